What follows belongs to an exercise in optimizing a design on an open flow for small area and a short achievable clock period; a production flow would make more cautious choices. RTL that was checked went through simulation tests only; none was proved equivalent to the original. The runs stand in the order in which they began. Some may have run side by side, so a run need not build on the results above it, and the first need not be the original design. Not every run is shown, and edits may drop behaviour that the tests do not exercise. The RTL of runs 6 and 7 was laid out without a check of its function. Power figures rest on the tool's default switching activity, not on a simulated workload.

===== flow/design.v =====
`default_nettype none
module conv_1_control #(
    parameter
        AXI_HP_BIT   = 64,
        ADDR_WIDTH   = 14,
        DATA_WIDTH   = 16,
        ROW_WIDTH    = 10,
        COLUMN_WIDTH = 9,
        MAC_WIDTH    = DATA_WIDTH + DATA_WIDTH,
        OUT_WIDTH    = MAC_WIDTH + 4
)(
    input  wire                                            clk,
    input  wire                                            reset,
    input  wire                                            sudo_reset,
    input  wire                                            conv1_en,
    output reg                                             conv1_done,
    input wire  [9:0]                                      in_row,      
    input wire  [9:0]                                      in_column,   
    input wire  [11:0]                                     input_channel,   
    input wire  [11:0]                                     output_channel,   
    output reg                                             in_rd_en,
    output reg  [ADDR_WIDTH:0]                             in_rd_addr,
    input  wire [AXI_HP_BIT-1:0]                           in_rd_data,
    output reg                                             we_rd_en,
    output reg  [ADDR_WIDTH-1:0]                           we_rd_addr,
    input  wire [AXI_HP_BIT-1:0]                           we_rd_data,
    output reg                                             out_wr_en,
    output reg [ADDR_WIDTH-1:0]                            out_wr_addr,
    output reg [AXI_HP_BIT-1:0]                            out_wr_data
);
    localparam IDLE          = 0,
               LOAD_WEIGHT   = 1,
               LOAD_DATA     = 2,
               LAST_ADD      = 8,
               CONVOLUTION   = 3,
               STORE         = 4,
               DELETE        = 7,
               NEXT          = 5,
               DONE          = 6;
    reg [3:0] state, n_state;
    reg [63:0] buffer [0:3];
    reg [12:0] channel_cnt, weight_cnt, output_cnt;
    reg [10:0] input_cnt;
    reg [3:0] add_cnt;
    reg [5:0] next_channel;
    reg [14:0] next_weight;
    reg [10:0] out_channel_cnt;
    reg [3:0] wait_cnt;
    always@(posedge clk or negedge reset)begin
        if(!reset)begin
            state <= IDLE;
        end
        else if(sudo_reset)begin
            state <= IDLE;
        end
        else
            state <= n_state;
    end
    always@(*)begin
        n_state = state;
        conv1_done = 0;
        case(state)
            IDLE: begin
                if(conv1_en)begin
                    n_state = LOAD_WEIGHT;
                end
            end
            LOAD_WEIGHT: begin
                n_state = LOAD_DATA;
            end
            LOAD_DATA: begin
                n_state = CONVOLUTION;
            end
            CONVOLUTION: begin
                if(channel_cnt == input_channel - 1)begin
                    n_state = STORE;
                end else if(add_cnt == 3)begin
                    n_state = LAST_ADD;
                end else begin
                    n_state = LOAD_DATA;
                end
            end
            LAST_ADD:begin
                n_state = LOAD_WEIGHT;
            end
            STORE: begin
                if(next_channel==(in_row*in_column/4-1))begin
                    n_state = NEXT;
                end else begin
                    n_state = DELETE;
                end  
            end
            DELETE:begin
                n_state = LOAD_WEIGHT;
            end
            NEXT:begin
                if(next_weight == (output_channel-1)*input_channel/4)begin
                    n_state = DONE;
                end else begin
                    n_state = LOAD_WEIGHT;
                end
            end
            DONE:begin
                conv1_done = 1;
                n_state = IDLE;
            end
            default: n_state = IDLE;
        endcase
    end
    always@(posedge clk or negedge reset)begin
        if(!reset)begin
            in_rd_en      <= 0;
            in_rd_addr    <= 0;  
            input_cnt     <= 0;
            we_rd_en      <= 0;
            we_rd_addr    <= 0;
            weight_cnt    <= 0;
            buffer[0]     <= 0;
            buffer[1]     <= 0;
            buffer[2]     <= 0;
            buffer[3]     <= 0;              
            channel_cnt   <= 0;
            out_wr_en     <= 0;
            out_wr_addr   <= 0;
            out_wr_data   <= 0;
            output_cnt    <= 0;
            next_channel  <= 0;
            next_weight   <= 0;
        end
        else if(sudo_reset)begin
            in_rd_en      <= 0;
            in_rd_addr    <= 0;  
            input_cnt     <= 0;
            we_rd_en      <= 0;
            we_rd_addr    <= 0;
            weight_cnt    <= 0;
            buffer[0]     <= 0;
            buffer[1]     <= 0;
            buffer[2]     <= 0;
            buffer[3]     <= 0;              
            channel_cnt   <= 0;
            out_wr_en     <= 0;
            out_wr_addr   <= 0;
            out_wr_data   <= 0;
            output_cnt    <= 0;
            next_channel  <= 0;
            next_weight   <= 0;
        end
        else if(state == IDLE)begin
            in_rd_en      <= 0;
            in_rd_addr    <= 0;  
            input_cnt     <= 0;
            we_rd_en      <= 0;
            we_rd_addr    <= 0;
            weight_cnt    <= 0;  
            buffer[0]     <= 0;
            buffer[1]     <= 0;
            buffer[2]     <= 0;
            buffer[3]     <= 0;              
            channel_cnt   <= 0;
            add_cnt       <= 0;
            out_wr_en     <= 0;
            out_wr_addr   <= 0;
            out_wr_data   <= 0;
            output_cnt    <= 0;
            next_channel  <= 0;
            next_weight   <= 0;
        end
        else if(state == LOAD_WEIGHT)begin
            in_rd_en      <= 0;
            in_rd_addr    <= 0;  
            input_cnt     <= input_cnt;
            we_rd_en      <= 1;
            we_rd_addr    <= next_weight + weight_cnt;  
            weight_cnt    <= weight_cnt;    
            buffer[0]     <= buffer[0];
            buffer[1]     <= buffer[1];
            buffer[2]     <= buffer[2];
            buffer[3]     <= buffer[3];    
            channel_cnt   <= channel_cnt;
            add_cnt       <= 0;
            out_wr_en     <= 0;
            out_wr_addr   <= 0;
            out_wr_data   <= 0;
            output_cnt    <= output_cnt;
        end
        else if(state == LOAD_DATA)begin
            in_rd_en      <= 1;
            in_rd_addr    <= input_cnt;  
            input_cnt     <= input_cnt;
            we_rd_en      <= 1;
            we_rd_addr    <= next_weight + weight_cnt;  
            weight_cnt    <= weight_cnt;    
            buffer[0]     <= buffer[0];
            buffer[1]     <= buffer[1];
            buffer[2]     <= buffer[2];
            buffer[3]     <= buffer[3];    
            channel_cnt   <= channel_cnt;
            add_cnt       <= add_cnt;
            out_wr_en     <= 0;
            out_wr_addr   <= 0;
            out_wr_data   <= 0;
            output_cnt    <= output_cnt;
        end
        else if(state == CONVOLUTION)begin
            in_rd_en      <= 0;
            in_rd_addr    <= 0;  
            input_cnt     <= input_cnt + in_row*in_column/4;
            we_rd_en      <= 0;
            we_rd_addr    <= next_weight + weight_cnt;  
            if(add_cnt == 0)begin
                buffer[0] <= $signed(buffer[0]) + $signed(in_rd_data[15:0])  * $signed(we_rd_data[15:0]);      
                buffer[1] <= $signed(buffer[1]) + $signed(in_rd_data[31:16]) * $signed(we_rd_data[15:0]);     
                buffer[2] <= $signed(buffer[2]) + $signed(in_rd_data[47:32]) * $signed(we_rd_data[15:0]);     
                buffer[3] <= $signed(buffer[3]) + $signed(in_rd_data[63:48]) * $signed(we_rd_data[15:0]);     
            end
            else if(add_cnt == 1)begin
                buffer[0] <= $signed(buffer[0]) + $signed(in_rd_data[15:0])  * $signed(we_rd_data[31:16]);      
                buffer[1] <= $signed(buffer[1]) + $signed(in_rd_data[31:16]) * $signed(we_rd_data[31:16]);     
                buffer[2] <= $signed(buffer[2]) + $signed(in_rd_data[47:32]) * $signed(we_rd_data[31:16]);     
                buffer[3] <= $signed(buffer[3]) + $signed(in_rd_data[63:48]) * $signed(we_rd_data[31:16]);     
            end
            else if(add_cnt == 2)begin
                buffer[0] <= $signed(buffer[0]) + $signed(in_rd_data[15:0])  * $signed(we_rd_data[47:32]);      
                buffer[1] <= $signed(buffer[1]) + $signed(in_rd_data[31:16]) * $signed(we_rd_data[47:32]);     
                buffer[2] <= $signed(buffer[2]) + $signed(in_rd_data[47:32]) * $signed(we_rd_data[47:32]);     
                buffer[3] <= $signed(buffer[3]) + $signed(in_rd_data[63:48]) * $signed(we_rd_data[47:32]);     
            end
            else if(add_cnt == 3)begin
                buffer[0] <= $signed(buffer[0]) + $signed(in_rd_data[15:0])  * $signed(we_rd_data[63:48]);      
                buffer[1] <= $signed(buffer[1]) + $signed(in_rd_data[31:16]) * $signed(we_rd_data[63:48]);     
                buffer[2] <= $signed(buffer[2]) + $signed(in_rd_data[47:32]) * $signed(we_rd_data[63:48]);     
                buffer[3] <= $signed(buffer[3]) + $signed(in_rd_data[63:48]) * $signed(we_rd_data[63:48]);     
            end
            if(add_cnt == 3)begin
                weight_cnt    <= weight_cnt + 1;  
            end
            add_cnt       <= add_cnt +1;
            channel_cnt   <= channel_cnt + 1;
            out_wr_en     <= 0;
            out_wr_addr   <= 0;
            out_wr_data   <= 0;
            output_cnt    <= output_cnt;
        end    
        else if(state == LAST_ADD)begin
                buffer[0] <= $signed(buffer[0]) + $signed(in_rd_data[15:0])  * $signed(we_rd_data[63:63]);      
                buffer[1] <= $signed(buffer[1]) + $signed(in_rd_data[31:16]) * $signed(we_rd_data[63:63]);     
                buffer[2] <= $signed(buffer[2]) + $signed(in_rd_data[47:32]) * $signed(we_rd_data[63:63]);     
                buffer[3] <= $signed(buffer[3]) + $signed(in_rd_data[63:48]) * $signed(we_rd_data[63:63]);     
        end
        else if(state == STORE)begin
            in_rd_en      <= 0;
            in_rd_addr    <= 0;  
            input_cnt     <= input_cnt%(in_row*in_column/4) + 1;
            we_rd_en      <= 0;
            we_rd_addr    <= next_weight;  
            weight_cnt    <= 0;  
            channel_cnt   <= 0;
            out_wr_en     <= 1;
            out_wr_addr   <= output_cnt;
            out_wr_data   <= {buffer[3][15:0],buffer[2][15:0],buffer[1][15:0],buffer[0][15:0]};
            output_cnt    <= output_cnt + 1;
            next_channel  <= next_channel + 1;
        end  
        else if(state == DELETE)begin
            buffer[0]     <= 0;
            buffer[1]     <= 0;
            buffer[2]     <= 0;
            buffer[3]     <= 0;        
        end    
        else if(state == NEXT)begin
            buffer[0]     <= 0;
            buffer[1]     <= 0;
            buffer[2]     <= 0;
            buffer[3]     <= 0;        
            next_channel  <= 0;
            next_weight <= next_weight + input_channel/4;
        end    
        else if(state == DONE)begin
            in_rd_en      <= 0;
            in_rd_addr    <= 0;  
            input_cnt     <= 0;
            we_rd_en      <= 0;
            we_rd_addr    <= 0;
            weight_cnt    <= 0;
            buffer[0]     <= 0;
            buffer[1]     <= 0;
            buffer[2]     <= 0;
            buffer[3]     <= 0;              
            channel_cnt   <= 0;
            out_wr_en     <= 0;
            out_wr_addr   <= 0;
            out_wr_data   <= 0;
            output_cnt    <= 0;
            next_channel  <= 0;
            next_weight   <= 0;
        end
    end
endmodule

===== flow/run.sh =====
#!/bin/bash
# synth_recipe.tcl (not shown) runs the flow's synth.tcl, then flattens the netlist and writes it again
# the make line also repeats each setting of config.mk as NAME=value (left out here)
make -C /OpenROAD-flow-scripts/flow DESIGN_CONFIG=/design/flow/config.mk WORK_HOME=/design/flow/orfs CLKGATE_MAP_FILE= SYNTH_SCRIPT=/design/flow/synth_recipe.tcl finish

===== flow/config.mk =====
export PLATFORM = sky130hd
export DESIGN_NAME = conv_1_control
export DESIGN_NICKNAME = conv_1_control
export VERILOG_FILES = /design/flow/design.v
export SDC_FILE = /design/flow/constraint.sdc
export NUM_CORES = 8
export LEC_CHECK = 0
export CAP_MARGIN = 30
export CORE_MARGIN = 2
export CORE_UTILIZATION = 40
export SLEW_MARGIN = 30

===== flow/constraint.sdc =====
create_clock -name core_clock -period 140.0 [get_ports {clk}]
set_input_delay 28.0000 -clock core_clock [delete_from_list [all_inputs] [get_ports {clk}]]
set_output_delay 28.0000 -clock core_clock [all_outputs]
set_load 0.01 [all_outputs]

==> results.sh, run 1 <==
export IMPL_synth_area_per_cell_um2=8.29
export IMPL_synthArstFlopShare_pct=98.4
export IMPL_cp_required_ps=140580
export IMPL_cpMostUsedCell="o21a_1"
export IMPL_ys_ff_latch=248
export IMPL_yosys_warnings=2
export IMPL_core_mm2=0.302
export IMPL_vias=100000
export IMPL_cp_arrival_ps=131900
export IMPL_final_max_slew_violation_count=0
export IMPL_dieArea_mm2=0.308
export IMPL_skew_ps=70.2
export IMPL_drc=0
export IMPL_cts_tree="built"
export IMPL_crit_path_end_kind="flop"
export IMPL_clk_pin_slew_worst_paths_ps=60
export IMPL_boundaryPins=287
export IMPL_setup_tns_ps=0
export IMPL_wl_per_cell_um=20.9
export IMPL_antenna_found_initial=38
export IMPL_areaGrowthSynthToFinish_pct=6.69
export IMPL_start_util_pct=40.1
export IMPL_critPathTopFamily="compound AO/OA/AOI/OAI gates"
export IMPL_rows=202
export IMPL_ant_nets=0
export IMPL_timing_max_cap_violations=0
export IMPL_hold_path_class="reg2reg"
export IMPL_drtIter0Drc=6945
export IMPL_worst_pin_slew_ps=1040
export IMPL_grt_pass1_wl_mm=606
export IMPL_portBuffers=281
export IMPL_synth_yosys_seq_area_share_pct=5.13
export IMPL_clockRootBuffer="clkbuf_16"
export IMPL_globalplace_congestion=0.921
export IMPL_cp_start_kind="input pin"
export IMPL_clkLatencyLatePin_ps=710
export IMPL_finalCritPeriodShare_pct=93.8
export IMPL_wl_mm=386
export IMPL_synthesis_area_mm2=0.121
export IMPL_max_slew_margin_pct=30.4
export IMPL_crit_buf_inv=18
export IMPL_synth_cell_types=126
export IMPL_design_final_nets=18100
export IMPL_vias_per_cell=5.41
export IMPL_die_w_um=555
export IMPL_fmax_mhz=7.62
export IMPL_htreeDepth=2
export IMPL_crit_fanout=41
export IMPL_hpwl_mm=288
export IMPL_clock_sinks=248
export IMPL_post_route_min_period_ps=131320
export IMPL_status="complete, no violations"
export IMPL_synth_edff_count=4
export IMPL_first_pass_iters=5
export IMPL_die_h_um=555
export IMPL_grt_setup_unrepaired="no"
export IMPL_gr_total_overflow=0
export IMPL_hold_viol_final=0
export IMPL_slowest_delay_ps=720
export IMPL_layout_drive_gt1_share_pct=4.53
export IMPL_grt_pass1_vias=103000
export IMPL_setup_violations=0
export IMPL_numCtsBuffers=39
export IMPL_cts_buffer_depth=3
export IMPL_track_usage_pct=25.2
export IMPL_grt_max_degree=80
export IMPL_holdBufCountCts=0
export IMPL_critical_path_class="in2reg"
export IMPL_syn_inst=14600
export IMPL_yosys_most_used_dff="dfrtp_1"
export IMPL_slowest_stage="clkdlybuf4s50_1"
[repair_timing]
| item | 4_1_cts | 5_1_grt |
|---|---|---|
| gates resized for setup | 0 | 24 |
| buffers inserted | 0 | 3 |
| setup endpoints to repair | 0 | 11 |
[routing by layer]
layer / GRT usage [%] / vias to the layer above / part of all wire [%]
met4: 6.93 / 32 / 3.2
met5: 0 / - / 0.047
li1: - / 46400 / -
met3: 4.07 / 674 / 7.5
met1: 33.4 / 49900 / 43
met2: 42.4 / 3181 / 47
[metrics by stage]
step	cell area, µm²	cells	hold WS, ps	worst slack, ps	utilization, %
4_1_cts	129000	18500	484	5730	42.8
2_1_floorplan	121000	14700	486	15240	-
5_1_grt	129000	18500	499	126	42.8
6_report	129000	18500	474	8680	42.8
3_3_place_gp	128000	18400	462	6740	42.3
3_5_place_dp	128000	18400	470	5440	42.3
[kinds of logic after synthesis]
family / Yosys count / synth area share, %
muxes: 154 / 1.39
and+or+nand+nor: 4216 / 16.9
DFF: 248 / 5.13
xor gates and xnor gates: 1105 / 7.99
buffers and inverters: 3313 / 10.3
AOI/OAI and AO/OA: 2207 / 12.6
adders and majority gates: 3403 / 45.7
other: 1 / 0.00309
[layout make-up]
class | count | area [µm²]
diodes | 8 | 20.0
clock buffers | 52 | 1090
clock inverters | 16 | 188
fillers | 30700 | 173000
inverters | 2597 | 9750
multi-input cells | 11100 | 103000
flip-flops and latches | 248 | 6230
well taps | 3978 | 4980
repair buffers | 510 | 4250
[cell usage in the layout (no fill, tap or decap), drive strengths merged, types with 156 or more instances in the layout]
| cell | Yosys | final |
|---|---|---|
| a22o | 156 | 156 |
| nand2 | 1760 | 1760 |
| a21oi | 526 | 526 |
| nor2b | 185 | 185 |
| ha | 1687 | 1687 |
| o21bai | 162 | 162 |
| fa | 1716 | 1716 |
| clkdlybuf4s50 | 0 | 205 |
| buf | 91 | 304 |
| o21a | 204 | 204 |
| nor2 | 533 | 534 |
| inv | 2596 | 2598 |
| dfrtp | 244 | 244 |
| nor3 | 265 | 265 |
| and2 | 1022 | 1022 |
| xor2 | 246 | 246 |
| o21ai | 233 | 233 |
| a21o | 233 | 233 |
| xnor2 | 858 | 858 |
[synth_stat cells (11+ instances only)]
cell type / instances / share of area, %
a2111oi_0: 11 / 0.079
nor2_1: 532 / 1.6
a21o_1: 233 / 1.4
o21ai_1: 11 / 0.045
o21a_1: 203 / 1.3
and3_1: 50 / 0.26
and4_1: 14 / 0.10
o2111ai_1: 12 / 0.087
or2_2: 44 / 0.23
a21oi_1: 523 / 2.2
nor4_1: 32 / 0.16
fa_1: 1716 / 28
xor2_1: 246 / 1.8
a21boi_0: 15 / 0.093
buf_2: 26 / 0.11
nand2b_1: 71 / 0.37
and2_1: 1022 / 5.3
nor3_1: 258 / 1.1
o211ai_1: 41 / 0.25
ha_1: 1687 / 17
mux2_2: 91 / 0.84
mux2i_1: 56 / 0.46
a22o_1: 156 / 1.1
nand2_1: 1756 / 5.4
inv_1: 2588 / 8.0
o21bai_1: 162 / 1.0
o31a_1: 18 / 0.13
or3_1: 33 / 0.17
nor2b_1: 185 / 0.95
a211oi_1: 134 / 0.83
a31oi_1: 40 / 0.21
o22ai_1: 74 / 0.38
clkbuf_1: 624 / 1.9
a22oi_1: 30 / 0.19
a31o_2: 11 / 0.079
nor3b_1: 15 / 0.093
o31ai_1: 142 / 0.88
nand3_1: 105 / 0.43
o21ai_0: 219 / 0.90
nand4_1: 35 / 0.18
xnor2_1: 858 / 6.2
buf_1: 56 / 0.17
dfrtp_1: 244 / 5.0
[tightest hold or removal path, stage by stage (launching register included)]
cell and delay (ps):
dfrtp_1 340, nand2_1 50, o21ai_0 60
[registers in the layout, indices dropped and copies added, names as in the netlist]
signal        flops
state             4
in_rd_addr       11
out_wr_data      64
next_channel      6
out_wr_addr      13
we_rd_addr       14
weight_cnt       13
we_rd_en          1
in_rd_en          1
output_cnt       13
input_cnt        11
next_weight      15
out_wr_en         1
buffer           64
add_cnt           4
channel_cnt      13
[path summary, 6_finish.rpt]
path                                                 from                           to  slack (ps)  depth (start not counted)
worst max-delay path                            in_row[3]    input_cnt[10]$_DFFE_PN0P_        8680                        447
worst min-delay path            we_rd_addr[0]$_DFFE_PN0P_    we_rd_addr[0]$_DFFE_PN0P_         470                          2
worst max register to register   input_cnt[6]$_DFFE_PN0P_    input_cnt[10]$_DFFE_PN0P_       40270                        433
worst min register to register  we_rd_addr[0]$_DFFE_PN0P_    we_rd_addr[0]$_DFFE_PN0P_         470                          2
max in group asynchronous                           reset     buffer[1][3]$_DFFE_PN0P_      111120                          3
min in group asynchronous                           reset  channel_cnt[12]$_DFFE_PN0P_       27280                          1
Power of run 1 is not shown: default switching activity piles up to over one toggle a cycle in this logic, so the estimate is an artifact.
==> inputs of run 2 (changes only) <==
==> flow/design.v (replaced) <==
`default_nettype none
module conv_1_control #(
    parameter
        AXI_HP_BIT   = 64,
        ADDR_WIDTH   = 14,
        DATA_WIDTH   = 16,
        ROW_WIDTH    = 10,
        COLUMN_WIDTH = 9,
        MAC_WIDTH    = DATA_WIDTH + DATA_WIDTH,
        OUT_WIDTH    = MAC_WIDTH + 4
)(
    input  wire                    clk,
    input  wire                    reset,
    input  wire                    sudo_reset,
    input  wire                    conv1_en,
    output wire                    conv1_done,
    input  wire [9:0]              in_row,
    input  wire [9:0]              in_column,
    input  wire [11:0]             input_channel,
    input  wire [11:0]             output_channel,
    output wire                    in_rd_en,
    output wire [ADDR_WIDTH:0]     in_rd_addr,
    input  wire [AXI_HP_BIT-1:0]   in_rd_data,
    output reg                     we_rd_en,
    output wire [ADDR_WIDTH-1:0]   we_rd_addr,
    input  wire [AXI_HP_BIT-1:0]   we_rd_data,
    output reg                     out_wr_en,
    output wire [ADDR_WIDTH-1:0]   out_wr_addr,
    output wire [AXI_HP_BIT-1:0]   out_wr_data
);
    reg s_idle, s_lw, s_ld, s_conv, s_la, s_store, s_del, s_next, s_done;
    assign conv1_done = s_done;
    assign in_rd_en   = s_conv;
    reg [11:0] ic_q, oc_q;
    reg [11:0] cc;           
    reg [5:0]  nc;           
    reg [10:0] x;            
    reg [10:0] rn;           
    reg [13:0] wa;           
    reg [12:0] oa;           
    reg [17:0] u;            
    reg        u_ovf;
    reg [10:0] nn;           
    reg        n_big;        
    reg        f1;           
    reg        fin;          
    reg        g0;           
    reg [15:0] in_q0, in_q1, in_q2, in_q3;
    reg [15:0] wl_q;
    reg [15:0] acc0, acc1, acc2, acc3;
    assign in_rd_addr  = {4'b0000, x};
    assign we_rd_addr  = wa;
    assign out_wr_addr = {1'b0, oa};
    assign out_wr_data = {acc3, acc2, acc1, acc0};
    wire [12:0] cc_inc;      
    conv1_inc #(.W(12)) u_cc_inc (.a(cc), .ci(s_conv), .y(cc_inc));
    wire last  = (cc_inc == {1'b0, ic_q});
    wire a3    = (cc[1:0] == 2'd3);
    wire cc0   = (cc == 12'd0);
    wire [6:0] nc_inc;
    conv1_inc #(.W(6)) u_nc_inc (.a(nc), .ci(s_store), .y(nc_inc));
    wire ncmatch = (nc_inc == nn[6:0]) && (nn[10:7] == 4'd0) && !n_big;
    wire g0conv = s_conv & g0;
    wire store1 = s_store & g0;
    wire usub   = store1 | s_next;
    wire [17:0] ub;
    assign ub[1:0]   = ({2{g0conv}} & oc_q[1:0]) | ({2{store1}} & ~ic_q[1:0]) | {2{s_next}};
    assign ub[11:2]  = ({10{g0conv}} & oc_q[11:2]) | ({10{usub}} & ~ic_q[11:2]);
    assign ub[17:12] = {6{usub}};
    wire [18:0] usum;
    conv1_add #(.W(18)) u_uadd (.a(u), .b(ub), .ci(usub), .y(usum));
    wire umatch = !u_ovf && (u[16:2] == 15'd0);
    wire ic_zero = (ic_q == 12'd0);
    wire wa_inc  = s_conv & a3;
    wire [13:0] wb = {{4{s_del}}, {10{s_del}} & ~ic_q[11:2]};
    wire [13:0] wsum;
    wire        wc13;
    conv1_add #(.W(13)) u_wadd (.a(wa[12:0]), .b(wb[12:0]), .ci(s_del | wa_inc), .y({wc13, wsum[12:0]}));
    assign wsum[13] = wa[13] ^ wb[13] ^ (wc13 & ~ic_zero);
    wire [13:0] oa_inc;
    conv1_inc #(.W(13)) u_oa_inc (.a(oa), .ci(s_lw & out_wr_en), .y(oa_inc));
    wire [11:0] xsum;
    conv1_add #(.W(11)) u_xadd (.a(x), .b(nn), .ci(1'b0), .y(xsum));
    wire n_is1  = !n_big && (nn == 11'd1);
    wire bit10  = xsum[10] & ~n_is1;
    wire [10:0] ra_n = s_conv ? {10'h3ff, ~bit10} : rn;
    wire ba = s_conv ? xsum[9] : s_store ? x[7] : (s_del | s_next) ? x[5] : s_lw ? x[3] : x[1];
    wire bb = s_conv ? xsum[8] : s_store ? x[6] : (s_del | s_next) ? x[4] : s_lw ? x[2] : x[0];
    wire [10:0] rb_n, rc_n;
    conv1_divstep u_dsa (.rn(ra_n), .b(ba), .n(nn), .big(n_big), .rn_o(rb_n));
    conv1_divstep u_dsb (.rn(rb_n), .b(bb), .n(nn), .big(n_big), .rn_o(rc_n));
    wire [11:0] xnew;
    conv1_inc #(.W(11)) u_xinc (.a(~rc_n), .ci(1'b1), .y(xnew));
    wire [7:0] b_one, b_two, b_neg;
    genvar gi;
    generate
        for (gi = 0; gi < 8; gi = gi + 1) begin : g_booth
            wire bm1 = (gi == 0) ? 1'b0 : wl_q[2*gi-1];
            wire b0  = wl_q[2*gi];
            wire b1  = wl_q[2*gi+1];
            assign b_one[gi] = b0 ^ bm1;
            assign b_two[gi] = (b1 & ~b0 & ~bm1) | (~b1 & b0 & bm1);
            assign b_neg[gi] = b1;
        end
    endgenerate
    wire clr = f1 | (s_conv & cc0);
    wire [15:0] y0, y1, y2, y3;
    conv1_lane u_l0 (.a(in_q0), .one(b_one), .two(b_two), .neg(b_neg), .c(acc0 & {16{~clr}}), .y(y0));
    conv1_lane u_l1 (.a(in_q1), .one(b_one), .two(b_two), .neg(b_neg), .c(acc1 & {16{~clr}}), .y(y1));
    conv1_lane u_l2 (.a(in_q2), .one(b_one), .two(b_two), .neg(b_neg), .c(acc2 & {16{~clr}}), .y(y2));
    conv1_lane u_l3 (.a(in_q3), .one(b_one), .two(b_two), .neg(b_neg), .c(acc3 & {16{~clr}}), .y(y3));
    wire rc_big = (in_q0[6] & wl_q[9]) | (in_q0[7] & (wl_q[8] | wl_q[9])) |
                  (in_q0[8] & (wl_q[7] | wl_q[8] | wl_q[9])) |
                  (in_q0[9] & (wl_q[6] | wl_q[7] | wl_q[8] | wl_q[9])) |
                  (y0[15:13] != 3'd0);
    wire sl0 = s_conv & (cc[1:0] == 2'd0);
    wire sl1 = s_conv & (cc[1:0] == 2'd1);
    wire sl2 = s_conv & (cc[1:0] == 2'd2);
    wire sl3 = s_conv & a3;
    wire [15:0] wsel = ({16{sl0}} & we_rd_data[15:0])  | ({16{sl1}} & we_rd_data[31:16]) |
                       ({16{sl2}} & we_rd_data[47:32]) | ({16{sl3}} & we_rd_data[63:48]) |
                       ({16{s_la}} & {16{we_rd_data[63]}}) |
                       ({16{s_idle}} & {6'd0, in_column});
    always @(posedge clk or negedge reset) begin
        if (!reset) begin
            s_idle <= 1'b1; s_lw <= 1'b0; s_ld <= 1'b0; s_conv <= 1'b0; s_la <= 1'b0;
            s_store <= 1'b0; s_del <= 1'b0; s_next <= 1'b0; s_done <= 1'b0;
            we_rd_en <= 1'b0; out_wr_en <= 1'b0;
        end else if (sudo_reset) begin
            s_idle <= 1'b1; s_lw <= 1'b0; s_ld <= 1'b0; s_conv <= 1'b0; s_la <= 1'b0;
            s_store <= 1'b0; s_del <= 1'b0; s_next <= 1'b0; s_done <= 1'b0;
            we_rd_en <= 1'b0; out_wr_en <= 1'b0;
        end else begin
            s_idle  <= (s_idle & ~conv1_en) | s_done;
            s_lw    <= (s_idle & conv1_en) | s_la | s_del | (s_next & ~umatch);
            s_ld    <= s_lw | (s_conv & ~last & ~a3);
            s_conv  <= s_ld;
            s_la    <= s_conv & ~last & a3;
            s_store <= s_conv & last;
            s_del   <= s_store & ~ncmatch;
            s_next  <= s_store & ncmatch;
            s_done  <= s_next & umatch;
            we_rd_en  <= s_lw | s_ld;
            out_wr_en <= s_store | s_del | s_next;
        end
    end
    always @(posedge clk) begin
        ic_q  <= input_channel;
        oc_q  <= output_channel;
        f1    <= s_idle;
        fin   <= s_lw & out_wr_en;
        g0    <= s_idle | (g0 & ~s_store);
        cc    <= (s_idle | s_store) ? 12'd0 : cc_inc[11:0];
        nc    <= (s_idle | s_next)  ? 6'd0  : nc_inc[5:0];
        oa    <= s_idle ? 13'd0 : oa_inc[12:0];
        wa    <= s_idle ? 14'd0 : wsum;
        u     <= s_idle ? 18'd0 : usum[17:0];
        u_ovf <= s_idle ? 1'b0  : (u_ovf | (g0conv & usum[18]) | (store1 & usum[17]));
        if (s_idle)             x <= 11'd0;
        else if (s_conv)        x <= xsum[10:0];
        else if (s_ld & fin)    x <= xnew[10:0];
        rn <= rc_n;
        if (f1) begin
            nn    <= y0[12:2];
            n_big <= rc_big;
        end
        in_q0 <= s_idle ? {6'd0, in_row} : in_rd_data[15:0];
        in_q1 <= in_rd_data[31:16];
        in_q2 <= in_rd_data[47:32];
        in_q3 <= in_rd_data[63:48];
        wl_q  <= wsel;
        acc0  <= y0;
        acc1  <= y1;
        acc2  <= y2;
        acc3  <= y3;
    end
endmodule
module conv1_divstep (
    input  wire [10:0] rn,
    input  wire        b,
    input  wire [10:0] n,
    input  wire        big,
    output wire [10:0] rn_o
);
    wire [11:0] tn = {rn, ~b};
    wire [12:0] s;
    conv1_add #(.W(12)) u_add (.a(tn), .b({1'b0, n}), .ci(1'b0), .y(s));
    wire keep = s[12] | big;
    assign rn_o = keep ? tn[10:0] : s[10:0];
endmodule
module conv1_add #(parameter W = 8) (
    input  wire [W-1:0] a,
    input  wire [W-1:0] b,
    input  wire         ci,
    output wire [W:0]   y
);
    wire [W:0] c;
    assign c[0] = ci;
    genvar i;
    generate
        for (i = 0; i < W; i = i + 1) begin : g
            conv1_fa u (.a(a[i]), .b(b[i]), .c(c[i]), .s(y[i]), .co(c[i+1]));
        end
    endgenerate
    assign y[W] = c[W];
endmodule
module conv1_inc #(parameter W = 8) (
    input  wire [W-1:0] a,
    input  wire         ci,
    output wire [W:0]   y
);
    wire [W:0] c;
    assign c[0] = ci;
    genvar i;
    generate
        for (i = 0; i < W; i = i + 1) begin : g
            conv1_ha u (.a(a[i]), .b(c[i]), .s(y[i]), .co(c[i+1]));
        end
    endgenerate
    assign y[W] = c[W];
endmodule
module conv1_fa (
    input  wire a,
    input  wire b,
    input  wire c,
    output wire s,
    output wire co
);
    assign s  = a ^ b ^ c;
    assign co = (a & b) | (a & c) | (b & c);
endmodule
module conv1_ha (
    input  wire a,
    input  wire b,
    output wire s,
    output wire co
);
    assign s  = a ^ b;
    assign co = a & b;
endmodule
module conv1_lane (
    input  wire [15:0] a,
    input  wire [7:0]  one,
    input  wire [7:0]  two,
    input  wire [7:0]  neg,
    input  wire [15:0] c,
    output wire [15:0] y
);
    wire w1, w2, w3, w4, w5, w6, w7, w8, w9, w10, w11, w12, w13, w14, w15, w16;
    wire w17, w18, w19, w20, w21, w22, w23, w24, w25, w26, w27, w28, w29, w30, w31, w32;
    wire w33, w34, w35, w36, w37, w38, w39, w40, w41, w42, w43, w44, w45, w46, w47, w48;
    wire w49, w50, w51, w52, w53, w54, w55, w56, w57, w58, w59, w60, w61, w62, w63, w64;
    wire w65, w66, w67, w68, w69, w70, w71, w72, w73, w74, w75, w76, w77, w78, w79, w80;
    wire w81, w82, w83, w84, w85, w86, w87, w88, w89, w90, w91, w92, w93, w94, w95, w96;
    wire w97, w98, w99, w100, w101, w102, w103, w104, w105, w106, w107, w108, w109, w110, w111, w112;
    wire w113, w114, w115, w116, w117, w118, w119, w120, w121, w122, w123, w124, w125, w126, w127, w128;
    wire w129, w130, w131, w132, w133, w134, w135, w136, w137, w138, w139, w140, w141, w142, w143, w144;
    wire w145, w146, w147, w148, w149, w150, w151, w152, w153, w154, w155, w156, w157, w158, w159, w160;
    wire w161, w162, w163, w164, w165, w166, w167, w168, w169, w170, w171, w172, w173, w174, w175, w176;
    wire w177, w178, w179, w180, w181, w182, w183, w184, w185, w186, w187, w188, w189, w190, w191, w192;
    wire w193, w194, w195, w196, w197, w198, w199, w200, w201, w202, w203, w204, w205, w206, w207, w208;
    wire w209;
    assign w1 = (one[0] & a[0]) ^ neg[0];
    assign w2 = ((one[0] & a[1]) | (two[0] & a[0])) ^ neg[0];
    assign w3 = ((one[0] & a[2]) | (two[0] & a[1])) ^ neg[0];
    assign w4 = ((one[0] & a[3]) | (two[0] & a[2])) ^ neg[0];
    assign w5 = ((one[0] & a[4]) | (two[0] & a[3])) ^ neg[0];
    assign w6 = ((one[0] & a[5]) | (two[0] & a[4])) ^ neg[0];
    assign w7 = ((one[0] & a[6]) | (two[0] & a[5])) ^ neg[0];
    assign w8 = ((one[0] & a[7]) | (two[0] & a[6])) ^ neg[0];
    assign w9 = ((one[0] & a[8]) | (two[0] & a[7])) ^ neg[0];
    assign w10 = ((one[0] & a[9]) | (two[0] & a[8])) ^ neg[0];
    assign w11 = ((one[0] & a[10]) | (two[0] & a[9])) ^ neg[0];
    assign w12 = ((one[0] & a[11]) | (two[0] & a[10])) ^ neg[0];
    assign w13 = ((one[0] & a[12]) | (two[0] & a[11])) ^ neg[0];
    assign w14 = ((one[0] & a[13]) | (two[0] & a[12])) ^ neg[0];
    assign w15 = ((one[0] & a[14]) | (two[0] & a[13])) ^ neg[0];
    assign w16 = ((one[0] & a[15]) | (two[0] & a[14])) ^ neg[0];
    assign w17 = (one[1] & a[0]) ^ neg[1];
    assign w18 = ((one[1] & a[1]) | (two[1] & a[0])) ^ neg[1];
    assign w19 = ((one[1] & a[2]) | (two[1] & a[1])) ^ neg[1];
    assign w20 = ((one[1] & a[3]) | (two[1] & a[2])) ^ neg[1];
    assign w21 = ((one[1] & a[4]) | (two[1] & a[3])) ^ neg[1];
    assign w22 = ((one[1] & a[5]) | (two[1] & a[4])) ^ neg[1];
    assign w23 = ((one[1] & a[6]) | (two[1] & a[5])) ^ neg[1];
    assign w24 = ((one[1] & a[7]) | (two[1] & a[6])) ^ neg[1];
    assign w25 = ((one[1] & a[8]) | (two[1] & a[7])) ^ neg[1];
    assign w26 = ((one[1] & a[9]) | (two[1] & a[8])) ^ neg[1];
    assign w27 = ((one[1] & a[10]) | (two[1] & a[9])) ^ neg[1];
    assign w28 = ((one[1] & a[11]) | (two[1] & a[10])) ^ neg[1];
    assign w29 = ((one[1] & a[12]) | (two[1] & a[11])) ^ neg[1];
    assign w30 = ((one[1] & a[13]) | (two[1] & a[12])) ^ neg[1];
    assign w31 = (one[2] & a[0]) ^ neg[2];
    assign w32 = ((one[2] & a[1]) | (two[2] & a[0])) ^ neg[2];
    assign w33 = ((one[2] & a[2]) | (two[2] & a[1])) ^ neg[2];
    assign w34 = ((one[2] & a[3]) | (two[2] & a[2])) ^ neg[2];
    assign w35 = ((one[2] & a[4]) | (two[2] & a[3])) ^ neg[2];
    assign w36 = ((one[2] & a[5]) | (two[2] & a[4])) ^ neg[2];
    assign w37 = ((one[2] & a[6]) | (two[2] & a[5])) ^ neg[2];
    assign w38 = ((one[2] & a[7]) | (two[2] & a[6])) ^ neg[2];
    assign w39 = ((one[2] & a[8]) | (two[2] & a[7])) ^ neg[2];
    assign w40 = ((one[2] & a[9]) | (two[2] & a[8])) ^ neg[2];
    assign w41 = ((one[2] & a[10]) | (two[2] & a[9])) ^ neg[2];
    assign w42 = ((one[2] & a[11]) | (two[2] & a[10])) ^ neg[2];
    assign w43 = (one[3] & a[0]) ^ neg[3];
    assign w44 = ((one[3] & a[1]) | (two[3] & a[0])) ^ neg[3];
    assign w45 = ((one[3] & a[2]) | (two[3] & a[1])) ^ neg[3];
    assign w46 = ((one[3] & a[3]) | (two[3] & a[2])) ^ neg[3];
    assign w47 = ((one[3] & a[4]) | (two[3] & a[3])) ^ neg[3];
    assign w48 = ((one[3] & a[5]) | (two[3] & a[4])) ^ neg[3];
    assign w49 = ((one[3] & a[6]) | (two[3] & a[5])) ^ neg[3];
    assign w50 = ((one[3] & a[7]) | (two[3] & a[6])) ^ neg[3];
    assign w51 = ((one[3] & a[8]) | (two[3] & a[7])) ^ neg[3];
    assign w52 = ((one[3] & a[9]) | (two[3] & a[8])) ^ neg[3];
    assign w53 = (one[4] & a[0]) ^ neg[4];
    assign w54 = ((one[4] & a[1]) | (two[4] & a[0])) ^ neg[4];
    assign w55 = ((one[4] & a[2]) | (two[4] & a[1])) ^ neg[4];
    assign w56 = ((one[4] & a[3]) | (two[4] & a[2])) ^ neg[4];
    assign w57 = ((one[4] & a[4]) | (two[4] & a[3])) ^ neg[4];
    assign w58 = ((one[4] & a[5]) | (two[4] & a[4])) ^ neg[4];
    assign w59 = ((one[4] & a[6]) | (two[4] & a[5])) ^ neg[4];
    assign w60 = ((one[4] & a[7]) | (two[4] & a[6])) ^ neg[4];
    assign w61 = (one[5] & a[0]) ^ neg[5];
    assign w62 = ((one[5] & a[1]) | (two[5] & a[0])) ^ neg[5];
    assign w63 = ((one[5] & a[2]) | (two[5] & a[1])) ^ neg[5];
    assign w64 = ((one[5] & a[3]) | (two[5] & a[2])) ^ neg[5];
    assign w65 = ((one[5] & a[4]) | (two[5] & a[3])) ^ neg[5];
    assign w66 = ((one[5] & a[5]) | (two[5] & a[4])) ^ neg[5];
    assign w67 = (one[6] & a[0]) ^ neg[6];
    assign w68 = ((one[6] & a[1]) | (two[6] & a[0])) ^ neg[6];
    assign w69 = ((one[6] & a[2]) | (two[6] & a[1])) ^ neg[6];
    assign w70 = ((one[6] & a[3]) | (two[6] & a[2])) ^ neg[6];
    assign w71 = (one[7] & a[0]) ^ neg[7];
    assign w72 = ((one[7] & a[1]) | (two[7] & a[0])) ^ neg[7];
    conv1_fa u74 (.a(w1), .b(neg[0]), .c(c[0]), .s(w73), .co(w74));
    conv1_fa u76 (.a(w3), .b(w17), .c(neg[1]), .s(w75), .co(w76));
    conv1_fa u78 (.a(w4), .b(w18), .c(c[3]), .s(w77), .co(w78));
    conv1_fa u80 (.a(w5), .b(w19), .c(w31), .s(w79), .co(w80));
    conv1_fa u82 (.a(w6), .b(w20), .c(w32), .s(w81), .co(w82));
    conv1_fa u84 (.a(w7), .b(w21), .c(w33), .s(w83), .co(w84));
    conv1_fa u86 (.a(w43), .b(neg[3]), .c(c[6]), .s(w85), .co(w86));
    conv1_fa u88 (.a(w8), .b(w22), .c(w34), .s(w87), .co(w88));
    conv1_fa u90 (.a(w9), .b(w23), .c(w35), .s(w89), .co(w90));
    conv1_fa u92 (.a(w45), .b(w53), .c(neg[4]), .s(w91), .co(w92));
    conv1_fa u94 (.a(w10), .b(w24), .c(w36), .s(w93), .co(w94));
    conv1_fa u96 (.a(w46), .b(w54), .c(c[9]), .s(w95), .co(w96));
    conv1_fa u98 (.a(w11), .b(w25), .c(w37), .s(w97), .co(w98));
    conv1_fa u100 (.a(w47), .b(w55), .c(w61), .s(w99), .co(w100));
    conv1_fa u102 (.a(w12), .b(w26), .c(w38), .s(w101), .co(w102));
    conv1_fa u104 (.a(w48), .b(w56), .c(w62), .s(w103), .co(w104));
    conv1_fa u106 (.a(w13), .b(w27), .c(w39), .s(w105), .co(w106));
    conv1_fa u108 (.a(w49), .b(w57), .c(w63), .s(w107), .co(w108));
    conv1_fa u110 (.a(w67), .b(neg[6]), .c(c[12]), .s(w109), .co(w110));
    conv1_fa u112 (.a(w14), .b(w28), .c(w40), .s(w111), .co(w112));
    conv1_fa u114 (.a(w50), .b(w58), .c(w64), .s(w113), .co(w114));
    conv1_fa u116 (.a(w15), .b(w29), .c(w41), .s(w115), .co(w116));
    conv1_fa u118 (.a(w51), .b(w59), .c(w65), .s(w117), .co(w118));
    conv1_fa u120 (.a(w69), .b(w71), .c(neg[7]), .s(w119), .co(w120));
    assign w121 = w16 ^ w30 ^ w42;
    assign w122 = w52 ^ w60 ^ w66;
    assign w123 = w70 ^ w72 ^ c[15];
    conv1_fa u125 (.a(w74), .b(w2), .c(c[1]), .s(w124), .co(w125));
    conv1_fa u127 (.a(w78), .b(w79), .c(neg[2]), .s(w126), .co(w127));
    conv1_fa u129 (.a(w80), .b(w81), .c(c[5]), .s(w128), .co(w129));
    conv1_fa u131 (.a(w82), .b(w83), .c(w85), .s(w130), .co(w131));
    conv1_fa u133 (.a(w84), .b(w86), .c(w87), .s(w132), .co(w133));
    conv1_fa u135 (.a(w88), .b(w89), .c(w91), .s(w134), .co(w135));
    conv1_fa u137 (.a(w90), .b(w92), .c(w93), .s(w136), .co(w137));
    conv1_fa u139 (.a(w94), .b(w96), .c(w97), .s(w138), .co(w139));
    conv1_fa u141 (.a(w99), .b(neg[5]), .c(c[10]), .s(w140), .co(w141));
    conv1_fa u143 (.a(w98), .b(w100), .c(w101), .s(w142), .co(w143));
    conv1_fa u145 (.a(w102), .b(w104), .c(w105), .s(w144), .co(w145));
    conv1_fa u147 (.a(w106), .b(w108), .c(w110), .s(w146), .co(w147));
    conv1_fa u149 (.a(w111), .b(w113), .c(w68), .s(w148), .co(w149));
    conv1_fa u151 (.a(w112), .b(w114), .c(w115), .s(w150), .co(w151));
    conv1_fa u153 (.a(w117), .b(w119), .c(c[14]), .s(w152), .co(w153));
    assign w154 = w116 ^ w118 ^ w120;
    assign w155 = w121 ^ w122 ^ w123;
    conv1_fa u157 (.a(w125), .b(w75), .c(c[2]), .s(w156), .co(w157));
    conv1_fa u159 (.a(w131), .b(w132), .c(w44), .s(w158), .co(w159));
    conv1_fa u161 (.a(w133), .b(w134), .c(c[8]), .s(w160), .co(w161));
    conv1_fa u163 (.a(w135), .b(w136), .c(w95), .s(w162), .co(w163));
    conv1_fa u165 (.a(w137), .b(w138), .c(w140), .s(w164), .co(w165));
    conv1_fa u167 (.a(w139), .b(w141), .c(w142), .s(w166), .co(w167));
    conv1_fa u169 (.a(w143), .b(w144), .c(w107), .s(w168), .co(w169));
    conv1_fa u171 (.a(w145), .b(w146), .c(w148), .s(w170), .co(w171));
    conv1_fa u173 (.a(w147), .b(w149), .c(w150), .s(w172), .co(w173));
    assign w174 = w151 ^ w153 ^ w154;
    conv1_fa u176 (.a(w157), .b(w76), .c(w77), .s(w175), .co(w176));
    conv1_fa u178 (.a(w165), .b(w166), .c(w103), .s(w177), .co(w178));
    conv1_fa u180 (.a(w167), .b(w168), .c(w109), .s(w179), .co(w180));
    conv1_fa u182 (.a(w169), .b(w170), .c(c[13]), .s(w181), .co(w182));
    conv1_fa u184 (.a(w171), .b(w172), .c(w152), .s(w183), .co(w184));
    assign w185 = w173 ^ w174 ^ w155;
    conv1_fa u187 (.a(w176), .b(w126), .c(c[4]), .s(w186), .co(w187));
    conv1_fa u189 (.a(w187), .b(w127), .c(w128), .s(w188), .co(w189));
    conv1_fa u191 (.a(w189), .b(w129), .c(w130), .s(w190), .co(w191));
    conv1_fa u193 (.a(w191), .b(w158), .c(c[7]), .s(w192), .co(w193));
    conv1_fa u195 (.a(w193), .b(w159), .c(w160), .s(w194), .co(w195));
    conv1_fa u197 (.a(w195), .b(w161), .c(w162), .s(w196), .co(w197));
    conv1_fa u199 (.a(w197), .b(w163), .c(w164), .s(w198), .co(w199));
    conv1_fa u201 (.a(w199), .b(w177), .c(c[11]), .s(w200), .co(w201));
    conv1_fa u203 (.a(w201), .b(w178), .c(w179), .s(w202), .co(w203));
    conv1_fa u205 (.a(w203), .b(w180), .c(w181), .s(w204), .co(w205));
    conv1_fa u207 (.a(w205), .b(w182), .c(w183), .s(w206), .co(w207));
    assign w208 = w207 ^ w184 ^ w185;
    assign w209 = w208;
    assign y = {w209, w206, w204, w202, w200, w198, w196, w194, w192, w190, w188, w186, w175, w156, w124, w73};
endmodule
--- a/flow/config.mk
+++ b/flow/config.mk
@@ -9,3 +9,4 @@
 export CORE_MARGIN = 2
 export CORE_UTILIZATION = 40
 export SLEW_MARGIN = 30
+export SYNTH_HIERARCHICAL = 1
==> results.sh, run 2 <==
export IMPL_status="complete, no violations"
export IMPL_dieArea_mm2=0.0585
export IMPL_gr_total_overflow=0
export IMPL_grt_pass1_wl_mm=98.8
export IMPL_antenna_found_initial=0
export IMPL_timing_max_cap_violations=0
export IMPL_cts_buffer_depth=3
export IMPL_clock_sinks=280
export IMPL_multiInputGateArea_mm2=0.0156
export IMPL_rows=87
export IMPL_holdBufCountCts=0
export IMPL_clkLatencyLatePin_ps=580
export IMPL_drc=0
export IMPL_cts_setup_buffers=0
export IMPL_vias_per_cell=5.28
export IMPL_drtIter0Drc=942
export IMPL_worst_pin_slew_ps=902
export IMPL_cp_required_ps=112000
export IMPL_setup_tns_ps=0
export IMPL_globalplace_congestion=0.824
export IMPL_ant_nets=0
export IMPL_portBuffers=281
export IMPL_critical_path_class="reg2out"
export IMPL_wl_per_cell_um=21.4
export IMPL_grt_pass1_vias=16900
export IMPL_grt_setup_unrepaired="no"
export IMPL_post_route_min_period_ps=29600
export IMPL_seq_area_mm2=0.00580
export IMPL_wl_mm=62.0
export IMPL_reg2reg_to="x[10]$_SDFFE_PP0P_"
export IMPL_fmax_mhz=33.8
export IMPL_skew_ps=27.9
export IMPL_critPathLaunch="x[6]$_SDFFE_PP0P_"
export IMPL_largest_reg_flops=18
export IMPL_slowest_stage="clkdlybuf4s50_1"
export IMPL_final_fill_count=5110
export IMPL_largest_register="u"
export IMPL_grt_max_degree=78
export IMPL_start_util_pct=40.3
export IMPL_finalCritPeriodShare_pct=21.1
export IMPL_layout_common_cells="xnor2_1 (344), fa_1 (322), clkdlybuf4s50_1 (281), a22oi_1 (262), dfxtp_1 (249)"
export IMPL_die_h_um=242
export IMPL_numCtsBuffers=36
export IMPL_critPathTopFamily="buffers and inverters"
export IMPL_slowest_delay_ps=600
export IMPL_crit_buf_inv=1
export IMPL_cts_tree="built"
export IMPL_die_w_um=242
export IMPL_areaGrowthSynthToFinish_pct=18.6
export IMPL_track_usage_pct=21.4
export IMPL_r2r_cells=54
export IMPL_num_antenna_cells=0
export IMPL_boundaryPins=287
export IMPL_first_pass_iters=6
export IMPL_powerDensity_mw_per_mm2=22.0
export IMPL_hold_viol_final=0
export IMPL_p_leak_nw=10.3
export IMPL_mostFrequentLayoutCell="xnor2_1"
export IMPL_htreeDepth=2
export IMPL_hp_start="u_ovf$_SDFF_PP0_"
export IMPL_yosys_warnings=7
export IMPL_whs_endpoint="u_ovf$_SDFF_PP0_"
export IMPL_final_max_slew_violation_count=0
export IMPL_max_slew_margin_pct=39.9
export IMPL_ctsResizeCount=0
export IMPL_reg2reg_slack_ps=121160
export IMPL_setup_violations=0
export IMPL_synth_area_per_cell_um2=11.4
export IMPL_vdd_ir_drop_worst_uv=16.5
export IMPL_cp_arrival_ps=1600
export IMPL_cp_start_kind="flop"
export IMPL_synthesis_area_mm2=0.0226
export IMPL_whs_ps=476
export IMPL_clockRootBuffer="clkbuf_16"
export IMPL_finalPower_w=0.000591
export IMPL_rr_startpoint="nn[0]$_DFFE_PP_"
export IMPL_hpwl_mm=43.7
export IMPL_layout_drive_gt1_share_pct=10.9
export IMPL_syn_inst=1982
export IMPL_hold_path_depth=2
export IMPL_cp_cell_sequence="clkdlybuf4s50_1"
export IMPL_hold_path_class="reg2reg"
export IMPL_vias=15300
export IMPL_crit_path_end_kind="primary output"
export IMPL_clk_pin_slew_worst_paths_ps=60
export IMPL_core_mm2=0.0562
export IMPL_design_final_nets=2652
export IMPL_post_route_util_pct=47.8
export IMPL_crit_fanout=4
## run 2: changes by cell type in the layout (fill, tap and decap cells not counted), moves of 513 or more
cell	before	now
and2_1	1018	25
inv_1	2588	17
xnor2_1	857	344
ha_1	1687	43
nand2_1	1753	62
fa_1	1715	322
## run 2: how the worst max path moves through the flow
stage,to,slack (ps),depth (start not counted)
2_1_floorplan,wl_q[2]$_DFF_P_,111160,2
3_3_place_gp,wl_q[2]$_DFF_P_,110690,3
3_5_place_dp,wl_q[8]$_DFF_P_,110690,4
4_1_cts,in_rd_addr[1],110360,1
5_1_grt,in_rd_addr[1],110340,1
6_report,in_rd_addr[6],110400,1
## run 2: final cells by class
cell class	instances	share of cell area, %
Multi-Input combinational cell	1460	58.1
Clock inverter	21	1.32
Inverter	19	0.266
Tap cell	756	3.53
Clock buffer	45	3.71
Timing Repair Buffer	314	11.5
Sequential cell	280	21.6
## run 2: metal layers
metal | wire, µm | track usage, %
met5 | 0 | 0
met1 | 26500 | 28.3
met2 | 30200 | 36.0
met4 | 1280 | 5.23
met3 | 4010 | 4.33
## run 2: per-stage QoR
| step | worst slack (ps) | cell area [µm²] | cells |
|---|---|---|---|
| finish | 110400 | 26800 | 2895 |
| floorplan | 111160 | 22700 | 1989 |
| global route | 110340 | 26800 | 2895 |
| CTS | 110360 | 26800 | 2894 |
| global placement | 110690 | 25500 | 2828 |
| detailed placement | 110690 | 25500 | 2828 |
## run 2: power by group
part | internal, W | switching, W | total (W)
sequential | 0.000108 | 0.0000170 | 0.000125
clock | 0.0000629 | 0.0000406 | 0.000103
combinational | 0.000185 | 0.000177 | 0.000362
==> inputs of run 3 (changes only) <==
==> flow/flow/run.sh (new file) <==
#!/bin/bash
set -euo pipefail
cat >> config.mk <<'EOC'
export BUFFER_PORTS_ARGS = -buffer_cell sky130_fd_sc_hd__buf_1
export CTS_ARGS = -sink_clustering_enable -repair_clock_nets -dont_use_dummy_load -buf_list {sky130_fd_sc_hd__clkbuf_4 sky130_fd_sc_hd__clkbuf_8}
EOC
bash standard.sh > standard.log 2>&1
==> flow/standard.sh (new file) <==
#!/bin/bash
# synth_recipe.tcl (not shown) runs the flow's synth.tcl, then flattens the netlist and writes it again
# the make line also repeats each setting of config.mk as NAME=value (left out here)
make -C /OpenROAD-flow-scripts/flow DESIGN_CONFIG=/design/flow/config.mk WORK_HOME=/design/flow/orfs CLKGATE_MAP_FILE= SYNTH_SCRIPT=/design/flow/synth_recipe.tcl "${@:-finish}"
--- a/flow/config.mk
+++ b/flow/config.mk
@@ -10,3 +10,5 @@
 export CORE_UTILIZATION = 40
 export SLEW_MARGIN = 30
 export SYNTH_HIERARCHICAL = 1
+export BUFFER_PORTS_ARGS = -buffer_cell sky130_fd_sc_hd__buf_1
+export CTS_ARGS = -sink_clustering_enable -repair_clock_nets -dont_use_dummy_load -buf_list {sky130_fd_sc_hd__clkbuf_4 sky130_fd_sc_hd__clkbuf_8}
removed: flow/run.sh
==> results.sh, run 3 <==
export IMPL_status="complete, no violations"
export IMPL_worst_pin_slew_ps=861
export IMPL_cp_start_kind="flop"
export IMPL_hp_start="u_ovf$_SDFF_PP0_"
export IMPL_rows=87
export IMPL_crit_fanout=4
export IMPL_powerDensity_mw_per_mm2=21.8
export IMPL_design_final_nets=2664
export IMPL_drc=0
export IMPL_setup_tns_ps=0
export IMPL_reg2reg_to="x[10]$_SDFFE_PP0P_"
export IMPL_critical_path_class="reg2out"
export IMPL_final_fill_count=5307
export IMPL_post_route_min_period_ps=29230
export IMPL_p_leak_nw=9.22
export IMPL_met2_usage_pct=35.0
export IMPL_vias_per_cell=5.32
export IMPL_setup_violations=0
export IMPL_track_usage_pct=20.9
export IMPL_grt_pass1_vias=16700
export IMPL_clock_sinks=280
export IMPL_crit_buf_inv=1
export IMPL_dieArea_mm2=0.0585
export IMPL_vias=15300
export IMPL_r2r_cells=55
export IMPL_clk_pin_slew_worst_paths_ps=50
export IMPL_core_mm2=0.0562
export IMPL_vdd_ir_drop_worst_uv=13.0
export IMPL_reg2reg_slack_ps=121530
export IMPL_boundaryPins=287
export IMPL_layout_drive_gt1_share_pct=10.4
export IMPL_grt_setup_unrepaired="no"
export IMPL_drtIter0Drc=901
export IMPL_mostFrequentLayoutCell="xnor2_1"
export IMPL_rr_startpoint="nn[0]$_DFFE_PP_"
export IMPL_antenna_found_initial=1
export IMPL_cts_setup_buffers=0
export IMPL_first_pass_iters=6
export IMPL_largest_reg_flops=18
export IMPL_clockRootBuffer="clkbuf_8"
export IMPL_grt_met1_usage_pct=27.3
export IMPL_slowest_stage="dfxtp_1"
export IMPL_multiInputGateArea_mm2=0.0156
export IMPL_crit_path_end_kind="primary output"
export IMPL_max_slew_margin_pct=42.5
export IMPL_whs_endpoint="u_ovf$_SDFF_PP0_"
export IMPL_wl_mm=61.0
export IMPL_finalPower_w=0.000531
export IMPL_htreeDepth=2
export IMPL_clkLatencyLatePin_ps=640
export IMPL_place_ws_ps=111030
export IMPL_grt_max_degree=59
export IMPL_grt_pass1_wl_mm=95.9
export IMPL_yosys_warnings=7
export IMPL_ant_nets=0
export IMPL_hpwl_mm=43.2
export IMPL_top_usage_layer="met2"
export IMPL_skew_ps=76.3
export IMPL_cp_cell_sequence="buf_1"
export IMPL_cts_tree="built"
export IMPL_syn_inst=1982
export IMPL_holdBufCountCts=0
export IMPL_fin_ws_ps=110770
export IMPL_hold_path_class="reg2reg"
export IMPL_global_route_usage_met3_pct=4.05
export IMPL_areaGrowthSynthToFinish_pct=7.87
export IMPL_seq_area_mm2=0.00580
export IMPL_largest_register="u"
export IMPL_finalCritPeriodShare_pct=20.9
export IMPL_final_max_slew_violation_count=0
export IMPL_die_h_um=242
export IMPL_cp_arrival_ps=1230
export IMPL_cts_buffer_depth=3
export IMPL_gr_total_overflow=0
export IMPL_hold_viol_final=0
export IMPL_die_w_um=242
export IMPL_synthesis_area_mm2=0.0226
export IMPL_numCtsBuffers=53
export IMPL_portBuffers=281
export IMPL_wl_per_cell_um=21.2
export IMPL_synth_area_per_cell_um2=11.4
export IMPL_fmax_mhz=34.2
export IMPL_globalplace_congestion=0.877
export IMPL_timing_max_cap_violations=0
export IMPL_hold_path_depth=2
export IMPL_slowest_delay_ps=410
export IMPL_ctsResizeCount=0
export IMPL_critPathTopFamily="flip-flops"
export IMPL_cp_required_ps=112000
export IMPL_layout_common_cells="xnor2_1 (344), fa_1 (322), buf_1 (281), a22oi_1 (262), dfxtp_1 (248)"
export IMPL_start_util_pct=40.3
==> run 3: cell count changes in the layout (fill, tap and decap cells not counted), sizes merged <==
cell,previous run,this run
bufinv,6,0
buf,33,309
inv,22,18
clkinv,9,1
diode,0,3
clkdlybuf4s50,281,0
clkinvlp,3,0
clkbuf,45,53
==> run 3: report_power, final <==
part           leakage [nW]  internal, W  switching [W]
combinational          6.43     0.000168       0.000172
sequential             2.40     0.000108      0.0000177
clock                 0.381    0.0000330      0.0000318
total                  9.22     0.000309       0.000222
==> run 3: cell type report <==
cell class | instances | area share, %
sequential | 280 | 23.8
multi-input combinational | 1460 | 63.9
timing repair buffer | 309 | 5.18
antenna | 3 | 0.0308
clock buffer | 53 | 2.99
tap | 756 | 3.88
inverter | 19 | 0.292
==> run 3: per-layer routing <==
layer  vias up  routed length, µm
met5         -                  0
met4         0               1620
met3       106               4190
met2       633              29700
met1      7757              25500
li1       6825                  -
==> run 3: metrics by stage <==
| stage | hold WS, ps | cell area (µm²) | instances | utilization [%] |
|---|---|---|---|---|
| after floorplan | 394 | 22700 | 1989 | - |
| after global placement | 473 | 23700 | 2824 | 42.1 |
| after detailed placement | 479 | 23700 | 2824 | 42.1 |
| after CTS | 491 | 24400 | 2877 | 43.4 |
| after global routing | 526 | 24400 | 2878 | 43.4 |
| final | 481 | 24400 | 2880 | 43.5 |
==> run 3: worst max-delay path by stage <==
stage                           end  cells past startpoint         startpoint
CTS                  out_wr_data[5]                      1    acc0[5]$_DFF_P_
finish                in_rd_addr[7]                      1  x[7]$_SDFFE_PP0P_
global route          we_rd_addr[0]                      1   wa[0]$_SDFF_PP0_
detailed placement  wl_q[2]$_DFF_P_                      3     we_rd_data[50]
global placement    wl_q[2]$_DFF_P_                      3     we_rd_data[50]
floorplan           wl_q[2]$_DFF_P_                      2     we_rd_data[50]
==> inputs of run 4 (changes only) <==
==> flow/flow/run.sh (replaced) <==
#!/bin/bash
set -euo pipefail
cat >> config.mk <<'EOC'
export BUFFER_PORTS_ARGS = -buffer_cell sky130_fd_sc_hd__buf_1
export CTS_ARGS = -sink_clustering_enable -repair_clock_nets -dont_use_dummy_load -buf_list {sky130_fd_sc_hd__clkbuf_4 sky130_fd_sc_hd__clkbuf_8} -sink_clustering_size 18 -sink_clustering_max_diameter 60
EOC
bash standard.sh > standard.log 2>&1
--- a/flow/config.mk
+++ b/flow/config.mk
@@ -11,4 +11,4 @@
 export SLEW_MARGIN = 30
 export SYNTH_HIERARCHICAL = 1
 export BUFFER_PORTS_ARGS = -buffer_cell sky130_fd_sc_hd__buf_1
-export CTS_ARGS = -sink_clustering_enable -repair_clock_nets -dont_use_dummy_load -buf_list {sky130_fd_sc_hd__clkbuf_4 sky130_fd_sc_hd__clkbuf_8}
+export CTS_ARGS = -sink_clustering_enable -repair_clock_nets -dont_use_dummy_load -buf_list {sky130_fd_sc_hd__clkbuf_4 sky130_fd_sc_hd__clkbuf_8} -sink_clustering_size 18 -sink_clustering_max_diameter 60
==> results.sh, run 4 <==
export IMPL_status="complete, no violations"
export IMPL_cts_tree="built"
export IMPL_rows=87
export IMPL_wl_met3_mm=3.46
export IMPL_clockRootBuffer="clkbuf_8"
export IMPL_grt_setup_unrepaired="no"
export IMPL_cts_buffer_depth=3
export IMPL_r2r_cells=55
export IMPL_post_route_min_period_ps=29320
export IMPL_vias=15200
export IMPL_cp_arrival_ps=1320
export IMPL_setup_violations=0
export IMPL_holdBufCountCts=0
export IMPL_crit_path_end_kind="primary output"
export IMPL_rr_startpoint="nn[0]$_DFFE_PP_"
export IMPL_highest_layer="met4"
export IMPL_mostFrequentLayoutCell="xnor2_1"
export IMPL_slowest_delay_ps=420
export IMPL_drc=0
export IMPL_numCtsBuffers=30
export IMPL_design_final_nets=2641
export IMPL_grt_pass1_vias=16500
export IMPL_track_usage_pct=20.6
export IMPL_powerDensity_mw_per_mm2=21.3
export IMPL_timing_max_cap_violations=0
export IMPL_vias_per_cell=5.32
export IMPL_die_h_um=242
export IMPL_layout_drive_gt1_share_pct=9.39
export IMPL_wl_per_cell_um=21.2
export IMPL_critical_path_class="reg2out"
export IMPL_gr_total_overflow=0
export IMPL_cts_setup_buffers=0
export IMPL_synth_area_per_cell_um2=11.4
export IMPL_cp_cell_sequence="buf_1"
export IMPL_whs_endpoint="u_ovf$_SDFF_PP0_"
export IMPL_hold_path_depth=2
export IMPL_clk_pin_slew_worst_paths_ps=70
export IMPL_hold_viol_final=0
export IMPL_areaGrowthSynthToFinish_pct=6.46
export IMPL_crit_buf_inv=1
export IMPL_setup_tns_ps=0
export IMPL_hpwl_mm=43.2
export IMPL_ctsResizeCount=0
export IMPL_layout_common_cells="xnor2_1 (344), fa_1 (322), buf_1 (281), a22oi_1 (262), dfxtp_1 (248)"
export IMPL_first_pass_iters=6
export IMPL_core_mm2=0.0562
export IMPL_dieArea_mm2=0.0585
export IMPL_wl_mm=60.5
export IMPL_met2_length_mm=29.7
export IMPL_hp_start="u_ovf$_SDFF_PP0_"
export IMPL_die_w_um=242
export IMPL_grt_pass1_wl_mm=95.2
export IMPL_vdd_ir_drop_worst_uv=13.0
export IMPL_hold_path_class="reg2reg"
export IMPL_finalCritPeriodShare_pct=20.9
export IMPL_boundaryPins=287
export IMPL_portBuffers=281
export IMPL_fmax_mhz=34.1
export IMPL_htreeDepth=1
export IMPL_cp_start_kind="flop"
export IMPL_finalPower_w=0.000512
export IMPL_drtIter0Drc=983
export IMPL_final_fill_count=5339
export IMPL_skew_ps=141
export IMPL_slowest_stage="dfxtp_1"
export IMPL_antenna_found_initial=1
export IMPL_grt_max_degree=59
export IMPL_reg2reg_slack_ps=121600
export IMPL_clock_sinks=280
export IMPL_max_slew_margin_pct=41.5
export IMPL_start_util_pct=40.3
export IMPL_met1_length_mm=25.6
export IMPL_largest_reg_flops=18
export IMPL_largest_register="u"
export IMPL_crit_fanout=4
export IMPL_synthesis_area_mm2=0.0226
export IMPL_worst_pin_slew_ps=877
export IMPL_cp_required_ps=112000
export IMPL_globalplace_congestion=0.877
export IMPL_final_max_slew_violation_count=0
export IMPL_ant_nets=0
export IMPL_syn_inst=1982
export IMPL_clkLatencyLatePin_ps=720
export IMPL_p_leak_nw=9.05
export IMPL_yosys_warnings=7
export IMPL_reg2reg_to="x[10]$_SDFFE_PP0P_"
export IMPL_critPathTopFamily="flip-flops"
==> run 4: area by class of cell <==
cell class	instances	area [µm²]	area share, %
diodes	2	5.00	0.0208
clock buffers	30	413	1.71
inverters	19	71.3	0.296
multi-input cells	1460	15600	64.7
flip-flops and latches	280	5800	24.1
well taps	756	946	3.93
repair buffers	309	1260	5.25
==> run 4: tightest hold or removal path: stages, from the launching register on <==
cell and delay, ps:
dfxtp_1 340, a21oi_1 50, nor2_1 70
==> run 4: layer usage <==
layer  vias up  GRT usage (%)
li1       6770              -
met1      7761           27.2
met2       563           35.1
met3       101           3.19
met4         0           6.03
met5         -              0
==> run 4: where the power goes <==
part           switching [W]  internal [W]  leakage [nW]
clock              0.0000281     0.0000188         0.216
combinational       0.000172      0.000168          6.43
sequential         0.0000177      0.000108          2.40
==> run 4: stage by stage <==
step                      worst slack (ps)  hold WS, ps  instance area [µm²]  utilization [%]  std cells
after global placement              111040          473                23700             42.1       2824
after global routing                110620          538                24100             42.9       2855
after detailed placement            111030          479                23700             42.1       2824
final                               110680          490                24100             42.9       2856
after CTS                           110620          496                24100             42.9       2854
after floorplan                     111160          394                22700                -       1989
==> run 4: worst max path at each step <==
stage | cells past startpoint | slack [ps] | end | start
finish | 1 | 110680 | in_rd_addr[7] | x[7]$_SDFFE_PP0P_
global route | 1 | 110620 | we_rd_addr[0] | wa[0]$_SDFF_PP0_
CTS | 1 | 110620 | out_wr_data[9] | acc0[9]$_DFF_P_
detailed placement | 3 | 111030 | wl_q[2]$_DFF_P_ | we_rd_data[50]
global placement | 3 | 111040 | wl_q[2]$_DFF_P_ | we_rd_data[50]
floorplan | 2 | 111160 | wl_q[2]$_DFF_P_ | we_rd_data[50]
==> inputs of run 5 (changes only) <==
==> flow/flow/run.sh (replaced) <==
#!/bin/bash
set -euo pipefail
cat >> config.mk <<'EOC'
export BUFFER_PORTS_ARGS = -buffer_cell sky130_fd_sc_hd__buf_1
export CTS_ARGS = -sink_clustering_enable -repair_clock_nets -dont_use_dummy_load -buf_list {sky130_fd_sc_hd__clkbuf_8 sky130_fd_sc_hd__clkbuf_16} -sink_clustering_size 24 -sink_clustering_max_diameter 80
EOC
bash standard.sh > standard.log 2>&1
--- a/flow/config.mk
+++ b/flow/config.mk
@@ -11,4 +11,4 @@
 export SLEW_MARGIN = 30
 export SYNTH_HIERARCHICAL = 1
 export BUFFER_PORTS_ARGS = -buffer_cell sky130_fd_sc_hd__buf_1
-export CTS_ARGS = -sink_clustering_enable -repair_clock_nets -dont_use_dummy_load -buf_list {sky130_fd_sc_hd__clkbuf_4 sky130_fd_sc_hd__clkbuf_8} -sink_clustering_size 18 -sink_clustering_max_diameter 60
+export CTS_ARGS = -sink_clustering_enable -repair_clock_nets -dont_use_dummy_load -buf_list {sky130_fd_sc_hd__clkbuf_8 sky130_fd_sc_hd__clkbuf_16} -sink_clustering_size 24 -sink_clustering_max_diameter 80
==> results.sh, run 5 <==
export IMPL_clock_sinks=280
export IMPL_holdBufCountCts=0
export IMPL_slowest_delay_ps=420
export IMPL_drc=0
export IMPL_start_util_pct=40.3
export IMPL_final_fill_count=5309
export IMPL_grt_max_degree=59
export IMPL_crit_fanout=4
export IMPL_vias=15100
export IMPL_hpwl_mm=43.2
export IMPL_globalplace_congestion=0.877
export IMPL_antenna_found_initial=0
export IMPL_layout_common_cells="xnor2_1 (344), fa_1 (322), buf_1 (281), a22oi_1 (262), dfxtp_1 (248)"
export IMPL_critPathLaunch="x[6]$_SDFFE_PP0P_"
export IMPL_cts_tree="built"
export IMPL_ctsResizeCount=0
export IMPL_cts_setup_buffers=0
export IMPL_cp_cell_sequence="buf_1"
export IMPL_core_mm2=0.0562
export IMPL_swShare_pct=41.6
export IMPL_setup_violations=0
export IMPL_clockRootBuffer="clkbuf_16"
export IMPL_layout_drive_gt1_share_pct=9.13
export IMPL_htreeDepth=1
export IMPL_design_final_nets=2635
export IMPL_cp_arrival_ps=1190
export IMPL_cts_buffer_depth=3
export IMPL_wl_per_cell_um=21.1
export IMPL_wl_mm=60.2
export IMPL_dieArea_mm2=0.0585
export IMPL_portBuffers=281
export IMPL_mostFrequentLayoutCell="xnor2_1"
export IMPL_first_pass_iters=5
export IMPL_clk_pin_slew_worst_paths_ps=90
export IMPL_crit_cells=1
export IMPL_critPathTopFamily="flip-flops"
export IMPL_largest_reg_flops=18
export IMPL_die_h_um=242
export IMPL_synthesis_area_mm2=0.0226
export IMPL_vias_per_cell=5.31
export IMPL_sequentialPowerShare_pct=24.0
export IMPL_r2r_cells=55
export IMPL_reg2reg_slack_ps=121560
export IMPL_reg2reg_to="x[10]$_SDFFE_PP0P_"
export IMPL_post_route_min_period_ps=29190
export IMPL_powerDensity_mw_per_mm2=21.6
export IMPL_status="complete, no violations"
export IMPL_cp_start_kind="flop"
export IMPL_fmax_mhz=34.3
export IMPL_track_usage_pct=20.5
export IMPL_clock_power_share_pct=11.2
export IMPL_syn_inst=1982
export IMPL_slowest_stage="dfxtp_1"
export IMPL_p_sw_w=0.000218
export IMPL_vdd_ir_drop_worst_uv=14.2
export IMPL_setup_tns_ps=0
export IMPL_hold_path_class="reg2reg"
export IMPL_boundaryPins=287
export IMPL_dpl_cell_count=2824
export IMPL_max_slew_margin_pct=41.4
export IMPL_hold_viol_final=0
export IMPL_grt_pass1_wl_mm=94.8
export IMPL_final_max_slew_violation_count=0
export IMPL_skew_ps=78.8
export IMPL_yosys_warnings=7
export IMPL_p_int_w=0.000306
export IMPL_timing_max_cap_violations=0
export IMPL_worst_pin_slew_ps=878
export IMPL_p_leak_nw=9.13
export IMPL_cp_required_ps=112000
export IMPL_die_w_um=242
export IMPL_combPwrFrac_pct=64.8
export IMPL_crit_buf_inv=1
export IMPL_ant_nets=0
export IMPL_largest_register="u"
export IMPL_numCtsBuffers=24
export IMPL_fin_cells=2850
export IMPL_rr_startpoint="nn[0]$_DFFE_PP_"
export IMPL_drtIter0Drc=928
export IMPL_critPathCapture="in_rd_addr[6]"
export IMPL_critical_path_class="reg2out"
export IMPL_grt_setup_unrepaired="no"
export IMPL_gr_total_overflow=0
export IMPL_crit_path_end_kind="primary output"
export IMPL_areaGrowthSynthToFinish_pct=7.29
export IMPL_grt_pass1_vias=16500
export IMPL_finalCritPeriodShare_pct=20.9
export IMPL_rows=87
export IMPL_synth_area_per_cell_um2=11.4
export IMPL_clkLatencyLatePin_ps=570
==> run 5: cell type report <==
type	count	area [µm²]	area share [%]
multi-input cells	1460	15600	64.2
flip-flops and latches	280	5800	23.9
repair buffers	309	1260	5.21
well taps	756	946	3.90
clock buffers	24	601	2.47
inverters	19	71.3	0.294
diodes	2	5.00	0.0206
==> run 5: power groups by stage <==
| stage | Combinational, W | Sequential (W) | Clock, W |
|---|---|---|---|
| 6_report | 0.000339 | 0.000126 | 0.0000584 |
| 2_1_floorplan | 0.000383 | 0.000124 | 0 |
| 5_1_grt | 0.000393 | 0.000128 | 0.0000639 |
| 3_5_place_dp | 0.000343 | 0.000128 | 0 |
| 4_1_cts | 0.000347 | 0.000126 | 0.0000613 |
| 3_3_place_gp | 0.000336 | 0.000127 | 0 |
==> run 5: worst register-to-register path: cells and delay by family, from the launching register on <==
| family | cells | cell delay [ps] |
|---|---|---|
| multiplexers | 3 | 710 |
| AND/OR/NAND/NOR | 3 | 770 |
| flip-flops | 1 | 550 |
| buffers and inverters | 3 | 400 |
| AO/OA/AOI/OAI | 2 | 340 |
| adder cells (fa/ha/maj) | 44 | 15600 |
==> run 5: how the worst min path moves through the flow <==
stage / startpoint / cells past startpoint / endpoint / slack (ps)
after floorplan: s_idle$_DFF_PN1_ / 0 / f1$_DFF_P_ / 390
after global placement: u_ovf$_SDFF_PP0_ / 2 / u_ovf$_SDFF_PP0_ / 470
after detailed placement: u_ovf$_SDFF_PP0_ / 2 / u_ovf$_SDFF_PP0_ / 480
after CTS: u_ovf$_SDFF_PP0_ / 2 / u_ovf$_SDFF_PP0_ / 500
after global routing: u_ovf$_SDFF_PP0_ / 2 / u_ovf$_SDFF_PP0_ / 540
final: u_ovf$_SDFF_PP0_ / 2 / u_ovf$_SDFF_PP0_ / 490
==> run 5: stage by stage <==
stage / util, % / hold WS, ps / cell area (µm²) / setup slack (ps) / power (W)
global placement: 42.1 / 473 / 23700 / 111040 / 0.000463
global route: 43.2 / 537 / 24300 / 110730 / 0.000585
detailed placement: 42.1 / 479 / 23700 / 111030 / 0.000471
floorplan: - / 394 / 22700 / 111160 / 0.000507
CTS: 43.2 / 496 / 24300 / 110760 / 0.000535
finish: 43.2 / 486 / 24300 / 110810 / 0.000523
==> run 5: metal layers <==
layer  global-route usage (%)  part of all wire [%]
met5                        0                     0
met4                     5.63                   2.4
met3                     3.10                   6.0
met2                     34.9                    49
met1                     27.3                    43
==> inputs of run 6 (changes only) <==
--- a/flow/design.v
+++ b/flow/design.v
@@ -80,7 +80,9 @@
     wire [13:0] oa_inc;
     conv1_inc #(.W(13)) u_oa_inc (.a(oa), .ci(s_lw & out_wr_en), .y(oa_inc));
     wire [11:0] xsum;
-    conv1_add #(.W(11)) u_xadd (.a(x), .b(nn), .ci(1'b0), .y(xsum));
+    wire        xc1;
+    conv1_ha u_xh0 (.a(x[0]), .b(nn[0]), .s(xsum[0]), .co(xc1));
+    conv1_add #(.W(10)) u_xadd (.a(x[10:1]), .b(nn[10:1]), .ci(xc1), .y(xsum[11:1]));
     wire n_is1  = !n_big && (nn == 11'd1);
     wire bit10  = xsum[10] & ~n_is1;
     wire [10:0] ra_n = s_conv ? {10'h3ff, ~bit10} : rn;
@@ -89,8 +91,7 @@
     wire [10:0] rb_n, rc_n;
     conv1_divstep u_dsa (.rn(ra_n), .b(ba), .n(nn), .big(n_big), .rn_o(rb_n));
     conv1_divstep u_dsb (.rn(rb_n), .b(bb), .n(nn), .big(n_big), .rn_o(rc_n));
-    wire [11:0] xnew;
-    conv1_inc #(.W(11)) u_xinc (.a(~rc_n), .ci(1'b1), .y(xnew));
+    wire [10:0] xnew = 11'd0 - rc_n;
     wire [7:0] b_one, b_two, b_neg;
     genvar gi;
     generate
@@ -183,9 +184,11 @@
     output wire [10:0] rn_o
 );
     wire [11:0] tn = {rn, ~b};
-    wire [12:0] s;
-    conv1_add #(.W(12)) u_add (.a(tn), .b({1'b0, n}), .ci(1'b0), .y(s));
-    wire keep = s[12] | big;
+    wire [11:0] s;
+    wire        c1;
+    conv1_ha u_h0 (.a(tn[0]), .b(n[0]), .s(s[0]), .co(c1));
+    conv1_add #(.W(10)) u_add (.a(tn[10:1]), .b(n[10:1]), .ci(c1), .y(s[11:1]));
+    wire keep = (tn[11] & s[11]) | big;
     assign rn_o = keep ? tn[10:0] : s[10:0];
 endmodule
 module conv1_add #(parameter W = 8) (
==> results.sh, run 6 <==
export IMPL_start_util_pct=40.4
export IMPL_die_h_um=240
export IMPL_powerDensity_mw_per_mm2=22.1
export IMPL_cts_buffer_depth=3
export IMPL_fin_cells=2840
export IMPL_finalCritPeriodShare_pct=21.2
export IMPL_layout_drive_gt1_share_pct=7.08
export IMPL_yosys_warnings=7
export IMPL_fin_area_mm2=0.0240
export IMPL_core_mm2=0.0551
export IMPL_cts_setup_buffers=0
export IMPL_multiInputGateArea_mm2=0.0153
export IMPL_portBuffers=281
export IMPL_reg2reg_to="x[6]$_SDFFE_PP0P_"
export IMPL_worst_pin_slew_ps=768
export IMPL_first_pass_iters=6
export IMPL_cts_tree="built"
export IMPL_largest_register="u"
export IMPL_cp_start_kind="flop"
export IMPL_clockRootBuffer="clkbuf_16"
export IMPL_slowest_stage="dfrtp_2"
export IMPL_setup_tns_ps=0
export IMPL_drtIter0Drc=1217
export IMPL_synth_area_per_cell_um2=11.3
export IMPL_crit_fanout=37
export IMPL_hold_viol_final=0
export IMPL_grt_pass1_vias=16500
export IMPL_track_usage_pct=21.6
export IMPL_whs_endpoint="u_ovf$_SDFF_PP0_"
export IMPL_reg2reg_slack_ps=123370
export IMPL_hold_path_depth=2
export IMPL_setup_violations=0
export IMPL_clock_sinks=280
export IMPL_wl_mm=61.6
export IMPL_areaGrowthSynthToFinish_pct=7.96
export IMPL_gr_total_overflow=0
export IMPL_wl_per_cell_um=21.7
export IMPL_finalPower_w=0.000531
export IMPL_cp_required_ps=112000
export IMPL_cp_cell_sequence="buf_1"
export IMPL_antenna_found_initial=3
export IMPL_syn_inst=1978
export IMPL_post_route_min_period_ps=29630
export IMPL_dpl_cell_area_mm2=0.0234
export IMPL_boundaryPins=287
export IMPL_grt_max_degree=57
export IMPL_die_w_um=240
export IMPL_hold_path_class="reg2reg"
export IMPL_drc=0
export IMPL_holdBufCountCts=0
export IMPL_dieArea_mm2=0.0575
export IMPL_r2r_cells=42
export IMPL_status="complete, no violations"
export IMPL_dpl_cell_count=2814
export IMPL_rows=86
export IMPL_p_leak_nw=8.84
export IMPL_ant_nets=0
export IMPL_layout_common_cells="xnor2_1 (344), fa_1 (317), buf_1 (281), a22oi_1 (258), dfxtp_1 (248)"
export IMPL_seq_area_mm2=0.00581
export IMPL_clkLatencyLatePin_ps=610
export IMPL_synthesis_area_mm2=0.0223
export IMPL_hpwl_mm=45.2
export IMPL_grt_pass1_wl_mm=95.4
export IMPL_clk_pin_slew_worst_paths_ps=90
export IMPL_crit_buf_inv=1
export IMPL_rr_startpoint="nn[0]$_DFFE_PP_"
export IMPL_hp_start="u_ovf$_SDFF_PP0_"
export IMPL_final_max_slew_violation_count=0
export IMPL_ctsResizeCount=0
export IMPL_skew_ps=119
export IMPL_htreeDepth=1
export IMPL_timing_max_cap_violations=0
export IMPL_mostFrequentLayoutCell="xnor2_1"
export IMPL_final_fill_count=5245
export IMPL_vdd_ir_drop_worst_uv=14.2
export IMPL_critPathTopFamily="flip-flops"
export IMPL_numCtsBuffers=25
export IMPL_vias=15400
export IMPL_slowest_delay_ps=810
export IMPL_fmax_mhz=33.8
export IMPL_critical_path_class="reg2out"
export IMPL_grt_setup_unrepaired="no"
export IMPL_cp_arrival_ps=1620
export IMPL_largest_reg_flops=18
export IMPL_design_final_nets=2622
export IMPL_max_slew_margin_pct=48.8
export IMPL_globalplace_congestion=0.876
export IMPL_vias_per_cell=5.42
export IMPL_crit_path_end_kind="primary output"
## run 6: cell count changes in the layout (fill, tap and decap cells not counted), moves of 12 or more
cell     previous run  this run
a22o_1              1        15
and2_1             25        86
and2_4             60         0
mux2_2             18        48
mux2_4             20         0
mux2i_1            19         4
o21ai_0            31        19
## run 6: cell type report
type | instances | area share (%)
Multi-Input combinational cell | 1458 | 63.7
Sequential cell | 280 | 24.2
Timing Repair Buffer | 314 | 5.42
Tap cell | 748 | 3.90
Clock buffer | 25 | 2.60
Inverter | 14 | 0.219
Antenna cell | 1 | 0.0104
## run 6: where the power goes
part           switching [W]  internal (W)  leakage, nW
logic               0.000177      0.000167         6.13
clock network      0.0000300     0.0000312        0.308
registers          0.0000169      0.000108         2.40
total               0.000224      0.000307         8.84
## run 6: worst max-delay path by stage
stage | from | end | slack, ps | depth (start not counted)
after CTS | s_conv$_DFF_PN0_ | in_rd_en | 110350 | 1
final | s_conv$_DFF_PN0_ | in_rd_en | 110380 | 1
after global placement | we_rd_data[45] | wl_q[13]$_DFF_P_ | 110990 | 4
after global routing | s_conv$_DFF_PN0_ | in_rd_en | 110290 | 1
after detailed placement | we_rd_data[45] | wl_q[13]$_DFF_P_ | 110970 | 4
after floorplan | we_rd_data[62] | wl_q[14]$_DFF_P_ | 111100 | 3
## run 6: routing by layer
layer  global-route usage [%]  routed length (µm)  vias up
li1                         -                   -     6816
met1                     28.1               25700     7796
met2                     36.3               29700      646
met3                     4.01                4070      120
met4                     6.96                2110        4
met5                        0                  23        -
## run 6: per-stage QoR
stage	hold WS [ps]	setup WS (ps)	util [%]
floorplan	394	111100	-
global placement	459	110990	42.5
detailed placement	463	110970	42.5
CTS	483	110350	43.6
global route	533	110290	43.6
finish	484	110380	43.6
==> inputs of run 7 (changes only) <==
==> flow/flow/run.sh (replaced) <==
#!/bin/bash
set -euo pipefail
cat >> config.mk <<'EOC'
export BUFFER_PORTS_ARGS = -buffer_cell sky130_fd_sc_hd__buf_1
export CTS_ARGS = -sink_clustering_enable -repair_clock_nets -dont_use_dummy_load -buf_list {sky130_fd_sc_hd__clkbuf_8 sky130_fd_sc_hd__clkbuf_16} -sink_clustering_size 24 -sink_clustering_max_diameter 80
export RECOVER_POWER = 100
EOC
bash standard.sh > standard.log 2>&1
--- a/flow/config.mk
+++ b/flow/config.mk
@@ -12,3 +12,4 @@
 export SYNTH_HIERARCHICAL = 1
 export BUFFER_PORTS_ARGS = -buffer_cell sky130_fd_sc_hd__buf_1
 export CTS_ARGS = -sink_clustering_enable -repair_clock_nets -dont_use_dummy_load -buf_list {sky130_fd_sc_hd__clkbuf_8 sky130_fd_sc_hd__clkbuf_16} -sink_clustering_size 24 -sink_clustering_max_diameter 80
+export RECOVER_POWER = 100
==> results.sh, run 7 <==
export IMPL_status="finished with violations"
export IMPL_so_violations="max-capacitance violations, max-slew violations"
export IMPL_timing_max_cap_violations=3
export IMPL_clkLatencyLatePin_ps=610
export IMPL_grt_max_degree=57
export IMPL_htreeDepth=1
export IMPL_fmax_mhz=33.3
export IMPL_max_slew_margin_pct=-70.5
export IMPL_top_usage_layer="met2"
export IMPL_hold_viol_final=0
export IMPL_critPathTopFamily="flip-flops"
export IMPL_vias_per_cell=5.41
export IMPL_finalPower_w=0.000530
export IMPL_portBuffers=281
export IMPL_holdBufCountCts=0
export IMPL_first_pass_iters=5
export IMPL_clockRootBuffer="clkbuf_16"
export IMPL_setup_tns_ps=0
export IMPL_worst_pin_slew_ps=2560
export IMPL_design_final_nets=2622
export IMPL_syn_inst=1978
export IMPL_fin_area_mm2=0.0240
export IMPL_gr_total_overflow=0
export IMPL_yosys_warnings=7
export IMPL_wl_mm=61.6
export IMPL_p_int_w=0.000306
export IMPL_global_route_usage_met3_pct=4.01
export IMPL_critical_path_class="reg2out"
export IMPL_vdd_ir_drop_worst_uv=14.2
export IMPL_layout_common_cells="xnor2_1 (344), fa_1 (317), buf_1 (277), a22oi_1 (258), dfxtp_1 (248)"
export IMPL_largest_register="u"
export IMPL_track_usage_pct=21.6
export IMPL_powerDensity_mw_per_mm2=22.1
export IMPL_combPwrFrac_pct=64.8
export IMPL_grt_setup_unrepaired="no"
export IMPL_layout_drive_gt1_share_pct=5.69
export IMPL_clock_power_share_pct=11.6
export IMPL_sequentialPowerShare_pct=23.7
export IMPL_swShare_pct=42.2
export IMPL_crit_buf_inv=1
export IMPL_crit_fanout=37
export IMPL_slowest_delay_ps=1160
export IMPL_skew_ps=119
export IMPL_p_leak_nw=8.81
export IMPL_final_max_slew_violation_count=144
export IMPL_grt_pass1_vias=16500
export IMPL_largest_reg_flops=18
export IMPL_die_h_um=240
export IMPL_setup_violations=0
export IMPL_antenna_found_initial=3
export IMPL_crit_path_end_kind="primary output"
export IMPL_finalCritPeriodShare_pct=21.4
export IMPL_cp_cell_sequence="buf_1"
export IMPL_cp_required_ps=112000
export IMPL_dpl_cell_area_mm2=0.0234
export IMPL_cp_arrival_ps=1990
export IMPL_ctsResizeCount=0
export IMPL_wl_per_cell_um=21.7
export IMPL_areaGrowthSynthToFinish_pct=7.80
export IMPL_clk_pin_slew_worst_paths_ps=90
export IMPL_vias=15400
export IMPL_drtIter0Drc=1243
export IMPL_hpwl_mm=45.2
export IMPL_num_antenna_cells=0
export IMPL_cts_buffer_depth=3
export IMPL_grt_pass1_wl_mm=95.4
export IMPL_dieArea_mm2=0.0575
export IMPL_met2_usage_pct=36.3
export IMPL_die_w_um=240
export IMPL_hold_path_class="reg2reg"
export IMPL_post_route_min_period_ps=29990
export IMPL_grt_met1_usage_pct=28.1
export IMPL_start_util_pct=40.4
export IMPL_rows=86
export IMPL_drc=0
export IMPL_cts_tree="built"
export IMPL_p_sw_w=0.000223
export IMPL_synth_area_per_cell_um2=11.3
export IMPL_slowest_stage="dfrtp_1"
export IMPL_boundaryPins=287
export IMPL_cp_start_kind="flop"
export IMPL_mostFrequentLayoutCell="xnor2_1"
export IMPL_ant_nets=0
export IMPL_cts_setup_buffers=0
export IMPL_numCtsBuffers=25
export IMPL_clock_sinks=280
export IMPL_synthesis_area_mm2=0.0223
export IMPL_core_mm2=0.0551
export IMPL_globalplace_congestion=0.876
run 7: cell count changes in the layout (fill, tap and decap cells not counted), moves of 8 or more:
cell | previous run | this run
mux2_1 | 0 | 20
mux2_2 | 48 | 28
and2_0 | 0 | 17
and2_1 | 86 | 69
clkbuf_1 | 0 | 8
run 7: final cells by class:
class	instances	area, µm²
repair buffers	314	1290
multi-input cells	1458	15300
well taps	748	936
fillers	5248	31100
inverters	14	52.6
flip-flops and latches	280	5800
clock buffers	25	626
run 7: final timing paths:
| path | end | startpoint | depth (start not counted) | slack, ps |
|---|---|---|---|---|
| worst min register to register | u_ovf$_SDFF_PP0_ | u_ovf$_SDFF_PP0_ | 2 | 480 |
| min in group asynchronous | s_ld$_DFF_PN0_ | reset | 1 | 27360 |
| worst max-delay path | in_rd_en | s_conv$_DFF_PN0_ | 1 | 110010 |
| max in group asynchronous | out_wr_en$_DFF_PN0_ | reset | 1 | 112260 |
| worst min-delay path | u_ovf$_SDFF_PP0_ | u_ovf$_SDFF_PP0_ | 2 | 480 |
| worst max register to register | x[6]$_SDFFE_PP0P_ | nn[0]$_DFFE_PP_ | 42 | 122690 |
run 7: power groups by stage:
stage / logic [W] / registers [W] / clock network, W
6_report: 0.000343 / 0.000125 / 0.0000613
3_3_place_gp: 0.000334 / 0.000127 / 0
4_1_cts: 0.000352 / 0.000126 / 0.0000634
3_5_place_dp: 0.000346 / 0.000127 / 0
2_1_floorplan: 0.000380 / 0.000124 / 0
5_1_grt: 0.000396 / 0.000128 / 0.0000658
run 7: metal layers:
metal,routed length [µm],up-vias
met5,23,-
met4,2040,4
met3,4560,112
met2,29700,647
met1,25300,7783
li1,-,6815
run 7: through the flow:
stage | utilization, % | std cells | hold WS (ps) | setup WS (ps)
after floorplan | - | 1982 | 394 | 111100
after global placement | 42.5 | 2814 | 459 | 110990
after detailed placement | 42.5 | 2814 | 463 | 110970
after CTS | 43.6 | 2839 | 483 | 110350
after global routing | 43.5 | 2839 | 533 | 109890
final | 43.5 | 2839 | 483 | 110010
==> inputs of run 8 (changes only) <==
--- a/flow/design.v
+++ b/flow/design.v
@@ -18,7 +18,7 @@
     input  wire [9:0]              in_column,
     input  wire [11:0]             input_channel,
     input  wire [11:0]             output_channel,
-    output wire                    in_rd_en,
+    output reg                     in_rd_en,
     output wire [ADDR_WIDTH:0]     in_rd_addr,
     input  wire [AXI_HP_BIT-1:0]   in_rd_data,
     output reg                     we_rd_en,
@@ -28,9 +28,10 @@
     output wire [ADDR_WIDTH-1:0]   out_wr_addr,
     output wire [AXI_HP_BIT-1:0]   out_wr_data
 );
-    reg s_idle, s_lw, s_ld, s_conv, s_la, s_store, s_del, s_next, s_done;
+    reg s_idle, s_lw, s_ld, s_la, s_store, s_del, s_next, s_done;
     assign conv1_done = s_done;
-    assign in_rd_en   = s_conv;
+    wire s_conv;
+    assign s_conv = we_rd_en & ~s_ld;
     reg [11:0] ic_q, oc_q;
     reg [11:0] cc;           
     reg [5:0]  nc;           
@@ -124,18 +125,18 @@
                        ({16{s_idle}} & {6'd0, in_column});
     always @(posedge clk or negedge reset) begin
         if (!reset) begin
-            s_idle <= 1'b1; s_lw <= 1'b0; s_ld <= 1'b0; s_conv <= 1'b0; s_la <= 1'b0;
+            s_idle <= 1'b1; s_lw <= 1'b0; s_ld <= 1'b0; in_rd_en <= 1'b0; s_la <= 1'b0;
             s_store <= 1'b0; s_del <= 1'b0; s_next <= 1'b0; s_done <= 1'b0;
             we_rd_en <= 1'b0; out_wr_en <= 1'b0;
         end else if (sudo_reset) begin
-            s_idle <= 1'b1; s_lw <= 1'b0; s_ld <= 1'b0; s_conv <= 1'b0; s_la <= 1'b0;
+            s_idle <= 1'b1; s_lw <= 1'b0; s_ld <= 1'b0; in_rd_en <= 1'b0; s_la <= 1'b0;
             s_store <= 1'b0; s_del <= 1'b0; s_next <= 1'b0; s_done <= 1'b0;
             we_rd_en <= 1'b0; out_wr_en <= 1'b0;
         end else begin
             s_idle  <= (s_idle & ~conv1_en) | s_done;
             s_lw    <= (s_idle & conv1_en) | s_la | s_del | (s_next & ~umatch);
             s_ld    <= s_lw | (s_conv & ~last & ~a3);
-            s_conv  <= s_ld;
+            in_rd_en <= s_ld;
             s_la    <= s_conv & ~last & a3;
             s_store <= s_conv & last;
             s_del   <= s_store & ~ncmatch;
==> flow/flow/run.sh (replaced) <==
#!/bin/bash
set -euo pipefail
cat >> config.mk <<'EOC'
export BUFFER_PORTS_ARGS = -buffer_cell sky130_fd_sc_hd__buf_1
export CTS_ARGS = -sink_clustering_enable -repair_clock_nets -dont_use_dummy_load -buf_list {sky130_fd_sc_hd__clkbuf_8 sky130_fd_sc_hd__clkbuf_16} -sink_clustering_size 24 -sink_clustering_max_diameter 80
EOC
bash standard.sh > standard.log 2>&1
--- a/flow/config.mk
+++ b/flow/config.mk
@@ -7,9 +7,8 @@
 export LEC_CHECK = 0
 export CAP_MARGIN = 30
 export CORE_MARGIN = 2
-export CORE_UTILIZATION = 40
+export CORE_UTILIZATION = 65
 export SLEW_MARGIN = 30
 export SYNTH_HIERARCHICAL = 1
 export BUFFER_PORTS_ARGS = -buffer_cell sky130_fd_sc_hd__buf_1
 export CTS_ARGS = -sink_clustering_enable -repair_clock_nets -dont_use_dummy_load -buf_list {sky130_fd_sc_hd__clkbuf_8 sky130_fd_sc_hd__clkbuf_16} -sink_clustering_size 24 -sink_clustering_max_diameter 80
-export RECOVER_POWER = 100
==> results.sh, run 8 <==
export IMPL_grt_pass1_vias=16600
export IMPL_slowest_stage="dfxtp_1"
export IMPL_portBuffers=281
export IMPL_hold_path_class="reg2reg"
export IMPL_rows=67
export IMPL_clkLatencyLatePin_ps=540
export IMPL_worst_pin_slew_ps=926
export IMPL_first_pass_iters=6
export IMPL_start_util_pct=66.2
export IMPL_fmax_mhz=34.3
export IMPL_sequentialPowerShare_pct=21.7
export IMPL_fin_area_mm2=0.0234
export IMPL_hpwl_mm=40.7
export IMPL_layout_common_cells="xnor2_1 (346), fa_1 (317), buf_1 (281), a22oi_1 (274), dfxtp_1 (250)"
export IMPL_dpl_cell_area_mm2=0.0230
export IMPL_numCtsBuffers=18
export IMPL_critical_path_class="reg2out"
export IMPL_grt_setup_unrepaired="no"
export IMPL_track_usage_pct=32.5
export IMPL_crit_fanout=4
export IMPL_timing_max_cap_violations=0
export IMPL_clockRootBuffer="clkbuf_16"
export IMPL_cts_tree="built"
export IMPL_largest_register="u"
export IMPL_cts_buffer_depth=3
export IMPL_ctsResizeCount=0
export IMPL_combPwrFrac_pct=69.8
export IMPL_cp_required_ps=112000
export IMPL_crit_buf_inv=1
export IMPL_design_final_nets=2615
export IMPL_drc=0
export IMPL_die_h_um=189
export IMPL_areaGrowthSynthToFinish_pct=5.13
export IMPL_finalCritPeriodShare_pct=20.8
export IMPL_post_route_util_pct=69.6
export IMPL_vias=15600
export IMPL_critPathTopFamily="flip-flops"
export IMPL_layout_drive_gt1_share_pct=8.49
export IMPL_post_route_min_period_ps=29150
export IMPL_vdd_ir_drop_worst_uv=25.0
export IMPL_num_antenna_cells=0
export IMPL_final_max_slew_violation_count=0
export IMPL_setup_violations=0
export IMPL_globalplace_congestion=0.891
export IMPL_cp_cell_sequence="buf_1"
export IMPL_boundaryPins=287
export IMPL_skew_ps=50.6
export IMPL_core_mm2=0.0337
export IMPL_gr_total_overflow=0
export IMPL_clock_power_share_pct=8.5
export IMPL_setup_tns_ps=0
export IMPL_cp_arrival_ps=1150
export IMPL_drtIter0Drc=1330
export IMPL_holdBufCountCts=0
export IMPL_vias_per_cell=6.15
export IMPL_antenna_found_initial=0
export IMPL_max_slew_margin_pct=38.2
export IMPL_dieArea_mm2=0.0358
export IMPL_grt_pass1_wl_mm=91.0
export IMPL_status="complete, no violations"
export IMPL_clk_pin_slew_worst_paths_ps=90
export IMPL_slowest_delay_ps=450
export IMPL_clock_sinks=280
export IMPL_p_sw_w=0.000253
export IMPL_mostFrequentLayoutCell="xnor2_1"
export IMPL_ant_nets=0
export IMPL_synth_area_per_cell_um2=11.3
export IMPL_fin_cells=2532
export IMPL_yosys_warnings=7
export IMPL_cp_start_kind="flop"
export IMPL_swShare_pct=42.9
export IMPL_die_w_um=189
export IMPL_p_int_w=0.000337
export IMPL_wl_mm=56.6
export IMPL_htreeDepth=1
export IMPL_hold_viol_final=0
export IMPL_syn_inst=1973
export IMPL_wl_per_cell_um=22.4
export IMPL_crit_path_end_kind="primary output"
export IMPL_synthesis_area_mm2=0.0223
export IMPL_dpl_cell_count=2514
export IMPL_cts_setup_buffers=0
export IMPL_largest_reg_flops=18
export IMPL_grt_max_degree=69
export IMPL_powerDensity_mw_per_mm2=25.1
export IMPL_p_leak_nw=8.76
-- run 8: changes by cell type in the layout (fill, tap and decap cells not counted), moves of 8 or more --
cell / change
clkbuf_1: -8
or2_2: -9
and2_0: -17
a22oi_1: +16
nand3_1: +12
and2_1: -47
mux2_1: -20
and2_4: +60
a22o_1: -14
nand2b_1: +11
-- run 8: final timing paths --
check,startpoint,endpoint,slack [ps],cells past startpoint
setup / recovery,x[1]$_SDFFE_PP0P_,in_rd_addr[1],110850,1
min in group asynchronous,reset,s_done$_DFF_PN0_,27430,1
setup reg to reg,nn[0]$_DFFE_PP_,x[9]$_SDFFE_PP0P_,123710,41
hold / removal,u_ovf$_SDFF_PP0_,u_ovf$_SDFF_PP0_,490,2
hold reg to reg,u_ovf$_SDFF_PP0_,u_ovf$_SDFF_PP0_,490,2
max in group asynchronous,reset,s_next$_DFF_PN0_,112170,1
-- run 8: metrics by stage --
stage / worst slack (ps) / hold WS, ps / total power [W]
after global routing: 110810 / 511 / 0.000655
final: 110850 / 490 / 0.000589
after global placement: 111010 / 458 / 0.000532
after detailed placement: 110920 / 465 / 0.000542
after floorplan: 111130 / 415 / 0.000582
after CTS: 110840 / 489 / 0.000598
-- run 8: cell type report --
cell class                 instances  area, µm²
multi-input combinational       1462      15300
fill                            2675      10300
sequential                       280       5800
timing repair buffer             314       1300
tap                              448        561
clock buffer                      18        450
inverter                          10       37.5
-- run 8: worst reg2reg max path: cells and delay by family (launching register included) --
kind / cells / cell delay, ps
compound gates: 4 / 1270
xor+xnor: 1 / 110
fa+ha+maj: 31 / 12330
buf+inv: 1 / 220
flops: 1 / 520
mux: 2 / 860
simple gates: 2 / 870
-- run 8: routing by layer --
metal | track usage [%] | routed length (µm)
met5 | 0 | 0
met4 | 11.0 | 1930
met3 | 4.65 | 4320
met2 | 53.6 | 27200
met1 | 44.6 | 23200
-- run 8: power by group through the flow --
stage	clock network (W)	logic (W)	registers (W)
after global placement	0	0.000403	0.000129
final	0.0000500	0.000411	0.000128
after floorplan	0	0.000454	0.000128
after global routing	0.0000537	0.000472	0.000130
after detailed placement	0	0.000413	0.000129
after CTS	0.0000514	0.000418	0.000128
==> inputs of run 9 (changes only) <==
==> flow/config.mk (replaced) <==
export PLATFORM = sky130hd
export DESIGN_NAME = conv_1_control
export DESIGN_NICKNAME = conv_1_control
export VERILOG_FILES = /design/flow/design.v
export SDC_FILE = /design/flow/constraint.sdc
export NUM_CORES = 8
export LEC_CHECK = 0
export CAP_MARGIN = 10
export CORE_MARGIN = 2
export CORE_UTILIZATION = 40
export SLEW_MARGIN = 10
export SYNTH_HIERARCHICAL = 1
export BUFFER_PORTS_ARGS = -buffer_cell sky130_fd_sc_hd__buf_1
export CTS_ARGS = -sink_clustering_enable -repair_clock_nets -dont_use_dummy_load -buf_list {sky130_fd_sc_hd__clkbuf_8 sky130_fd_sc_hd__clkbuf_16} -sink_clustering_size 24 -sink_clustering_max_diameter 80
==> results.sh, run 9 <==
export IMPL_status="complete, no violations"
export IMPL_rows=86
export IMPL_design_final_nets=2623
export IMPL_first_pass_iters=7
export IMPL_post_route_util_pct=43.6
export IMPL_wl_per_cell_um=21.3
export IMPL_cp_start_kind="flop"
export IMPL_boundaryPins=287
export IMPL_slowest_delay_ps=410
export IMPL_setup_violations=0
export IMPL_htreeDepth=1
export IMPL_hold_path_class="reg2reg"
export IMPL_yosys_warnings=7
export IMPL_globalplace_congestion=0.853
export IMPL_largest_register="u"
export IMPL_setup_tns_ps=0
export IMPL_vias_per_cell=5.38
export IMPL_start_util_pct=40.5
export IMPL_layout_common_cells="xnor2_1 (346), fa_1 (317), buf_1 (281), a22oi_1 (274), dfxtp_1 (250)"
export IMPL_p_leak_nw=8.85
export IMPL_cp_required_ps=112000
export IMPL_finalCritPeriodShare_pct=20.9
export IMPL_holdBufCountCts=0
export IMPL_clock_sinks=280
export IMPL_die_w_um=240
export IMPL_clkLatencyLatePin_ps=590
export IMPL_powerDensity_mw_per_mm2=24.7
export IMPL_crit_fanout=3
export IMPL_post_route_min_period_ps=29190
export IMPL_ctsResizeCount=0
export IMPL_antenna_found_initial=1
export IMPL_critPathTopFamily="flip-flops"
export IMPL_largest_reg_flops=18
export IMPL_layout_drive_gt1_share_pct=8.89
export IMPL_clockRootBuffer="clkbuf_16"
export IMPL_fmax_mhz=34.3
export IMPL_wl_mm=60.6
export IMPL_grt_max_degree=64
export IMPL_portBuffers=281
export IMPL_grt_setup_unrepaired="no"
export IMPL_mostFrequentLayoutCell="xnor2_1"
export IMPL_final_fill_count=5303
export IMPL_skew_ps=84.3
export IMPL_slowest_stage="dfxtp_1"
export IMPL_dieArea_mm2=0.0577
export IMPL_vdd_ir_drop_worst_uv=23.7
export IMPL_final_max_slew_violation_count=0
export IMPL_gr_total_overflow=0
export IMPL_clk_pin_slew_worst_paths_ps=100
export IMPL_top_usage_layer="met2"
export IMPL_core_mm2=0.0551
export IMPL_grt_met1_usage_pct=28.6
export IMPL_crit_buf_inv=1
export IMPL_timing_max_cap_violations=0
export IMPL_cts_tree="built"
export IMPL_ant_nets=0
export IMPL_cp_arrival_ps=1190
export IMPL_cp_cell_sequence="buf_1"
export IMPL_drtIter0Drc=922
export IMPL_grt_pass1_vias=16600
export IMPL_max_slew_margin_pct=19.5
export IMPL_synthesis_area_mm2=0.0223
export IMPL_die_h_um=240
export IMPL_grt_pass1_wl_mm=95.4
export IMPL_vias=15300
export IMPL_cts_setup_buffers=0
export IMPL_whs_ps=486
export IMPL_hpwl_mm=43.9
export IMPL_worst_pin_slew_ps=1200
export IMPL_numCtsBuffers=24
export IMPL_synth_area_per_cell_um2=11.3
export IMPL_drc=0
export IMPL_fin_ws_ps=110810
export IMPL_place_ws_ps=110980
export IMPL_track_usage_pct=21.4
export IMPL_areaGrowthSynthToFinish_pct=7.66
export IMPL_met2_usage_pct=35.5
export IMPL_syn_inst=1973
export IMPL_critical_path_class="reg2out"
export IMPL_num_antenna_cells=0
export IMPL_global_route_usage_met3_pct=3.67
export IMPL_hold_viol_final=0
export IMPL_crit_path_end_kind="primary output"
export IMPL_cts_buffer_depth=3
## run 9: final cells by class
| cell class | instances | area (µm²) | area share (%) |
|---|---|---|---|
| Multi-Input combinational cell | 1462 | 15300 | 63.8 |
| Timing Repair Buffer | 316 | 1320 | 5.49 |
| Tap cell | 748 | 936 | 3.90 |
| Inverter | 10 | 37.5 | 0.156 |
| Clock buffer | 24 | 601 | 2.50 |
| Sequential cell | 280 | 5800 | 24.1 |
## run 9: path summary, 6_finish.rpt
kind	slack [ps]	to	startpoint	cells after the start
setup / recovery	110810	in_rd_addr[9]	x[9]$_SDFFE_PP0P_	1
hold / removal	490	u_ovf$_SDFF_PP0_	u_ovf$_SDFF_PP0_	2
setup reg to reg	123590	x[9]$_SDFFE_PP0P_	nn[0]$_DFFE_PP_	41
hold reg to reg	490	u_ovf$_SDFF_PP0_	u_ovf$_SDFF_PP0_	2
max in group asynchronous	112270	s_idle$_DFF_PN1_	reset	1
min in group asynchronous	27360	s_la$_DFF_PN0_	reset	1
## run 9: power breakdown
group	switching (W)	internal [W]	total (W)
Clock	0.0000290	0.0000300	0.0000590
Combinational	0.000207	0.000199	0.000406
Sequential	0.0000176	0.000111	0.000129
Total	0.000254	0.000340	0.000594
## run 9: per-layer routing
metal	part of all wire, %	up-vias
met5	0.021	-
met3	6.0	83
met2	48	563
met1	44	7817
li1	-	6816
met4	2.8	2
## run 9: through the flow
step	instance area, µm²	std cells	power [W]
floorplan	22300	1977	0.000582
global placement	23400	2816	0.000529
detailed placement	23400	2816	0.000539
CTS	24000	2840	0.000605
global route	24000	2840	0.000663
finish	24000	2840	0.000594
==> inputs of run 10 (changes only) <==
--- a/flow/config.mk
+++ b/flow/config.mk
@@ -7,7 +7,7 @@
 export LEC_CHECK = 0
 export CAP_MARGIN = 10
 export CORE_MARGIN = 2
-export CORE_UTILIZATION = 40
+export CORE_UTILIZATION = 75
 export SLEW_MARGIN = 10
 export SYNTH_HIERARCHICAL = 1
 export BUFFER_PORTS_ARGS = -buffer_cell sky130_fd_sc_hd__buf_1
==> results.sh, run 10 <==
export IMPL_htreeDepth=1
export IMPL_vdd_ir_drop_worst_uv=19.9
export IMPL_grt_pass1_wl_mm=90.2
export IMPL_max_slew_margin_pct=25.9
export IMPL_holdBufCountCts=0
export IMPL_crit_fanout=4
export IMPL_status="complete, no violations"
export IMPL_slowest_stage="dfxtp_1"
export IMPL_start_util_pct=75.7
export IMPL_place_ws_ps=110990
export IMPL_p_leak_nw=8.73
export IMPL_ctsResizeCount=0
export IMPL_drc=0
export IMPL_numCtsBuffers=17
export IMPL_slowest_delay_ps=460
export IMPL_syn_inst=1973
export IMPL_clock_power_share_pct=8.2
export IMPL_largest_register="u"
export IMPL_post_route_min_period_ps=29180
export IMPL_p_int_w=0.000337
export IMPL_cp_start_kind="flop"
export IMPL_combPwrFrac_pct=70.4
export IMPL_cp_required_ps=112000
export IMPL_critPathTopFamily="flip-flops"
export IMPL_finalCritPeriodShare_pct=20.8
export IMPL_wl_met3_mm=5.49
export IMPL_clkLatencyLatePin_ps=530
export IMPL_grt_pass1_vias=16700
export IMPL_hold_path_class="reg2reg"
export IMPL_hold_viol_final=0
export IMPL_mostFrequentLayoutCell="xnor2_1"
export IMPL_drtIter0Drc=2046
export IMPL_met1_length_mm=21.9
export IMPL_critical_path_class="reg2out"
export IMPL_boundaryPins=287
export IMPL_powerDensity_mw_per_mm2=25.6
export IMPL_fmax_mhz=34.3
export IMPL_worst_pin_slew_ps=1110
export IMPL_layout_common_cells="xnor2_1 (346), fa_1 (317), buf_1 (281), a22oi_1 (274), dfxtp_1 (250)"
export IMPL_ant_nets=0
export IMPL_cts_tree="built"
export IMPL_cp_cell_sequence="buf_1"
export IMPL_vias_per_cell=6.48
export IMPL_highest_layer="met4"
export IMPL_hpwl_mm=40.8
export IMPL_met2_length_mm=27.3
export IMPL_track_usage_pct=37.3
export IMPL_crit_path_end_kind="primary output"
export IMPL_fin_ws_ps=110820
export IMPL_setup_tns_ps=0
export IMPL_cp_arrival_ps=1180
export IMPL_largest_reg_flops=18
export IMPL_finalPower_w=0.000597
export IMPL_clock_sinks=280
export IMPL_skew_ps=39.6
export IMPL_gr_total_overflow=0
export IMPL_areaGrowthSynthToFinish_pct=4.70
export IMPL_p_sw_w=0.000260
export IMPL_cts_buffer_depth=3
export IMPL_grt_setup_unrepaired="no"
export IMPL_dieArea_mm2=0.0311
export IMPL_wl_per_cell_um=23.1
export IMPL_design_final_nets=2610
export IMPL_die_w_um=176
export IMPL_rows=63
export IMPL_sequentialPowerShare_pct=21.5
export IMPL_grt_max_degree=59
export IMPL_yosys_warnings=7
export IMPL_wl_mm=57.0
export IMPL_final_max_slew_violation_count=0
export IMPL_final_fill_count=1933
export IMPL_cts_setup_buffers=0
export IMPL_synth_area_per_cell_um2=11.3
export IMPL_portBuffers=281
export IMPL_first_pass_iters=8
export IMPL_core_mm2=0.0295
export IMPL_synthesis_area_mm2=0.0223
export IMPL_die_h_um=176
export IMPL_crit_buf_inv=1
export IMPL_swShare_pct=43.5
export IMPL_antenna_found_initial=5
export IMPL_clockRootBuffer="clkbuf_16"
export IMPL_layout_drive_gt1_share_pct=8.27
export IMPL_vias=16000
export IMPL_clk_pin_slew_worst_paths_ps=100
export IMPL_globalplace_congestion=0.906
export IMPL_timing_max_cap_violations=0
export IMPL_setup_violations=0
run 10: final timing paths:
| kind | start | end | slack, ps | depth (start not counted) |
|---|---|---|---|---|
| setup / recovery | x[5]$_SDFFE_PP0P_ | in_rd_addr[5] | 110820 | 1 |
| hold / removal | s_done$_DFF_PN0_ | s_idle$_DFF_PN1_ | 500 | 2 |
| setup reg to reg | nn[0]$_DFFE_PP_ | x[9]$_SDFFE_PP0P_ | 123570 | 40 |
| hold reg to reg | s_done$_DFF_PN0_ | s_idle$_DFF_PN1_ | 500 | 2 |
| max in group asynchronous | reset | s_del$_DFF_PN0_ | 112130 | 1 |
| min in group asynchronous | reset | s_la$_DFF_PN0_ | 27440 | 1 |
run 10: power groups by stage:
stage	clock network (W)	logic (W)	registers, W
floorplan	0	0.000454	0.000128
global placement	0	0.000393	0.000129
detailed placement	0	0.000413	0.000130
CTS	0.0000494	0.000419	0.000128
global route	0.0000523	0.000475	0.000130
finish	0.0000488	0.000420	0.000128
run 10: layout make-up:
| cell class | instances | area, µm² | area share (%) |
|---|---|---|---|
| multi-input combinational | 1462 | 15300 | 65.6 |
| sequential | 280 | 5800 | 24.8 |
| timing repair buffer | 310 | 1270 | 5.45 |
| tap | 390 | 488 | 2.09 |
| clock buffer | 17 | 425 | 1.82 |
| inverter | 10 | 37.5 | 0.161 |
| antenna | 4 | 10.0 | 0.0429 |
run 10: routing by layer:
metal  vias to the layer above  GRT usage, %
li1                       6785             -
met5                         -             0
met1                      7977          50.6
met4                         0          15.6
met3                       182          6.07
met2                      1072          60.1
run 10: through the flow:
stage                     util [%]  cells  cell area, µm²  hold WS [ps]
after CTS                     79.2   2469           23300           494
after global routing          79.2   2473           23300           524
after global placement        77.7   2452           22900           456
after detailed placement      77.7   2452           22900           480
final                         79.2   2473           23300           497
after floorplan                  -   1977           22300           415
==> inputs of run 11 (changes only) <==
--- a/flow/config.mk
+++ b/flow/config.mk
@@ -7,7 +7,7 @@
 export LEC_CHECK = 0
 export CAP_MARGIN = 10
 export CORE_MARGIN = 2
-export CORE_UTILIZATION = 75
+export CORE_UTILIZATION = 65
 export SLEW_MARGIN = 10
 export SYNTH_HIERARCHICAL = 1
 export BUFFER_PORTS_ARGS = -buffer_cell sky130_fd_sc_hd__buf_1
==> results.sh, run 11 <==
export IMPL_htreeDepth=1
export IMPL_syn_inst=1973
export IMPL_portBuffers=281
export IMPL_fin_cells=2532
export IMPL_layout_drive_gt1_share_pct=8.49
export IMPL_clockRootBuffer="clkbuf_16"
export IMPL_die_w_um=189
export IMPL_cts_setup_buffers=0
export IMPL_cts_tree="built"
export IMPL_p_int_w=0.000337
export IMPL_crit_path_end_kind="primary output"
export IMPL_p_leak_nw=8.76
export IMPL_grt_max_degree=69
export IMPL_setup_tns_ps=0
export IMPL_grt_met1_usage_pct=44.6
export IMPL_hpwl_mm=40.7
export IMPL_drc=0
export IMPL_top_usage_layer="met2"
export IMPL_synthesis_area_mm2=0.0223
export IMPL_critical_path_class="reg2out"
export IMPL_numCtsBuffers=18
export IMPL_clock_sinks=280
export IMPL_finalCritPeriodShare_pct=20.8
export IMPL_powerDensity_mw_per_mm2=25.1
export IMPL_timing_max_cap_violations=0
export IMPL_boundaryPins=287
export IMPL_cp_required_ps=112000
export IMPL_slowest_delay_ps=450
export IMPL_vias_per_cell=6.15
export IMPL_max_slew_margin_pct=38.2
export IMPL_dieArea_mm2=0.0358
export IMPL_critPathTopFamily="flip-flops"
export IMPL_grt_setup_unrepaired="no"
export IMPL_vias=15600
export IMPL_layout_common_cells="xnor2_1 (346), fa_1 (317), buf_1 (281), a22oi_1 (274), dfxtp_1 (250)"
export IMPL_grt_pass1_vias=16600
export IMPL_p_sw_w=0.000253
export IMPL_hold_viol_final=0
export IMPL_num_antenna_cells=0
export IMPL_mostFrequentLayoutCell="xnor2_1"
export IMPL_track_usage_pct=32.5
export IMPL_final_max_slew_violation_count=0
export IMPL_wl_per_cell_um=22.4
export IMPL_drtIter0Drc=1330
export IMPL_start_util_pct=66.2
export IMPL_design_final_nets=2615
export IMPL_cp_cell_sequence="buf_1"
export IMPL_grt_pass1_wl_mm=91.0
export IMPL_rows=67
export IMPL_holdBufCountCts=0
export IMPL_ctsResizeCount=0
export IMPL_crit_fanout=4
export IMPL_swShare_pct=42.9
export IMPL_ant_nets=0
export IMPL_combPwrFrac_pct=69.8
export IMPL_synth_area_per_cell_um2=11.3
export IMPL_skew_ps=50.6
export IMPL_areaGrowthSynthToFinish_pct=5.13
export IMPL_yosys_warnings=7
export IMPL_gr_total_overflow=0
export IMPL_largest_reg_flops=18
export IMPL_fmax_mhz=34.3
export IMPL_fin_ws_ps=110850
export IMPL_clkLatencyLatePin_ps=540
export IMPL_finalPower_w=0.000589
export IMPL_worst_pin_slew_ps=926
export IMPL_sequentialPowerShare_pct=21.7
export IMPL_vdd_ir_drop_worst_uv=25.0
export IMPL_place_ws_ps=110920
export IMPL_hold_path_class="reg2reg"
export IMPL_globalplace_congestion=0.891
export IMPL_largest_register="u"
export IMPL_clock_power_share_pct=8.5
export IMPL_slowest_stage="dfxtp_1"
export IMPL_wl_mm=56.6
export IMPL_clk_pin_slew_worst_paths_ps=90
export IMPL_crit_buf_inv=1
export IMPL_core_mm2=0.0337
export IMPL_die_h_um=189
export IMPL_antenna_found_initial=0
export IMPL_cts_buffer_depth=3
export IMPL_dpl_cell_count=2514
export IMPL_post_route_min_period_ps=29150
export IMPL_status="complete, no violations"
export IMPL_setup_violations=0
export IMPL_global_route_usage_met3_pct=4.65
export IMPL_cp_start_kind="flop"
export IMPL_first_pass_iters=6
export IMPL_cp_arrival_ps=1150
export IMPL_met2_usage_pct=53.6
## run 11: routing by layer
layer  wire length [µm]  up-vias
met5                  0        -
met4               1930        0
met3               4320      137
met2              27200      769
met1              23200     7860
li1                   -     6797
## run 11: power groups by stage
stage	sequential, W	clock [W]	combinational, W
after floorplan	0.000128	0	0.000454
after global placement	0.000129	0	0.000403
after detailed placement	0.000129	0	0.000413
after CTS	0.000128	0.0000514	0.000418
after global routing	0.000130	0.0000537	0.000472
final	0.000128	0.0000500	0.000411
## run 11: through the flow
step / hold slack [ps] / instance area [µm²] / util, %
4_1_cts: 489 / 23400 / 69.6
3_5_place_dp: 465 / 23000 / 68.2
3_3_place_gp: 458 / 23000 / 68.2
2_1_floorplan: 415 / 22300 / -
6_report: 490 / 23400 / 69.6
5_1_grt: 511 / 23400 / 69.6
## run 11: area by class of cell
cell class	instances	area (µm²)
fillers	2675	10300
repair buffers	314	1300
clock buffers	18	450
multi-input cells	1462	15300
flip-flops and latches	280	5800
well taps	448	561
inverters	10	37.5
## run 11: worst paths after layout
kind                                   start                 to  slack (ps)  depth (start not counted)
setup / recovery           x[1]$_SDFFE_PP0P_      in_rd_addr[1]      110850                          1
hold / removal              u_ovf$_SDFF_PP0_   u_ovf$_SDFF_PP0_         490                          2
setup reg to reg             nn[0]$_DFFE_PP_  x[9]$_SDFFE_PP0P_      123710                         41
hold reg to reg             u_ovf$_SDFF_PP0_   u_ovf$_SDFF_PP0_         490                          2
max in group asynchronous              reset   s_next$_DFF_PN0_      112170                          1
min in group asynchronous              reset   s_done$_DFF_PN0_       27430                          1
## run 11: worst register-to-register path, delay by kind of cell, from the launching register on
family          cells  cell delay (ps)
simple gates        2              870
fa+ha+maj          31            12330
xor+xnor            1              110
mux                 2              860
flops               1              520
buf+inv             1              220
compound gates      4             1270
==> inputs of run 12 (changes only) <==
--- a/flow/flow/run.sh
+++ b/flow/flow/run.sh
@@ -1,4 +1,11 @@
 #!/bin/bash
+# Layout flow: the standard flow (standard.sh, which also runs the
+# standard synthesis) with two changes to how the layout is made:
+#  - the port buffers are the smallest buffer cell (buf_1);
+#  - the clock tree uses clkbuf_8/clkbuf_16, larger sink clusters and no
+#    dummy loads.
+# standard.sh's output goes to standard.log; ORFS keeps each step's log
+# under orfs/logs/.
 set -euo pipefail
 cat >> config.mk <<'EOC'
 export BUFFER_PORTS_ARGS = -buffer_cell sky130_fd_sc_hd__buf_1
==> results.sh, run 12 <==
export IMPL_hold_path_class="reg2reg"
export IMPL_max_slew_margin_pct=38.2
export IMPL_timing_max_cap_violations=0
export IMPL_final_max_slew_violation_count=0
export IMPL_design_final_nets=2615
export IMPL_cts_tree="built"
export IMPL_start_util_pct=66.2
export IMPL_whs_ps=490
export IMPL_cp_start_kind="flop"
export IMPL_holdBufCountCts=0
export IMPL_slowest_delay_ps=450
export IMPL_status="complete, no violations"
export IMPL_post_route_util_pct=69.6
export IMPL_wl_per_cell_um=22.4
export IMPL_clk_pin_slew_worst_paths_ps=90
export IMPL_boundaryPins=287
export IMPL_areaGrowthSynthToFinish_pct=5.13
export IMPL_vias=15600
export IMPL_clockRootBuffer="clkbuf_16"
export IMPL_vias_per_cell=6.15
export IMPL_yosys_warnings=7
export IMPL_cp_arrival_ps=1150
export IMPL_p_leak_nw=8.76
export IMPL_numCtsBuffers=18
export IMPL_worst_pin_slew_ps=926
export IMPL_ctsResizeCount=0
export IMPL_rows=67
export IMPL_largest_reg_flops=18
export IMPL_core_mm2=0.0337
export IMPL_setup_tns_ps=0
export IMPL_antenna_found_initial=0
export IMPL_die_h_um=189
export IMPL_grt_max_degree=69
export IMPL_critical_path_class="reg2out"
export IMPL_gr_total_overflow=0
export IMPL_clock_sinks=280
export IMPL_slowest_stage="dfxtp_1"
export IMPL_cp_required_ps=112000
export IMPL_grt_pass1_wl_mm=91.0
export IMPL_synthesis_area_mm2=0.0223
export IMPL_syn_inst=1973
export IMPL_seq_area_mm2=0.00580
export IMPL_largest_register="u"
export IMPL_wl_mm=56.6
export IMPL_synth_area_per_cell_um2=11.3
export IMPL_grt_pass1_vias=16600
export IMPL_fmax_mhz=34.3
export IMPL_hold_viol_final=0
export IMPL_skew_ps=50.6
export IMPL_multiInputGateArea_mm2=0.0153
export IMPL_vdd_ir_drop_worst_uv=25.0
export IMPL_grt_setup_unrepaired="no"
export IMPL_drc=0
export IMPL_die_w_um=189
export IMPL_layout_common_cells="xnor2_1 (346), fa_1 (317), buf_1 (281), a22oi_1 (274), dfxtp_1 (250)"
export IMPL_layout_drive_gt1_share_pct=8.49
export IMPL_crit_fanout=4
export IMPL_fin_ws_ps=110850
export IMPL_clkLatencyLatePin_ps=540
export IMPL_first_pass_iters=6
export IMPL_place_ws_ps=110920
export IMPL_cp_cell_sequence="buf_1"
export IMPL_cts_setup_buffers=0
export IMPL_post_route_min_period_ps=29150
export IMPL_num_antenna_cells=0
export IMPL_track_usage_pct=32.5
export IMPL_critPathTopFamily="flip-flops"
export IMPL_finalCritPeriodShare_pct=20.8
export IMPL_crit_buf_inv=1
export IMPL_powerDensity_mw_per_mm2=25.1
export IMPL_portBuffers=281
export IMPL_drtIter0Drc=1330
export IMPL_dieArea_mm2=0.0358
export IMPL_mostFrequentLayoutCell="xnor2_1"
export IMPL_final_fill_count=2675
export IMPL_hpwl_mm=40.7
export IMPL_crit_path_end_kind="primary output"
export IMPL_htreeDepth=1
export IMPL_cts_buffer_depth=3
export IMPL_setup_violations=0
export IMPL_ant_nets=0
export IMPL_globalplace_congestion=0.891
run 12: final cells by class:
| type | instances | area share [%] |
|---|---|---|
| clock buffers | 18 | 1.92 |
| repair buffers | 314 | 5.56 |
| well taps | 448 | 2.39 |
| multi-input cells | 1462 | 65.3 |
| inverters | 10 | 0.160 |
| flip-flops and latches | 280 | 24.7 |
run 12: worst paths after layout:
path	start	end	slack, ps	cells after the start
worst max-delay path	x[1]$_SDFFE_PP0P_	in_rd_addr[1]	110850	1
worst min-delay path	u_ovf$_SDFF_PP0_	u_ovf$_SDFF_PP0_	490	2
worst max register to register	nn[0]$_DFFE_PP_	x[9]$_SDFFE_PP0P_	123710	41
worst min register to register	u_ovf$_SDFF_PP0_	u_ovf$_SDFF_PP0_	490	2
max in group asynchronous	reset	s_next$_DFF_PN0_	112170	1
min in group asynchronous	reset	s_done$_DFF_PN0_	27430	1
run 12: stage by stage:
| step | area, µm² | std cells | total power, W |
|---|---|---|---|
| CTS | 23400 | 2532 | 0.000598 |
| global placement | 23000 | 2514 | 0.000532 |
| finish | 23400 | 2532 | 0.000589 |
| detailed placement | 23000 | 2514 | 0.000542 |
| floorplan | 22300 | 1977 | 0.000582 |
| global route | 23400 | 2532 | 0.000655 |
run 12: worst register-to-register path: cells and delay by family, from the launching register on:
kind | cells | cell delay (ps)
adder cells (fa/ha/maj) | 31 | 12330
AO/OA/AOI/OAI | 4 | 1270
AND/OR/NAND/NOR | 2 | 870
multiplexers | 2 | 860
flip-flops | 1 | 520
buffers and inverters | 1 | 220
XOR/XNOR | 1 | 110
run 12: report_power, final:
group	total, W	switching [W]	internal [W]
registers	0.000128	0.0000163	0.000111
logic	0.000411	0.000209	0.000202
clock network	0.0000500	0.0000271	0.0000229
total	0.000589	0.000253	0.000337
run 12: routing by layer:
metal  routed length (µm)  track usage, %  part of all wire, %
met4                 1930            11.0                  3.4
met1                23200            44.6                   41
met3                 4320            4.65                  7.6
met5                    0               0                    0
met2                27200            53.6                   48
==> inputs of run 13 (changes only) <==
==> flow/design.v (replaced) <==
`default_nettype none
module conv_1_control #(
    parameter
        AXI_HP_BIT   = 64,
        ADDR_WIDTH   = 14,
        DATA_WIDTH   = 16,
        ROW_WIDTH    = 10,
        COLUMN_WIDTH = 9,
        MAC_WIDTH    = DATA_WIDTH + DATA_WIDTH,
        OUT_WIDTH    = MAC_WIDTH + 4
)(
    input  wire                    clk,
    input  wire                    reset,
    input  wire                    sudo_reset,
    input  wire                    conv1_en,
    output wire                    conv1_done,
    input  wire [9:0]              in_row,
    input  wire [9:0]              in_column,
    input  wire [11:0]             input_channel,
    input  wire [11:0]             output_channel,
    output reg                     in_rd_en,
    output wire [ADDR_WIDTH:0]     in_rd_addr,
    input  wire [AXI_HP_BIT-1:0]   in_rd_data,
    output reg                     we_rd_en,
    output wire [ADDR_WIDTH-1:0]   we_rd_addr,
    input  wire [AXI_HP_BIT-1:0]   we_rd_data,
    output reg                     out_wr_en,
    output wire [ADDR_WIDTH-1:0]   out_wr_addr,
    output wire [AXI_HP_BIT-1:0]   out_wr_data
);
    reg s_idle, s_lw, s_ld, s_la, s_store, s_del, s_next, s_done;
    assign conv1_done = s_done;
    wire s_conv;
    assign s_conv = we_rd_en & ~s_ld;
    reg [11:0] ic_q, oc_q;
    reg [11:0] cc;           
    reg [5:0]  nc;           
    reg [10:0] x;            
    reg [10:0] rn;           
    reg [13:0] wa;           
    reg [12:0] oa;           
    reg [17:0] u;            
    reg        u_ovf;
    reg [10:0] nn;           
    reg        n_big;        
    reg        f1;           
    reg        fin;          
    reg        g0;           
    reg [15:0] in_q0, in_q1, in_q2, in_q3;
    reg [15:0] wl_q;
    reg [15:0] acc0, acc1, acc2, acc3;
    assign in_rd_addr  = {4'b0000, x};
    assign we_rd_addr  = wa;
    assign out_wr_addr = {1'b0, oa};
    assign out_wr_data = {acc3, acc2, acc1, acc0};
    wire [12:0] cc_inc;      
    conv1_inc #(.W(12)) u_cc_inc (.a(cc), .ci(s_conv), .y(cc_inc));
    wire last  = (cc_inc == {1'b0, ic_q});
    wire a3    = (cc[1:0] == 2'd3);
    wire cc0   = (cc == 12'd0);
    wire [6:0] nc_inc;
    conv1_inc #(.W(6)) u_nc_inc (.a(nc), .ci(s_store), .y(nc_inc));
    wire ncmatch = (nc_inc == nn[6:0]) && (nn[10:7] == 4'd0) && !n_big;
    wire g0conv = s_conv & g0;
    wire store1 = s_store & g0;
    wire usub   = store1 | s_next;
    wire [17:0] ub;
    assign ub[1:0]   = ({2{g0conv}} & oc_q[1:0]) | ({2{store1}} & ~ic_q[1:0]) | {2{s_next}};
    assign ub[11:2]  = ({10{g0conv}} & oc_q[11:2]) | ({10{usub}} & ~ic_q[11:2]);
    assign ub[17:12] = {6{usub}};
    wire [18:0] usum;
    conv1_add #(.W(18)) u_uadd (.a(u), .b(ub), .ci(usub), .y(usum));
    wire umatch = !u_ovf && (u[16:2] == 15'd0);
    wire ic_zero = (ic_q == 12'd0);
    wire wa_inc  = s_conv & a3;
    wire [13:0] wb = {{4{s_del}}, {10{s_del}} & ~ic_q[11:2]};
    wire [13:0] wsum;
    wire        wc13;
    conv1_add #(.W(13)) u_wadd (.a(wa[12:0]), .b(wb[12:0]), .ci(s_del | wa_inc), .y({wc13, wsum[12:0]}));
    assign wsum[13] = wa[13] ^ wb[13] ^ (wc13 & ~ic_zero);
    wire [13:0] oa_inc;
    conv1_inc #(.W(13)) u_oa_inc (.a(oa), .ci(s_lw & out_wr_en), .y(oa_inc));
    wire [11:0] xsum;
    wire        xc1;
    conv1_ha u_xh0 (.a(x[0]), .b(nn[0]), .s(xsum[0]), .co(xc1));
    conv1_add #(.W(10)) u_xadd (.a(x[10:1]), .b(nn[10:1]), .ci(xc1), .y(xsum[11:1]));
    wire n_is1  = !n_big && (nn == 11'd1);
    wire bit10  = xsum[10] & ~n_is1;
    wire [10:0] ra_n = s_conv ? {10'h3ff, ~bit10} : rn;
    wire ba = s_conv ? xsum[9] : s_store ? x[7] : (s_del | s_next) ? x[5] : s_lw ? x[3] : x[1];
    wire bb = s_conv ? xsum[8] : s_store ? x[6] : (s_del | s_next) ? x[4] : s_lw ? x[2] : x[0];
    wire [10:0] rb_n, rc_n;
    conv1_divstep u_dsa (.rn(ra_n), .b(ba), .n(nn), .big(n_big), .rn_o(rb_n));
    conv1_divstep u_dsb (.rn(rb_n), .b(bb), .n(nn), .big(n_big), .rn_o(rc_n));
    wire [10:0] xnew = 11'd0 - rc_n;
    wire [15:0] w3;
    wire [15:0] w3c;
    assign w3[0] = wl_q[0];
    conv1_ha u_w3h (.a(wl_q[1]), .b(wl_q[0]), .s(w3[1]), .co(w3c[2]));
    genvar gi;
    generate
        for (gi = 2; gi < 15; gi = gi + 1) begin : g_w3
            conv1_fa u (.a(wl_q[gi]), .b(wl_q[gi-1]), .c(w3c[gi]), .s(w3[gi]), .co(w3c[gi+1]));
        end
    endgenerate
    assign w3[15] = wl_q[15] ^ wl_q[14] ^ w3c[15];
    wire clr = f1 | (s_conv & cc0);
    wire keep_acc = ~clr;
    wire [15:0] y0, y1, y2, y3;
    conv1_lane u_l0 (.a(in_q0), .w(wl_q), .t(w3), .cn(~(acc0 & {16{keep_acc}})), .y(y0));
    conv1_lane u_l1 (.a(in_q1), .w(wl_q), .t(w3), .cn(~(acc1 & {16{keep_acc}})), .y(y1));
    conv1_lane u_l2 (.a(in_q2), .w(wl_q), .t(w3), .cn(~(acc2 & {16{keep_acc}})), .y(y2));
    conv1_lane u_l3 (.a(in_q3), .w(wl_q), .t(w3), .cn(~(acc3 & {16{keep_acc}})), .y(y3));
    wire rc_big = (in_q0[6] & wl_q[9]) | (in_q0[7] & (wl_q[8] | wl_q[9])) |
                  (in_q0[8] & (wl_q[7] | wl_q[8] | wl_q[9])) |
                  (in_q0[9] & (wl_q[6] | wl_q[7] | wl_q[8] | wl_q[9])) |
                  (y0[15:13] != 3'd0);
    wire sl0 = s_conv & (cc[1:0] == 2'd0);
    wire sl1 = s_conv & (cc[1:0] == 2'd1);
    wire sl2 = s_conv & (cc[1:0] == 2'd2);
    wire sl3 = s_conv & a3;
    wire [15:0] wsel = ({16{sl0}} & we_rd_data[15:0])  | ({16{sl1}} & we_rd_data[31:16]) |
                       ({16{sl2}} & we_rd_data[47:32]) | ({16{sl3}} & we_rd_data[63:48]) |
                       ({16{s_la}} & {16{we_rd_data[63]}}) |
                       ({16{s_idle}} & {6'd0, in_column});
    always @(posedge clk or negedge reset) begin
        if (!reset) begin
            s_idle <= 1'b1; s_lw <= 1'b0; s_ld <= 1'b0; in_rd_en <= 1'b0; s_la <= 1'b0;
            s_store <= 1'b0; s_del <= 1'b0; s_next <= 1'b0; s_done <= 1'b0;
            we_rd_en <= 1'b0; out_wr_en <= 1'b0;
        end else if (sudo_reset) begin
            s_idle <= 1'b1; s_lw <= 1'b0; s_ld <= 1'b0; in_rd_en <= 1'b0; s_la <= 1'b0;
            s_store <= 1'b0; s_del <= 1'b0; s_next <= 1'b0; s_done <= 1'b0;
            we_rd_en <= 1'b0; out_wr_en <= 1'b0;
        end else begin
            s_idle  <= (s_idle & ~conv1_en) | s_done;
            s_lw    <= (s_idle & conv1_en) | s_la | s_del | (s_next & ~umatch);
            s_ld    <= s_lw | (s_conv & ~last & ~a3);
            in_rd_en <= s_ld;
            s_la    <= s_conv & ~last & a3;
            s_store <= s_conv & last;
            s_del   <= s_store & ~ncmatch;
            s_next  <= s_store & ncmatch;
            s_done  <= s_next & umatch;
            we_rd_en  <= s_lw | s_ld;
            out_wr_en <= s_store | s_del | s_next;
        end
    end
    always @(posedge clk) begin
        ic_q  <= input_channel;
        oc_q  <= output_channel;
        f1    <= s_idle;
        fin   <= s_lw & out_wr_en;
        g0    <= s_idle | (g0 & ~s_store);
        cc    <= (s_idle | s_store) ? 12'd0 : cc_inc[11:0];
        nc    <= (s_idle | s_next)  ? 6'd0  : nc_inc[5:0];
        oa    <= s_idle ? 13'd0 : oa_inc[12:0];
        wa    <= s_idle ? 14'd0 : wsum;
        u     <= s_idle ? 18'd0 : usum[17:0];
        u_ovf <= s_idle ? 1'b0  : (u_ovf | (g0conv & usum[18]) | (store1 & usum[17]));
        if (s_idle)             x <= 11'd0;
        else if (s_conv)        x <= xsum[10:0];
        else if (s_ld & fin)    x <= xnew[10:0];
        rn <= rc_n;
        if (f1) begin
            nn    <= y0[12:2];
            n_big <= rc_big;
        end
        in_q0 <= s_idle ? {6'd0, in_row} : in_rd_data[15:0];
        in_q1 <= in_rd_data[31:16];
        in_q2 <= in_rd_data[47:32];
        in_q3 <= in_rd_data[63:48];
        wl_q  <= wsel;
        acc0  <= y0;
        acc1  <= y1;
        acc2  <= y2;
        acc3  <= y3;
    end
endmodule
module conv1_divstep (
    input  wire [10:0] rn,
    input  wire        b,
    input  wire [10:0] n,
    input  wire        big,
    output wire [10:0] rn_o
);
    wire [11:0] tn = {rn, ~b};
    wire [11:0] s;
    wire        c1;
    conv1_ha u_h0 (.a(tn[0]), .b(n[0]), .s(s[0]), .co(c1));
    conv1_add #(.W(10)) u_add (.a(tn[10:1]), .b(n[10:1]), .ci(c1), .y(s[11:1]));
    wire keep = (tn[11] & s[11]) | big;
    assign rn_o = keep ? tn[10:0] : s[10:0];
endmodule
module conv1_add #(parameter W = 8) (
    input  wire [W-1:0] a,
    input  wire [W-1:0] b,
    input  wire         ci,
    output wire [W:0]   y
);
    wire [W:0] c;
    assign c[0] = ci;
    genvar i;
    generate
        for (i = 0; i < W; i = i + 1) begin : g
            conv1_fa u (.a(a[i]), .b(b[i]), .c(c[i]), .s(y[i]), .co(c[i+1]));
        end
    endgenerate
    assign y[W] = c[W];
endmodule
module conv1_inc #(parameter W = 8) (
    input  wire [W-1:0] a,
    input  wire         ci,
    output wire [W:0]   y
);
    wire [W:0] c;
    assign c[0] = ci;
    genvar i;
    generate
        for (i = 0; i < W; i = i + 1) begin : g
            conv1_ha u (.a(a[i]), .b(c[i]), .s(y[i]), .co(c[i+1]));
        end
    endgenerate
    assign y[W] = c[W];
endmodule
module conv1_pp (
    input  wire s1,
    input  wire a1,
    input  wire s2,
    input  wire a2,
    input  wire s3,
    input  wire a3,
    output wire yn
);
    assign yn = ~((s1 & a1) | (s2 & a2) | (s3 & a3));
endmodule
module conv1_fa (
    input  wire a,
    input  wire b,
    input  wire c,
    output wire s,
    output wire co
);
    assign s  = a ^ b ^ c;
    assign co = (a & b) | (a & c) | (b & c);
endmodule
module conv1_ha (
    input  wire a,
    input  wire b,
    output wire s,
    output wire co
);
    assign s  = a ^ b;
    assign co = a & b;
endmodule
module conv1_lane (
    input  wire [15:0] a,
    input  wire [15:0] w,
    input  wire [15:0] t,
    input  wire [15:0] cn,
    output wire [15:0] y
);
    wire w1, w2, w3, w4, w5, w6, w7, w8, w9, w10, w11, w12, w13, w14, w15, w16;
    wire w17, w18, w19, w20, w21, w22, w23, w24, w25, w26, w27, w28, w29, w30, w31, w32;
    wire w33, w34, w35, w36, w37, w38, w39, w40, w41, w42, w43, w44, w45, w46, w47, w48;
    wire w49, w50, w51, w52, w53, w54, w55, w56, w57, w58, w59, w60, w61, w62, w63, w64;
    wire w65, w66, w67, w68, w69, w70, w71, w72, w73, w74, w75, w76, w77, w78, w79, w80;
    wire w81, w82, w83, w84, w85, w86, w87, w88, w89, w90, w91, w92, w93, w94, w95, w96;
    wire w97, w98, w99, w100, w101, w102, w103, w104, w105, w106, w107, w108, w109, w110, w111, w112;
    wire w113, w114, w115, w116, w117, w118, w119, w120, w121, w122, w123, w124, w125, w126, w127, w128;
    wire w129, w130, w131, w132, w133, w134, w135, w136, w137, w138, w139, w140, w141, w142, w143, w144;
    wire w145, w146, w147, w148, w149, w150, w151, w152, w153, w154, w155, w156, w157, w158, w159, w160;
    wire w161, w162, w163, w164, w165, w166, w167, w168, w169, w170, w171, w172, w173, w174, w175, w176;
    wire w177, w178, w179, w180, w181, w182, w183, w184, w185, w186, w187, w188, w189, w190, w191, w192;
    wire w193, w194, w195, w196, w197, w198, w199, w200, w201, w202, w203, w204, w205, w206, w207, w208;
    wire d1_0 = a[0] & ~a[1];
    wire d2_0 = ~a[0] & a[1];
    wire d3_0 = a[0] & a[1];
    wire d1_1 = a[2] & ~a[3];
    wire d2_1 = ~a[2] & a[3];
    wire d3_1 = a[2] & a[3];
    wire d1_2 = a[4] & ~a[5];
    wire d2_2 = ~a[4] & a[5];
    wire d3_2 = a[4] & a[5];
    wire d1_3 = a[6] & ~a[7];
    wire d2_3 = ~a[6] & a[7];
    wire d3_3 = a[6] & a[7];
    wire d1_4 = a[8] & ~a[9];
    wire d2_4 = ~a[8] & a[9];
    wire d3_4 = a[8] & a[9];
    wire d1_5 = a[10] & ~a[11];
    wire d2_5 = ~a[10] & a[11];
    wire d3_5 = a[10] & a[11];
    wire d1_6 = a[12] & ~a[13];
    wire d2_6 = ~a[12] & a[13];
    wire d3_6 = a[12] & a[13];
    wire d1_7 = a[14] & ~a[15];
    wire d2_7 = ~a[14] & a[15];
    wire d3_7 = a[14] & a[15];
    assign w1 = ~(a[0] & w[0]);
    conv1_pp u2 (.s1(d1_0), .a1(w[1]), .s2(d2_0), .a2(w[0]), .s3(d3_0), .a3(t[1]), .yn(w2));
    conv1_pp u3 (.s1(d1_0), .a1(w[2]), .s2(d2_0), .a2(w[1]), .s3(d3_0), .a3(t[2]), .yn(w3));
    conv1_pp u4 (.s1(d1_0), .a1(w[3]), .s2(d2_0), .a2(w[2]), .s3(d3_0), .a3(t[3]), .yn(w4));
    conv1_pp u5 (.s1(d1_0), .a1(w[4]), .s2(d2_0), .a2(w[3]), .s3(d3_0), .a3(t[4]), .yn(w5));
    conv1_pp u6 (.s1(d1_0), .a1(w[5]), .s2(d2_0), .a2(w[4]), .s3(d3_0), .a3(t[5]), .yn(w6));
    conv1_pp u7 (.s1(d1_0), .a1(w[6]), .s2(d2_0), .a2(w[5]), .s3(d3_0), .a3(t[6]), .yn(w7));
    conv1_pp u8 (.s1(d1_0), .a1(w[7]), .s2(d2_0), .a2(w[6]), .s3(d3_0), .a3(t[7]), .yn(w8));
    conv1_pp u9 (.s1(d1_0), .a1(w[8]), .s2(d2_0), .a2(w[7]), .s3(d3_0), .a3(t[8]), .yn(w9));
    conv1_pp u10 (.s1(d1_0), .a1(w[9]), .s2(d2_0), .a2(w[8]), .s3(d3_0), .a3(t[9]), .yn(w10));
    conv1_pp u11 (.s1(d1_0), .a1(w[10]), .s2(d2_0), .a2(w[9]), .s3(d3_0), .a3(t[10]), .yn(w11));
    conv1_pp u12 (.s1(d1_0), .a1(w[11]), .s2(d2_0), .a2(w[10]), .s3(d3_0), .a3(t[11]), .yn(w12));
    conv1_pp u13 (.s1(d1_0), .a1(w[12]), .s2(d2_0), .a2(w[11]), .s3(d3_0), .a3(t[12]), .yn(w13));
    conv1_pp u14 (.s1(d1_0), .a1(w[13]), .s2(d2_0), .a2(w[12]), .s3(d3_0), .a3(t[13]), .yn(w14));
    conv1_pp u15 (.s1(d1_0), .a1(w[14]), .s2(d2_0), .a2(w[13]), .s3(d3_0), .a3(t[14]), .yn(w15));
    conv1_pp u16 (.s1(d1_0), .a1(w[15]), .s2(d2_0), .a2(w[14]), .s3(d3_0), .a3(t[15]), .yn(w16));
    assign w17 = ~(a[2] & w[0]);
    conv1_pp u18 (.s1(d1_1), .a1(w[1]), .s2(d2_1), .a2(w[0]), .s3(d3_1), .a3(t[1]), .yn(w18));
    conv1_pp u19 (.s1(d1_1), .a1(w[2]), .s2(d2_1), .a2(w[1]), .s3(d3_1), .a3(t[2]), .yn(w19));
    conv1_pp u20 (.s1(d1_1), .a1(w[3]), .s2(d2_1), .a2(w[2]), .s3(d3_1), .a3(t[3]), .yn(w20));
    conv1_pp u21 (.s1(d1_1), .a1(w[4]), .s2(d2_1), .a2(w[3]), .s3(d3_1), .a3(t[4]), .yn(w21));
    conv1_pp u22 (.s1(d1_1), .a1(w[5]), .s2(d2_1), .a2(w[4]), .s3(d3_1), .a3(t[5]), .yn(w22));
    conv1_pp u23 (.s1(d1_1), .a1(w[6]), .s2(d2_1), .a2(w[5]), .s3(d3_1), .a3(t[6]), .yn(w23));
    conv1_pp u24 (.s1(d1_1), .a1(w[7]), .s2(d2_1), .a2(w[6]), .s3(d3_1), .a3(t[7]), .yn(w24));
    conv1_pp u25 (.s1(d1_1), .a1(w[8]), .s2(d2_1), .a2(w[7]), .s3(d3_1), .a3(t[8]), .yn(w25));
    conv1_pp u26 (.s1(d1_1), .a1(w[9]), .s2(d2_1), .a2(w[8]), .s3(d3_1), .a3(t[9]), .yn(w26));
    conv1_pp u27 (.s1(d1_1), .a1(w[10]), .s2(d2_1), .a2(w[9]), .s3(d3_1), .a3(t[10]), .yn(w27));
    conv1_pp u28 (.s1(d1_1), .a1(w[11]), .s2(d2_1), .a2(w[10]), .s3(d3_1), .a3(t[11]), .yn(w28));
    conv1_pp u29 (.s1(d1_1), .a1(w[12]), .s2(d2_1), .a2(w[11]), .s3(d3_1), .a3(t[12]), .yn(w29));
    conv1_pp u30 (.s1(d1_1), .a1(w[13]), .s2(d2_1), .a2(w[12]), .s3(d3_1), .a3(t[13]), .yn(w30));
    assign w31 = ~(a[4] & w[0]);
    conv1_pp u32 (.s1(d1_2), .a1(w[1]), .s2(d2_2), .a2(w[0]), .s3(d3_2), .a3(t[1]), .yn(w32));
    conv1_pp u33 (.s1(d1_2), .a1(w[2]), .s2(d2_2), .a2(w[1]), .s3(d3_2), .a3(t[2]), .yn(w33));
    conv1_pp u34 (.s1(d1_2), .a1(w[3]), .s2(d2_2), .a2(w[2]), .s3(d3_2), .a3(t[3]), .yn(w34));
    conv1_pp u35 (.s1(d1_2), .a1(w[4]), .s2(d2_2), .a2(w[3]), .s3(d3_2), .a3(t[4]), .yn(w35));
    conv1_pp u36 (.s1(d1_2), .a1(w[5]), .s2(d2_2), .a2(w[4]), .s3(d3_2), .a3(t[5]), .yn(w36));
    conv1_pp u37 (.s1(d1_2), .a1(w[6]), .s2(d2_2), .a2(w[5]), .s3(d3_2), .a3(t[6]), .yn(w37));
    conv1_pp u38 (.s1(d1_2), .a1(w[7]), .s2(d2_2), .a2(w[6]), .s3(d3_2), .a3(t[7]), .yn(w38));
    conv1_pp u39 (.s1(d1_2), .a1(w[8]), .s2(d2_2), .a2(w[7]), .s3(d3_2), .a3(t[8]), .yn(w39));
    conv1_pp u40 (.s1(d1_2), .a1(w[9]), .s2(d2_2), .a2(w[8]), .s3(d3_2), .a3(t[9]), .yn(w40));
    conv1_pp u41 (.s1(d1_2), .a1(w[10]), .s2(d2_2), .a2(w[9]), .s3(d3_2), .a3(t[10]), .yn(w41));
    conv1_pp u42 (.s1(d1_2), .a1(w[11]), .s2(d2_2), .a2(w[10]), .s3(d3_2), .a3(t[11]), .yn(w42));
    assign w43 = ~(a[6] & w[0]);
    conv1_pp u44 (.s1(d1_3), .a1(w[1]), .s2(d2_3), .a2(w[0]), .s3(d3_3), .a3(t[1]), .yn(w44));
    conv1_pp u45 (.s1(d1_3), .a1(w[2]), .s2(d2_3), .a2(w[1]), .s3(d3_3), .a3(t[2]), .yn(w45));
    conv1_pp u46 (.s1(d1_3), .a1(w[3]), .s2(d2_3), .a2(w[2]), .s3(d3_3), .a3(t[3]), .yn(w46));
    conv1_pp u47 (.s1(d1_3), .a1(w[4]), .s2(d2_3), .a2(w[3]), .s3(d3_3), .a3(t[4]), .yn(w47));
    conv1_pp u48 (.s1(d1_3), .a1(w[5]), .s2(d2_3), .a2(w[4]), .s3(d3_3), .a3(t[5]), .yn(w48));
    conv1_pp u49 (.s1(d1_3), .a1(w[6]), .s2(d2_3), .a2(w[5]), .s3(d3_3), .a3(t[6]), .yn(w49));
    conv1_pp u50 (.s1(d1_3), .a1(w[7]), .s2(d2_3), .a2(w[6]), .s3(d3_3), .a3(t[7]), .yn(w50));
    conv1_pp u51 (.s1(d1_3), .a1(w[8]), .s2(d2_3), .a2(w[7]), .s3(d3_3), .a3(t[8]), .yn(w51));
    conv1_pp u52 (.s1(d1_3), .a1(w[9]), .s2(d2_3), .a2(w[8]), .s3(d3_3), .a3(t[9]), .yn(w52));
    assign w53 = ~(a[8] & w[0]);
    conv1_pp u54 (.s1(d1_4), .a1(w[1]), .s2(d2_4), .a2(w[0]), .s3(d3_4), .a3(t[1]), .yn(w54));
    conv1_pp u55 (.s1(d1_4), .a1(w[2]), .s2(d2_4), .a2(w[1]), .s3(d3_4), .a3(t[2]), .yn(w55));
    conv1_pp u56 (.s1(d1_4), .a1(w[3]), .s2(d2_4), .a2(w[2]), .s3(d3_4), .a3(t[3]), .yn(w56));
    conv1_pp u57 (.s1(d1_4), .a1(w[4]), .s2(d2_4), .a2(w[3]), .s3(d3_4), .a3(t[4]), .yn(w57));
    conv1_pp u58 (.s1(d1_4), .a1(w[5]), .s2(d2_4), .a2(w[4]), .s3(d3_4), .a3(t[5]), .yn(w58));
    conv1_pp u59 (.s1(d1_4), .a1(w[6]), .s2(d2_4), .a2(w[5]), .s3(d3_4), .a3(t[6]), .yn(w59));
    conv1_pp u60 (.s1(d1_4), .a1(w[7]), .s2(d2_4), .a2(w[6]), .s3(d3_4), .a3(t[7]), .yn(w60));
    assign w61 = ~(a[10] & w[0]);
    conv1_pp u62 (.s1(d1_5), .a1(w[1]), .s2(d2_5), .a2(w[0]), .s3(d3_5), .a3(t[1]), .yn(w62));
    conv1_pp u63 (.s1(d1_5), .a1(w[2]), .s2(d2_5), .a2(w[1]), .s3(d3_5), .a3(t[2]), .yn(w63));
    conv1_pp u64 (.s1(d1_5), .a1(w[3]), .s2(d2_5), .a2(w[2]), .s3(d3_5), .a3(t[3]), .yn(w64));
    conv1_pp u65 (.s1(d1_5), .a1(w[4]), .s2(d2_5), .a2(w[3]), .s3(d3_5), .a3(t[4]), .yn(w65));
    conv1_pp u66 (.s1(d1_5), .a1(w[5]), .s2(d2_5), .a2(w[4]), .s3(d3_5), .a3(t[5]), .yn(w66));
    assign w67 = ~(a[12] & w[0]);
    conv1_pp u68 (.s1(d1_6), .a1(w[1]), .s2(d2_6), .a2(w[0]), .s3(d3_6), .a3(t[1]), .yn(w68));
    conv1_pp u69 (.s1(d1_6), .a1(w[2]), .s2(d2_6), .a2(w[1]), .s3(d3_6), .a3(t[2]), .yn(w69));
    conv1_pp u70 (.s1(d1_6), .a1(w[3]), .s2(d2_6), .a2(w[2]), .s3(d3_6), .a3(t[3]), .yn(w70));
    assign w71 = ~(a[14] & w[0]);
    conv1_pp u72 (.s1(d1_7), .a1(w[1]), .s2(d2_7), .a2(w[0]), .s3(d3_7), .a3(t[1]), .yn(w72));
    conv1_fa u74 (.a(w3), .b(w17), .c(cn[2]), .s(w73), .co(w74));
    conv1_fa u76 (.a(w4), .b(w18), .c(cn[3]), .s(w75), .co(w76));
    conv1_fa u78 (.a(w5), .b(w19), .c(w31), .s(w77), .co(w78));
    conv1_fa u80 (.a(w6), .b(w20), .c(w32), .s(w79), .co(w80));
    conv1_fa u82 (.a(w7), .b(w21), .c(w33), .s(w81), .co(w82));
    conv1_fa u84 (.a(w8), .b(w22), .c(w34), .s(w83), .co(w84));
    conv1_fa u86 (.a(w9), .b(w23), .c(w35), .s(w85), .co(w86));
    conv1_fa u88 (.a(w45), .b(w53), .c(cn[8]), .s(w87), .co(w88));
    conv1_fa u90 (.a(w10), .b(w24), .c(w36), .s(w89), .co(w90));
    conv1_fa u92 (.a(w46), .b(w54), .c(cn[9]), .s(w91), .co(w92));
    conv1_fa u94 (.a(w11), .b(w25), .c(w37), .s(w93), .co(w94));
    conv1_fa u96 (.a(w47), .b(w55), .c(w61), .s(w95), .co(w96));
    conv1_fa u98 (.a(w12), .b(w26), .c(w38), .s(w97), .co(w98));
    conv1_fa u100 (.a(w48), .b(w56), .c(w62), .s(w99), .co(w100));
    conv1_fa u102 (.a(w13), .b(w27), .c(w39), .s(w101), .co(w102));
    conv1_fa u104 (.a(w49), .b(w57), .c(w63), .s(w103), .co(w104));
    conv1_fa u106 (.a(w14), .b(w28), .c(w40), .s(w105), .co(w106));
    conv1_fa u108 (.a(w50), .b(w58), .c(w64), .s(w107), .co(w108));
    conv1_fa u110 (.a(w15), .b(w29), .c(w41), .s(w109), .co(w110));
    conv1_fa u112 (.a(w51), .b(w59), .c(w65), .s(w111), .co(w112));
    conv1_fa u114 (.a(w69), .b(w71), .c(cn[14]), .s(w113), .co(w114));
    assign w115 = w16 ^ w30 ^ w42;
    assign w116 = w52 ^ w60 ^ w66;
    assign w117 = w70 ^ w72 ^ cn[15];
    conv1_fa u119 (.a(w76), .b(w77), .c(cn[4]), .s(w118), .co(w119));
    conv1_fa u121 (.a(w78), .b(w79), .c(cn[5]), .s(w120), .co(w121));
    conv1_fa u123 (.a(w80), .b(w81), .c(w43), .s(w122), .co(w123));
    conv1_fa u125 (.a(w82), .b(w83), .c(w44), .s(w124), .co(w125));
    conv1_fa u127 (.a(w84), .b(w85), .c(w87), .s(w126), .co(w127));
    conv1_fa u129 (.a(w86), .b(w88), .c(w89), .s(w128), .co(w129));
    conv1_fa u131 (.a(w90), .b(w92), .c(w93), .s(w130), .co(w131));
    conv1_fa u133 (.a(w94), .b(w96), .c(w97), .s(w132), .co(w133));
    conv1_fa u135 (.a(w98), .b(w100), .c(w101), .s(w134), .co(w135));
    conv1_fa u137 (.a(w103), .b(w67), .c(cn[12]), .s(w136), .co(w137));
    conv1_fa u139 (.a(w102), .b(w104), .c(w105), .s(w138), .co(w139));
    conv1_fa u141 (.a(w107), .b(w68), .c(cn[13]), .s(w140), .co(w141));
    conv1_fa u143 (.a(w106), .b(w108), .c(w109), .s(w142), .co(w143));
    assign w144 = w110 ^ w112 ^ w114;
    assign w145 = w115 ^ w116 ^ w117;
    conv1_fa u147 (.a(w121), .b(w122), .c(cn[6]), .s(w146), .co(w147));
    conv1_fa u149 (.a(w123), .b(w124), .c(cn[7]), .s(w148), .co(w149));
    conv1_fa u151 (.a(w127), .b(w128), .c(w91), .s(w150), .co(w151));
    conv1_fa u153 (.a(w129), .b(w130), .c(w95), .s(w152), .co(w153));
    conv1_fa u155 (.a(w131), .b(w132), .c(w99), .s(w154), .co(w155));
    conv1_fa u157 (.a(w133), .b(w134), .c(w136), .s(w156), .co(w157));
    conv1_fa u159 (.a(w135), .b(w137), .c(w138), .s(w158), .co(w159));
    conv1_fa u161 (.a(w139), .b(w141), .c(w142), .s(w160), .co(w161));
    assign w162 = w143 ^ w144 ^ w145;
    conv1_fa u164 (.a(w149), .b(w125), .c(w126), .s(w163), .co(w164));
    conv1_fa u166 (.a(w151), .b(w152), .c(cn[10]), .s(w165), .co(w166));
    conv1_fa u168 (.a(w153), .b(w154), .c(cn[11]), .s(w167), .co(w168));
    conv1_fa u170 (.a(w157), .b(w158), .c(w140), .s(w169), .co(w170));
    conv1_fa u172 (.a(w159), .b(w160), .c(w111), .s(w171), .co(w172));
    conv1_fa u174 (.a(w168), .b(w155), .c(w156), .s(w173), .co(w174));
    conv1_fa u176 (.a(w170), .b(w171), .c(w113), .s(w175), .co(w176));
    assign w177 = w172 ^ w161 ^ w162;
    assign w178 = ~(w1 ^ cn[0]);
    assign w179 = w1 | cn[0];
    conv1_fa u181 (.a(w2), .b(cn[1]), .c(w179), .s(w180), .co(w181));
    assign w182 = ~(w73 ^ w181);
    assign w183 = w73 | w181;
    conv1_fa u185 (.a(w74), .b(w75), .c(w183), .s(w184), .co(w185));
    assign w186 = ~(w118 ^ w185);
    assign w187 = w118 | w185;
    conv1_fa u189 (.a(w119), .b(w120), .c(w187), .s(w188), .co(w189));
    assign w190 = ~(w146 ^ w189);
    assign w191 = w146 | w189;
    conv1_fa u193 (.a(w147), .b(w148), .c(w191), .s(w192), .co(w193));
    assign w194 = ~(w163 ^ w193);
    assign w195 = w163 | w193;
    conv1_fa u197 (.a(w164), .b(w150), .c(w195), .s(w196), .co(w197));
    assign w198 = ~(w165 ^ w197);
    assign w199 = w165 | w197;
    conv1_fa u201 (.a(w166), .b(w167), .c(w199), .s(w200), .co(w201));
    assign w202 = ~(w173 ^ w201);
    assign w203 = w173 | w201;
    conv1_fa u205 (.a(w174), .b(w169), .c(w203), .s(w204), .co(w205));
    assign w206 = ~(w175 ^ w205);
    assign w207 = w175 | w205;
    assign w208 = w176 ^ w177 ^ w207;
    assign y = ~{w208, w206, w204, w202, w200, w198, w196, w194, w192, w190, w188, w186, w184, w182, w180, w178};
endmodule
--- a/flow/flow/run.sh
+++ b/flow/flow/run.sh
@@ -9,6 +9,6 @@
 set -euo pipefail
 cat >> config.mk <<'EOC'
 export BUFFER_PORTS_ARGS = -buffer_cell sky130_fd_sc_hd__buf_1
-export CTS_ARGS = -sink_clustering_enable -repair_clock_nets -dont_use_dummy_load -buf_list {sky130_fd_sc_hd__clkbuf_8 sky130_fd_sc_hd__clkbuf_16} -sink_clustering_size 24 -sink_clustering_max_diameter 80
+export CTS_ARGS = -sink_clustering_enable -repair_clock_nets -dont_use_dummy_load -buf_list {sky130_fd_sc_hd__clkbuf_16} -sink_clustering_size 30 -sink_clustering_max_diameter 90
 EOC
 bash standard.sh > standard.log 2>&1
==> flow/config.mk (replaced) <==
export PLATFORM = sky130hd
export DESIGN_NAME = conv_1_control
export DESIGN_NICKNAME = conv_1_control
export VERILOG_FILES = /design/flow/design.v
export SDC_FILE = /design/flow/constraint.sdc
export NUM_CORES = 8
export LEC_CHECK = 0
export CAP_MARGIN = 10
export CORE_MARGIN = 2
export CORE_UTILIZATION = 50
export SLEW_MARGIN = 10
export SYNTH_HIERARCHICAL = 1
export BUFFER_PORTS_ARGS = -buffer_cell sky130_fd_sc_hd__buf_1
export CTS_ARGS = -sink_clustering_enable -repair_clock_nets -dont_use_dummy_load -buf_list {sky130_fd_sc_hd__clkbuf_16} -sink_clustering_size 30 -sink_clustering_max_diameter 90
==> results.sh, run 13 <==
export IMPL_vias=15800
export IMPL_cts_buffer_depth=3
export IMPL_boundaryPins=287
export IMPL_ctsResizeCount=0
export IMPL_hpwl_mm=40.6
export IMPL_vdd_ir_drop_worst_uv=9.01
export IMPL_portBuffers=281
export IMPL_mostFrequentLayoutCell="fa_1"
export IMPL_grt_pass1_vias=16100
export IMPL_fin_cells=2508
export IMPL_rows=73
export IMPL_finalCritPeriodShare_pct=20.9
export IMPL_syn_inst=1706
export IMPL_cp_cell_sequence="buf_1"
export IMPL_worst_pin_slew_ps=1190
export IMPL_core_mm2=0.0397
export IMPL_dpl_cell_count=2491
export IMPL_drtIter0Drc=2878
export IMPL_layout_common_cells="fa_1 (296), buf_1 (281), a222oi_1 (256), dfxtp_1 (252), inv_1 (126)"
export IMPL_cp_required_ps=112000
export IMPL_track_usage_pct=27.4
export IMPL_place_ws_ps=110930
export IMPL_ant_nets=0
export IMPL_htreeDepth=1
export IMPL_antenna_found_initial=1
export IMPL_drc=0
export IMPL_globalplace_congestion=0.856
export IMPL_critPathTopFamily="flip-flops"
export IMPL_skew_ps=85.2
export IMPL_wl_mm=56.6
export IMPL_synth_area_per_cell_um2=11.8
export IMPL_p_leak_nw=8.15
export IMPL_grt_pass1_wl_mm=89.9
export IMPL_clockRootBuffer="clkbuf_16"
export IMPL_combPwrFrac_pct=60.3
export IMPL_synthesis_area_mm2=0.0201
export IMPL_cp_start_kind="flop"
export IMPL_multiInputGateArea_mm2=0.0135
export IMPL_p_int_w=0.000232
export IMPL_setup_violations=0
export IMPL_sequentialPowerShare_pct=28.2
export IMPL_cp_arrival_ps=1200
export IMPL_cts_setup_buffers=0
export IMPL_max_slew_margin_pct=20.6
export IMPL_grt_max_degree=81
export IMPL_holdBufCountCts=0
export IMPL_largest_register="u"
export IMPL_cts_tree="built"
export IMPL_swShare_pct=42.9
export IMPL_setup_tns_ps=0
export IMPL_final_max_slew_violation_count=0
export IMPL_areaGrowthSynthToFinish_pct=10.1
export IMPL_crit_buf_inv=1
export IMPL_crit_fanout=2
export IMPL_first_pass_iters=15
export IMPL_hold_viol_final=0
export IMPL_seq_area_mm2=0.00579
export IMPL_post_route_min_period_ps=29190
export IMPL_p_sw_w=0.000175
export IMPL_clkLatencyLatePin_ps=560
export IMPL_final_fill_count=3523
export IMPL_slowest_stage="dfxtp_1"
export IMPL_vias_per_cell=6.29
export IMPL_clk_pin_slew_worst_paths_ps=120
export IMPL_wl_per_cell_um=22.6
export IMPL_whs_ps=501
export IMPL_largest_reg_flops=18
export IMPL_design_final_nets=2526
export IMPL_clock_sinks=280
export IMPL_grt_setup_unrepaired="no"
export IMPL_timing_max_cap_violations=0
export IMPL_fin_ws_ps=110810
export IMPL_dieArea_mm2=0.0418
export IMPL_gr_total_overflow=0
export IMPL_hold_path_class="reg2reg"
export IMPL_layout_drive_gt1_share_pct=6.31
export IMPL_crit_path_end_kind="primary output"
export IMPL_die_w_um=204
export IMPL_numCtsBuffers=16
export IMPL_critical_path_class="reg2out"
export IMPL_fmax_mhz=34.3
export IMPL_status="complete, no violations"
export IMPL_powerDensity_mw_per_mm2=18.4
export IMPL_slowest_delay_ps=380
export IMPL_yosys_warnings=7
export IMPL_clock_power_share_pct=11.5
export IMPL_start_util_pct=50.6
export IMPL_die_h_um=204
## run 13: path summary, 6_finish.rpt
check / start / slack (ps) / cells after the start / endpoint
min reg2reg: s_done$_DFF_PN0_ / 500 / 2 / s_idle$_DFF_PN1_
max in group asynchronous: reset / 112210 / 1 / in_rd_en$_DFF_PN0_
min: s_done$_DFF_PN0_ / 500 / 2 / s_idle$_DFF_PN1_
max: acc1[2]$_DFF_P_ / 110810 / 1 / out_wr_data[18]
max reg2reg: nn[0]$_DFFE_PP_ / 123400 / 40 / x[9]$_SDFFE_PP0P_
min in group asynchronous: reset / 27400 / 1 / s_del$_DFF_PN0_
## run 13: cell type report
cell class                      instances  area share [%]
Clock buffer                           16            1.81
Tap cell                              525            2.97
Antenna cell                            1          0.0113
Sequential cell                       280            26.2
Timing Repair Buffer                  308            5.68
Multi-Input combinational cell       1252            61.2
Inverter                              126            2.14
## run 13: power by group through the flow
stage	Sequential (W)	Combinational (W)	Clock, W
floorplan	0.000120	0.000174	0
global placement	0.000116	0.000242	0
detailed placement	0.000117	0.000246	0
CTS	0.000115	0.000248	0.0000485
global route	0.000117	0.000282	0.0000512
finish	0.000115	0.000245	0.0000468
## run 13: through the flow
stage | power (W) | utilization, % | cell area, µm²
6_report | 0.000407 | 55.7 | 22100
5_1_grt | 0.000451 | 55.7 | 22100
4_1_cts | 0.000412 | 55.7 | 22100
3_5_place_dp | 0.000363 | 54.7 | 21700
3_3_place_gp | 0.000358 | 54.7 | 21700
2_1_floorplan | 0.000294 | - | 20100
## run 13: per-layer routing
layer,GRT usage (%),wire length [µm],vias to the layer above
li1,-,-,6921
met1,38.6,23600,7857
met2,43.5,26200,910
met3,5.10,5510,96
met4,7.58,1240,0
met5,0,0,-
==> inputs of run 14 (changes only) <==
--- a/flow/flow/run.sh
+++ b/flow/flow/run.sh
@@ -9,6 +9,6 @@
 set -euo pipefail
 cat >> config.mk <<'EOC'
 export BUFFER_PORTS_ARGS = -buffer_cell sky130_fd_sc_hd__buf_1
-export CTS_ARGS = -sink_clustering_enable -repair_clock_nets -dont_use_dummy_load -buf_list {sky130_fd_sc_hd__clkbuf_16} -sink_clustering_size 30 -sink_clustering_max_diameter 90
+export CTS_ARGS = -sink_clustering_enable -repair_clock_nets -dont_use_dummy_load -buf_list {sky130_fd_sc_hd__clkbuf_8 sky130_fd_sc_hd__clkbuf_16} -sink_clustering_size 24 -sink_clustering_max_diameter 80
 EOC
 bash standard.sh > standard.log 2>&1
==> flow/config.mk (replaced) <==
export PLATFORM = sky130hd
export DESIGN_NAME = conv_1_control
export DESIGN_NICKNAME = conv_1_control
export VERILOG_FILES = /design/flow/design.v
export SDC_FILE = /design/flow/constraint.sdc
export NUM_CORES = 8
export LEC_CHECK = 0
export CAP_MARGIN = 10
export CORE_MARGIN = 2
export CORE_UTILIZATION = 65
export SLEW_MARGIN = 10
export SYNTH_HIERARCHICAL = 1
export BUFFER_PORTS_ARGS = -buffer_cell sky130_fd_sc_hd__buf_1
export CTS_ARGS = -sink_clustering_enable -repair_clock_nets -dont_use_dummy_load -buf_list {sky130_fd_sc_hd__clkbuf_8 sky130_fd_sc_hd__clkbuf_16} -sink_clustering_size 24 -sink_clustering_max_diameter 80
==> results.sh, run 14 <==
export IMPL_status="complete, no violations"
export IMPL_hold_viol_final=0
export IMPL_whs_ps=503
export IMPL_cp_required_ps=112000
export IMPL_layout_drive_gt1_share_pct=6.15
export IMPL_rows=64
export IMPL_wl_per_cell_um=23.5
export IMPL_portBuffers=281
export IMPL_vias=16200
export IMPL_clkLatencyLatePin_ps=540
export IMPL_final_max_slew_violation_count=0
export IMPL_setup_tns_ps=0
export IMPL_grt_max_degree=66
export IMPL_multiInputGateArea_mm2=0.0135
export IMPL_worst_pin_slew_ps=1260
export IMPL_start_util_pct=65.8
export IMPL_antenna_found_initial=4
export IMPL_hold_path_depth=2
export IMPL_grt_setup_unrepaired="no"
export IMPL_skew_ps=51.4
export IMPL_globalplace_congestion=0.890
export IMPL_layout_common_cells="fa_1 (298), buf_1 (281), a222oi_1 (256), dfxtp_1 (253), inv_1 (126)"
export IMPL_dpl_cell_count=2360
export IMPL_drc=0
export IMPL_drtIter0Drc=3126
export IMPL_dieArea_mm2=0.0323
export IMPL_setup_violations=0
export IMPL_max_slew_margin_pct=16.1
export IMPL_p_int_w=0.000238
export IMPL_wl_mm=55.9
export IMPL_critPathTopFamily="flip-flops"
export IMPL_fmax_mhz=34.3
export IMPL_crit_path_end_kind="primary output"
export IMPL_clock_power_share_pct=12.3
export IMPL_die_w_um=180
export IMPL_die_h_um=180
export IMPL_synthesis_area_mm2=0.0201
export IMPL_gr_total_overflow=0
export IMPL_combPwrFrac_pct=60.0
export IMPL_ctsResizeCount=0
export IMPL_vdd_ir_drop_worst_uv=14.6
export IMPL_cp_start_kind="flop"
export IMPL_rr_startpoint="nn[0]$_DFFE_PP_"
export IMPL_track_usage_pct=34.3
export IMPL_mostFrequentLayoutCell="fa_1"
export IMPL_slowest_delay_ps=470
export IMPL_swShare_pct=43.2
export IMPL_crit_buf_inv=1
export IMPL_hold_path_class="reg2reg"
export IMPL_powerDensity_mw_per_mm2=19.0
export IMPL_p_sw_w=0.000181
export IMPL_whs_endpoint="s_idle$_DFF_PN1_"
export IMPL_post_route_min_period_ps=29180
export IMPL_clock_sinks=280
export IMPL_finalCritPeriodShare_pct=20.8
export IMPL_sequentialPowerShare_pct=27.7
export IMPL_finalPower_w=0.000419
export IMPL_syn_inst=1706
export IMPL_numCtsBuffers=19
export IMPL_fin_ws_ps=110820
export IMPL_grt_pass1_wl_mm=88.8
export IMPL_cp_cell_sequence="buf_1"
export IMPL_core_mm2=0.0305
export IMPL_cts_buffer_depth=3
export IMPL_final_fill_count=2304
export IMPL_p_leak_nw=8.18
export IMPL_critical_path_class="reg2out"
export IMPL_design_final_nets=2527
export IMPL_largest_register="u"
export IMPL_slowest_stage="dfxtp_1"
export IMPL_crit_fanout=2
export IMPL_r2r_cells=40
export IMPL_holdBufCountCts=0
export IMPL_seq_area_mm2=0.00579
export IMPL_hp_start="s_done$_DFF_PN0_"
export IMPL_timing_max_cap_violations=0
export IMPL_clk_pin_slew_worst_paths_ps=90
export IMPL_yosys_warnings=7
export IMPL_cts_setup_buffers=0
export IMPL_htreeDepth=1
export IMPL_grt_pass1_vias=16500
export IMPL_boundaryPins=287
export IMPL_areaGrowthSynthToFinish_pct=9.62
export IMPL_clockRootBuffer="clkbuf_16"
export IMPL_fin_cells=2383
export IMPL_largest_reg_flops=18
export IMPL_synth_area_per_cell_um2=11.8
export IMPL_vias_per_cell=6.81
export IMPL_ant_nets=0
export IMPL_reg2reg_to="x[9]$_SDFFE_PP0P_"
export IMPL_reg2reg_slack_ps=123190
export IMPL_cp_arrival_ps=1180
export IMPL_hpwl_mm=39.1
export IMPL_place_ws_ps=110800
export IMPL_cts_tree="built"
export IMPL_first_pass_iters=15
[run 14: power by group through the flow]
stage	clock network [W]	logic, W	registers, W
2_1_floorplan	0	0.000174	0.000120
3_3_place_gp	0	0.000237	0.000117
3_5_place_dp	0	0.000246	0.000118
4_1_cts	0.0000529	0.000250	0.000116
5_1_grt	0.0000547	0.000285	0.000118
6_report	0.0000515	0.000251	0.000116
[run 14: cell type report]
cell class | instances | share of cell area, %
multi-input combinational | 1252 | 61.5
sequential | 280 | 26.3
timing repair buffer | 306 | 5.64
antenna | 4 | 0.0455
tap | 396 | 2.25
clock buffer | 19 | 2.16
inverter | 126 | 2.15
[run 14: routing by layer]
layer | routed length [µm] | vias to the layer above | global-route usage, %
li1 | - | 6916 | -
met1 | 21200 | 7993 | 46.7
met2 | 26100 | 1158 | 53.9
met3 | 6070 | 155 | 7.13
met4 | 2530 | 0 | 14.4
met5 | 0 | - | 0
[run 14: worst max-delay path by stage]
stage                      startpoint          endpoint  cells past startpoint
global route          acc1[1]$_DFF_P_   out_wr_data[17]                      1
detailed placement     we_rd_data[63]  wl_q[13]$_DFF_P_                      4
global placement       we_rd_data[63]   wl_q[2]$_DFF_P_                      4
CTS                 x[1]$_SDFFE_PP0P_     in_rd_addr[1]                      1
finish                acc1[1]$_DFF_P_   out_wr_data[17]                      1
floorplan              we_rd_data[63]   wl_q[4]$_DFF_P_                      5
[run 14: metrics by stage]
step	utilization (%)	cell area (µm²)
floorplan	-	20100
global placement	70.6	21500
detailed placement	70.6	21500
CTS	72.1	22000
global route	72.2	22000
finish	72.2	22000
==> inputs of run 15 (changes only) <==
--- a/flow/design.v
+++ b/flow/design.v
@@ -234,6 +234,20 @@
 );
     assign yn = ~((s1 & a1) | (s2 & a2) | (s3 & a3));
 endmodule
+module conv1_xnor (
+    input  wire a,
+    input  wire b,
+    output wire y
+);
+    assign y = ~(a ^ b);
+endmodule
+module conv1_or (
+    input  wire a,
+    input  wire b,
+    output wire y
+);
+    assign y = a | b;
+endmodule
 module conv1_fa (
     input  wire a,
     input  wire b,
@@ -425,29 +439,29 @@
     conv1_fa u174 (.a(w168), .b(w155), .c(w156), .s(w173), .co(w174));
     conv1_fa u176 (.a(w170), .b(w171), .c(w113), .s(w175), .co(w176));
     assign w177 = w172 ^ w161 ^ w162;
-    assign w178 = ~(w1 ^ cn[0]);
-    assign w179 = w1 | cn[0];
+    conv1_xnor u179 (.a(w1), .b(cn[0]), .y(w178));
+    conv1_or u179o (.a(w1), .b(cn[0]), .y(w179));
     conv1_fa u181 (.a(w2), .b(cn[1]), .c(w179), .s(w180), .co(w181));
-    assign w182 = ~(w73 ^ w181);
-    assign w183 = w73 | w181;
+    conv1_xnor u183 (.a(w73), .b(w181), .y(w182));
+    conv1_or u183o (.a(w73), .b(w181), .y(w183));
     conv1_fa u185 (.a(w74), .b(w75), .c(w183), .s(w184), .co(w185));
-    assign w186 = ~(w118 ^ w185);
-    assign w187 = w118 | w185;
+    conv1_xnor u187 (.a(w118), .b(w185), .y(w186));
+    conv1_or u187o (.a(w118), .b(w185), .y(w187));
     conv1_fa u189 (.a(w119), .b(w120), .c(w187), .s(w188), .co(w189));
-    assign w190 = ~(w146 ^ w189);
-    assign w191 = w146 | w189;
+    conv1_xnor u191 (.a(w146), .b(w189), .y(w190));
+    conv1_or u191o (.a(w146), .b(w189), .y(w191));
     conv1_fa u193 (.a(w147), .b(w148), .c(w191), .s(w192), .co(w193));
-    assign w194 = ~(w163 ^ w193);
-    assign w195 = w163 | w193;
+    conv1_xnor u195 (.a(w163), .b(w193), .y(w194));
+    conv1_or u195o (.a(w163), .b(w193), .y(w195));
     conv1_fa u197 (.a(w164), .b(w150), .c(w195), .s(w196), .co(w197));
-    assign w198 = ~(w165 ^ w197);
-    assign w199 = w165 | w197;
+    conv1_xnor u199 (.a(w165), .b(w197), .y(w198));
+    conv1_or u199o (.a(w165), .b(w197), .y(w199));
     conv1_fa u201 (.a(w166), .b(w167), .c(w199), .s(w200), .co(w201));
-    assign w202 = ~(w173 ^ w201);
-    assign w203 = w173 | w201;
+    conv1_xnor u203 (.a(w173), .b(w201), .y(w202));
+    conv1_or u203o (.a(w173), .b(w201), .y(w203));
     conv1_fa u205 (.a(w174), .b(w169), .c(w203), .s(w204), .co(w205));
-    assign w206 = ~(w175 ^ w205);
-    assign w207 = w175 | w205;
+    conv1_xnor u207 (.a(w175), .b(w205), .y(w206));
+    conv1_or u207o (.a(w175), .b(w205), .y(w207));
     assign w208 = w176 ^ w177 ^ w207;
     assign y = ~{w208, w206, w204, w202, w200, w198, w196, w194, w192, w190, w188, w186, w184, w182, w180, w178};
 endmodule
--- a/flow/flow/run.sh
+++ b/flow/flow/run.sh
@@ -9,6 +9,6 @@
 set -euo pipefail
 cat >> config.mk <<'EOC'
 export BUFFER_PORTS_ARGS = -buffer_cell sky130_fd_sc_hd__buf_1
-export CTS_ARGS = -sink_clustering_enable -repair_clock_nets -dont_use_dummy_load -buf_list {sky130_fd_sc_hd__clkbuf_8 sky130_fd_sc_hd__clkbuf_16} -sink_clustering_size 24 -sink_clustering_max_diameter 80
+export CTS_ARGS = -sink_clustering_enable -repair_clock_nets -dont_use_dummy_load -buf_list {sky130_fd_sc_hd__clkbuf_8} -sink_clustering_size 16 -sink_clustering_max_diameter 60
 EOC
 bash standard.sh > standard.log 2>&1
--- a/flow/config.mk
+++ b/flow/config.mk
@@ -11,4 +11,4 @@
 export SLEW_MARGIN = 10
 export SYNTH_HIERARCHICAL = 1
 export BUFFER_PORTS_ARGS = -buffer_cell sky130_fd_sc_hd__buf_1
-export CTS_ARGS = -sink_clustering_enable -repair_clock_nets -dont_use_dummy_load -buf_list {sky130_fd_sc_hd__clkbuf_8 sky130_fd_sc_hd__clkbuf_16} -sink_clustering_size 24 -sink_clustering_max_diameter 80
+export CTS_ARGS = -sink_clustering_enable -repair_clock_nets -dont_use_dummy_load -buf_list {sky130_fd_sc_hd__clkbuf_8} -sink_clustering_size 16 -sink_clustering_max_diameter 60
==> results.sh, run 15 <==
export IMPL_status="complete, no violations"
export IMPL_grt_max_degree=74
export IMPL_design_final_nets=2485
export IMPL_cp_start_kind="flop"
export IMPL_hold_path_class="reg2reg"
export IMPL_cp_arrival_ps=1240
export IMPL_layout_drive_gt1_share_pct=6.99
export IMPL_mostFrequentLayoutCell="fa_1"
export IMPL_cts_setup_buffers=0
export IMPL_vdd_ir_drop_worst_uv=23.9
export IMPL_vias=16400
export IMPL_ctsResizeCount=0
export IMPL_globalplace_congestion=0.922
export IMPL_p_leak_nw=7.71
export IMPL_cp_cell_sequence="buf_1"
export IMPL_drc=0
export IMPL_dieArea_mm2=0.0321
export IMPL_track_usage_pct=35.0
export IMPL_clkLatencyLatePin_ps=610
export IMPL_core_mm2=0.0304
export IMPL_crit_buf_inv=1
export IMPL_gr_total_overflow=0
export IMPL_finalCritPeriodShare_pct=20.9
export IMPL_post_route_min_period_ps=29240
export IMPL_grt_setup_unrepaired="no"
export IMPL_boundaryPins=287
export IMPL_cp_required_ps=112000
export IMPL_final_fill_count=2330
export IMPL_antenna_found_initial=1
export IMPL_max_slew_margin_pct=19.6
export IMPL_syn_inst=1682
export IMPL_largest_register="u"
export IMPL_largest_reg_flops=18
export IMPL_slowest_stage="dfxtp_1"
export IMPL_slowest_delay_ps=440
export IMPL_final_max_slew_violation_count=0
export IMPL_start_util_pct=65.6
export IMPL_post_route_util_pct=71.7
export IMPL_dpl_cell_area_mm2=0.0214
export IMPL_reg2reg_slack_ps=123300
export IMPL_grt_pass1_vias=16300
export IMPL_htreeDepth=1
export IMPL_critical_path_class="reg2out"
export IMPL_fmax_mhz=34.2
export IMPL_hold_viol_final=0
export IMPL_areaGrowthSynthToFinish_pct=9.41
export IMPL_skew_ps=82.7
export IMPL_multiInputGateArea_mm2=0.0136
export IMPL_synthesis_area_mm2=0.0199
export IMPL_fin_area_mm2=0.0218
export IMPL_hpwl_mm=38.9
export IMPL_crit_path_end_kind="primary output"
export IMPL_wl_mm=55.4
export IMPL_cts_tree="built"
export IMPL_setup_tns_ps=0
export IMPL_seq_area_mm2=0.00579
export IMPL_finalPower_w=0.000429
export IMPL_numCtsBuffers=28
export IMPL_drtIter0Drc=3161
export IMPL_timing_max_cap_violations=0
export IMPL_vias_per_cell=6.91
export IMPL_fin_cells=2370
export IMPL_first_pass_iters=19
export IMPL_yosys_warnings=7
export IMPL_die_w_um=179
export IMPL_setup_violations=0
export IMPL_rows=64
export IMPL_synth_area_per_cell_um2=11.9
export IMPL_cts_buffer_depth=3
export IMPL_clk_pin_slew_worst_paths_ps=100
export IMPL_powerDensity_mw_per_mm2=19.7
export IMPL_clockRootBuffer="clkbuf_8"
export IMPL_dpl_cell_count=2341
export IMPL_crit_fanout=4
export IMPL_holdBufCountCts=0
export IMPL_critPathTopFamily="flip-flops"
export IMPL_layout_common_cells="fa_1 (297), buf_1 (281), a222oi_1 (256), dfxtp_1 (253), nor2b_1 (125)"
export IMPL_portBuffers=281
export IMPL_wl_per_cell_um=23.4
export IMPL_die_h_um=179
export IMPL_grt_pass1_wl_mm=87.8
export IMPL_ant_nets=0
export IMPL_clock_sinks=280
export IMPL_worst_pin_slew_ps=1200
==> run 15: final cells by class <==
cell class              count  area share (%)
well taps                 396            2.27
multi-input cells        1284            62.4
clock buffers              28            1.77
inverters                  70            1.20
repair buffers            311            5.86
diodes                      1          0.0115
flip-flops and latches    280            26.5
==> run 15: layer usage <==
layer / vias to the layer above / part of all wire (%) / track usage, %
li1: 6900 / - / -
met1: 8111 / 39 / 49.3
met2: 1193 / 46 / 55.4
met3: 166 / 11 / 6.62
met4: 0 / 3.0 / 10.7
met5: - / 0 / 0
==> run 15: path summary, 6_finish.rpt <==
path	start	endpoint	cells after the start
worst max-delay path	x[5]$_SDFFE_PP0P_	in_rd_addr[5]	1
worst min-delay path	s_idle$_DFF_PN1_	f1$_DFF_P_	0
worst max register to register	nn[0]$_DFFE_PP_	x[9]$_SDFFE_PP0P_	40
worst min register to register	s_idle$_DFF_PN1_	f1$_DFF_P_	0
max in group asynchronous	reset	s_idle$_DFF_PN1_	1
min in group asynchronous	reset	s_next$_DFF_PN0_	1
==> run 15: stage by stage <==
stage | setup slack [ps] | hold slack (ps)
global route | 110690 | 509
finish | 110760 | 496
detailed placement | 110960 | 485
floorplan | 111130 | 401
global placement | 111000 | 486
CTS | 110720 | 490
==> run 15: report_power, final <==
group / internal, W / switching [W] / leakage (nW)
clock: 0.0000176 / 0.0000269 / 0.201
sequential: 0.000102 / 0.0000131 / 2.40
combinational: 0.000125 / 0.000145 / 5.10
==> inputs of run 16 (changes only) <==
--- a/flow/flow/run.sh
+++ b/flow/flow/run.sh
@@ -9,6 +9,6 @@
 set -euo pipefail
 cat >> config.mk <<'EOC'
 export BUFFER_PORTS_ARGS = -buffer_cell sky130_fd_sc_hd__buf_1
-export CTS_ARGS = -sink_clustering_enable -repair_clock_nets -dont_use_dummy_load -buf_list {sky130_fd_sc_hd__clkbuf_8} -sink_clustering_size 16 -sink_clustering_max_diameter 60
+export CTS_ARGS = -sink_clustering_enable -repair_clock_nets -dont_use_dummy_load -buf_list {sky130_fd_sc_hd__clkbuf_8 sky130_fd_sc_hd__clkbuf_16} -sink_clustering_size 24 -sink_clustering_max_diameter 80
 EOC
 bash standard.sh > standard.log 2>&1
--- a/flow/config.mk
+++ b/flow/config.mk
@@ -11,4 +11,4 @@
 export SLEW_MARGIN = 10
 export SYNTH_HIERARCHICAL = 1
 export BUFFER_PORTS_ARGS = -buffer_cell sky130_fd_sc_hd__buf_1
-export CTS_ARGS = -sink_clustering_enable -repair_clock_nets -dont_use_dummy_load -buf_list {sky130_fd_sc_hd__clkbuf_8} -sink_clustering_size 16 -sink_clustering_max_diameter 60
+export CTS_ARGS = -sink_clustering_enable -repair_clock_nets -dont_use_dummy_load -buf_list {sky130_fd_sc_hd__clkbuf_8 sky130_fd_sc_hd__clkbuf_16} -sink_clustering_size 24 -sink_clustering_max_diameter 80
==> results.sh, run 16 <==
export IMPL_ant_nets=0
export IMPL_critPathCapture="in_rd_addr[5]"
export IMPL_vdd_ir_drop_worst_uv=21.2
export IMPL_hold_path_class="reg2reg"
export IMPL_yosys_warnings=7
export IMPL_fmax_mhz=34.3
export IMPL_grt_pass1_wl_mm=87.8
export IMPL_critPathLaunch="x[5]$_SDFFE_PP0P_"
export IMPL_hp_start="s_done$_DFF_PN0_"
export IMPL_mostFrequentLayoutCell="fa_1"
export IMPL_rows=64
export IMPL_antenna_found_initial=1
export IMPL_cp_required_ps=112000
export IMPL_vias_per_cell=6.90
export IMPL_cts_buffer_depth=3
export IMPL_reg2reg_to="x[8]$_SDFFE_PP0P_"
export IMPL_drtIter0Drc=3439
export IMPL_grt_setup_unrepaired="no"
export IMPL_ctsResizeCount=0
export IMPL_p_leak_nw=7.74
export IMPL_holdBufCountCts=0
export IMPL_final_max_slew_violation_count=0
export IMPL_vias=16300
export IMPL_crit_fanout=4
export IMPL_clock_sinks=280
export IMPL_place_ws_ps=110960
export IMPL_skew_ps=73.1
export IMPL_reg2reg_slack_ps=123350
export IMPL_final_fill_count=2315
export IMPL_start_util_pct=65.6
export IMPL_synthesis_area_mm2=0.0199
export IMPL_max_slew_margin_pct=17.7
export IMPL_status="complete, no violations"
export IMPL_fin_ws_ps=110820
export IMPL_numCtsBuffers=19
export IMPL_slowest_stage="dfxtp_1"
export IMPL_portBuffers=281
export IMPL_htreeDepth=1
export IMPL_dieArea_mm2=0.0321
export IMPL_largest_register="u"
export IMPL_rr_startpoint="nn[0]$_DFFE_PP_"
export IMPL_layout_drive_gt1_share_pct=6.57
export IMPL_powerDensity_mw_per_mm2=19.9
export IMPL_wl_per_cell_um=23.5
export IMPL_die_w_um=179
export IMPL_wl_mm=55.5
export IMPL_cp_cell_sequence="buf_1"
export IMPL_crit_buf_inv=1
export IMPL_largest_reg_flops=18
export IMPL_drc=0
export IMPL_finalCritPeriodShare_pct=20.8
export IMPL_finalPower_w=0.000437
export IMPL_hpwl_mm=38.9
export IMPL_critical_path_class="reg2out"
export IMPL_setup_violations=0
export IMPL_die_h_um=179
export IMPL_seq_area_mm2=0.00579
export IMPL_timing_max_cap_violations=0
export IMPL_crit_cells=1
export IMPL_syn_inst=1682
export IMPL_boundaryPins=287
export IMPL_areaGrowthSynthToFinish_pct=9.87
export IMPL_clockRootBuffer="clkbuf_16"
export IMPL_setup_tns_ps=0
export IMPL_clkLatencyLatePin_ps=550
export IMPL_slowest_delay_ps=450
export IMPL_hold_viol_final=0
export IMPL_worst_pin_slew_ps=1230
export IMPL_clk_pin_slew_worst_paths_ps=90
export IMPL_cp_arrival_ps=1180
export IMPL_critPathTopFamily="flip-flops"
export IMPL_gr_total_overflow=0
export IMPL_cts_tree="built"
export IMPL_post_route_min_period_ps=29180
export IMPL_crit_path_end_kind="primary output"
export IMPL_design_final_nets=2476
export IMPL_globalplace_congestion=0.922
export IMPL_grt_max_degree=74
export IMPL_dpl_cell_count=2341
export IMPL_core_mm2=0.0304
export IMPL_cp_start_kind="flop"
export IMPL_track_usage_pct=35.1
export IMPL_first_pass_iters=19
export IMPL_synth_area_per_cell_um2=11.9
export IMPL_cts_setup_buffers=0
export IMPL_multiInputGateArea_mm2=0.0136
export IMPL_r2r_cells=40
export IMPL_grt_pass1_vias=16300
export IMPL_fin_cells=2361
export IMPL_layout_common_cells="fa_1 (297), buf_1 (281), a222oi_1 (256), dfxtp_1 (253), nor2b_1 (125)"
-- run 16: how the worst min path moves through the flow --
| stage | slack, ps | to | cells past startpoint |
|---|---|---|---|
| 2_1_floorplan | 400 | f1$_DFF_P_ | 0 |
| 3_3_place_gp | 490 | s_idle$_DFF_PN1_ | 2 |
| 3_5_place_dp | 480 | s_idle$_DFF_PN1_ | 2 |
| 4_1_cts | 510 | s_idle$_DFF_PN1_ | 2 |
| 5_1_grt | 530 | f1$_DFF_P_ | 0 |
| 6_report | 490 | s_idle$_DFF_PN1_ | 2 |
-- run 16: report_power, final --
| part | leakage [nW] | switching [W] | internal (W) |
|---|---|---|---|
| clock network | 0.234 | 0.0000278 | 0.0000241 |
| logic | 5.10 | 0.000145 | 0.000125 |
| registers | 2.40 | 0.0000132 | 0.000102 |
-- run 16: final cells by class --
type	count	area share, %
Tap cell	396	2.26
Inverter	70	1.20
Clock buffer	19	2.17
Multi-Input combinational cell	1284	62.1
Antenna cell	1	0.0114
Timing Repair Buffer	311	5.84
Sequential cell	280	26.4
-- run 16: per-stage QoR --
step	area, µm²	util (%)	hold slack, ps
floorplan	20000	-	401
detailed placement	21400	70.5	485
global route	21900	72.0	534
global placement	21400	70.5	486
finish	21900	72.0	494
CTS	21900	72.0	506
-- run 16: routing by layer --
| metal | track usage (%) | vias up | wire (µm) |
|---|---|---|---|
| met5 | 0 | - | 0 |
| met2 | 55.8 | 1209 | 25700 |
| met4 | 10.1 | 0 | 1620 |
| met3 | 6.81 | 140 | 6430 |
| li1 | - | 6887 | - |
| met1 | 49.3 | 8051 | 21700 |
==> inputs of run 17 (changes only) <==
==> flow/flow/run.sh (replaced) <==
#!/bin/bash
# Layout flow: the standard flow (standard.sh, which also runs the
# standard synthesis) with two changes to how the layout is made:
#  - the port buffers are the smallest buffer cell (buf_1);
#  - the clock tree uses clkbuf_8 with sink clusters of up to 16 flip-flops and no
#    dummy loads.
# standard.sh's output goes to standard.log; ORFS keeps each step's log
# under orfs/logs/.
set -euo pipefail
cat >> config.mk <<'EOC'
export BUFFER_PORTS_ARGS = -buffer_cell sky130_fd_sc_hd__buf_1
export CTS_ARGS = -sink_clustering_enable -repair_clock_nets -dont_use_dummy_load -buf_list {sky130_fd_sc_hd__clkbuf_8} -sink_clustering_size 16 -sink_clustering_max_diameter 60
EOC
bash standard.sh > standard.log 2>&1
--- a/flow/config.mk
+++ b/flow/config.mk
@@ -11,4 +11,4 @@
 export SLEW_MARGIN = 10
 export SYNTH_HIERARCHICAL = 1
 export BUFFER_PORTS_ARGS = -buffer_cell sky130_fd_sc_hd__buf_1
-export CTS_ARGS = -sink_clustering_enable -repair_clock_nets -dont_use_dummy_load -buf_list {sky130_fd_sc_hd__clkbuf_8 sky130_fd_sc_hd__clkbuf_16} -sink_clustering_size 24 -sink_clustering_max_diameter 80
+export CTS_ARGS = -sink_clustering_enable -repair_clock_nets -dont_use_dummy_load -buf_list {sky130_fd_sc_hd__clkbuf_8} -sink_clustering_size 16 -sink_clustering_max_diameter 60
==> results.sh, run 17 <==
export IMPL_max_slew_margin_pct=19.6
export IMPL_htreeDepth=1
export IMPL_die_h_um=179
export IMPL_p_sw_w=0.000185
export IMPL_drtIter0Drc=3161
export IMPL_skew_ps=82.7
export IMPL_clock_power_share_pct=10.4
export IMPL_first_pass_iters=19
export IMPL_cts_setup_buffers=0
export IMPL_portBuffers=281
export IMPL_cts_tree="built"
export IMPL_vias_per_cell=6.91
export IMPL_timing_max_cap_violations=0
export IMPL_syn_inst=1682
export IMPL_critical_path_class="reg2out"
export IMPL_wl_mm=55.4
export IMPL_core_mm2=0.0304
export IMPL_numCtsBuffers=28
export IMPL_layout_common_cells="fa_1 (297), buf_1 (281), a222oi_1 (256), dfxtp_1 (253), nor2b_1 (125)"
export IMPL_globalplace_congestion=0.922
export IMPL_cts_buffer_depth=3
export IMPL_dpl_cell_area_mm2=0.0214
export IMPL_finalPower_w=0.000429
export IMPL_fin_cells=2370
export IMPL_ctsResizeCount=0
export IMPL_yosys_warnings=7
export IMPL_holdBufCountCts=0
export IMPL_gr_total_overflow=0
export IMPL_clock_sinks=280
export IMPL_sequentialPowerShare_pct=26.8
export IMPL_crit_path_end_kind="primary output"
export IMPL_areaGrowthSynthToFinish_pct=9.41
export IMPL_vdd_ir_drop_worst_uv=23.9
export IMPL_crit_fanout=4
export IMPL_clockRootBuffer="clkbuf_8"
export IMPL_cp_cell_sequence="buf_1"
export IMPL_largest_register="u"
export IMPL_dpl_cell_count=2341
export IMPL_design_final_nets=2485
export IMPL_p_leak_nw=7.71
export IMPL_synth_area_per_cell_um2=11.9
export IMPL_drc=0
export IMPL_crit_buf_inv=1
export IMPL_cp_start_kind="flop"
export IMPL_clkLatencyLatePin_ps=610
export IMPL_mostFrequentLayoutCell="fa_1"
export IMPL_rows=64
export IMPL_wl_per_cell_um=23.4
export IMPL_synthesis_area_mm2=0.0199
export IMPL_critPathTopFamily="flip-flops"
export IMPL_grt_setup_unrepaired="no"
export IMPL_hold_viol_final=0
export IMPL_grt_max_degree=74
export IMPL_cp_arrival_ps=1240
export IMPL_dieArea_mm2=0.0321
export IMPL_p_int_w=0.000244
export IMPL_post_route_min_period_ps=29240
export IMPL_fin_area_mm2=0.0218
export IMPL_layout_drive_gt1_share_pct=6.99
export IMPL_grt_pass1_wl_mm=87.8
export IMPL_antenna_found_initial=1
export IMPL_slowest_delay_ps=440
export IMPL_boundaryPins=287
export IMPL_setup_tns_ps=0
export IMPL_worst_pin_slew_ps=1200
export IMPL_die_w_um=179
export IMPL_powerDensity_mw_per_mm2=19.7
export IMPL_grt_pass1_vias=16300
export IMPL_clk_pin_slew_worst_paths_ps=100
export IMPL_cp_required_ps=112000
export IMPL_combPwrFrac_pct=62.8
export IMPL_swShare_pct=43.1
export IMPL_fmax_mhz=34.2
export IMPL_start_util_pct=65.6
export IMPL_hold_path_class="reg2reg"
export IMPL_slowest_stage="dfxtp_1"
export IMPL_setup_violations=0
export IMPL_largest_reg_flops=18
export IMPL_hpwl_mm=38.9
export IMPL_track_usage_pct=35.0
export IMPL_final_max_slew_violation_count=0
export IMPL_status="complete, no violations"
export IMPL_finalCritPeriodShare_pct=20.9
export IMPL_ant_nets=0
export IMPL_vias=16400
[run 17: layout make-up]
| cell class | count | area (µm²) |
|---|---|---|
| antenna | 1 | 2.50 |
| clock buffer | 28 | 385 |
| fill | 2330 | 8600 |
| inverter | 70 | 263 |
| multi-input combinational | 1284 | 13600 |
| sequential | 280 | 5790 |
| tap | 396 | 495 |
| timing repair buffer | 311 | 1280 |
[run 17: final timing paths]
check	start	to	slack, ps	cells after the start
setup reg to reg	nn[0]$_DFFE_PP_	x[9]$_SDFFE_PP0P_	123300	40
hold reg to reg	s_idle$_DFF_PN1_	f1$_DFF_P_	500	0
hold / removal	s_idle$_DFF_PN1_	f1$_DFF_P_	500	0
min in group asynchronous	reset	s_next$_DFF_PN0_	27340	1
setup / recovery	x[5]$_SDFFE_PP0P_	in_rd_addr[5]	110760	1
max in group asynchronous	reset	s_idle$_DFF_PN1_	112270	1
[run 17: routing by layer]
| layer | up-vias | global-route usage (%) | routed length, µm |
|---|---|---|---|
| met2 | 1193 | 55.4 | 25600 |
| li1 | 6900 | - | - |
| met4 | 0 | 10.7 | 1650 |
| met3 | 166 | 6.62 | 6270 |
| met5 | - | 0 | 0 |
| met1 | 8111 | 49.3 | 21800 |
[run 17: metrics by stage]
| stage | hold WS, ps | worst slack (ps) | util, % |
|---|---|---|---|
| after CTS | 490 | 110720 | 71.7 |
| after floorplan | 401 | 111130 | - |
| after global placement | 486 | 111000 | 70.5 |
| after global routing | 509 | 110690 | 71.7 |
| final | 496 | 110760 | 71.7 |
| after detailed placement | 485 | 110960 | 70.5 |
[run 17: power groups by stage]
| stage | combinational (W) | clock, W | sequential, W |
|---|---|---|---|
| 6_report | 0.000270 | 0.0000446 | 0.000115 |
| 5_1_grt | 0.000305 | 0.0000482 | 0.000117 |
| 2_1_floorplan | 0.000195 | 0 | 0.000120 |
| 3_3_place_gp | 0.000258 | 0 | 0.000116 |
| 3_5_place_dp | 0.000266 | 0 | 0.000117 |
| 4_1_cts | 0.000269 | 0.0000456 | 0.000115 |
==> inputs of run 18 (changes only) <==
--- a/flow/flow/run.sh
+++ b/flow/flow/run.sh
@@ -10,5 +10,6 @@
 cat >> config.mk <<'EOC'
 export BUFFER_PORTS_ARGS = -buffer_cell sky130_fd_sc_hd__buf_1
 export CTS_ARGS = -sink_clustering_enable -repair_clock_nets -dont_use_dummy_load -buf_list {sky130_fd_sc_hd__clkbuf_8} -sink_clustering_size 16 -sink_clustering_max_diameter 60
+export SETUP_SLACK_MARGIN = 110.95
 EOC
 bash standard.sh > standard.log 2>&1
--- a/flow/config.mk
+++ b/flow/config.mk
@@ -12,3 +12,4 @@
 export SYNTH_HIERARCHICAL = 1
 export BUFFER_PORTS_ARGS = -buffer_cell sky130_fd_sc_hd__buf_1
 export CTS_ARGS = -sink_clustering_enable -repair_clock_nets -dont_use_dummy_load -buf_list {sky130_fd_sc_hd__clkbuf_8} -sink_clustering_size 16 -sink_clustering_max_diameter 60
+export SETUP_SLACK_MARGIN = 110.95
==> results.sh, run 18 <==
export IMPL_fin_ws_ps=110880
export IMPL_largest_reg_flops=18
export IMPL_yosys_warnings=7
export IMPL_ant_nets=0
export IMPL_start_util_pct=65.6
export IMPL_hold_path_depth=2
export IMPL_post_route_min_period_ps=29130
export IMPL_largest_register="u"
export IMPL_cp_arrival_ps=1120
export IMPL_reg2reg_slack_ps=123300
export IMPL_layout_common_cells="fa_1 (297), a222oi_1 (256), buf_1 (175), dfxtp_1 (158), nor2b_1 (125)"
export IMPL_holdBufCountCts=0
export IMPL_cp_required_ps=112000
export IMPL_cp_start_kind="flop"
export IMPL_grt_max_degree=74
export IMPL_r2r_cells=40
export IMPL_clock_power_share_pct=9.9
export IMPL_reg2reg_to="x[8]$_SDFFE_PP0P_"
export IMPL_areaGrowthSynthToFinish_pct=16.3
export IMPL_powerDensity_mw_per_mm2=19.5
export IMPL_cts_tree="built"
export IMPL_wl_met3_mm=6.35
export IMPL_hold_path_class="reg2reg"
export IMPL_slowest_stage="dfrtp_1"
export IMPL_final_fill_count=2103
export IMPL_die_h_um=179
export IMPL_clk_pin_slew_worst_paths_ps=80
export IMPL_dieArea_mm2=0.0321
export IMPL_whs_endpoint="s_idle$_DFF_PN1_"
export IMPL_crit_buf_inv=1
export IMPL_antenna_found_initial=1
export IMPL_seq_area_mm2=0.00593
export IMPL_met1_length_mm=22.3
export IMPL_vias_per_cell=6.81
export IMPL_timing_max_cap_violations=0
export IMPL_cts_buffer_depth=3
export IMPL_p_sw_w=0.000189
export IMPL_vdd_ir_drop_worst_uv=26.9
export IMPL_p_int_w=0.000263
export IMPL_fmax_mhz=34.3
export IMPL_finalPower_w=0.000452
export IMPL_numCtsBuffers=28
export IMPL_globalplace_congestion=0.922
export IMPL_layout_drive_gt1_share_pct=20.1
export IMPL_met2_length_mm=27.0
export IMPL_highest_layer="met4"
export IMPL_combPwrFrac_pct=64.1
export IMPL_critical_path_class="reg2out"
export IMPL_multiInputGateArea_mm2=0.0136
export IMPL_p_leak_nw=8.59
export IMPL_setup_violations=0
export IMPL_grt_pass1_vias=16900
export IMPL_track_usage_pct=36.1
export IMPL_swShare_pct=41.9
export IMPL_hold_viol_final=0
export IMPL_max_slew_margin_pct=18.6
export IMPL_first_pass_iters=17
export IMPL_clockRootBuffer="clkbuf_8"
export IMPL_wl_mm=57.3
export IMPL_boundaryPins=287
export IMPL_grt_setup_unrepaired="yes"
export IMPL_die_w_um=179
export IMPL_syn_inst=1682
export IMPL_wl_per_cell_um=23.5
export IMPL_drtIter0Drc=3245
export IMPL_synthesis_area_mm2=0.0199
export IMPL_drc=0
export IMPL_place_ws_ps=110960
export IMPL_htreeDepth=1
export IMPL_finalCritPeriodShare_pct=20.8
export IMPL_critPathTopFamily="flip-flops"
export IMPL_post_route_util_pct=76.3
export IMPL_sequentialPowerShare_pct=26.1
export IMPL_design_final_nets=2557
export IMPL_grt_pass1_wl_mm=90.6
export IMPL_crit_path_end_kind="primary output"
export IMPL_hp_start="s_done$_DFF_PN0_"
export IMPL_final_max_slew_violation_count=0
export IMPL_synth_area_per_cell_um2=11.9
export IMPL_setup_tns_ps=0
export IMPL_clock_sinks=280
export IMPL_clkLatencyLatePin_ps=620
export IMPL_mostFrequentLayoutCell="fa_1"
export IMPL_core_mm2=0.0304
export IMPL_status="complete, no violations"
export IMPL_crit_fanout=2
export IMPL_gr_total_overflow=0
export IMPL_portBuffers=281
export IMPL_slowest_delay_ps=390
export IMPL_skew_ps=94.0
export IMPL_cp_cell_sequence="clkbuf_2"
export IMPL_vias=16600
export IMPL_worst_pin_slew_ps=1220
export IMPL_rows=64
export IMPL_hpwl_mm=38.9
export IMPL_rr_startpoint="nn[0]$_DFFE_PP_"
[run 18: cell types whose count changed in the layout (fill, tap and decap cells not counted), sizes merged]
cell	previous run	this run
buf	311	378
clkbuf	28	33
[run 18: power by group through the flow]
stage	registers, W	logic (W)	clock network, W
2_1_floorplan	0.000120	0.000195	0
3_3_place_gp	0.000116	0.000258	0
3_5_place_dp	0.000117	0.000266	0
4_1_cts	0.000117	0.000284	0.0000456
5_1_grt	0.000120	0.000325	0.0000484
6_report	0.000118	0.000290	0.0000446
[run 18: routing by layer]
layer / vias to the layer above / GRT usage [%]
met4: 0 / 11.8
met3: 144 / 7.49
met2: 1173 / 57.8
met5: - / 0
li1: 7041 / -
met1: 8266 / 49.7
[run 18: final cells by class]
type / instances / share of cell area (%)
timing repair buffer: 383 / 10.9
inverter: 70 / 1.13
clock buffer: 28 / 1.66
multi-input combinational: 1284 / 58.7
antenna: 1 / 0.0108
sequential: 280 / 25.5
tap: 396 / 2.14
[run 18: worst max-delay path by stage]
stage	from	to	slack, ps	depth (start not counted)
after CTS	out_wr_en$_DFF_PN0_	out_wr_en	110840	1
after floorplan	we_rd_data[63]	wl_q[4]$_DFF_P_	111130	5
after detailed placement	we_rd_data[63]	wl_q[11]$_DFF_P_	110960	4
final	out_wr_en$_DFF_PN0_	out_wr_en	110880	1
after global routing	s_done$_DFF_PN0_	conv1_done	110830	1
after global placement	we_rd_data[63]	wl_q[0]$_DFF_P_	111000	4
[run 18: repair_timing]
item / in CTS / in global routing
resized for setup: 281 / 20
endpoints found under the setup margin: 105 / 95
setup buffers: 53 / 19
[run 18: through the flow]
stage	cells	instance area, µm²	hold WS [ps]
after global placement	2341	21400	486
after detailed placement	2341	21400	485
after global routing	2442	23200	509
after floorplan	1686	20000	401
after CTS	2422	23000	491
final	2442	23200	491
==> inputs of run 19 (changes only) <==
--- a/flow/flow/run.sh
+++ b/flow/flow/run.sh
@@ -9,7 +9,6 @@
 set -euo pipefail
 cat >> config.mk <<'EOC'
 export BUFFER_PORTS_ARGS = -buffer_cell sky130_fd_sc_hd__buf_1
-export CTS_ARGS = -sink_clustering_enable -repair_clock_nets -dont_use_dummy_load -buf_list {sky130_fd_sc_hd__clkbuf_8} -sink_clustering_size 16 -sink_clustering_max_diameter 60
-export SETUP_SLACK_MARGIN = 110.95
+export CTS_ARGS = -sink_clustering_enable -repair_clock_nets -dont_use_dummy_load -buf_list {sky130_fd_sc_hd__clkbuf_8} -sink_clustering_size 20 -sink_clustering_max_diameter 50
 EOC
 bash standard.sh > standard.log 2>&1
--- a/flow/config.mk
+++ b/flow/config.mk
@@ -11,5 +11,4 @@
 export SLEW_MARGIN = 10
 export SYNTH_HIERARCHICAL = 1
 export BUFFER_PORTS_ARGS = -buffer_cell sky130_fd_sc_hd__buf_1
-export CTS_ARGS = -sink_clustering_enable -repair_clock_nets -dont_use_dummy_load -buf_list {sky130_fd_sc_hd__clkbuf_8} -sink_clustering_size 16 -sink_clustering_max_diameter 60
-export SETUP_SLACK_MARGIN = 110.95
+export CTS_ARGS = -sink_clustering_enable -repair_clock_nets -dont_use_dummy_load -buf_list {sky130_fd_sc_hd__clkbuf_8} -sink_clustering_size 20 -sink_clustering_max_diameter 50
==> results.sh, run 19 <==
export IMPL_hp_start="s_done$_DFF_PN0_"
export IMPL_slowest_delay_ps=380
export IMPL_wl_mm=55.5
export IMPL_crit_buf_inv=1
export IMPL_p_int_w=0.000246
export IMPL_clk_pin_slew_worst_paths_ps=110
export IMPL_drc=0
export IMPL_whs_endpoint="s_idle$_DFF_PN1_"
export IMPL_final_max_slew_violation_count=0
export IMPL_rr_startpoint="nn[0]$_DFFE_PP_"
export IMPL_p_leak_nw=7.73
export IMPL_boundaryPins=287
export IMPL_layout_drive_gt1_share_pct=7.14
export IMPL_fin_ws_ps=110760
export IMPL_finalCritPeriodShare_pct=20.9
export IMPL_worst_pin_slew_ps=1170
export IMPL_cp_required_ps=112000
export IMPL_p_sw_w=0.000186
export IMPL_numCtsBuffers=31
export IMPL_setup_tns_ps=0
export IMPL_place_ws_ps=110960
export IMPL_core_mm2=0.0304
export IMPL_critical_path_class="reg2out"
export IMPL_cp_arrival_ps=1240
export IMPL_ctsResizeCount=0
export IMPL_syn_inst=1682
export IMPL_slowest_stage="dfxtp_1"
export IMPL_die_w_um=179
export IMPL_vias_per_cell=6.85
export IMPL_critPathTopFamily="flip-flops"
export IMPL_synthesis_area_mm2=0.0199
export IMPL_globalplace_congestion=0.922
export IMPL_fmax_mhz=34.2
export IMPL_hold_path_depth=2
export IMPL_clock_sinks=280
export IMPL_reg2reg_to="x[9]$_SDFFE_PP0P_"
export IMPL_cts_buffer_depth=3
export IMPL_portBuffers=281
export IMPL_design_final_nets=2488
export IMPL_hpwl_mm=38.9
export IMPL_first_pass_iters=19
export IMPL_setup_violations=0
export IMPL_largest_register="u"
export IMPL_areaGrowthSynthToFinish_pct=9.62
export IMPL_vdd_ir_drop_worst_uv=23.9
export IMPL_max_slew_margin_pct=21.7
export IMPL_largest_reg_flops=18
export IMPL_combPwrFrac_pct=62.5
export IMPL_grt_max_degree=74
export IMPL_die_h_um=179
export IMPL_synth_area_per_cell_um2=11.9
export IMPL_status="complete, no violations"
export IMPL_crit_fanout=2
export IMPL_track_usage_pct=35.3
export IMPL_powerDensity_mw_per_mm2=19.8
export IMPL_gr_total_overflow=0
export IMPL_antenna_found_initial=1
export IMPL_skew_ps=109
export IMPL_cts_setup_buffers=0
export IMPL_mostFrequentLayoutCell="fa_1"
export IMPL_r2r_cells=40
export IMPL_wl_per_cell_um=23.4
export IMPL_sequentialPowerShare_pct=26.7
export IMPL_yosys_warnings=7
export IMPL_dieArea_mm2=0.0321
export IMPL_cp_start_kind="flop"
export IMPL_clock_power_share_pct=10.8
export IMPL_start_util_pct=65.6
export IMPL_hold_viol_final=0
export IMPL_grt_pass1_wl_mm=88.2
export IMPL_crit_path_end_kind="primary output"
export IMPL_cp_cell_sequence="buf_1"
export IMPL_vias=16300
export IMPL_post_route_min_period_ps=29240
export IMPL_rows=64
export IMPL_drtIter0Drc=3222
export IMPL_swShare_pct=43.0
export IMPL_holdBufCountCts=0
export IMPL_layout_common_cells="fa_1 (297), buf_1 (281), a222oi_1 (256), dfxtp_1 (253), nor2b_1 (125)"
export IMPL_hold_path_class="reg2reg"
export IMPL_grt_pass1_vias=16300
export IMPL_grt_setup_unrepaired="no"
export IMPL_htreeDepth=1
export IMPL_timing_max_cap_violations=0
export IMPL_clkLatencyLatePin_ps=660
export IMPL_ant_nets=0
export IMPL_reg2reg_slack_ps=123230
export IMPL_clockRootBuffer="clkbuf_8"
export IMPL_cts_tree="built"
## run 19: metrics by stage
stage                     cell area (µm²)  total power, W  hold WS [ps]  instances  util, %
after floorplan                     20000        0.000315           401       1686        -
after global placement              21400        0.000374           486       2341     70.5
after detailed placement            21400        0.000383           485       2341     70.5
after CTS                           21900        0.000432           509       2372     71.9
after global routing                21900        0.000473           542       2373     71.9
final                               21900        0.000432           503       2373     71.9
## run 19: metal layers
layer / share of wire, % / vias up / routed length (µm) / global-route usage (%)
li1: - / 6907 / - / -
met1: 39 / 8063 / 21800 / 49.6
met2: 46 / 1143 / 25800 / 55.4
met3: 11 / 145 / 6120 / 6.72
met4: 3.3 / 0 / 1830 / 11.6
met5: 0 / - / 0 / 0
## run 19: cell type report
class	instances	area, µm²
antenna	1	2.50
clock buffer	31	427
fill	2310	8560
inverter	70	263
multi-input combinational	1284	13600
sequential	280	5790
tap	396	495
timing repair buffer	311	1280
## run 19: power by group through the flow
| stage | sequential [W] | clock [W] | combinational, W |
|---|---|---|---|
| 3_5_place_dp | 0.000117 | 0 | 0.000266 |
| 5_1_grt | 0.000117 | 0.0000507 | 0.000305 |
| 2_1_floorplan | 0.000120 | 0 | 0.000195 |
| 3_3_place_gp | 0.000116 | 0 | 0.000258 |
| 4_1_cts | 0.000115 | 0.0000478 | 0.000269 |
| 6_report | 0.000115 | 0.0000467 | 0.000270 |
## run 19: worst max-delay path by stage
stage	start	to	slack (ps)	depth (start not counted)
6_report	wa[0]$_SDFF_PP0_	we_rd_addr[0]	110760	1
5_1_grt	wa[0]$_SDFF_PP0_	we_rd_addr[0]	110680	1
4_1_cts	wa[9]$_SDFF_PP0_	we_rd_addr[9]	110730	1
3_5_place_dp	we_rd_data[63]	wl_q[11]$_DFF_P_	110960	4
3_3_place_gp	we_rd_data[63]	wl_q[0]$_DFF_P_	111000	4
2_1_floorplan	we_rd_data[63]	wl_q[4]$_DFF_P_	111130	5
==> inputs of run 20 (changes only) <==
--- a/flow/flow/run.sh
+++ b/flow/flow/run.sh
@@ -9,6 +9,6 @@
 set -euo pipefail
 cat >> config.mk <<'EOC'
 export BUFFER_PORTS_ARGS = -buffer_cell sky130_fd_sc_hd__buf_1
-export CTS_ARGS = -sink_clustering_enable -repair_clock_nets -dont_use_dummy_load -buf_list {sky130_fd_sc_hd__clkbuf_8} -sink_clustering_size 20 -sink_clustering_max_diameter 50
+export CTS_ARGS = -sink_clustering_enable -repair_clock_nets -dont_use_dummy_load -buf_list {sky130_fd_sc_hd__clkbuf_8} -sink_clustering_size 16 -sink_clustering_max_diameter 60
 EOC
 bash standard.sh > standard.log 2>&1
==> flow/config.mk (replaced) <==
export PLATFORM = sky130hd
export DESIGN_NAME = conv_1_control
export DESIGN_NICKNAME = conv_1_control
export VERILOG_FILES = /design/flow/design.v
export SDC_FILE = /design/flow/constraint.sdc
export NUM_CORES = 8
export LEC_CHECK = 0
export CAP_MARGIN = 10
export CORE_MARGIN = 2
export CORE_UTILIZATION = 75
export SLEW_MARGIN = 10
export SYNTH_HIERARCHICAL = 1
export BUFFER_PORTS_ARGS = -buffer_cell sky130_fd_sc_hd__buf_1
export CTS_ARGS = -sink_clustering_enable -repair_clock_nets -dont_use_dummy_load -buf_list {sky130_fd_sc_hd__clkbuf_8} -sink_clustering_size 16 -sink_clustering_max_diameter 60
==> results.sh, run 20 <==
export IMPL_track_usage_pct=39.3
export IMPL_slowest_stage="dfxtp_1"
export IMPL_clk_pin_slew_worst_paths_ps=100
export IMPL_htreeDepth=1
export IMPL_timing_max_cap_violations=0
export IMPL_setup_violations=0
export IMPL_wl_mm=55.2
export IMPL_portBuffers=281
export IMPL_largest_reg_flops=18
export IMPL_antenna_found_initial=2
export IMPL_drc=0
export IMPL_crit_fanout=4
export IMPL_max_slew_margin_pct=20.3
export IMPL_grt_setup_unrepaired="no"
export IMPL_critical_path_class="reg2out"
export IMPL_cts_buffer_depth=3
export IMPL_holdBufCountCts=0
export IMPL_clkLatencyLatePin_ps=600
export IMPL_mostFrequentLayoutCell="fa_1"
export IMPL_post_route_util_pct=83.2
export IMPL_dieArea_mm2=0.0279
export IMPL_critPathTopFamily="flip-flops"
export IMPL_rows=59
export IMPL_synth_area_per_cell_um2=11.9
export IMPL_worst_pin_slew_ps=1190
export IMPL_crit_path_end_kind="primary output"
export IMPL_slowest_delay_ps=430
export IMPL_die_h_um=167
export IMPL_ctsResizeCount=0
export IMPL_cp_required_ps=112000
export IMPL_vias=16500
export IMPL_first_pass_iters=28
export IMPL_areaGrowthSynthToFinish_pct=8.75
export IMPL_vdd_ir_drop_worst_uv=25.9
export IMPL_synthesis_area_mm2=0.0199
export IMPL_vias_per_cell=7.18
export IMPL_gr_total_overflow=0
export IMPL_p_leak_nw=7.67
export IMPL_layout_drive_gt1_share_pct=6.71
export IMPL_syn_inst=1682
export IMPL_globalplace_congestion=0.913
export IMPL_die_w_um=167
export IMPL_start_util_pct=76.5
export IMPL_wl_per_cell_um=23.9
export IMPL_hold_path_class="reg2reg"
export IMPL_skew_ps=88.8
export IMPL_clockRootBuffer="clkbuf_8"
export IMPL_crit_buf_inv=1
export IMPL_drtIter0Drc=4093
export IMPL_powerDensity_mw_per_mm2=19.8
export IMPL_design_final_nets=2480
export IMPL_yosys_warnings=7
export IMPL_layout_common_cells="fa_1 (297), buf_1 (281), a222oi_1 (256), dfxtp_1 (253), nor2b_1 (125)"
export IMPL_grt_max_degree=63
export IMPL_cp_start_kind="flop"
export IMPL_clock_sinks=280
export IMPL_setup_tns_ps=0
export IMPL_cp_arrival_ps=1230
export IMPL_cts_setup_buffers=0
export IMPL_grt_pass1_wl_mm=87.6
export IMPL_ant_nets=0
export IMPL_core_mm2=0.0261
export IMPL_status="complete, no violations"
export IMPL_finalCritPeriodShare_pct=20.9
export IMPL_grt_pass1_vias=16800
export IMPL_boundaryPins=287
export IMPL_cts_tree="built"
export IMPL_post_route_min_period_ps=29230
export IMPL_numCtsBuffers=24
export IMPL_hold_viol_final=0
export IMPL_fmax_mhz=34.2
export IMPL_hpwl_mm=38.2
export IMPL_cp_cell_sequence="buf_1"
export IMPL_largest_register="u"
export IMPL_final_max_slew_violation_count=0
==> run 20: worst paths after layout <==
| kind | start | to | slack [ps] | cells past startpoint |
|---|---|---|---|---|
| min reg2reg | s_done$_DFF_PN0_ | s_idle$_DFF_PN1_ | 480 | 2 |
| max in group asynchronous | reset | s_idle$_DFF_PN1_ | 112270 | 1 |
| max reg2reg | nn[0]$_DFFE_PP_ | x[9]$_SDFFE_PP0P_ | 123370 | 40 |
| max | x[6]$_SDFFE_PP0P_ | in_rd_addr[6] | 110770 | 1 |
| min | s_done$_DFF_PN0_ | s_idle$_DFF_PN1_ | 480 | 2 |
| min in group asynchronous | reset | s_ld$_DFF_PN0_ | 27350 | 1 |
==> run 20: layer usage <==
metal,routed length [µm],track usage (%),vias to the layer above
li1,-,-,6890
met1,19900,53.9,8078
met2,26000,61.5,1374
met3,7140,9.46,202
met4,2150,15.1,0
met5,0,0,-
==> run 20: area by class of cell <==
cell class	count	area (µm²)
Tap cell	335	419
Inverter	70	263
Antenna cell	2	5.00
Fill cell	1570	4370
Sequential cell	280	5790
Clock buffer	24	330
Multi-Input combinational cell	1284	13600
Timing Repair Buffer	310	1270
==> run 20: per-stage QoR <==
stage                     setup WS (ps)  cells  hold slack [ps]  total power, W  cell area [µm²]
after floorplan                  111130   1686              401        0.000315            20000
after global placement           111050   2279              454        0.000370            21400
after detailed placement         111000   2279              457        0.000382            21400
after CTS                        110740   2303              480        0.000426            21700
after global routing             110720   2305              499        0.000464            21700
final                            110770   2305              480        0.000430            21700
==> run 20: power breakdown <==
group          internal (W)  total [W]  switching (W)
sequential         0.000102   0.000116      0.0000139
combinational      0.000126   0.000273       0.000147
clock             0.0000153  0.0000412      0.0000259
total              0.000243   0.000430       0.000187

## what the ideal ports hide
In the flow no input, the clock included, has a driving cell. The finished layouts below were timed again as built, in two steps. Step 1 assumes that a clkbuf_16 drives the clock port and a buf_2 every other input. Step 2 also shifts input and output timing later by t, the mid clock arrival at the registers, as if the neighbouring blocks saw the same clock. Slacks: no drivers / after step 1 / after step 2; pairs: no drivers / after step 1.
run	shift t [ns]	setup slack, ns	worst hold slack (ns)
run 1	0.760	8.684 / 8.739 / 7.979	0.474 / 0.474 / 0.474
run 2	0.626	110.396 / 110.339 / 110.636	0.476 / 0.476 / 0.476
run 3	0.662	110.771 / 110.714 / 111.003	0.481 / 0.481 / 0.481
run 4	0.708	110.676 / 110.619 / 111.059	0.490 / 0.490 / 0.490
run 5	0.591	110.807 / 110.752 / 111.026	0.486 / 0.486 / 0.486
run 6	0.609	110.375 / 110.315 / 110.924	0.484 / 0.484 / 0.484
run 7	0.609	110.012 / 109.952 / 110.561	0.483 / 0.483 / 0.483
run 8	0.569	110.854 / 110.795 / 110.904	0.490 / 0.490 / 0.490
run 9	0.605	110.808 / 110.751 / 110.997	0.486 / 0.486 / 0.486
run 10	0.567	110.821 / 110.767 / 110.973	0.497 / 0.497 / 0.497
run 11	0.569	110.854 / 110.795 / 110.904	0.490 / 0.490 / 0.490
run 12	0.569	110.854 / 110.795 / 110.904	0.490 / 0.490 / 0.490
run 13	0.573	110.805 / 110.748 / 110.910	0.501 / 0.501 / 0.501
run 14	0.561	110.819 / 110.768 / 110.772	0.503 / 0.503 / 0.503
run 15	0.620	110.763 / 110.716 / 110.919	0.496 / 0.496 / 0.496
run 16	0.567	110.817 / 110.765 / 110.930	0.494 / 0.494 / 0.494
run 17	0.620	110.763 / 110.716 / 110.919	0.496 / 0.496 / 0.496
run 18	0.619	110.875 / 110.828 / 110.911	0.491 / 0.491 / 0.491
run 19	0.660	110.757 / 110.703 / 110.929	0.503 / 0.503 / 0.503
run 20	0.609	110.766 / 110.715 / 110.929	0.480 / 0.480 / 0.480
For run 1, which loses most, drivers alone change the setup slack by +0.055 ns; drivers and shift together by -0.705 ns.
